What follows belongs to an exercise in optimizing a design on an open flow for small area; a production flow would make more cautious choices.
Where RTL was checked, it was by simulation tests only, not by an equivalence proof against the original.
Runs are listed by start time; runs that overlapped did not see each other's results, and the first one shown may already differ from the original design.
The series may have gaps, and a smaller design here may also do less where the tests do not look.
The RTL of runs 3 to 11 was laid out without a check of its function.
No driver is modelled on the clock port, so clocking that relies on it looks cheaper here than on a real chip.

## design.v

```verilog
module egcoding(
	input wire clk,
	input wire rst,
	input wire rx,
	output wire tx
);
	localparam S_IDLE  = 4'd0;
	localparam S_RLEN0 = 4'd1;
	localparam S_RLEN1 = 4'd2;
	localparam S_RDATA = 4'd3;
	localparam S_WRITE = 4'd4;
	localparam S_RESP  = 4'd5;
	localparam S_FETCH = 4'd6;
	localparam S_RUN   = 4'd7;
	localparam S_TX    = 4'd8;
	localparam S_END   = 4'd9;
	localparam S_CNT0  = 4'd10;
	localparam S_CNT1  = 4'd11;
	localparam S_TXF   = 4'd12;
	reg[3:0] state;
	reg[511:0] ra, rb;
	reg[5:0] ph;
	wire[7:0] ra_out = ra[511:504];
	wire[7:0] rb_out = rb[511:504];
	reg ubusy, umode;         
	reg[3:0] baud, bitn;      
	reg[7:0] sr;              
	reg bor;                  
	wire udone = ubusy && bitn == 4'd9 && baud == 4'd15;
	wire ushift = ubusy && bitn != 4'd0 && bitn != 4'd9 && baud == (umode ? 4'd15 : 4'd8);
	wire rxv = ubusy && !umode && bitn == 4'd8 && baud == 4'd9;
	wire rxend = udone && !umode;
	assign tx = !(ubusy && umode) || bitn == 4'd9 || (bitn != 4'd0 && (sr[0] ^ bor));
	reg[6:0] i;
	reg[6:0] len_in, len_res;
	reg mcomp;
	reg[7:0] cur;
	reg[3:0] p;       
	reg[3:0] bc;      
	reg zm;           
	reg ex;           
	reg dry;          
	wire[7:0] inc = rb_out + 8'd1;
	reg[2:0] msb;
	integer k;
	always @(*) begin
		msb = 3'd0;
		for (k = 1; k < 8; k = k + 1)
			if (inc[k]) msb = k;
	end
	wire ebit = !p[3] && cur[p[2:0]];
	wire code_done = zm ? (p == 4'd1) : (cur[0] && p == 4'd0);
	wire wslot = state == S_WRITE && ph[4:0] == i[4:0];
	always @(posedge clk) begin
		ph <= ph + 6'd1;
		ra <= {ra[503:256], (wslot && ph[5] != i[5]) ? sr : ra[255:248],
		       ra[247:0], (wslot && ph[5] == i[5]) ? sr : ra_out};
		rb <= {rb[503:0], state == S_RESP ? ra_out : rb_out};
	end
	always @(posedge clk) begin
		if (ubusy) begin
			baud <= baud + 4'd1;
			if (baud == 4'd15)
				bitn <= bitn + 4'd1;
			if (udone)
				ubusy <= 0;
		end else if (!rx) begin
			ubusy <= 1;
			umode <= 0;
			baud <= 4'd1;
			bitn <= 4'd0;
		end
		if (ushift) begin
			sr <= {rx && !umode, sr[7:1]};
			bor <= bor && !sr[0];
		end
		case (state)
		S_IDLE: if (rxend) begin
			case (sr[1:0])
			2'd0: state <= S_RLEN0;
			2'd1: begin
				dry <= 1;
				i <= 7'd0;
				bc <= 4'd0;
				p <= 4'd0;
				zm <= 0;
				sr <= 8'd0;
				state <= S_FETCH;
			end
			default: begin
				mcomp <= !sr[0];
				len_res <= len_in;
				sr <= 8'd0;
				ubusy <= 1; umode <= 1; baud <= 4'd0; bitn <= 4'd0; bor <= 0;
				state <= S_RESP;
			end
			endcase
		end
		S_RLEN0: if (rxv) begin
			len_in <= sr[6:0];
			state <= S_RLEN1;
		end
		S_RLEN1: if (rxv) begin
			i <= 7'd0;
			state <= S_RDATA;
		end
		S_RDATA: begin
			if (i == len_in) begin
				if (!ubusy || !bitn[3])
					state <= S_IDLE;
			end else if (rxv)
				state <= S_WRITE;
		end
		S_WRITE: if (wslot) begin
			i <= i + 7'd1;
			state <= S_RDATA;
		end
		S_RESP: if (udone)
			state <= S_IDLE;
		S_FETCH: begin
			if (i == len_res)
				state <= S_END;
			else if (ph == i[5:0]) begin
				if (mcomp) begin
					cur <= inc;
					p <= {msb, 1'b0};
				end else
					cur <= rb_out;
				i <= i + 7'd1;
				ex <= 0;
				state <= S_RUN;
			end
		end
		S_RUN: begin
			if (ex)
				state <= S_FETCH;
			else if (mcomp) begin
				bc <= bc + 4'd1;
				p <= p - 4'd1;
				ex <= p == 4'd0;
				if (dry) begin
					if (bc == 4'd0)
						sr <= sr + 8'd1;
				end else begin
					sr <= {ebit, sr[7:1]};
					if (bc[2:0] == 3'd7) begin
						ubusy <= 1; umode <= 1; baud <= 4'd0; bitn <= 4'd0; bor <= 0;
						state <= S_TX;
					end
				end
			end else begin
				cur <= {1'b0, cur[7:1]};
				bc <= bc + 4'd1;
				ex <= bc[2:0] == 3'd7;
				if (!zm) begin
					if (cur[0]) begin
						zm <= 1;
						if (!dry)
							sr <= {sr[6:0], 1'b1};
					end else
						p <= p + 4'd1;
				end else begin
					if (!dry)
						sr <= {sr[6:0], cur[0]};
					p <= p - 4'd1;
				end
				if (code_done) begin
					zm <= 0;
					p <= 4'd0;
					if (dry)
						sr <= sr + 8'd1;
					else begin
						ubusy <= 1; umode <= 1; baud <= 4'd0; bitn <= 4'd0; bor <= 1;
						state <= S_TX;
					end
				end
			end
		end
		S_TX: if (udone)
			state <= S_RUN;
		S_END: begin
			if (dry) begin
				if (!mcomp)
					sr <= sr + 8'd1;
				ubusy <= 1; umode <= 1; baud <= 4'd0; bitn <= 4'd0; bor <= 0;
				state <= S_CNT0;
			end else if (mcomp) begin
				if (bc == 4'd0)
					state <= S_IDLE;
				else begin
					bc <= bc + 4'd1;
					sr <= {1'b0, sr[7:1]};
					if (bc[2:0] == 3'd7) begin
						ubusy <= 1; umode <= 1; baud <= 4'd0; bitn <= 4'd0; bor <= 0;
						state <= S_TX;
					end
				end
			end else begin
				ubusy <= 1; umode <= 1; baud <= 4'd0; bitn <= 4'd0; bor <= 1;
				state <= S_TXF;
			end
		end
		S_CNT0: if (udone) begin
			ubusy <= 1; umode <= 1; baud <= 4'd0; bitn <= 4'd0; bor <= 0;
			state <= S_CNT1;
		end
		S_CNT1: if (udone) begin
			dry <= 0;
			i <= 7'd0;
			bc <= 4'd0;
			p <= 4'd0;
			zm <= 0;
			state <= S_FETCH;
		end
		S_TXF: if (udone)
			state <= S_IDLE;
		default: state <= S_IDLE;
		endcase
		if (!rst) begin
			state <= S_IDLE;
			ubusy <= 0;
		end
	end
endmodule
```

## constraint.sdc

```tcl
create_clock -name core_clock -period 12.0 [get_ports {clk}]
set_input_delay 2.4000 -clock core_clock [delete_from_list [all_inputs] [get_ports {clk}]]
set_output_delay 2.4000 -clock core_clock [all_outputs]
set_load 0.01 [all_outputs]
```

## config.mk

```make
export PLATFORM = sky130hd
export DESIGN_NAME = egcoding
export DESIGN_NICKNAME = egcoding
export VERILOG_FILES = /design/flow/design.v
export SDC_FILE = /design/flow/constraint.sdc
export NUM_CORES = 4
export LEC_CHECK = 0
export CAP_MARGIN = 20
export CORE_MARGIN = 2
export CORE_UTILIZATION = 40
export SLEW_MARGIN = 20
```

## run.sh

```bash
#!/bin/bash
# synth_recipe.tcl (not shown) runs the flow's synth.tcl, then flattens the netlist and writes it again
# the make line also repeats each setting of config.mk as NAME=value (left out here)
make -C /OpenROAD-flow-scripts/flow DESIGN_CONFIG=/design/flow/config.mk WORK_HOME=/design/flow/orfs CLKGATE_MAP_FILE= SYNTH_SCRIPT=/design/flow/synth_recipe.tcl finish
```

==> impl_metrics.env, run 1 <==
export IMPL_outcome="timing/DRC/antenna clean"
export IMPL_finClkSkew_ns=0.0195
export IMPL_area_growth_pct=16.4
export IMPL_yosysSeqAreaShare_pct=85.3
export IMPL_antenna_found_initial=2
export IMPL_critical_path_slowest_cell="clkdlybuf4s50_1"
export IMPL_clockBufferDepth=3
export IMPL_synth_edf_count=41
export IMPL_seq_area_mm2=0.0223
export IMPL_htreeDepth=3
export IMPL_holdCritPathClass="register to register"
export IMPL_syn_cell_area_mm2=0.0262
export IMPL_clock_sinks=1094
export IMPL_core_rowCount=93
export IMPL_viasPerCell=4.36
export IMPL_slew_viol_final=0
export IMPL_ioPinCount=4
export IMPL_rsz0062_at_grt="false"
export IMPL_cp_buffers_inverters=2
export IMPL_tightest_slew_ns=1.02
export IMPL_wl_per_cell_um=14.1
export IMPL_ant_nets=0
export IMPL_yosys_area_top_type="dfxtp_1"
export IMPL_cts_tree="done"
export IMPL_die_y_um=260
export IMPL_cp_end_kind="output pin"
export IMPL_path_delay_family="buffers and inverters"
export IMPL_drc_errors=0
export IMPL_via_count=11600
export IMPL_required_ns=9.60
export IMPL_worstSkewPairLatency_ns=0.64
export IMPL_cpPeakStageDelay_ns=0.58
export IMPL_multi_input_area_mm2=0.00358
export IMPL_yosys_top_cells_area="dfxtp_1 (81%), edfxtp_1 (4.7%), xor2_1 (0.97%), ha_1 (0.86%), mux2_2 (0.86%)"
export IMPL_n_fill_cell=5553
export IMPL_clock_fmax_mhz=200
export IMPL_start_util_pct=40.5
export IMPL_grt_first_pass_wirelength_um=61700
export IMPL_maxSlewHeadroom_pct=31.4
export IMPL_synth_cell_type_count=70
export IMPL_cts_root_buf="clkbuf_16"
export IMPL_drt_first_pass_iters=5
export IMPL_numCtsBuffers=94
export IMPL_cp_start_kind="register"
export IMPL_crit_arrival_ns=2.59
export IMPL_drive_gt1_share_pct=11.2
export IMPL_dieArea_mm2=0.0675
export IMPL_finalWeightedCongestion=0.851
export IMPL_postSynthCellCount=1686
export IMPL_die_x_um=260
export IMPL_synth_common_cells="dfxtp_1 (1053), nor2_1 (52), nand2_1 (47), o21ai_0 (44), edfxtp_1 (41)"
export IMPL_ys_flop_type="dfxtp_1"
export IMPL_cts_setup_buffers=0
export IMPL_grt_pass1_vias=11500
export IMPL_synth_warnings=1
export IMPL_ys_ff_latch=1094
export IMPL_final_util_pct=47.2
export IMPL_setup_tns_ns=0
export IMPL_nets=1759
export IMPL_synth_most_common_cell="dfxtp_1"
export IMPL_drt_iter0_drc=696
export IMPL_min_period_ns=4.99
export IMPL_core_mm2=0.0646
export IMPL_final_hold_violation_count=0
export IMPL_clk_pin_slew_worst_paths_ns=0.07
export IMPL_drt_wl_total_um=37600
export IMPL_maxCapViolCount=0
export IMPL_worstSetupPathType="register to output pin"
export IMPL_synth_nets=1707
export IMPL_finalSetupViolations=0
export IMPL_avgSynthCellArea_um2=15.5
export IMPL_yosysTopAreaCellShare_pct=80.6
export IMPL_cts_resized=0
export IMPL_dp_hpwl_um=20800
export IMPL_async_flop_share_pct=0
export IMPL_timing_final_crit_share_pct=41.6
export IMPL_grt_max_degree=29
export IMPL_io_buffers=3
export IMPL_gr_total_overflow=0
export IMPL_crit_fanout=10
export IMPL_track_usage_pct=11.5
export IMPL_cp_cell_sequence="inv_1 > ha_1 > o2111ai_1 > clkdlybuf4s50_1"
export IMPL_holdBufCountCts=0
metrics by stage:
| step | instance area, um^2 | worst slack (ns) | hold slack, ns | std cells |
|---|---|---|---|---|
| 2_1_floorplan | 26200 | 8.44 | 0.310 | 1686 |
| 3_3_place_gp | 27100 | 7.71 | 0.310 | 2497 |
| 3_5_place_dp | 27100 | 7.68 | 0.312 | 2497 |
| 4_1_cts | 30400 | 6.97 | 0.312 | 2670 |
| 5_1_grt | 30500 | 6.86 | 0.312 | 2670 |
| 6_report | 30500 | 7.01 | 0.308 | 2671 |
worst paths after layout:
check             slack (ns)     from  depth (start not counted)      end
setup / recovery        7.01    sr[0]                          4       tx
hold / removal          0.31  ra[264]                          0  ra[272]
setup reg to reg        8.99  baud[0]                          6     p[3]
hold reg to reg         0.31  ra[264]                          0  ra[272]
cell families (layout without fill, tap and decap cells):
group           after synthesis  after routing  synth area share (%)
compound gates              174            174                  4.52
xor+xnor                     52             52                  1.74
fa+ha+maj                    18             18                 0.861
buf+inv                      71            200                  1.12
flops                      1094           1094                  85.3
mux                          34             34                  1.49
other cells                   0              1                     0
simple gates                243            243                  4.98
worst reg2reg max path, cell delays in order, from the launching register on:
cell,delay (ns)
dfxtp_1,0.48
ha_1,0.31
nand4_2,0.23
or2_2,0.40
a22oi_1,0.33
o21ai_0,0.24
a211oi_1,0.64
placed cells by master, fill, tap and decap left out, types with 6 or more instances in the layout:
cell type,n
a21oi_1,35
or3_1,7
nor3_1,20
nor2b_1,12
o221ai_1,12
and2_1,7
a31oi_1,10
xor2_1,29
mux2_2,20
nor3b_1,7
nand4_1,7
nor2_1,51
mux2i_1,12
o21ai_0,44
clkbuf_1,15
xnor2_1,23
clkbuf_16,98
ha_1,18
and3_1,14
inv_1,18
o211ai_1,6
dfxtp_1,1053
bufinv_16,10
o2111ai_1,8
nand3_1,33
clkinv_2,12
buf_4,6
edfxtp_1,41
o22ai_1,6
nand2_1,47
nand2b_1,11
clkbuf_8,20
cell type report:
class,count,share of cell area (%)
inverter,18,0.222
timing repair buffer,9,0.247
antenna,1,0.00822
clock buffer,133,9.14
tap,855,3.51
multi-input combinational,521,11.7
sequential,1094,73.3
clock inverter,40,1.87
state kept, by name (all words and copies together) (netlist names):
signal / count
p: 4
bc: 4
bitn: 4
ex: 1
cur: 8
len_res: 7
rb: 512
ph: 6
len_in: 7
dry: 1
mcomp: 1
umode: 1
i: 7
bor: 1
baud: 4
zm: 1
state: 4
sr: 8
ubusy: 1
ra: 512
routing by layer:
metal,global-route usage [%],vias to the layer above,share of wire [%]
met4,5.03,0,3.3
li1,-,5744,-
met3,3.58,93,5.7
met5,0,-,0
met2,15.9,263,41
met1,16.3,5540,51
Power of run 1 is not shown: the default activity estimate is doubtful for this run.
==> run 2: changes to the inputs <==
--- a/config.mk
+++ b/config.mk
@@ -8,4 +8,5 @@
 export CAP_MARGIN = 20
 export CORE_MARGIN = 2
 export CORE_UTILIZATION = 40
+export CTS_BUF_LIST = sky130_fd_sc_hd__clkbuf_8
 export SLEW_MARGIN = 20
==> impl_metrics.env, run 2 <==
export IMPL_setup_tns_ns=0
export IMPL_worstSkewPairLatency_ns=0.77
export IMPL_min_period_ns=5.12
export IMPL_cp_end_kind="output pin"
export IMPL_crit_arrival_ns=2.72
export IMPL_layout_commonest_cell="dfxtp_1"
export IMPL_ant_nets=0
export IMPL_n_fill_cell=5651
export IMPL_drive_gt1_share_pct=13.7
export IMPL_yosysTopAreaCellShare_pct=80.6
export IMPL_core_rowCount=93
export IMPL_dp_hpwl_um=20800
export IMPL_die_x_um=260
export IMPL_final_hold_violation_count=0
export IMPL_cts_resized=0
export IMPL_htreeDepth=4
export IMPL_required_ns=9.60
export IMPL_via_count=12000
export IMPL_ys_flop_type="dfxtp_1"
export IMPL_timing_final_crit_share_pct=42.7
export IMPL_die_y_um=260
export IMPL_avgSynthCellArea_um2=15.5
export IMPL_reg_largest_list="ra (512), rb (512)"
export IMPL_clock_sinks=1094
export IMPL_path_depth=4
export IMPL_track_usage_pct=11.8
export IMPL_grt_pass1_vias=12100
export IMPL_cts_setup_buffers=0
export IMPL_viasPerCell=4.30
export IMPL_async_flop_share_pct=0
export IMPL_clockBufferDepth=3
export IMPL_slew_viol_final=0
export IMPL_clock_fmax_mhz=195
export IMPL_yosys_area_top_type="dfxtp_1"
export IMPL_drt_wl_total_um=38400
export IMPL_crit_fanout=10
export IMPL_finClkSkew_ns=0.0295
export IMPL_design_area_mm2=0.0301
export IMPL_rsz0062_at_grt="false"
export IMPL_start_util_pct=40.5
export IMPL_holdCritPathClass="register to register"
export IMPL_wl_per_cell_um=13.8
export IMPL_synth_edf_count=41
export IMPL_gr_total_overflow=0
export IMPL_worstSetupPathType="register to output pin"
export IMPL_cp_start_kind="register"
export IMPL_finalWeightedCongestion=0.851
export IMPL_path_delay_family="buffers and inverters"
export IMPL_holdBufCountCts=0
export IMPL_yosys_top_cells_area="dfxtp_1 (81%), edfxtp_1 (4.7%), xor2_1 (0.97%), ha_1 (0.86%), mux2_2 (0.86%)"
export IMPL_cts_tree="done"
export IMPL_core_mm2=0.0646
export IMPL_synth_nets=1707
export IMPL_placed_area_mm2=0.0271
export IMPL_drc_errors=0
export IMPL_tightest_slew_ns=0.966
export IMPL_critical_path_slowest_cell="clkdlybuf4s50_1"
export IMPL_outcome="timing/DRC/antenna clean"
export IMPL_synth_most_common_cell="dfxtp_1"
export IMPL_cts_root_buf="clkbuf_8"
export IMPL_synth_warnings=1
export IMPL_grt_max_degree=29
export IMPL_numCtsBuffers=155
export IMPL_synth_common_cells="dfxtp_1 (1053), nor2_1 (52), nand2_1 (47), o21ai_0 (44), edfxtp_1 (41)"
export IMPL_worst_r2r_cell_count=6
export IMPL_min_path_cells=0
export IMPL_io_buffers=3
export IMPL_cpPeakStageDelay_ns=0.58
export IMPL_synth_cell_type_count=70
export IMPL_nets=1820
export IMPL_maxCapViolCount=0
export IMPL_area_growth_pct=15.2
export IMPL_layout_common_cells="dfxtp_1 (1053), clkbuf_8 (178), inv_1 (78)"
export IMPL_finalSetupViolations=0
export IMPL_antenna_found_initial=2
export IMPL_ys_ff_latch=1094
export IMPL_ioPinCount=4
export IMPL_final_util_pct=46.7
export IMPL_postSynthCellCount=1686
export IMPL_yosysSeqAreaShare_pct=85.3
export IMPL_maxSlewHeadroom_pct=35.2
export IMPL_drt_first_pass_iters=7
export IMPL_syn_cell_area_mm2=0.0262
export IMPL_drt_iter0_drc=676
export IMPL_grt_first_pass_wirelength_um=62900
export IMPL_dieArea_mm2=0.0675
export IMPL_cp_buffers_inverters=2
export IMPL_clk_pin_slew_worst_paths_ns=0.06
export IMPL_cp_cell_sequence="inv_1 > ha_1 > o2111ai_1 > clkdlybuf4s50_1"
run 2: cell families after synthesis:
family                   synth area share (%)
adder cells (fa/ha/maj)                 0.861
XOR/XNOR                                 1.74
flip-flops                               85.3
AO/OA/AOI/OAI                            4.52
multiplexers                             1.49
buffers and inverters                    1.12
AND/OR/NAND/NOR                          4.98
run 2: area by class of cell:
type | count | area [um^2] | share of cell area [%]
sequential | 1094 | 22300 | 74.0
multi-input combinational | 521 | 3580 | 11.9
clock buffer | 178 | 2450 | 8.13
tap | 855 | 1070 | 3.55
clock inverter | 101 | 574 | 1.91
timing repair buffer | 9 | 75.1 | 0.249
inverter | 18 | 67.6 | 0.224
antenna | 1 | 2.50 | 0.00830
run 2: stage by stage:
stage | hold WS (ns) | worst slack, ns | cells
finish | 0.309 | 6.88 | 2777
global route | 0.309 | 6.71 | 2776
CTS | 0.305 | 6.80 | 2776
detailed placement | 0.312 | 7.68 | 2497
global placement | 0.310 | 7.71 | 2497
floorplan | 0.310 | 8.44 | 1686
run 2: metal layers:
layer / routed length (um) / GRT usage (%) / up-vias
li1: - / - / 5892
met1: 19200 / 16.2 / 5676
met3: 2330 / 4.06 / 81
met2: 15700 / 16.0 / 303
met5: 0 / 0 / -
met4: 1130 / 6.98 / 0
run 2: worst paths after layout:
check | startpoint | to | slack [ns]
setup / recovery | sr[0] | tx | 6.88
hold / removal | ra[362] | ra[370] | 0.31
setup reg to reg | baud[0] | p[0] | 8.96
hold reg to reg | ra[362] | ra[370] | 0.31
Power of run 2 is not shown: the default activity estimate is doubtful for this run.
==> run 3: changes to the inputs <==
==> design.v (replaced) <==
module egcoding(
	input wire clk,
	input wire rst,
	input wire rx,
	output wire tx
);
	localparam S_IDLE  = 4'd0;
	localparam S_RLEN  = 4'd1;
	localparam S_RDATA = 4'd2;
	localparam S_WRITE = 4'd3;
	localparam S_FETCH = 4'd4;
	localparam S_RUN   = 4'd5;
	localparam S_END   = 4'd6;
	localparam S_RESP  = 4'd8;
	localparam S_TX    = 4'd9;
	localparam S_CNT   = 4'd10;
	reg[3:0] state;
	reg[511:0] ra, rb;
	reg[5:0] ph;
	wire[7:0] ra_out = ra[511:504];
	wire[7:0] rb_out = rb[511:504];
	wire umode = state[3];    
	reg ubusy;
	reg[3:0] baud, bitn;      
	reg[7:0] sr;              
	reg bor;                  
	wire udone = ubusy && bitn == 4'd9 && baud == 4'd15;
	wire ushift = ubusy && bitn != 4'd0 && bitn != 4'd9 && baud == (umode ? 4'd15 : 4'd8);
	wire rxv = ubusy && !umode && bitn == 4'd8 && baud == 4'd9;
	wire rxend = udone && !umode;
	assign tx = !(ubusy && umode) || bitn == 4'd9 || (bitn != 4'd0 && (sr[0] ^ bor));
	reg[6:0] i;
	reg[6:0] len_in;
	reg mcomp;
	reg[7:0] cur;
	reg[3:0] p;       
	reg[3:0] bc;      
	reg zm;           
	reg dry;          
	wire[7:0] ld = rb_out + {7'd0, mcomp};
	reg[2:0] msb;
	integer k;
	always @(*) begin
		msb = 3'd0;
		for (k = 1; k < 8; k = k + 1)
			if (ld[k]) msb = k;
	end
	wire cbit = cur[mcomp ? p[2:0] : bc[2:0]];
	wire ebit = cbit && !p[3];
	wire code_done = zm ? (p == 4'd1) : (cbit && p == 4'd0);
	wire used = mcomp ? p == 4'd15 : bc[2:0] == 3'd0;
	wire wslot = state == S_WRITE && ph[4:0] == i[4:0];
	wire copy = state == S_RESP && dry;
	wire beyond = !len_in[6] && ph >= len_in[5:0];
	always @(posedge clk) begin
		ph <= ph + 6'd1;
		ra <= {ra[503:256], (wslot && ph[5] != i[5]) ? sr : ra[255:248],
		       ra[247:0], (wslot && ph[5] == i[5]) ? sr : ra_out};
		rb <= {rb[503:0], copy ? (beyond ? {8{mcomp}} : ra_out) : rb_out};
	end
	always @(posedge clk) begin
		if (ubusy) begin
			baud <= baud + 4'd1;
			if (baud == 4'd15)
				bitn <= bitn + 4'd1;
			if (udone)
				ubusy <= 0;
		end else if (!rx) begin
			ubusy <= 1;
			baud <= 4'd1;
			bitn <= 4'd0;
		end
		if (ushift) begin
			sr <= {rx && !umode, sr[7:1]};
			bor <= bor && !sr[0];
		end
		case (state)
		S_IDLE: if (rxend) begin
			case (sr[1:0])
			2'd0: state <= S_RLEN;
			2'd1: begin
				dry <= 1;
				i <= 7'd0;
				bc <= 4'd0;
				p <= 4'd0;
				zm <= 0;
				sr <= {7'd0, !mcomp};
				state <= S_FETCH;
			end
			default: begin
				mcomp <= !sr[0];
				dry <= 1;
				sr <= 8'd0;
				ubusy <= 1; baud <= 4'd0; bitn <= 4'd0; bor <= 0;
				state <= S_RESP;
			end
			endcase
		end
		S_RLEN: if (rxv) begin
			len_in <= sr[6:0];
			i <= 7'h7f;
			state <= S_RDATA;
		end
		S_RDATA: begin
			if (i == len_in) begin
				if (!ubusy || !bitn[3])
					state <= S_IDLE;
			end else if (rxv)
				state <= S_WRITE;
		end
		S_WRITE: if (wslot) begin
			i <= i + 7'd1;
			state <= S_RDATA;
		end
		S_RESP: if (udone)
			state <= S_IDLE;
		S_FETCH: begin
			if (i[6])
				state <= S_END;
			else if (ph == i[5:0]) begin
				if (mcomp && rb_out == 8'hff)
					state <= S_END;
				else begin
					cur <= ld;
					if (mcomp)
						p <= {msb, 1'b0};
					i <= i + 7'd1;
					state <= S_RUN;
				end
			end
		end
		S_RUN: begin
			bc <= bc + 4'd1;
			if (mcomp) begin
				p <= p - 4'd1;
				if (dry) begin
					if (bc == 4'd0)
						sr <= sr + 8'd1;
				end else
					sr <= {ebit, sr[7:1]};
				if (!dry && bc[2:0] == 3'd7) begin
					ubusy <= 1; baud <= 4'd0; bitn <= 4'd0; bor <= 0;
					state <= S_TX;
				end else if (p == 4'd0)
					state <= S_FETCH;
			end else begin
				if (!zm) begin
					if (cbit)
						zm <= 1;
					else
						p <= p + 4'd1;
				end else
					p <= p - 4'd1;
				if (!dry && (zm || cbit))
					sr <= {sr[6:0], cbit};
				if (code_done) begin
					zm <= 0;
					p <= 4'd0;
					if (dry)
						sr <= sr + 8'd1;
				end
				if (code_done && !dry) begin
					ubusy <= 1; baud <= 4'd0; bitn <= 4'd0; bor <= 1;
					state <= S_TX;
				end else if (bc[2:0] == 3'd7)
					state <= S_FETCH;
			end
		end
		S_TX: if (udone)
			state <= used ? S_FETCH : S_RUN;
		S_END: begin
			if (dry) begin
				ubusy <= 1; baud <= 4'd0; bitn <= 4'd0; bor <= 0;
				state <= S_CNT;
			end else if (!mcomp) begin
				ubusy <= 1; baud <= 4'd0; bitn <= 4'd0; bor <= 1;
				state <= S_RESP;
			end else if (bc == 4'd0)
				state <= S_IDLE;
			else begin
				bc <= bc + 4'd1;
				sr <= {1'b0, sr[7:1]};
				if (bc[2:0] == 3'd7) begin
					ubusy <= 1; baud <= 4'd0; bitn <= 4'd0; bor <= 0;
					state <= S_TX;
				end
			end
		end
		S_CNT: if (udone) begin
			if (dry) begin
				dry <= 0;
				ubusy <= 1; baud <= 4'd0; bitn <= 4'd0; bor <= 0;
			end else begin
				i <= 7'd0;
				bc <= 4'd0;
				p <= 4'd0;
				zm <= 0;
				state <= S_FETCH;
			end
		end
		default: state <= S_IDLE;
		endcase
		if (!rst) begin
			state <= S_IDLE;
			ubusy <= 0;
		end
	end
endmodule
==> flow/run.sh (new file) <==
#!/bin/bash
# Standard layout, with the clock tree built without dummy loads.
set -euo pipefail
bash standard.sh "CTS_ARGS=-sink_clustering_enable -repair_clock_nets -dont_use_dummy_load" finish > standard.log 2>&1
==> standard.sh (new file) <==
#!/bin/bash
# synth_recipe.tcl (not shown) runs the flow's synth.tcl, then flattens the netlist and writes it again
# the make line also repeats each setting of config.mk as NAME=value (left out here)
make -C /OpenROAD-flow-scripts/flow DESIGN_CONFIG=/design/flow/config.mk WORK_HOME=/design/flow/orfs CLKGATE_MAP_FILE= SYNTH_SCRIPT=/design/flow/synth_recipe.tcl "${@:-finish}"
--- a/config.mk
+++ b/config.mk
@@ -8,5 +8,4 @@
 export CAP_MARGIN = 20
 export CORE_MARGIN = 2
 export CORE_UTILIZATION = 40
-export CTS_BUF_LIST = sky130_fd_sc_hd__clkbuf_8
 export SLEW_MARGIN = 20
removed: run.sh
==> impl_metrics.env, run 3 <==
export IMPL_outcome="timing/DRC/antenna clean"
export IMPL_yosysTopAreaCellShare_pct=81.4
export IMPL_n_fill_cell=5640
export IMPL_grt_max_degree=33
export IMPL_area_growth_pct=12.9
export IMPL_synth_top_family_by_area="compound AO/OA/AOI/OAI gates"
export IMPL_dieArea_mm2=0.0667
export IMPL_layout_commonest_cell="dfxtp_1"
export IMPL_rsz0062_at_grt="false"
export IMPL_ys_ff_latch=1085
export IMPL_min_period_ns=5.05
export IMPL_htreeDepth=3
export IMPL_drive_gt1_share_pct=8.05
export IMPL_synth_most_common_cell="dfxtp_1"
export IMPL_synth_warnings=1
export IMPL_postSynthCellCount=1673
export IMPL_critPathCapture="tx"
export IMPL_yosys_top_cells_area="dfxtp_1 (81%), edfxtp_1 (3.8%), ha_1 (1.3%), xnor2_1 (0.98%), nor2_1 (0.87%)"
export IMPL_finClkSkew_ns=0.0689
export IMPL_synth_common_cells="dfxtp_1 (1052), nor2_1 (60), nand2_1 (51), a21oi_1 (43), o21ai_0 (41)"
export IMPL_synth_edf_count=33
export IMPL_drt_iter0_drc=685
export IMPL_grt_first_pass_wirelength_um=61200
export IMPL_clk_pin_slew_worst_paths_ns=0.06
export IMPL_ioPinCount=4
export IMPL_avgSynthCellArea_um2=15.5
export IMPL_core_mm2=0.0642
export IMPL_clock_sinks=1085
export IMPL_yosys_area_top_type="dfxtp_1"
export IMPL_synth_simple_gate_area_share_pct=4.62
export IMPL_io_buffers=3
export IMPL_timing_final_crit_share_pct=42.1
export IMPL_synth_xor_area_share_pct=1.39
export IMPL_drc_errors=0
export IMPL_nets=1772
export IMPL_gr_total_overflow=0
export IMPL_r2r_start="mcomp"
export IMPL_synth_cell_type_count=73
export IMPL_cts_root_buf="clkbuf_16"
export IMPL_worstSetupPathType="register to output pin"
export IMPL_holdBufCountCts=0
export IMPL_clock_fmax_mhz=198
export IMPL_crit_fanout=11
export IMPL_dp_hpwl_um=21800
export IMPL_required_ns=9.60
export IMPL_reg_largest_list="ra (512), rb (512)"
export IMPL_maxCapViolCount=0
export IMPL_numCtsBuffers=95
export IMPL_slew_viol_final=0
export IMPL_drt_first_pass_iters=5
export IMPL_finalSetupViolations=0
export IMPL_startpoint="sr[0]"
export IMPL_cts_tree="done"
export IMPL_die_x_um=258
export IMPL_track_usage_pct=11.5
export IMPL_clockBufferDepth=3
export IMPL_via_count=11500
export IMPL_maxSlewHeadroom_pct=34.1
export IMPL_wl_per_cell_um=14.2
export IMPL_tightest_slew_ns=0.988
export IMPL_cp_start_kind="register"
export IMPL_finalWeightedCongestion=0.837
export IMPL_rrSetupSlack_ns=8.60
export IMPL_drt_wl_total_um=37000
export IMPL_yosys_area_share_adder_pct=1.31
export IMPL_holdCritPathClass="register to register"
export IMPL_antenna_found_initial=0
export IMPL_synth_nets=1703
export IMPL_layout_common_cells="dfxtp_1 (1052), clkbuf_16 (95), nor2_1 (60)"
export IMPL_async_flop_share_pct=0
export IMPL_ys_flop_type="dfxtp_1"
export IMPL_cts_resized=0
export IMPL_syn_cell_area_mm2=0.0259
export IMPL_setup_tns_ns=0
export IMPL_die_y_um=258
export IMPL_worst_r2r_cell_count=8
export IMPL_viasPerCell=4.42
export IMPL_cts_setup_buffers=0
export IMPL_synthMuxAreaShare_pct=1.21
export IMPL_r2r_end="p[1]"
export IMPL_crit_arrival_ns=2.65
export IMPL_synth_compound_gate_area_share_pct=5.16
export IMPL_grt_pass1_vias=11600
export IMPL_start_util_pct=40.3
export IMPL_final_hold_violation_count=0
export IMPL_cp_end_kind="output pin"
export IMPL_yosysSeqAreaShare_pct=85.2
export IMPL_worstSkewPairLatency_ns=0.64
export IMPL_ant_nets=0
export IMPL_core_rowCount=93
## run 3: worst min path at each step
stage / start / end / slack (ns) / cells past startpoint
finish: ra[133] / ra[141] / 0.26 / 0
global route: ra[133] / ra[141] / 0.27 / 0
floorplan: ra[92] / ra[100] / 0.31 / 0
CTS: ra[133] / ra[141] / 0.27 / 0
detailed placement: rb[150] / rb[158] / 0.31 / 0
global placement: rb[73] / rb[81] / 0.31 / 0
## run 3: stage by stage
step / setup WS [ns] / area [um^2] / util, % / cells / hold slack [ns]
6_report: 6.95 / 29200 / 45.5 / 2596 / 0.261
5_1_grt: 6.78 / 29200 / 45.5 / 2595 / 0.271
4_1_cts: 6.90 / 29200 / 45.5 / 2595 / 0.266
3_5_place_dp: 7.56 / 26800 / 41.8 / 2500 / 0.312
3_3_place_gp: 7.68 / 26800 / 41.8 / 2500 / 0.310
2_1_floorplan: 8.38 / 25900 / - / 1673 / 0.310
## run 3: critical path: stages (launching register included)
cell             delay (ns)
dfxtp_1                0.56
inv_1                  0.25
ha_1                   0.37
a21oi_1                0.12
o21ai_0                0.10
nand3_1                0.10
clkdlybuf4s50_1        0.54
## run 3: routing by layer
metal  up-vias  share of wire [%]  wire length [um]  GRT usage [%]
met5         -                  0                 0              0
met4         0                3.3              1210           5.22
met3        98                5.1              1870           3.12
met2       232                 41             15300           16.2
met1      5509                 50             18600           16.4
li1       5640                  -                 -              -
## run 3: final cells by class
type | count | area (um^2) | area share (%)
sequential | 1085 | 22100 | 75.5
tap | 855 | 1070 | 3.66
antenna | 1 | 2.50 | 0.00856
timing repair buffer | 8 | 67.6 | 0.231
clock buffer | 95 | 2380 | 8.14
multi-input combinational | 523 | 3540 | 12.1
inverter | 29 | 109 | 0.373
## run 3: cell families after synthesis
group,count (synthesis)
buffers and inverters,65
AND/OR/NAND/NOR,234
multiplexers,28
AO/OA/AOI/OAI,193
flip-flops,1085
XOR/XNOR,41
adder cells (fa/ha/maj),27
Power of run 3 is not shown: the default activity estimate is doubtful for this run.
==> run 4: changes to the inputs <==
==> flow/run.sh (replaced) <==
#!/bin/bash
# Standard layout, with the clock tree built without dummy loads.
set -euo pipefail
bash standard.sh "CTS_ARGS=-sink_clustering_enable -repair_clock_nets -dont_use_dummy_load -buf_list sky130_fd_sc_hd__clkbuf_16 -sink_clustering_size 35 -sink_clustering_max_diameter 60" finish > standard.log 2>&1
==> impl_metrics.env, run 4 <==
export IMPL_min_period_ns=5.00
export IMPL_crit_fanout=11
export IMPL_synth_warnings=1
export IMPL_dp_hpwl_um=21800
export IMPL_yosys_area_top_type="dfxtp_1"
export IMPL_clock_sinks=1085
export IMPL_clock_fmax_mhz=200
export IMPL_setup_tns_ns=0
export IMPL_cts_tree="done"
export IMPL_worstSkewPairLatency_ns=0.61
export IMPL_grt_use_met1_pct=16.4
export IMPL_worstSetupPathType="register to output pin"
export IMPL_core_rowCount=93
export IMPL_yosysTopAreaCellShare_pct=81.4
export IMPL_grt_pass1_vias=10900
export IMPL_finalWeightedCongestion=0.837
export IMPL_numCtsBuffers=45
export IMPL_yosys_top_cells_area="dfxtp_1 (81%), edfxtp_1 (3.8%), ha_1 (1.3%), xnor2_1 (0.98%), nor2_1 (0.87%)"
export IMPL_reg_largest_list="ra (512), rb (512)"
export IMPL_ys_ff_latch=1085
export IMPL_io_buffers=3
export IMPL_seq_area_mm2=0.0221
export IMPL_grt_max_degree=36
export IMPL_cts_setup_buffers=0
export IMPL_track_usage_pct=10.9
export IMPL_required_ns=9.60
export IMPL_start_util_pct=40.3
export IMPL_drc_errors=0
export IMPL_holdBufCountCts=0
export IMPL_layout_common_cells="dfxtp_1 (1052), nor2_1 (60), nand2_1 (51)"
export IMPL_nets=1722
export IMPL_async_flop_share_pct=0
export IMPL_synth_most_common_cell="dfxtp_1"
export IMPL_htreeDepth=2
export IMPL_rsz0062_at_grt="false"
export IMPL_area_growth_pct=8.09
export IMPL_ioPinCount=4
export IMPL_multi_input_area_mm2=0.00354
export IMPL_n_fill_cell=5753
export IMPL_grt_first_pass_wirelength_um=58900
export IMPL_syn_cell_area_mm2=0.0259
export IMPL_ant_nets=0
export IMPL_tightest_slew_ns=0.986
export IMPL_core_mm2=0.0642
export IMPL_avgSynthCellArea_um2=15.5
export IMPL_die_x_um=258
export IMPL_finClkSkew_ns=0.0990
export IMPL_crit_arrival_ns=2.60
export IMPL_dieArea_mm2=0.0667
export IMPL_finalSetupViolations=0
export IMPL_drt_wl_total_um=35800
export IMPL_wl_per_cell_um=14.1
export IMPL_antenna_found_initial=0
export IMPL_via_count=11100
export IMPL_grt_most_used_layer="met1"
export IMPL_slew_viol_final=0
export IMPL_synth_cell_type_count=73
export IMPL_final_hold_violation_count=0
export IMPL_drt_first_pass_iters=5
export IMPL_ys_flop_type="dfxtp_1"
export IMPL_yosysSeqAreaShare_pct=85.2
export IMPL_cp_end_kind="output pin"
export IMPL_die_y_um=258
export IMPL_synth_edf_count=33
export IMPL_viasPerCell=4.37
export IMPL_diodes=0
export IMPL_cts_resized=0
export IMPL_grt_use_met3_pct=2.35
export IMPL_layout_commonest_cell="dfxtp_1"
export IMPL_outcome="timing/DRC/antenna clean"
export IMPL_synth_nets=1703
export IMPL_grtUsageMet2_pct=15.5
export IMPL_clockBufferDepth=3
export IMPL_cp_start_kind="register"
export IMPL_timing_final_crit_share_pct=41.7
export IMPL_clk_pin_slew_worst_paths_ns=0.11
export IMPL_maxCapViolCount=0
export IMPL_synth_common_cells="dfxtp_1 (1052), nor2_1 (60), nand2_1 (51), a21oi_1 (43), o21ai_0 (41)"
export IMPL_maxSlewHeadroom_pct=34.3
export IMPL_drt_iter0_drc=696
export IMPL_holdCritPathClass="register to register"
export IMPL_cts_root_buf="clkbuf_16"
export IMPL_gr_total_overflow=0
export IMPL_drive_gt1_share_pct=5.33
export IMPL_postSynthCellCount=1673
run 4: cell counts after synthesis:
No cell type changed its count.
run 4: critical path, cell delays in order (launching register included):
cell and delay, ns:
dfxtp_1 0.56, inv_1 0.24, ha_1 0.37, a21oi_1 0.12
o21ai_0 0.10, nand3_1 0.10, clkdlybuf4s50_1 0.54
run 4: path summary, 6_finish.rpt:
check                from  endpoint  slack [ns]  cells after the start
hold reg to reg   rb[503]   rb[511]        0.25                      0
hold / removal    rb[503]   rb[511]        0.25                      0
setup reg to reg    mcomp      p[2]        8.57                      8
setup / recovery    sr[0]        tx        7.00                      6
run 4: cells by family after synthesis:
| family | Yosys count | share of synthesized area (%) |
|---|---|---|
| AO/OA/AOI/OAI | 193 | 5.16 |
| XOR/XNOR | 41 | 1.39 |
| adder cells (fa/ha/maj) | 27 | 1.31 |
| buffers and inverters | 65 | 1.08 |
| flip-flops | 1085 | 85.2 |
| multiplexers | 28 | 1.21 |
| AND/OR/NAND/NOR | 234 | 4.62 |
run 4: cell type report:
class / instances / share of cell area, %
inverter: 29 / 0.389
timing repair buffer: 8 / 0.242
tap: 855 / 3.83
multi-input combinational: 523 / 12.7
sequential: 1085 / 78.9
clock buffer: 45 / 4.03
run 4: metal layers:
layer	vias to the layer above	wire length, um
li1	5536	-
met1	5320	18700
met2	199	14500
met3	67	1660
met4	0	990
met5	-	0
run 4: metrics by stage:
stage	cell area, um^2	utilization (%)	cells	setup WS [ns]	hold slack, ns
after global placement	26800	41.8	2500	7.68	0.310
after detailed placement	26800	41.8	2500	7.56	0.312
final	28000	43.5	2545	7.00	0.246
after floorplan	25900	-	1673	8.38	0.310
after global routing	28000	43.5	2545	6.82	0.231
after CTS	28000	43.5	2545	6.94	0.233
Power of run 4 is not shown: the default activity estimate is doubtful for this run.
==> run 5: changes to the inputs <==
--- a/design.v
+++ b/design.v
@@ -37,7 +37,8 @@
 	reg[3:0] bc;      
 	reg zm;           
 	reg dry;          
-	wire[7:0] ld = rb_out + {7'd0, mcomp};
+	wire[7:0] inc = rb_out + 8'd1;
+	wire[7:0] ld = mcomp ? inc : rb_out;
 	reg[2:0] msb;
 	integer k;
 	always @(*) begin
@@ -49,17 +50,18 @@
 	wire ebit = cbit && !p[3];
 	wire code_done = zm ? (p == 4'd1) : (cbit && p == 4'd0);
 	wire used = mcomp ? p == 4'd15 : bc[2:0] == 3'd0;
-	wire wslot = state == S_WRITE && ph[4:0] == i[4:0];
+	wire hit = ph == i[5:0];
+	wire wslot = state == S_WRITE && hit;
+	wire cnt = state == S_RUN && dry && (mcomp ? bc == 4'd0 : code_done);
 	wire copy = state == S_RESP && dry;
 	wire beyond = !len_in[6] && ph >= len_in[5:0];
 	always @(posedge clk) begin
 		ph <= ph + 6'd1;
-		ra <= {ra[503:256], (wslot && ph[5] != i[5]) ? sr : ra[255:248],
-		       ra[247:0], (wslot && ph[5] == i[5]) ? sr : ra_out};
+		ra <= {ra[503:0], wslot ? cur : ra_out};
 		rb <= {rb[503:0], copy ? (beyond ? {8{mcomp}} : ra_out) : rb_out};
 	end
 	always @(posedge clk) begin
-		if (ubusy) begin
+		if (ubusy || cnt) begin
 			baud <= baud + 4'd1;
 			if (baud == 4'd15)
 				bitn <= bitn + 4'd1;
@@ -84,7 +86,8 @@
 				bc <= 4'd0;
 				p <= 4'd0;
 				zm <= 0;
-				sr <= {7'd0, !mcomp};
+				bitn <= 4'd0;
+				baud <= {3'd0, !mcomp};
 				state <= S_FETCH;
 			end
 			default: begin
@@ -105,8 +108,10 @@
 			if (i == len_in) begin
 				if (!ubusy || !bitn[3])
 					state <= S_IDLE;
-			end else if (rxv)
+			end else if (rxv) begin
+				cur <= sr;
 				state <= S_WRITE;
+			end
 		end
 		S_WRITE: if (wslot) begin
 			i <= i + 7'd1;
@@ -117,7 +122,7 @@
 		S_FETCH: begin
 			if (i[6])
 				state <= S_END;
-			else if (ph == i[5:0]) begin
+			else if (hit) begin
 				if (mcomp && rb_out == 8'hff)
 					state <= S_END;
 				else begin
@@ -133,10 +138,7 @@
 			bc <= bc + 4'd1;
 			if (mcomp) begin
 				p <= p - 4'd1;
-				if (dry) begin
-					if (bc == 4'd0)
-						sr <= sr + 8'd1;
-				end else
+				if (!dry)
 					sr <= {ebit, sr[7:1]};
 				if (!dry && bc[2:0] == 3'd7) begin
 					ubusy <= 1; baud <= 4'd0; bitn <= 4'd0; bor <= 0;
@@ -156,8 +158,6 @@
 				if (code_done) begin
 					zm <= 0;
 					p <= 4'd0;
-					if (dry)
-						sr <= sr + 8'd1;
 				end
 				if (code_done && !dry) begin
 					ubusy <= 1; baud <= 4'd0; bitn <= 4'd0; bor <= 1;
@@ -170,6 +170,7 @@
 			state <= used ? S_FETCH : S_RUN;
 		S_END: begin
 			if (dry) begin
+				sr <= {bitn, baud};
 				ubusy <= 1; baud <= 4'd0; bitn <= 4'd0; bor <= 0;
 				state <= S_CNT;
 			end else if (!mcomp) begin
==> flow/run.sh (replaced) <==
#!/bin/bash
# Standard layout, with the clock tree built without dummy loads.
set -euo pipefail
bash standard.sh "CTS_ARGS=-sink_clustering_enable -repair_clock_nets -dont_use_dummy_load -buf_list sky130_fd_sc_hd__clkbuf_16 -sink_clustering_size 38 -sink_clustering_max_diameter 50" finish > standard.log 2>&1
==> impl_metrics.env, run 5 <==
export IMPL_layout_common_cells="dfxtp_1 (1052), clkbuf_16 (71), nor2_1 (58)"
export IMPL_synth_common_cells="dfxtp_1 (1052), nor2_1 (58), o21ai_0 (55), a21oi_1 (47), nand2_1 (40)"
export IMPL_synth_cell_type_count=77
export IMPL_core_mm2=0.0631
export IMPL_worstSetupPathType="register to output pin"
export IMPL_clock_fmax_mhz=211
export IMPL_worstSkewPairLatency_ns=0.64
export IMPL_grt_pass1_vias=10900
export IMPL_synth_edf_count=33
export IMPL_dieArea_mm2=0.0659
export IMPL_drc_errors=0
export IMPL_async_flop_share_pct=0
export IMPL_postSynthCellCount=1636
export IMPL_seq_area_mm2=0.0221
export IMPL_cp_end_kind="output pin"
export IMPL_wl_per_cell_um=14.6
export IMPL_drt_wl_total_um=36900
export IMPL_crit_fanout=7
export IMPL_n_fill_cell=5579
export IMPL_finClkSkew_ns=0.0746
export IMPL_viasPerCell=4.32
export IMPL_finalWeightedCongestion=0.823
export IMPL_core_rowCount=92
export IMPL_via_count=10900
export IMPL_outcome="timing/DRC/antenna clean"
export IMPL_yosys_top_cells_area="dfxtp_1 (82%), edfxtp_1 (3.9%), ha_1 (1.1%), o21ai_0 (1.1%), a21oi_1 (0.92%)"
export IMPL_crit_arrival_ns=2.34
export IMPL_numCtsBuffers=71
export IMPL_multi_input_area_mm2=0.00323
export IMPL_maxSlewHeadroom_pct=31.0
export IMPL_startpoint="sr[0]"
export IMPL_syn_cell_area_mm2=0.0255
export IMPL_tightest_slew_ns=1.03
export IMPL_timing_final_crit_share_pct=39.5
export IMPL_track_usage_pct=11.5
export IMPL_maxCapViolCount=0
export IMPL_die_y_um=257
export IMPL_yosysTopAreaCellShare_pct=82.5
export IMPL_slew_viol_final=0
export IMPL_ioPinCount=4
export IMPL_grt_max_degree=39
export IMPL_area_growth_pct=10.9
export IMPL_cts_tree="done"
export IMPL_r2r_start="state[2]"
export IMPL_yosys_area_top_type="dfxtp_1"
export IMPL_clk_pin_slew_worst_paths_ns=0.11
export IMPL_cp_start_kind="register"
export IMPL_clock_sinks=1085
export IMPL_gr_total_overflow=0
export IMPL_cts_setup_buffers=0
export IMPL_dp_hpwl_um=21700
export IMPL_cts_resized=0
export IMPL_finalNonFillerCells=2525
export IMPL_ant_nets=0
export IMPL_clockBufferDepth=3
export IMPL_layout_commonest_cell="dfxtp_1"
export IMPL_holdBufCountCts=0
export IMPL_drive_gt1_share_pct=6.37
export IMPL_ys_ff_latch=1085
export IMPL_start_util_pct=40.5
export IMPL_die_x_um=257
export IMPL_dp_cells=2454
export IMPL_cts_root_buf="clkbuf_16"
export IMPL_grt_first_pass_wirelength_um=60000
export IMPL_drt_first_pass_iters=5
export IMPL_synth_warnings=1
export IMPL_reg_largest_list="ra (512), rb (512)"
export IMPL_drt_iter0_drc=523
export IMPL_setup_tns_ns=0
export IMPL_avgSynthCellArea_um2=15.6
export IMPL_yosysSeqAreaShare_pct=86.4
export IMPL_hp_start="ra[256]"
export IMPL_io_buffers=3
export IMPL_nets=1706
export IMPL_rsz0062_at_grt="false"
export IMPL_htreeDepth=3
export IMPL_min_period_ns=4.74
export IMPL_synth_most_common_cell="dfxtp_1"
export IMPL_holdCritPathClass="register to register"
export IMPL_final_util_pct=44.9
export IMPL_ys_flop_type="dfxtp_1"
export IMPL_synth_nets=1661
export IMPL_finalSetupViolations=0
export IMPL_final_hold_violation_count=0
export IMPL_diodes=0
export IMPL_antenna_found_initial=0
export IMPL_required_ns=9.60
==> run 5: cell count changes after synthesis, moves of 7 or more <==
cell      change
a211oi_1      -7
clkbuf_1     +10
nand2_1      -11
nor4_1        -9
a31oi_1       -9
o21ai_0      +14
==> run 5: critical path, cell delays in order (launching register included) <==
cell             delay, ns
dfxtp_1               0.42
inv_1                 0.12
ha_1                  0.36
a21oi_1               0.13
o21ai_0               0.09
nand3_1               0.11
clkdlybuf4s50_1       0.54
==> run 5: cells by family after synthesis <==
| family | share of synthesized area (%) |
|---|---|
| XOR/XNOR | 1.20 |
| adder cells (fa/ha/maj) | 1.08 |
| AND/OR/NAND/NOR | 4.30 |
| AO/OA/AOI/OAI | 4.81 |
| flip-flops | 86.4 |
| multiplexers | 1.26 |
| buffers and inverters | 1.00 |
==> run 5: cell type report <==
cell class | instances | area share [%]
Tap cell | 846 | 3.74
Timing Repair Buffer | 10 | 0.292
Inverter | 28 | 0.371
Multi-Input combinational cell | 485 | 11.4
Clock buffer | 71 | 6.28
Sequential cell | 1085 | 77.9
==> run 5: path summary, 6_finish.rpt <==
kind	cells after the start	slack, ns	end
max reg2reg	7	8.69	bitn[3]
min	0	0.25	ra[264]
max	6	7.26	tx
min reg2reg	0	0.25	ra[264]
==> run 5: metrics by stage <==
step	hold WS, ns	setup slack, ns	area, um^2
floorplan	0.310	8.35	25500
global placement	0.310	7.86	26500
detailed placement	0.312	7.87	26500
CTS	0.254	7.23	28300
global route	0.256	7.08	28300
finish	0.254	7.26	28300
==> run 5: per-layer routing <==
layer / global-route usage (%) / part of all wire [%] / vias up
met5: 0 / 0 / -
met4: 5.43 / 3.5 / 0
met3: 2.46 / 4.0 / 87
met2: 16.3 / 40 / 170
met1: 16.7 / 52 / 5229
li1: - / - / 5434
Power of run 5 is not shown: the default activity estimate is doubtful for this run.
==> run 6: changes to the inputs <==
==> flow/run.sh (replaced) <==
#!/bin/bash
# Standard layout, with the clock tree built without dummy loads.
set -euo pipefail
bash standard.sh "CTS_ARGS=-sink_clustering_enable -repair_clock_nets -dont_use_dummy_load -buf_list sky130_fd_sc_hd__clkbuf_8 -sink_clustering_size 22 -sink_clustering_max_diameter 45" finish > standard.log 2>&1
==> impl_metrics.env, run 6 <==
export IMPL_outcome="timing/DRC/antenna clean"
export IMPL_required_ns=9.60
export IMPL_cpPeakStageDelay_ns=0.54
export IMPL_reg_largest_list="ra (512), rb (512)"
export IMPL_ant_nets=0
export IMPL_min_period_ns=4.81
export IMPL_synth_cell_type_count=77
export IMPL_ys_ff_latch=1085
export IMPL_holdCritPathClass="register to register"
export IMPL_drt_iter0_drc=526
export IMPL_synth_most_common_cell="dfxtp_1"
export IMPL_finalSetupViolations=0
export IMPL_final_hold_violation_count=0
export IMPL_gr_total_overflow=0
export IMPL_crit_fanout=7
export IMPL_drive_gt1_share_pct=7.37
export IMPL_die_y_um=257
export IMPL_setup_tns_ns=0
export IMPL_via_count=11000
export IMPL_io_buffers=3
export IMPL_holdBufCountCts=0
export IMPL_tightest_slew_ns=1.04
export IMPL_synth_simple_gate_area_share_pct=4.30
export IMPL_cts_setup_buffers=0
export IMPL_yosys_area_share_adder_pct=1.08
export IMPL_clockBufferDepth=3
export IMPL_n_fill_cell=5657
export IMPL_critical_path_slowest_cell="clkdlybuf4s50_1"
export IMPL_core_rowCount=92
export IMPL_viasPerCell=4.31
export IMPL_maxCapViolCount=0
export IMPL_synth_warnings=1
export IMPL_dieArea_mm2=0.0659
export IMPL_cp_end_kind="output pin"
export IMPL_async_flop_share_pct=0
export IMPL_drt_wl_total_um=36700
export IMPL_core_mm2=0.0631
export IMPL_yosys_top_cells_area="dfxtp_1 (82%), edfxtp_1 (3.9%), ha_1 (1.1%), o21ai_0 (1.1%), a21oi_1 (0.92%)"
export IMPL_synth_compound_gate_area_share_pct=4.81
export IMPL_synth_xor_area_share_pct=1.20
export IMPL_drt_first_pass_iters=6
export IMPL_clock_fmax_mhz=208
export IMPL_diodes=0
export IMPL_ioPinCount=4
export IMPL_hp_start="ra[210]"
export IMPL_yosysTopAreaCellShare_pct=82.5
export IMPL_numCtsBuffers=89
export IMPL_cts_root_buf="clkbuf_8"
export IMPL_synth_top_family_by_area="compound AO/OA/AOI/OAI gates"
export IMPL_yosys_area_top_type="dfxtp_1"
export IMPL_nets=1724
export IMPL_avgSynthCellArea_um2=15.6
export IMPL_synth_edf_count=33
export IMPL_cts_resized=0
export IMPL_synth_nets=1661
export IMPL_clock_sinks=1085
export IMPL_track_usage_pct=11.5
export IMPL_maxSlewHeadroom_pct=30.3
export IMPL_timing_final_crit_share_pct=40.1
export IMPL_worstSkewPairLatency_ns=0.68
export IMPL_synthMuxAreaShare_pct=1.26
export IMPL_layout_common_cells="dfxtp_1 (1052), clkbuf_8 (89), nor2_1 (58)"
export IMPL_yosysSeqAreaShare_pct=86.4
export IMPL_rsz0062_at_grt="false"
export IMPL_startpoint="sr[0]"
export IMPL_grt_max_degree=34
export IMPL_cp_start_kind="register"
export IMPL_finalWeightedCongestion=0.823
export IMPL_worstSetupPathType="register to output pin"
export IMPL_grt_pass1_vias=11000
export IMPL_dp_hpwl_um=21700
export IMPL_crit_arrival_ns=2.41
export IMPL_r2r_start="state[2]"
export IMPL_antenna_found_initial=0
export IMPL_clk_pin_slew_worst_paths_ns=0.11
export IMPL_die_x_um=257
export IMPL_postSynthCellCount=1636
export IMPL_cts_tree="done"
export IMPL_layout_commonest_cell="dfxtp_1"
export IMPL_slew_viol_final=0
export IMPL_wl_per_cell_um=14.4
export IMPL_syn_cell_area_mm2=0.0255
export IMPL_cp_cell_sequence="inv_1 > ha_1 > a21oi_1 > o21ai_0 > nand3_1 > clkdlybuf4s50_1"
export IMPL_synth_common_cells="dfxtp_1 (1052), nor2_1 (58), o21ai_0 (55), a21oi_1 (47), nand2_1 (40)"
export IMPL_drc_errors=0
export IMPL_finClkSkew_ns=0.0826
export IMPL_ys_flop_type="dfxtp_1"
export IMPL_grt_first_pass_wirelength_um=60300
export IMPL_start_util_pct=40.5
export IMPL_area_growth_pct=8.70
export IMPL_htreeDepth=3
## run 6: cell counts after synthesis
No cell type changed its count.
## run 6: cell type report
type	count	area, um^2	share of cell area, %
Tap cell	846	1060	3.81
Sequential cell	1085	22100	79.4
Timing Repair Buffer	10	82.6	0.298
Multi-Input combinational cell	485	3230	11.7
Inverter	28	105	0.379
Clock buffer	89	1220	4.41
## run 6: path summary, 6_finish.rpt
path                   to  slack [ns]  cells after the start
hold reg to reg   ra[218]        0.24                      0
setup / recovery       tx        7.19                      6
hold / removal    ra[218]        0.24                      0
setup reg to reg  bitn[3]        8.67                      7
## run 6: worst max-delay path, delay by kind of cell, from the launching register on
| family | cells | cell delay, ns |
|---|---|---|
| buffers and inverters | 2 | 0.66 |
| DFF | 1 | 0.42 |
| adders and majority gates | 1 | 0.36 |
| AOI/OAI and AO/OA | 2 | 0.23 |
| and+or+nand+nor | 1 | 0.11 |
## run 6: logic make-up after synthesis
kind of cell	count (synthesis)
xor gates and xnor gates	35
buffers and inverters	66
DFF	1085
and+or+nand+nor	215
muxes	30
AOI/OAI and AO/OA	183
adders and majority gates	22
## run 6: stage by stage
step           std cells  setup WS [ns]  util, %  instance area [um^2]  hold slack, ns
2_1_floorplan       1636           8.35        -                 25500           0.310
3_3_place_gp        2454           7.86     42.1                 26500           0.310
3_5_place_dp        2454           7.87     42.1                 26500           0.312
4_1_cts             2543           7.14     44.0                 27800           0.241
5_1_grt             2543           7.00     44.0                 27800           0.234
6_report            2543           7.19     44.0                 27800           0.241
## run 6: layer usage
metal	global-route usage (%)	vias up	wire length, um
met3	3.00	78	1480
met5	0	-	0
met2	16.3	170	15000
li1	-	5460	-
met4	4.54	0	1100
met1	16.6	5257	19200
Power of run 6 is not shown: the default activity estimate is doubtful for this run.
==> run 7: changes to the inputs <==
==> flow/run.sh (replaced) <==
#!/bin/bash
# Standard layout with a custom clock tree (flow/cts_tree.tcl) in place of TritonCTS.
set -euo pipefail
export CT_LEAF=sky130_fd_sc_hd__clkbuf_8
export CT_LEAF_SIZE=24
export CT_MID=sky130_fd_sc_hd__clkbuf_16
export CT_MID_SIZE=8
bash standard.sh "PRE_CTS_TCL=$PWD/flow/cts_tree.tcl" finish > standard.log 2>&1
==> flow/cts_tree.tcl (new file) <==
# Clock tree built in place of TritonCTS (sourced as the PRE_CTS hook).
# The flip-flops are split into compact clusters of nearly equal size by
# recursive bisection of their placement; each cluster gets one leaf buffer
# at its centre, the leaf buffers are grouped the same way under mid-level
# buffers, and one root buffer at the clock port drives the mid-level ones.
# Every flip-flop sees the same number of buffers between it and the port.

proc ct_env {name default} {
  if {[info exists ::env($name)] && $::env($name) ne ""} { return $::env($name) }
  return $default
}

set ct_leaf_master [ct_env CT_LEAF sky130_fd_sc_hd__clkbuf_4]
set ct_leaf_size   [ct_env CT_LEAF_SIZE 14]
set ct_mid_master  [ct_env CT_MID sky130_fd_sc_hd__clkbuf_16]
set ct_mid_size    [ct_env CT_MID_SIZE 20]
set ct_root_master [ct_env CT_ROOT sky130_fd_sc_hd__clkbuf_16]

set ct_db [ord::get_db]
set ct_block [ord::get_db_block]

# Items are {x y object}; returns k groups of near-equal size.
proc ct_split {items k} {
  if {$k <= 1 || [llength $items] <= 1} { return [list $items] }
  set xs {}; set ys {}
  foreach it $items { lappend xs [lindex $it 0]; lappend ys [lindex $it 1] }
  set xs [lsort -real $xs]; set ys [lsort -real $ys]
  set axis [expr {([lindex $xs end] - [lindex $xs 0]) >= ([lindex $ys end] - [lindex $ys 0]) ? 0 : 1}]
  set sorted [lsort -real -index $axis $items]
  set k1 [expr {$k / 2}]
  set k2 [expr {$k - $k1}]
  set n [llength $sorted]
  set n1 [expr {int(round(double($n) * $k1 / $k))}]
  return [concat [ct_split [lrange $sorted 0 [expr {$n1 - 1}]] $k1] \
                 [ct_split [lrange $sorted $n1 end] $k2]]
}

proc ct_centre {items} {
  set sx 0.0; set sy 0.0
  foreach it $items { set sx [expr {$sx + [lindex $it 0]}]; set sy [expr {$sy + [lindex $it 1]}] }
  set n [llength $items]
  return [list [expr {$sx / $n}] [expr {$sy / $n}]]
}

set ct_count 0
# Makes a buffer at the centre of items, drives every item's input terminal
# from it, and returns {x y input_iterm}.
proc ct_buffer {master_name items level} {
  global ct_db ct_block ct_count
  set master [$ct_db findMaster $master_name]
  set name "ctree_${level}_${ct_count}"
  incr ct_count
  set inst [odb::dbInst_create $ct_block $master $name]
  set c [ct_centre $items]
  set w [$master getWidth]
  set h [$master getHeight]
  $inst setLocation [expr {int([lindex $c 0] - $w / 2)}] [expr {int([lindex $c 1] - $h / 2)}]
  $inst setPlacementStatus PLACED
  set net [odb::dbNet_create $ct_block "clknet_${name}"]
  $net setSigType CLOCK
  foreach it $items {
    set term [lindex $it 2]
    $term disconnect
    $term connect $net
  }
  [$inst findITerm X] connect $net
  return [list [lindex $c 0] [lindex $c 1] [$inst findITerm A]]
}

set ct_clk [$ct_block findNet clk]
set ct_sinks {}
foreach term [$ct_clk getITerms] {
  set b [[$term getInst] getBBox]
  lappend ct_sinks [list [expr {([$b xMin] + [$b xMax]) / 2.0}] [expr {([$b yMin] + [$b yMax]) / 2.0}] $term]
}
set n_sinks [llength $ct_sinks]
set n_leaf [expr {int(ceil(double($n_sinks) / $ct_leaf_size))}]
set leaves {}
foreach group [ct_split $ct_sinks $n_leaf] {
  lappend leaves [ct_buffer $ct_leaf_master $group leaf]
}
set n_mid [expr {int(ceil(double([llength $leaves]) / $ct_mid_size))}]
set mids {}
foreach group [ct_split $leaves $n_mid] {
  lappend mids [ct_buffer $ct_mid_master $group mid]
}
set root [ct_buffer $ct_root_master $mids root]
[lindex $root 2] connect $ct_clk
puts "custom clock tree: $n_sinks sinks, $n_leaf leaf ($ct_leaf_master), $n_mid mid ($ct_mid_master), 1 root ($ct_root_master)"
global_connect

# The tree is built: keep the rest of cts.tcl, without TritonCTS.
rename clock_tree_synthesis ct_unused_clock_tree_synthesis
proc clock_tree_synthesis {args} { puts "clock_tree_synthesis skipped: custom tree" }
--- a/config.mk
+++ b/config.mk
@@ -5,6 +5,7 @@
 export SDC_FILE = /design/flow/constraint.sdc
 export NUM_CORES = 4
 export LEC_CHECK = 0
+export ABC_AREA = 1
 export CAP_MARGIN = 20
 export CORE_MARGIN = 2
 export CORE_UTILIZATION = 40
==> impl_metrics.env, run 7 <==
export IMPL_io_buffers=3
export IMPL_synth_most_common_cell="dfxtp_1"
export IMPL_start_util_pct=40.4
export IMPL_tool_error="Error: cts.tcl, 6 can't read \"ct_db\": no such variable"
export IMPL_yosys_area_top_type="dfxtp_1"
export IMPL_ys_flop_type="dfxtp_1"
export IMPL_finalWeightedCongestion=0.821
export IMPL_postSynthCellCount=1732
export IMPL_core_rowCount=92
export IMPL_ioPinCount=4
export IMPL_synth_edf_count=33
export IMPL_dp_hpwl_um=21900
export IMPL_synth_warnings=1
export IMPL_yosysTopAreaCellShare_pct=83.0
export IMPL_async_flop_share_pct=0
export IMPL_synth_nets=1757
export IMPL_synth_common_cells="dfxtp_1 (1052), nand2_1 (176), inv_1 (97), nor2_1 (70), nand3_1 (56)"
export IMPL_avgSynthCellArea_um2=14.7
export IMPL_yosysSeqAreaShare_pct=86.9
export IMPL_synth_cell_type_count=43
export IMPL_die_x_um=256
export IMPL_stop_stage="clock tree synthesis (4_1_cts)"
export IMPL_yosys_top_cells_area="dfxtp_1 (83%), edfxtp_1 (3.9%), nand2_1 (2.6%), inv_1 (1.4%), nand3_1 (1.1%)"
export IMPL_ys_ff_latch=1085
export IMPL_die_y_um=256
export IMPL_syn_cell_area_mm2=0.0254
export IMPL_outcome="did not finish"
==> run 7: changes by cell type after synthesis, moves of 6 or more <==
cell and delta:
a21oi_1 -13, a31oi_1 +8, clkbuf_1 -21, inv_1 +70, inv_2 +6, mux2i_1 -16
nand2_1 +136, nand2b_1 -16, nand3_1 +27, nor2_1 +12, o21ai_0 -14, o31ai_1 -8
xnor2_1 -16, xor2_1 +10
==> run 7: worst max path at each step <==
stage	end	slack (ns)	cells after the start
detailed placement	tx	7.89	4
floorplan	tx	8.59	3
global placement	tx	7.89	4
==> run 7: through the flow <==
stage / hold slack (ns) / worst slack, ns / instance area (um^2) / utilization (%) / instances
global placement: 0.310 / 7.89 / 26400 / 42.0 / 2568
floorplan: 0.310 / 8.59 / 25400 / - / 1732
detailed placement: 0.312 / 7.89 / 26400 / 42.0 / 2568
==> run 7: cells by family after synthesis <==
family                   share of synthesized area [%]
multiplexers                                     0.355
flip-flops                                        86.9
adder cells (fa/ha/maj)                           1.08
AND/OR/NAND/NOR                                   6.16
buffers and inverters                             1.83
XOR/XNOR                                          1.00
AO/OA/AOI/OAI                                     2.68
==> run 8: changes to the inputs <==
==> flow/run.sh (replaced) <==
#!/bin/bash
# Standard layout with a custom clock tree (flow/cts_tree.tcl) in place of TritonCTS.
set -euo pipefail
export CT_LEAF=sky130_fd_sc_hd__clkbuf_4
export CT_LEAF_SIZE=12
export CT_MID=sky130_fd_sc_hd__clkbuf_16
export CT_MID_SIZE=12
bash standard.sh "PRE_CTS_TCL=$PWD/flow/cts_tree.tcl" finish > standard.log 2>&1
==> impl_metrics.env, run 8 <==
export IMPL_finalWeightedCongestion=0.821
export IMPL_dp_cells=2568
export IMPL_die_y_um=256
export IMPL_yosysTopAreaCellShare_pct=83.0
export IMPL_stop_stage="clock tree synthesis (4_1_cts)"
export IMPL_tool_error="Error: cts.tcl, 6 can't read \"ct_db\": no such variable"
export IMPL_dp_hpwl_um=21900
export IMPL_async_flop_share_pct=0
export IMPL_dpl_worst_slack_ns=7.89
export IMPL_synth_nets=1757
export IMPL_yosysSeqAreaShare_pct=86.9
export IMPL_die_x_um=256
export IMPL_io_buffers=3
export IMPL_outcome="did not finish"
export IMPL_ys_ff_latch=1085
export IMPL_synth_edf_count=33
export IMPL_synth_warnings=1
export IMPL_ioPinCount=4
export IMPL_avgSynthCellArea_um2=14.7
export IMPL_core_rowCount=92
export IMPL_start_util_pct=40.4
export IMPL_synth_cell_type_count=43
export IMPL_ys_flop_type="dfxtp_1"
export IMPL_postSynthCellCount=1732
export IMPL_yosys_top_cells_area="dfxtp_1 (83%), edfxtp_1 (3.9%), nand2_1 (2.6%), inv_1 (1.4%), nand3_1 (1.1%)"
export IMPL_yosys_area_top_type="dfxtp_1"
export IMPL_synth_most_common_cell="dfxtp_1"
export IMPL_syn_cell_area_mm2=0.0254
export IMPL_synth_common_cells="dfxtp_1 (1052), nand2_1 (176), inv_1 (97), nor2_1 (70), nand3_1 (56)"
run 8: cell counts after synthesis:
Identical to the previous run, type by type.
run 8: worst max path at each step:
stage,slack (ns),cells past startpoint,to
after detailed placement,7.89,4,tx
after global placement,7.89,4,tx
after floorplan,8.59,3,tx
run 8: cell families after synthesis:
kind of cell | synth area share (%)
buffers and inverters | 1.83
adders and majority gates | 1.08
and+or+nand+nor | 6.16
xor gates and xnor gates | 1.00
DFF | 86.9
muxes | 0.355
AOI/OAI and AO/OA | 2.68
run 8: stage by stage:
step | util, % | hold slack, ns | area, um^2
detailed placement | 42.0 | 0.312 | 26400
floorplan | - | 0.310 | 25400
global placement | 42.0 | 0.310 | 26400
==> run 9: changes to the inputs <==
==> flow/run.sh (replaced) <==
#!/bin/bash
# Standard layout, with the clock tree built without dummy loads.
set -euo pipefail
bash standard.sh "CTS_ARGS=-sink_clustering_enable -repair_clock_nets -dont_use_dummy_load -buf_list sky130_fd_sc_hd__clkbuf_16 -sink_clustering_size 36 -sink_clustering_max_diameter 50" finish > standard.log 2>&1
--- a/config.mk
+++ b/config.mk
@@ -8,5 +8,5 @@
 export ABC_AREA = 1
 export CAP_MARGIN = 20
 export CORE_MARGIN = 2
-export CORE_UTILIZATION = 40
+export CORE_UTILIZATION = 70
 export SLEW_MARGIN = 20
removed: flow/cts_tree.tcl
==> impl_metrics.env, run 9 <==
export IMPL_outcome="timing/DRC/antenna clean"
export IMPL_clockBufferDepth=3
export IMPL_grt_max_degree=37
export IMPL_dp_hpwl_um=23300
export IMPL_reg_largest_list="ra (512), rb (512)"
export IMPL_synth_cell_type_count=43
export IMPL_clk_pin_slew_worst_paths_ns=0.12
export IMPL_layout_commonest_cell="dfxtp_1"
export IMPL_finalSetupViolations=0
export IMPL_worstSkewPairLatency_ns=0.63
export IMPL_dieArea_mm2=0.0378
export IMPL_cts_resized=0
export IMPL_crit_arrival_ns=2.29
export IMPL_final_hold_violation_count=0
export IMPL_synth_compound_gate_area_share_pct=2.68
export IMPL_drt_iter0_drc=956
export IMPL_n_fill_cell=1965
export IMPL_synthMuxAreaShare_pct=0.355
export IMPL_htreeDepth=2
export IMPL_area_growth_pct=6.86
export IMPL_design_area_mm2=0.0271
export IMPL_synth_simple_gate_area_share_pct=6.16
export IMPL_required_ns=9.60
export IMPL_cts_setup_buffers=0
export IMPL_grt_pass1_vias=11700
export IMPL_synth_edf_count=33
export IMPL_cts_root_buf="clkbuf_16"
export IMPL_slew_viol_final=0
export IMPL_grt_first_pass_wirelength_um=66100
export IMPL_holdCritPathClass="register to register"
export IMPL_worstSetupPathType="register to output pin"
export IMPL_die_y_um=194
export IMPL_grt_use_met3_pct=3.19
export IMPL_gr_total_overflow=0
export IMPL_timing_final_crit_share_pct=39.1
export IMPL_grtUsageMet2_pct=37.6
export IMPL_synth_top_family_by_area="simple AND/OR/NAND/NOR gates"
export IMPL_io_buffers=3
export IMPL_synth_warnings=1
export IMPL_yosys_top_cells_area="dfxtp_1 (83%), edfxtp_1 (3.9%), nand2_1 (2.6%), inv_1 (1.4%), nand3_1 (1.1%)"
export IMPL_die_x_um=194
export IMPL_dp_cells=2185
export IMPL_synth_common_cells="dfxtp_1 (1052), nand2_1 (176), inv_1 (97), nor2_1 (70), nand3_1 (56)"
export IMPL_viasPerCell=5.06
export IMPL_crit_fanout=6
export IMPL_cts_tree="done"
export IMPL_grt_most_used_layer="met2"
export IMPL_drt_first_pass_iters=8
export IMPL_ys_ff_latch=1085
export IMPL_rsz0062_at_grt="false"
export IMPL_synth_most_common_cell="dfxtp_1"
export IMPL_clock_fmax_mhz=213
export IMPL_core_mm2=0.0357
export IMPL_track_usage_pct=22.8
export IMPL_yosysSeqAreaShare_pct=86.9
export IMPL_cp_start_kind="register"
export IMPL_ant_nets=0
export IMPL_min_period_ns=4.69
export IMPL_postSynthCellCount=1732
export IMPL_cpPeakStageDelay_ns=0.57
export IMPL_diodes=0
export IMPL_cp_end_kind="output pin"
export IMPL_finClkSkew_ns=0.101
export IMPL_antenna_found_initial=1
export IMPL_critical_path_slowest_cell="clkdlybuf4s50_1"
export IMPL_finalWeightedCongestion=0.872
export IMPL_final_util_pct=76.1
export IMPL_finalNonFillerCells=2232
export IMPL_synth_nets=1757
export IMPL_drt_wl_total_um=41600
export IMPL_tightest_slew_ns=1.05
export IMPL_yosysTopAreaCellShare_pct=83.0
export IMPL_ys_flop_type="dfxtp_1"
export IMPL_grt_use_met1_pct=31.5
export IMPL_yosys_area_top_type="dfxtp_1"
export IMPL_yosys_area_share_adder_pct=1.08
export IMPL_nets=1798
export IMPL_synth_xor_area_share_pct=1.00
export IMPL_drc_errors=0
export IMPL_drive_gt1_share_pct=4.86
export IMPL_start_util_pct=71.2
export IMPL_ioPinCount=4
export IMPL_holdBufCountCts=0
export IMPL_core_rowCount=69
export IMPL_clock_sinks=1085
export IMPL_avgSynthCellArea_um2=14.7
export IMPL_cp_cell_sequence="inv_1 > ha_1 > o2111ai_1 > clkdlybuf4s50_1"
export IMPL_wl_per_cell_um=18.6
export IMPL_layout_common_cells="dfxtp_1 (1052), nand2_1 (176), inv_1 (97)"
export IMPL_setup_tns_ns=0
export IMPL_maxSlewHeadroom_pct=30.1
export IMPL_maxCapViolCount=0
export IMPL_via_count=11300
export IMPL_placed_area_mm2=0.0259
export IMPL_async_flop_share_pct=0
export IMPL_syn_cell_area_mm2=0.0254
export IMPL_numCtsBuffers=47
-- run 9: worst paths after layout --
check,start,to,slack [ns],cells past startpoint
max reg2reg,mcomp,p[3],8.88,10
min,rb[341],rb[349],0.29,0
max,sr[0],tx,7.31,4
min reg2reg,rb[341],rb[349],0.29,0
-- run 9: layout make-up --
cell class                 count  area, um^2  share of cell area (%)
sequential                  1085       22100                    81.3
multi-input combinational    529        2870                    10.6
inverter                     103         387                    1.43
clock buffer                  47        1180                    4.34
timing repair buffer           7        60.1                   0.221
tap                          461         577                    2.13
-- run 9: kinds of logic (layout without fill, tap and decap cells) --
logic type	Yosys count	count (layout)
compound gates	118	118
fa+ha+maj	22	22
simple gates	352	352
buf+inv	118	157
mux	8	8
xor+xnor	29	29
flops	1085	1085
-- run 9: critical path: cells and delay by family (launching register included) --
kind / cells / cell delay (ns)
buf+inv: 2 / 0.69
flops: 1 / 0.46
fa+ha+maj: 1 / 0.32
compound gates: 1 / 0.22
-- run 9: layer usage --
layer | up-vias | routed length, um
met4 | 0 | 1110
met1 | 5370 | 19200
met5 | - | 0
met2 | 318 | 19600
li1 | 5531 | -
met3 | 85 | 1620
-- run 9: stage by stage --
stage | setup WS, ns | hold WS, ns
floorplan | 8.59 | 0.310
global placement | 7.97 | 0.310
detailed placement | 7.93 | 0.312
CTS | 7.28 | 0.290
global route | 7.23 | 0.292
finish | 7.31 | 0.294
Power of run 9 is not shown: the default activity estimate is doubtful for this run.
==> run 10: changes to the inputs <==
==> flow/run.sh (replaced) <==
#!/bin/bash
# Standard layout, with the clock tree built without dummy loads.
set -euo pipefail
bash standard.sh "CTS_ARGS=-sink_clustering_enable -repair_clock_nets -dont_use_dummy_load -buf_list sky130_fd_sc_hd__clkbuf_8 -sink_clustering_size 20 -sink_clustering_max_diameter 40" finish > standard.log 2>&1
==> impl_metrics.env, run 10 <==
export IMPL_outcome="timing/DRC/antenna clean"
export IMPL_clock_sinks=1085
export IMPL_ioPinCount=4
export IMPL_holdBufCountCts=0
export IMPL_reg_largest_list="ra (512), rb (512)"
export IMPL_drt_first_pass_iters=6
export IMPL_drc_errors=0
export IMPL_critPathCapture="tx"
export IMPL_holdCritPathClass="register to register"
export IMPL_maxCapViolCount=0
export IMPL_setup_tns_ns=0
export IMPL_maxSlewHeadroom_pct=29.1
export IMPL_layout_commonest_cell="dfxtp_1"
export IMPL_dp_hpwl_um=23300
export IMPL_numCtsBuffers=78
export IMPL_grt_max_degree=24
export IMPL_rsz0062_at_grt="false"
export IMPL_cp_end_kind="output pin"
export IMPL_multi_input_area_mm2=0.00287
export IMPL_n_fill_cell=2001
export IMPL_grt_first_pass_wirelength_um=62200
export IMPL_syn_cell_area_mm2=0.0254
export IMPL_dieArea_mm2=0.0378
export IMPL_grt_pass1_vias=11500
export IMPL_cts_resized=0
export IMPL_yosys_top_cells_area="dfxtp_1 (83%), edfxtp_1 (3.9%), nand2_1 (2.6%), inv_1 (1.4%), nand3_1 (1.1%)"
export IMPL_drt_iter0_drc=788
export IMPL_htreeDepth=3
export IMPL_yosysTopAreaCellShare_pct=83.0
export IMPL_die_x_um=194
export IMPL_cts_tree="done"
export IMPL_worstSkewPairLatency_ns=0.65
export IMPL_layout_common_cells="dfxtp_1 (1052), nand2_1 (176), inv_1 (97)"
export IMPL_ys_ff_latch=1085
export IMPL_min_period_ns=4.71
export IMPL_synth_warnings=1
export IMPL_ys_flop_type="dfxtp_1"
export IMPL_yosys_area_top_type="dfxtp_1"
export IMPL_r2r_end="p[3]"
export IMPL_final_hold_violation_count=0
export IMPL_track_usage_pct=21.2
export IMPL_ant_nets=0
export IMPL_wl_per_cell_um=16.9
export IMPL_clk_pin_slew_worst_paths_ns=0.10
export IMPL_core_mm2=0.0357
export IMPL_avgSynthCellArea_um2=14.7
export IMPL_cp_start_kind="register"
export IMPL_cts_root_buf="clkbuf_8"
export IMPL_drt_wl_total_um=38300
export IMPL_yosysSeqAreaShare_pct=86.9
export IMPL_gr_total_overflow=0
export IMPL_tightest_slew_ns=1.06
export IMPL_finalSetupViolations=0
export IMPL_crit_arrival_ns=2.31
export IMPL_seq_area_mm2=0.0221
export IMPL_viasPerCell=4.94
export IMPL_postSynthCellCount=1732
export IMPL_io_buffers=3
export IMPL_timing_final_crit_share_pct=39.2
export IMPL_area_growth_pct=6.46
export IMPL_diodes=0
export IMPL_cts_setup_buffers=0
export IMPL_synth_common_cells="dfxtp_1 (1052), nand2_1 (176), inv_1 (97), nor2_1 (70), nand3_1 (56)"
export IMPL_crit_fanout=6
export IMPL_drive_gt1_share_pct=6.49
export IMPL_finalWeightedCongestion=0.872
export IMPL_worstSetupPathType="register to output pin"
export IMPL_die_y_um=194
export IMPL_nets=1829
export IMPL_synth_edf_count=33
export IMPL_clock_fmax_mhz=212
export IMPL_synth_cell_type_count=43
export IMPL_via_count=11200
export IMPL_async_flop_share_pct=0
export IMPL_startpoint="sr[0]"
export IMPL_synth_most_common_cell="dfxtp_1"
export IMPL_required_ns=9.60
export IMPL_r2r_start="mcomp"
export IMPL_finClkSkew_ns=0.0789
export IMPL_worst_r2r_cell_count=10
export IMPL_clockBufferDepth=3
export IMPL_core_rowCount=69
export IMPL_synth_nets=1757
export IMPL_rrSetupSlack_ns=8.89
export IMPL_start_util_pct=71.2
export IMPL_antenna_found_initial=0
export IMPL_slew_viol_final=0
[run 10: cell counts after synthesis]
No cell type changed its count.
[run 10: how the worst min path moves through the flow]
stage,start,end,slack (ns),cells past startpoint
after floorplan,ra[92],ra[100],0.31,0
after detailed placement,ra[320],ra[328],0.31,0
final,rb[18],rb[26],0.28,0
after global routing,rb[18],rb[26],0.27,0
after CTS,ra[353],ra[361],0.27,0
after global placement,ra[497],ra[505],0.31,0
[run 10: worst max-delay path, cell delays in order, from the launching register on]
cell             delay (ns)
dfxtp_1                0.44
inv_1                  0.12
ha_1                   0.32
o2111ai_1              0.23
clkdlybuf4s50_1        0.58
[run 10: logic make-up after synthesis]
group	share of synthesized area, %
XOR/XNOR	1.00
AO/OA/AOI/OAI	2.68
AND/OR/NAND/NOR	6.16
multiplexers	0.355
flip-flops	86.9
buffers and inverters	1.83
adder cells (fa/ha/maj)	1.08
[run 10: area by class of cell]
cell class / instances / area share (%)
Multi-Input combinational cell: 529 / 10.6
Tap cell: 461 / 2.14
Sequential cell: 1085 / 81.6
Inverter: 103 / 1.43
Timing Repair Buffer: 7 / 0.222
Clock buffer: 78 / 3.97
[run 10: per-stage QoR]
| stage | instance area, um^2 | setup WS, ns | std cells | utilization (%) | hold slack (ns) |
|---|---|---|---|---|---|
| after floorplan | 25400 | 8.59 | 1732 | - | 0.310 |
| after global placement | 25900 | 7.97 | 2185 | 72.7 | 0.310 |
| after detailed placement | 25900 | 7.93 | 2185 | 72.7 | 0.312 |
| after CTS | 27000 | 7.24 | 2263 | 75.8 | 0.272 |
| after global routing | 27000 | 7.18 | 2263 | 75.8 | 0.271 |
| final | 27000 | 7.29 | 2263 | 75.8 | 0.285 |
[run 10: layer usage]
metal	vias up	track usage [%]	share of wire (%)
li1	5576	-	-
met5	-	0	0
met2	284	33.5	45
met4	0	6.92	2.6
met1	5240	29.5	47
met3	81	4.79	4.9
Power of run 10 is not shown: the default activity estimate is doubtful for this run.
==> run 11: changes to the inputs <==
==> flow/run.sh (replaced) <==
#!/bin/bash
# Standard layout, with the clock tree built without dummy loads.
set -euo pipefail
bash standard.sh "CTS_ARGS=-sink_clustering_enable -repair_clock_nets -dont_use_dummy_load -buf_list sky130_fd_sc_hd__clkbuf_8 -sink_clustering_size 22 -sink_clustering_max_diameter 45" finish > standard.log 2>&1
--- a/config.mk
+++ b/config.mk
@@ -8,5 +8,5 @@
 export ABC_AREA = 1
 export CAP_MARGIN = 20
 export CORE_MARGIN = 2
-export CORE_UTILIZATION = 70
+export CORE_UTILIZATION = 85
 export SLEW_MARGIN = 20
==> impl_metrics.env, run 11 <==
export IMPL_async_flop_share_pct=0
export IMPL_synth_common_cells="dfxtp_1 (1052), nand2_1 (176), inv_1 (97), nor2_1 (70), nand3_1 (56)"
export IMPL_dp_hpwl_um=45700
export IMPL_start_util_pct=86.1
export IMPL_synth_warnings=1
export IMPL_yosysTopAreaCellShare_pct=83.0
export IMPL_yosys_top_cells_area="dfxtp_1 (83%), edfxtp_1 (3.9%), nand2_1 (2.6%), inv_1 (1.4%), nand3_1 (1.1%)"
export IMPL_ys_flop_type="dfxtp_1"
export IMPL_postSynthCellCount=1732
export IMPL_synth_cell_type_count=43
export IMPL_yosys_area_top_type="dfxtp_1"
export IMPL_syn_cell_area_mm2=0.0254
export IMPL_finalWeightedCongestion=0.923
export IMPL_yosysSeqAreaShare_pct=86.9
export IMPL_ys_ff_latch=1085
export IMPL_avgSynthCellArea_um2=14.7
export IMPL_synth_edf_count=33
export IMPL_core_rowCount=63
export IMPL_ioPinCount=4
export IMPL_die_y_um=177
export IMPL_synth_nets=1757
export IMPL_io_buffers=3
export IMPL_outcome="did not finish"
export IMPL_die_x_um=177
export IMPL_synth_most_common_cell="dfxtp_1"
export IMPL_stop_stage="detailed placement (3_5_place_dp)"
export IMPL_tool_error="[ERROR DPL-0033] detailed placement checks failed during check placement."
==> run 11: cell counts after synthesis <==
Identical to the previous run, type by type.
==> run 11: worst max path at each step <==
stage,endpoint,slack [ns],cells after the start
3_3_place_gp,tx,8.01,4
2_1_floorplan,tx,8.59,3
==> run 11: through the flow <==
stage / area [um^2] / cells / setup slack, ns
global placement: 25800 / 2113 / 8.01
floorplan: 25400 / 1732 / 8.59
==> run 11: cell families after synthesis <==
group / synth area share [%]
AOI/OAI and AO/OA: 2.68
xor gates and xnor gates: 1.00
adders and majority gates: 1.08
buffers and inverters: 1.83
DFF: 86.9
muxes: 0.355
and+or+nand+nor: 6.16
==> run 12: changes to the inputs <==
--- a/design.v
+++ b/design.v
@@ -21,12 +21,12 @@
 	wire[7:0] rb_out = rb[511:504];
 	wire umode = state[3];    
 	reg ubusy;
-	reg[3:0] baud, bitn;      
+	reg[3:0] baud, bitn;
 	reg[7:0] sr;              
 	reg bor;                  
-	wire udone = ubusy && bitn == 4'd9 && baud == 4'd15;
-	wire ushift = ubusy && bitn != 4'd0 && bitn != 4'd9 && baud == (umode ? 4'd15 : 4'd8);
-	wire rxv = ubusy && !umode && bitn == 4'd8 && baud == 4'd9;
+	wire udone = ubusy && bitn == 4'd9 && baud == {3'b111, umode};
+	wire ushift = ubusy && bitn != 4'd0 && bitn != 4'd9 && baud == {umode, 3'b111};
+	wire rxv = ubusy && !umode && bitn == 4'd8 && baud == 4'd8;
 	wire rxend = udone && !umode;
 	assign tx = !(ubusy && umode) || bitn == 4'd9 || (bitn != 4'd0 && (sr[0] ^ bor));
 	reg[6:0] i;
@@ -48,13 +48,34 @@
 	end
 	wire cbit = cur[mcomp ? p[2:0] : bc[2:0]];
 	wire ebit = cbit && !p[3];
-	wire code_done = zm ? (p == 4'd1) : (cbit && p == 4'd0);
+	wire code_done = p == 4'd0 && (zm || cbit);
 	wire used = mcomp ? p == 4'd15 : bc[2:0] == 3'd0;
 	wire hit = ph == i[5:0];
 	wire wslot = state == S_WRITE && hit;
-	wire cnt = state == S_RUN && dry && (mcomp ? bc == 4'd0 : code_done);
 	wire copy = state == S_RESP && dry;
 	wire beyond = !len_in[6] && ph >= len_in[5:0];
+	reg txgo;
+	reg cnt;
+	always @(*) begin
+		txgo = 0;
+		cnt = 0;
+		case (state)
+		S_IDLE: txgo = rxend && sr[1];
+		S_RUN: begin
+			if (mcomp) begin
+				txgo = !dry && bc[2:0] == 3'd7;
+				cnt = dry && bc == 4'd0;
+			end else begin
+				txgo = !dry && code_done;
+				cnt = dry && code_done;
+			end
+		end
+		S_FETCH: cnt = dry && !mcomp && i[6];
+		S_END: txgo = dry || !mcomp || (bc != 4'd0 && bc[2:0] == 3'd7);
+		S_CNT: txgo = udone && dry;
+		default: ;
+		endcase
+	end
 	always @(posedge clk) begin
 		ph <= ph + 6'd1;
 		ra <= {ra[503:0], wslot ? cur : ra_out};
@@ -65,17 +86,21 @@
 			baud <= baud + 4'd1;
 			if (baud == 4'd15)
 				bitn <= bitn + 4'd1;
-			if (udone)
-				ubusy <= 0;
-		end else if (!rx) begin
+		end
+		if (udone)
+			ubusy <= 0;
+		if (!ubusy && !rx || txgo || state == S_IDLE && rxend && sr[1:0] == 2'd1) begin
+			baud <= 4'd0;
+			bitn <= 4'd0;
+		end
+		if (!ubusy && !rx || txgo)
 			ubusy <= 1;
-			baud <= 4'd1;
-			bitn <= 4'd0;
-		end
 		if (ushift) begin
 			sr <= {rx && !umode, sr[7:1]};
 			bor <= bor && !sr[0];
 		end
+		if (txgo)
+			bor <= !mcomp && !dry && (state == S_RUN || state == S_END);
 		case (state)
 		S_IDLE: if (rxend) begin
 			case (sr[1:0])
@@ -86,15 +111,12 @@
 				bc <= 4'd0;
 				p <= 4'd0;
 				zm <= 0;
-				bitn <= 4'd0;
-				baud <= {3'd0, !mcomp};
 				state <= S_FETCH;
 			end
 			default: begin
 				mcomp <= !sr[0];
 				dry <= 1;
 				sr <= 8'd0;
-				ubusy <= 1; baud <= 4'd0; bitn <= 4'd0; bor <= 0;
 				state <= S_RESP;
 			end
 			endcase
@@ -113,7 +135,7 @@
 				state <= S_WRITE;
 			end
 		end
-		S_WRITE: if (wslot) begin
+		S_WRITE: if (hit) begin
 			i <= i + 7'd1;
 			state <= S_RDATA;
 		end
@@ -136,33 +158,28 @@
 		end
 		S_RUN: begin
 			bc <= bc + 4'd1;
+			p <= p - 4'd1;
 			if (mcomp) begin
-				p <= p - 4'd1;
 				if (!dry)
 					sr <= {ebit, sr[7:1]};
-				if (!dry && bc[2:0] == 3'd7) begin
-					ubusy <= 1; baud <= 4'd0; bitn <= 4'd0; bor <= 0;
+				if (txgo)
 					state <= S_TX;
-				end else if (p == 4'd0)
+				else if (p == 4'd0)
 					state <= S_FETCH;
 			end else begin
-				if (!zm) begin
-					if (cbit)
-						zm <= 1;
-					else
-						p <= p + 4'd1;
-				end else
-					p <= p - 4'd1;
+				if (!zm && cbit) begin
+					zm <= 1;
+					p <= ~p;
+				end
 				if (!dry && (zm || cbit))
 					sr <= {sr[6:0], cbit};
 				if (code_done) begin
 					zm <= 0;
 					p <= 4'd0;
 				end
-				if (code_done && !dry) begin
-					ubusy <= 1; baud <= 4'd0; bitn <= 4'd0; bor <= 1;
+				if (txgo)
 					state <= S_TX;
-				end else if (bc[2:0] == 3'd7)
+				else if (bc[2:0] == 3'd7)
 					state <= S_FETCH;
 			end
 		end
@@ -171,27 +188,22 @@
 		S_END: begin
 			if (dry) begin
 				sr <= {bitn, baud};
-				ubusy <= 1; baud <= 4'd0; bitn <= 4'd0; bor <= 0;
 				state <= S_CNT;
-			end else if (!mcomp) begin
-				ubusy <= 1; baud <= 4'd0; bitn <= 4'd0; bor <= 1;
+			end else if (!mcomp)
 				state <= S_RESP;
-			end else if (bc == 4'd0)
+			else if (bc == 4'd0)
 				state <= S_IDLE;
 			else begin
 				bc <= bc + 4'd1;
 				sr <= {1'b0, sr[7:1]};
-				if (bc[2:0] == 3'd7) begin
-					ubusy <= 1; baud <= 4'd0; bitn <= 4'd0; bor <= 0;
+				if (txgo)
 					state <= S_TX;
-				end
 			end
 		end
 		S_CNT: if (udone) begin
-			if (dry) begin
+			if (dry)
 				dry <= 0;
-				ubusy <= 1; baud <= 4'd0; bitn <= 4'd0; bor <= 0;
-			end else begin
+			else begin
 				i <= 7'd0;
 				bc <= 4'd0;
 				p <= 4'd0;
==> flow/run.sh (replaced) <==
#!/bin/bash
# The standard layout, with TritonCTS run without dummy loads and with
# small clusters of clkbuf_8 leaf buffers.
set -euo pipefail
bash standard.sh "CTS_ARGS=-sink_clustering_enable -repair_clock_nets -dont_use_dummy_load -buf_list sky130_fd_sc_hd__clkbuf_8 -sink_clustering_size 20 -sink_clustering_max_diameter 40" finish > standard.log 2>&1
--- a/config.mk
+++ b/config.mk
@@ -8,5 +8,5 @@
 export ABC_AREA = 1
 export CAP_MARGIN = 20
 export CORE_MARGIN = 2
-export CORE_UTILIZATION = 85
+export CORE_UTILIZATION = 70
 export SLEW_MARGIN = 20
==> impl_metrics.env, run 12 <==
export IMPL_outcome="timing/DRC/antenna clean"
export IMPL_clock_sinks=1085
export IMPL_r2r_end="p[3]"
export IMPL_finalSetupViolations=0
export IMPL_diodes=0
export IMPL_maxSlewHeadroom_pct=24.7
export IMPL_ys_ff_latch=1085
export IMPL_antenna_found_initial=0
export IMPL_finalNonFillerCells=2242
export IMPL_drc_errors=0
export IMPL_nets=1807
export IMPL_grtUsageMet2_pct=33.9
export IMPL_timing_final_crit_share_pct=38.7
export IMPL_hp_start="ra[410]"
export IMPL_viasPerCell=4.91
export IMPL_area_growth_pct=6.83
export IMPL_worstSkewPairLatency_ns=0.66
export IMPL_dp_cells=2158
export IMPL_numCtsBuffers=84
export IMPL_worst_r2r_cell_count=9
export IMPL_cp_start_kind="register"
export IMPL_drt_first_pass_iters=8
export IMPL_cts_resized=0
export IMPL_yosys_area_top_type="dfxtp_1"
export IMPL_crit_fanout=5
export IMPL_crit_arrival_ns=2.25
export IMPL_grt_pass1_vias=11600
export IMPL_drt_wl_total_um=38200
export IMPL_dp_hpwl_um=23600
export IMPL_maxCapViolCount=0
export IMPL_via_count=11000
export IMPL_synth_edf_count=34
export IMPL_layout_commonest_cell="dfxtp_1"
export IMPL_synth_warnings=1
export IMPL_core_mm2=0.0357
export IMPL_synth_nets=1726
export IMPL_wl_per_cell_um=17.0
export IMPL_postSynthCellCount=1702
export IMPL_clockBufferDepth=3
export IMPL_whs_endpoint="ra[418]"
export IMPL_min_path_cells=0
export IMPL_drive_gt1_share_pct=9.10
export IMPL_rrSetupSlack_ns=9.11
export IMPL_cp_cell_sequence="inv_1 > ha_1 > nand3_1 > inv_1 > o2111ai_1 > clkdlybuf4s50_1"
export IMPL_cp_buffers_inverters=3
export IMPL_cts_tree="done"
export IMPL_die_y_um=195
export IMPL_final_hold_violation_count=0
export IMPL_track_usage_pct=21.3
export IMPL_cts_setup_buffers=0
export IMPL_cts_root_buf="clkbuf_8"
export IMPL_ys_flop_type="dfxtp_1"
export IMPL_dpl_worst_slack_ns=7.94
export IMPL_drt_iter0_drc=563
export IMPL_dieArea_mm2=0.0378
export IMPL_reg_largest_list="ra (512), rb (512)"
export IMPL_gr_total_overflow=0
export IMPL_worstSetupPathType="register to output pin"
export IMPL_path_delay_family="buffers and inverters"
export IMPL_holdWs_ns=0.283
export IMPL_required_ns=9.60
export IMPL_setup_slack_ns=7.35
export IMPL_clk_pin_slew_worst_paths_ns=0.11
export IMPL_htreeDepth=3
export IMPL_grt_use_met1_pct=29.5
export IMPL_async_flop_share_pct=0
export IMPL_cp_end_kind="output pin"
export IMPL_yosysSeqAreaShare_pct=86.8
export IMPL_synth_most_common_cell="dfxtp_1"
export IMPL_critical_path_slowest_cell="clkdlybuf4s50_1"
export IMPL_cpPeakStageDelay_ns=0.58
export IMPL_tightest_slew_ns=1.12
export IMPL_synth_cell_type_count=50
export IMPL_grt_max_degree=31
export IMPL_r2r_start="mcomp"
export IMPL_synth_common_cells="dfxtp_1 (1051), nand2_1 (137), inv_1 (100), a21oi_1 (53)"
export IMPL_avgSynthCellArea_um2=14.9
export IMPL_finClkSkew_ns=0.0795
export IMPL_holdBufCountCts=0
export IMPL_clock_fmax_mhz=215
export IMPL_grt_first_pass_wirelength_um=62500
export IMPL_setup_tns_ns=0
export IMPL_yosys_top_cells_area="dfxtp_1 (83%), edfxtp_1 (4.0%), nand2_1 (2.0%), inv_1 (1.5%), a21oi_1 (1.0%)"
export IMPL_finalWeightedCongestion=0.871
export IMPL_core_rowCount=69
export IMPL_grt_use_met3_pct=4.16
export IMPL_io_buffers=3
export IMPL_holdCritPathClass="register to register"
export IMPL_min_period_ns=4.65
export IMPL_ant_nets=0
export IMPL_yosysTopAreaCellShare_pct=82.8
export IMPL_grt_most_used_layer="met2"
export IMPL_slew_viol_final=0
export IMPL_syn_cell_area_mm2=0.0254
export IMPL_path_common_cell="inv_1"
export IMPL_layout_common_cells="dfxtp_1 (1051), nand2_1 (137), inv_1 (100)"
export IMPL_start_util_pct=71.3
export IMPL_die_x_um=195
export IMPL_ioPinCount=4
export IMPL_rsz0062_at_grt="false"
## run 12: metal layers
layer  up-vias  wire length [um]  part of all wire [%]
met4         0              1200                   3.1
met3        97              1690                   4.4
met1      5144             17800                    47
li1       5522                 -                     -
met5         -                 0                     0
met2       254             17500                    46
## run 12: worst max path at each step
stage | from | end | slack, ns | cells after the start
after floorplan | bitn[0] | tx | 8.55 | 5
after global placement | bitn[0] | tx | 7.94 | 6
after detailed placement | bitn[0] | tx | 7.94 | 6
after CTS | bitn[0] | tx | 7.27 | 6
after global routing | bitn[0] | tx | 7.19 | 6
final | bitn[0] | tx | 7.35 | 6
## run 12: through the flow
step | util [%] | area, um^2
finish | 76.1 | 27100
global route | 76.1 | 27100
CTS | 76.1 | 27100
detailed placement | 72.9 | 26000
global placement | 72.9 | 26000
floorplan | - | 25400
## run 12: kinds of logic after synthesis
kind of cell / Yosys count / synth area share [%]
flip-flops: 1085 / 86.8
AND/OR/NAND/NOR: 283 / 5.43
AO/OA/AOI/OAI: 156 / 3.64
buffers and inverters: 127 / 1.96
XOR/XNOR: 22 / 0.758
adder cells (fa/ha/maj): 21 / 1.03
multiplexers: 8 / 0.355
## run 12: cell type report
| type | count | area [um^2] |
|---|---|---|
| Sequential cell | 1085 | 22100 |
| Fill cell | 1936 | 8510 |
| Tap cell | 461 | 577 |
| Multi-Input combinational cell | 490 | 2850 |
| Clock buffer | 84 | 1160 |
| Timing Repair Buffer | 8 | 65.1 |
| Inverter | 114 | 433 |
## run 12: worst reg2reg max path, stage by stage (launching register included)
cell and delay, ns:
edfxtp_1 0.32, buf_4 0.29, inv_2 0.29, nor4_2 0.50
nand3_1 0.19, nor3_1 0.25, xnor2_1 0.21, nand2_1 0.16
o21ai_0 0.31, o211ai_1 0.14
Power of run 12 is not shown: the default activity estimate is doubtful for this run.
==> run 13: changes to the inputs <==
==> flow/run.sh (replaced) <==
#!/bin/bash
# The standard layout; TritonCTS runs without dummy loads, and flow/cts_fix.tcl
# upsizes the clock buffers of clusters whose slew is over the target.
set -euo pipefail
export CT_TARGET_PS=118
bash standard.sh "CTS_ARGS=-sink_clustering_enable -repair_clock_nets -dont_use_dummy_load -buf_list sky130_fd_sc_hd__clkbuf_8 -sink_clustering_size 26 -sink_clustering_max_diameter 50" "PRE_CTS_TCL=$PWD/flow/cts_fix.tcl" finish > standard.log 2>&1
==> flow/cts_fix.tcl (new file) <==
# PRE_CTS hook: run TritonCTS as ORFS would, then give each clock buffer
# whose output slew (estimated from placement) is over the target the next
# larger clock buffer, so that the few wide clusters still meet the slew
# limit at the flip-flop clock pins.
rename ::clock_tree_synthesis ::ct_tritoncts
proc ::clock_tree_synthesis {args} {
  ::ct_tritoncts {*}$args
  set target [expr {[info exists ::env(CT_TARGET_PS)] ? $::env(CT_TARGET_PS) : 118}]
  set bigger [dict create sky130_fd_sc_hd__clkbuf_4 sky130_fd_sc_hd__clkbuf_8 sky130_fd_sc_hd__clkbuf_8 sky130_fd_sc_hd__clkbuf_16]
  set_propagated_clock [all_clocks]
  for {set pass 0} {$pass < 3} {incr pass} {
    estimate_parasitics -placement
    set changed 0
    foreach inst [get_cells -filter "ref_name=~sky130_fd_sc_hd__clkbuf_*"] {
      set out [get_pins -of_objects $inst -filter "direction==output"]
      set worst 0
      foreach edge {rise fall} {
        set worst [expr {max($worst, [sta::time_ui_sta [get_property $out slew_max_$edge]] * 1e12)}]
      }
      set ref [get_property $inst ref_name]
      if {$worst > $target && [dict exists $bigger $ref]} {
        replace_cell $inst [dict get $bigger $ref]
        incr changed
      }
    }
    puts "clock buffer upsizing pass $pass: $changed buffers upsized"
    if {$changed == 0} break
  }
  unset_propagated_clock [all_clocks]
}
==> impl_metrics.env, run 13 <==
export IMPL_viasPerCell=5.13
export IMPL_drt_iter0_drc=866
export IMPL_finalWeightedCongestion=0.871
export IMPL_die_y_um=195
export IMPL_yosys_area_top_type="dfxtp_1"
export IMPL_final_hold_violation_count=0
export IMPL_min_path_cells=0
export IMPL_start_util_pct=71.3
export IMPL_clock_fmax_mhz=217
export IMPL_cts_tree="done"
export IMPL_grt_max_degree=31
export IMPL_track_usage_pct=24.4
export IMPL_holdCritPathClass="register to register"
export IMPL_slew_viol_final=0
export IMPL_maxSlewHeadroom_pct=27.4
export IMPL_crit_fanout=5
export IMPL_area_growth_pct=7.02
export IMPL_yosysTopAreaCellShare_pct=82.8
export IMPL_synth_simple_gate_area_share_pct=5.43
export IMPL_timing_final_crit_share_pct=38.4
export IMPL_worst_r2r_cell_count=13
export IMPL_multi_input_area_mm2=0.00285
export IMPL_cts_resized=0
export IMPL_ioPinCount=4
export IMPL_drive_gt1_share_pct=7.54
export IMPL_synth_common_cells="dfxtp_1 (1051), nand2_1 (137), inv_1 (100), a21oi_1 (53)"
export IMPL_dieArea_mm2=0.0378
export IMPL_synth_cell_type_count=50
export IMPL_min_period_ns=4.61
export IMPL_synth_edf_count=34
export IMPL_worstSkewPairLatency_ns=0.63
export IMPL_yosys_top_cells_area="dfxtp_1 (83%), edfxtp_1 (4.0%), nand2_1 (2.0%), inv_1 (1.5%), a21oi_1 (1.0%)"
export IMPL_setup_tns_ns=0
export IMPL_maxCapViolCount=0
export IMPL_finalSetupViolations=0
export IMPL_required_ns=9.60
export IMPL_crit_arrival_ns=2.21
export IMPL_ys_ff_latch=1085
export IMPL_rsz0062_at_grt="false"
export IMPL_numCtsBuffers=54
export IMPL_drt_first_pass_iters=6
export IMPL_grt_pass1_vias=12100
export IMPL_wl_per_cell_um=20.0
export IMPL_drc_errors=0
export IMPL_die_x_um=195
export IMPL_clock_sinks=1085
export IMPL_avgSynthCellArea_um2=14.9
export IMPL_antenna_found_initial=1
export IMPL_ys_flop_type="dfxtp_1"
export IMPL_core_mm2=0.0357
export IMPL_tightest_slew_ns=1.08
export IMPL_yosysSeqAreaShare_pct=86.8
export IMPL_synth_top_family_by_area="simple AND/OR/NAND/NOR gates"
export IMPL_grt_first_pass_wirelength_um=70200
export IMPL_cts_setup_buffers=0
export IMPL_diodes=0
export IMPL_ant_nets=0
export IMPL_outcome="timing/DRC/antenna clean"
export IMPL_critical_path_slowest_cell="clkdlybuf4s50_1"
export IMPL_async_flop_share_pct=0
export IMPL_reg_largest_list="ra (512), rb (512)"
export IMPL_layout_common_cells="dfxtp_1 (1051), nand2_1 (137), inv_1 (100)"
export IMPL_drt_wl_total_um=44200
export IMPL_synth_warnings=1
export IMPL_synth_most_common_cell="dfxtp_1"
export IMPL_cpPeakStageDelay_ns=0.58
export IMPL_cp_cell_sequence="inv_1 > ha_1 > nand3_1 > inv_1 > o2111ai_1 > clkdlybuf4s50_1"
export IMPL_final_util_pct=76.3
export IMPL_nets=1777
export IMPL_yosys_area_share_adder_pct=1.03
export IMPL_synth_xor_area_share_pct=0.758
export IMPL_path_common_cell="inv_1"
export IMPL_dp_hpwl_um=23600
export IMPL_gr_total_overflow=0
export IMPL_via_count=11400
export IMPL_syn_cell_area_mm2=0.0254
export IMPL_synth_compound_gate_area_share_pct=3.64
export IMPL_postSynthCellCount=1702
export IMPL_io_buffers=3
export IMPL_seq_area_mm2=0.0221
export IMPL_core_rowCount=69
export IMPL_layout_commonest_cell="dfxtp_1"
export IMPL_synthMuxAreaShare_pct=0.355
export IMPL_clk_pin_slew_worst_paths_ns=0.10
export IMPL_synth_nets=1726
export IMPL_cp_end_kind="output pin"
export IMPL_finClkSkew_ns=0.116
export IMPL_cp_start_kind="register"
export IMPL_holdBufCountCts=0
export IMPL_n_fill_cell=1917
export IMPL_worstSetupPathType="register to output pin"
-- run 13: cell type report --
cell class,count,share of cell area (%)
Sequential cell,1085,81.1
Multi-Input combinational cell,490,10.5
Clock buffer,54,4.43
Tap cell,461,2.12
Inverter,114,1.59
Timing Repair Buffer,8,0.239
-- run 13: logic make-up (layout without fill, tap and decap cells) --
family                   after synthesis  count (layout)
flip-flops                          1085            1085
multiplexers                           8               8
XOR/XNOR                              22              22
buffers and inverters                127             176
adder cells (fa/ha/maj)               21              21
AO/OA/AOI/OAI                        156             156
AND/OR/NAND/NOR                      283             283
-- run 13: final timing paths --
path / from / endpoint / slack [ns]
hold reg to reg: ra[40] / ra[48] / 0.29
hold / removal: ra[40] / ra[48] / 0.29
setup reg to reg: mcomp / sr[3] / 9.10
setup / recovery: bitn[0] / tx / 7.39
-- run 13: per-stage QoR --
| stage | setup slack, ns | std cells | instance area (um^2) | hold slack (ns) |
|---|---|---|---|---|
| final | 7.39 | 2212 | 27200 | 0.288 |
| after global routing | 7.25 | 2212 | 27200 | 0.294 |
| after CTS | 7.93 | 2212 | 27200 | 0.312 |
| after detailed placement | 7.94 | 2158 | 26000 | 0.312 |
| after global placement | 7.94 | 2157 | 26000 | 0.310 |
| after floorplan | 8.55 | 1702 | 25400 | 0.310 |
-- run 13: worst max-delay path, delay by kind of cell (launching register included) --
kind / cells / cell delay [ns]
buffers and inverters: 3 / 0.75
AO/OA/AOI/OAI: 1 / 0.20
flip-flops: 1 / 0.40
AND/OR/NAND/NOR: 1 / 0.10
adder cells (fa/ha/maj): 1 / 0.23
-- run 13: metal layers --
layer,track usage (%),routed length (um)
met5,0,0
met4,8.66,1570
met3,4.42,2540
met2,40.2,21000
met1,32.8,19100
Power of run 13 is not shown: the default activity estimate is doubtful for this run.
==> run 14: changes to the inputs <==
==> flow/run.sh (replaced) <==
#!/bin/bash
# The standard layout, with TritonCTS run without dummy loads and with
# small clusters of clkbuf_8 leaf buffers.
set -euo pipefail
bash standard.sh "CTS_ARGS=-sink_clustering_enable -repair_clock_nets -dont_use_dummy_load -buf_list sky130_fd_sc_hd__clkbuf_8 -sink_clustering_size 20 -sink_clustering_max_diameter 40" finish > standard.log 2>&1
--- a/config.mk
+++ b/config.mk
@@ -9,4 +9,5 @@
 export CAP_MARGIN = 20
 export CORE_MARGIN = 2
 export CORE_UTILIZATION = 70
+export PLACE_DENSITY = 0.95
 export SLEW_MARGIN = 20
removed: flow/cts_fix.tcl
==> impl_metrics.env, run 14 <==
export IMPL_tightest_slew_ns=1.02
export IMPL_ant_nets=0
export IMPL_holdCritPathClass="register to register"
export IMPL_dieArea_mm2=0.0378
export IMPL_die_x_um=195
export IMPL_drc_errors=0
export IMPL_reg_largest_list="ra (512), rb (512)"
export IMPL_async_flop_share_pct=0
export IMPL_r2r_start="dry"
export IMPL_clockBufferDepth=3
export IMPL_holdBufCountCts=0
export IMPL_core_rowCount=69
export IMPL_cts_setup_buffers=0
export IMPL_synth_common_cells="dfxtp_1 (1051), nand2_1 (137), inv_1 (100), a21oi_1 (53)"
export IMPL_cp_start_kind="register"
export IMPL_synth_cell_type_count=50
export IMPL_synth_warnings=1
export IMPL_grt_max_degree=32
export IMPL_clock_sinks=1085
export IMPL_yosysTopAreaCellShare_pct=82.8
export IMPL_wl_per_cell_um=19.1
export IMPL_gr_total_overflow=0
export IMPL_finalWeightedCongestion=0.885
export IMPL_synth_most_common_cell="dfxtp_1"
export IMPL_grt_first_pass_wirelength_um=67200
export IMPL_track_usage_pct=23.3
export IMPL_maxSlewHeadroom_pct=31.4
export IMPL_yosys_area_top_type="dfxtp_1"
export IMPL_viasPerCell=5.12
export IMPL_required_ns=9.60
export IMPL_ioPinCount=4
export IMPL_n_fill_cell=1889
export IMPL_avgSynthCellArea_um2=14.9
export IMPL_cp_end_kind="output pin"
export IMPL_crit_arrival_ns=2.26
export IMPL_drt_first_pass_iters=6
export IMPL_die_y_um=195
export IMPL_numCtsBuffers=82
export IMPL_critical_path_slowest_cell="clkdlybuf4s50_1"
export IMPL_cts_root_buf="clkbuf_8"
export IMPL_ys_ff_latch=1085
export IMPL_slew_viol_final=0
export IMPL_drt_iter0_drc=879
export IMPL_io_buffers=3
export IMPL_critPathCapture="tx"
export IMPL_drive_gt1_share_pct=9.01
export IMPL_startpoint="bitn[0]"
export IMPL_cts_resized=0
export IMPL_area_growth_pct=6.71
export IMPL_diodes=0
export IMPL_final_util_pct=76.0
export IMPL_grt_pass1_vias=12100
export IMPL_antenna_found_initial=1
export IMPL_nets=1802
export IMPL_worst_r2r_cell_count=5
export IMPL_min_period_ns=4.66
export IMPL_synth_edf_count=34
export IMPL_yosys_top_cells_area="dfxtp_1 (83%), edfxtp_1 (4.0%), nand2_1 (2.0%), inv_1 (1.5%), a21oi_1 (1.0%)"
export IMPL_cts_tree="done"
export IMPL_synth_nets=1726
export IMPL_layout_common_cells="dfxtp_1 (1051), nand2_1 (137), inv_1 (100)"
export IMPL_setup_tns_ns=0
export IMPL_ys_flop_type="dfxtp_1"
export IMPL_via_count=11500
export IMPL_rrSetupSlack_ns=9.02
export IMPL_crit_fanout=5
export IMPL_postSynthCellCount=1702
export IMPL_outcome="timing/DRC/antenna clean"
export IMPL_yosysSeqAreaShare_pct=86.8
export IMPL_rsz0062_at_grt="false"
export IMPL_syn_cell_area_mm2=0.0254
export IMPL_path_common_cell="inv_1"
export IMPL_core_mm2=0.0357
export IMPL_final_hold_violation_count=0
export IMPL_layout_commonest_cell="dfxtp_1"
export IMPL_finClkSkew_ns=0.0911
export IMPL_worstSkewPairLatency_ns=0.65
export IMPL_timing_final_crit_share_pct=38.8
export IMPL_maxCapViolCount=0
export IMPL_finalSetupViolations=0
export IMPL_htreeDepth=3
export IMPL_cpPeakStageDelay_ns=0.57
export IMPL_r2r_end="rb[0]"
export IMPL_cp_cell_sequence="inv_1 > ha_1 > nand3_1 > inv_1 > o2111ai_1 > clkdlybuf4s50_1"
export IMPL_worstSetupPathType="register to output pin"
export IMPL_start_util_pct=71.3
export IMPL_clock_fmax_mhz=215
export IMPL_clk_pin_slew_worst_paths_ns=0.11
export IMPL_dp_hpwl_um=26500
export IMPL_drt_wl_total_um=42800
## run 14: cell types whose count changed in the layout (fill, tap and decap cells not counted)
cell	before	now
buf_2	1	0
a211oi_1	1	0
clkbuf_8	13	82
nor4_1	4	2
buf_4	4	2
nor4_2	1	3
clkbuf_16	41	0
a211oi_2	0	1
## run 14: cells by family after synthesis
kind of cell               count (synthesis)  synth area share, %
xor gates and xnor gates                  22                0.758
and+or+nand+nor                          283                 5.43
buffers and inverters                    127                 1.96
DFF                                     1085                 86.8
muxes                                      8                0.355
AOI/OAI and AO/OA                        156                 3.64
adders and majority gates                 21                 1.03
## run 14: how the worst min path moves through the flow
stage / startpoint / endpoint / slack [ns] / depth (start not counted)
detailed placement: ra[156] / ra[164] / 0.31 / 0
finish: ra[196] / ra[204] / 0.27 / 0
CTS: ra[196] / ra[204] / 0.28 / 0
floorplan: ra[92] / ra[100] / 0.31 / 0
global placement: rb[281] / rb[289] / 0.31 / 0
global route: ra[196] / ra[204] / 0.28 / 0
## run 14: per-stage QoR
stage / cell area, um^2 / worst slack (ns) / instances / hold WS, ns
final: 27100 / 7.34 / 2237 / 0.274
after CTS: 27100 / 7.30 / 2237 / 0.278
after detailed placement: 26000 / 7.93 / 2155 / 0.312
after global routing: 27100 / 7.23 / 2237 / 0.285
after global placement: 26000 / 8.00 / 2155 / 0.310
after floorplan: 25400 / 8.55 / 1702 / 0.310
## run 14: cell type report
cell class	instances	area (um^2)	share of cell area (%)
sequential	1085	22100	81.4
multi-input combinational	490	2870	10.6
clock buffer	82	1130	4.16
tap	461	577	2.13
inverter	114	433	1.60
timing repair buffer	5	45.0	0.166
## run 14: critical path: cells and delay by family, from the launching register on
kind,cells,cell delay [ns]
and+or+nand+nor,1,0.10
adders and majority gates,1,0.23
buffers and inverters,3,0.75
AOI/OAI and AO/OA,1,0.19
DFF,1,0.41
## run 14: per-layer routing
metal | wire, um | track usage [%]
met5 | 0 | 0
met2 | 20800 | 39.4
met1 | 18000 | 29.6
met4 | 1460 | 8.58
met3 | 2550 | 5.24
Power of run 14 is not shown: the default activity estimate is doubtful for this run.
==> run 15: changes to the inputs <==
--- a/config.mk
+++ b/config.mk
@@ -8,6 +8,6 @@
 export ABC_AREA = 1
 export CAP_MARGIN = 20
 export CORE_MARGIN = 2
-export CORE_UTILIZATION = 70
-export PLACE_DENSITY = 0.95
+export CORE_UTILIZATION = 78
+export PLACE_DENSITY = 0.9
 export SLEW_MARGIN = 20
==> impl_metrics.env, run 15 <==
export IMPL_hp_start="ra[22]"
export IMPL_finalWeightedCongestion=0.912
export IMPL_postSynthCellCount=1702
export IMPL_grt_max_degree=32
export IMPL_synth_nets=1726
export IMPL_timing_final_crit_share_pct=39.2
export IMPL_yosysSeqAreaShare_pct=86.8
export IMPL_placed_area_mm2=0.0259
export IMPL_numCtsBuffers=73
export IMPL_ys_ff_latch=1085
export IMPL_holdCritPathClass="register to register"
export IMPL_core_mm2=0.0323
export IMPL_setup_tns_ns=0
export IMPL_grt_pass1_vias=11900
export IMPL_synth_cell_type_count=50
export IMPL_avgSynthCellArea_um2=14.9
export IMPL_dieArea_mm2=0.0340
export IMPL_finClkSkew_ns=0.0640
export IMPL_async_flop_share_pct=0
export IMPL_diodes=0
export IMPL_required_ns=9.60
export IMPL_track_usage_pct=25.4
export IMPL_yosys_area_top_type="dfxtp_1"
export IMPL_start_util_pct=78.7
export IMPL_holdBufCountCts=0
export IMPL_clk_pin_slew_worst_paths_ns=0.11
export IMPL_synth_edf_count=34
export IMPL_maxCapViolCount=0
export IMPL_cts_root_buf="clkbuf_8"
export IMPL_syn_cell_area_mm2=0.0254
export IMPL_cp_start_kind="register"
export IMPL_worstSetupPathType="register to output pin"
export IMPL_ioPinCount=4
export IMPL_crit_arrival_ns=2.30
export IMPL_io_buffers=3
export IMPL_synth_warnings=1
export IMPL_rsz0062_at_grt="false"
export IMPL_core_rowCount=66
export IMPL_slew_viol_final=0
export IMPL_r2r_start="mcomp"
export IMPL_clock_fmax_mhz=213
export IMPL_cp_end_kind="output pin"
export IMPL_crit_fanout=5
export IMPL_design_area_mm2=0.0270
export IMPL_cts_resized=0
export IMPL_ys_flop_type="dfxtp_1"
export IMPL_cts_setup_buffers=0
export IMPL_reg_largest_list="ra (512), rb (512)"
export IMPL_drc_errors=0
export IMPL_dp_hpwl_um=27200
export IMPL_worstSkewPairLatency_ns=0.67
export IMPL_layout_common_cells="dfxtp_1 (1051), nand2_1 (137), inv_1 (100)"
export IMPL_min_period_ns=4.70
export IMPL_viasPerCell=5.23
export IMPL_finalSetupViolations=0
export IMPL_area_growth_pct=6.08
export IMPL_clock_sinks=1085
export IMPL_tightest_slew_ns=1.07
export IMPL_startpoint="bitn[0]"
export IMPL_final_hold_violation_count=0
export IMPL_seq_area_mm2=0.0221
export IMPL_layout_commonest_cell="dfxtp_1"
export IMPL_grt_first_pass_wirelength_um=64600
export IMPL_cts_tree="done"
export IMPL_yosysTopAreaCellShare_pct=82.8
export IMPL_n_fill_cell=1378
export IMPL_yosys_top_cells_area="dfxtp_1 (83%), edfxtp_1 (4.0%), nand2_1 (2.0%), inv_1 (1.5%), a21oi_1 (1.0%)"
export IMPL_ant_nets=0
export IMPL_gr_total_overflow=0
export IMPL_synth_most_common_cell="dfxtp_1"
export IMPL_drt_first_pass_iters=6
export IMPL_die_y_um=184
export IMPL_drive_gt1_share_pct=8.44
export IMPL_drt_wl_total_um=41300
export IMPL_clockBufferDepth=3
export IMPL_outcome="timing/DRC/antenna clean"
export IMPL_synth_common_cells="dfxtp_1 (1051), nand2_1 (137), inv_1 (100), a21oi_1 (53)"
export IMPL_via_count=11500
export IMPL_drt_iter0_drc=1268
export IMPL_die_x_um=184
export IMPL_wl_per_cell_um=18.7
export IMPL_maxSlewHeadroom_pct=28.0
export IMPL_multi_input_area_mm2=0.00286
export IMPL_nets=1792
export IMPL_antenna_found_initial=0
export IMPL_htreeDepth=3
run 15: per-stage QoR:
stage | hold slack, ns | utilization (%) | cells | setup WS (ns)
final | 0.275 | 83.5 | 2208 | 7.30
after global routing | 0.285 | 83.5 | 2208 | 7.21
after CTS | 0.286 | 83.4 | 2208 | 7.27
after detailed placement | 0.312 | 80.3 | 2135 | 7.95
after global placement | 0.311 | 80.3 | 2135 | 8.03
after floorplan | 0.310 | - | 1702 | 8.55
run 15: path summary, 6_finish.rpt:
| path | endpoint | slack (ns) | cells after the start |
|---|---|---|---|
| worst max-delay path | tx | 7.30 | 6 |
| worst min-delay path | ra[30] | 0.27 | 0 |
| worst max register to register | sr[3] | 8.58 | 11 |
| worst min register to register | ra[30] | 0.27 | 0 |
run 15: kinds of logic after synthesis:
| logic type | share of synthesized area [%] |
|---|---|
| compound gates | 3.64 |
| xor+xnor | 0.758 |
| fa+ha+maj | 1.03 |
| buf+inv | 1.96 |
| flops | 86.8 |
| mux | 0.355 |
| simple gates | 5.43 |
run 15: worst max-delay path, stage by stage, from the launching register on:
cell and delay [ns]:
dfxtp_1 0.41, inv_1 0.13, ha_1 0.23, nand3_1 0.10
inv_1 0.04, o2111ai_1 0.18, clkdlybuf4s50_1 0.59
run 15: layer usage:
| metal | track usage, % | share of wire (%) |
|---|---|---|
| met1 | 32.2 | 41 |
| met2 | 42.5 | 49 |
| met3 | 4.43 | 5.7 |
| met4 | 13.1 | 5.1 |
| met5 | 0 | 0 |
run 15: cell type report:
class | count | share of cell area [%]
sequential | 1085 | 81.9
multi-input combinational | 490 | 10.6
clock buffer | 73 | 3.73
tap | 442 | 2.05
timing repair buffer | 4 | 0.139
inverter | 114 | 1.61
Power of run 15 is not shown: the default activity estimate is doubtful for this run.
==> run 16: changes to the inputs <==
==> flow/run.sh (replaced) <==
#!/bin/bash
# The standard layout, with two changes:
#  - synthesis maps with an area-only ABC script (flow/synth.tcl,
#    flow/area.script); the registers are the standard synthesis's;
#  - TritonCTS runs without dummy loads, with small clusters of clkbuf_8.
set -euo pipefail
export MY_ABC_SCRIPT=$PWD/flow/area.script
bash standard.sh "SYNTH_SCRIPT=$PWD/flow/synth.tcl" "CTS_ARGS=-sink_clustering_enable -repair_clock_nets -dont_use_dummy_load -buf_list sky130_fd_sc_hd__clkbuf_8 -sink_clustering_size 20 -sink_clustering_max_diameter 40" finish > standard.log 2>&1
==> flow/area.script (new file) <==
strash
&get -n
&fraig -x
&put
scorr
dc2
dch -f
map -a
strash
dch -f
map -a
strash
dch -f
amap
topo
==> flow/synth.tcl (new file) <==
proc synth {args} { yosys synth -nofsm -noshare {*}$args }
# The standard synthesis (synth_recipe.tcl), but with ABC mapping by an
# area-only script (flow/area.script) in place of ORFS's, which also
# buffers and upsizes for speed.
proc abc {args} {
  set i [lsearch $args -script]
  if {$i >= 0} { set args [lreplace $args $i [expr {$i + 1}] -script $::env(MY_ABC_SCRIPT)] }
  set j [lsearch $args -D]
  if {$j >= 0} { set args [lreplace $args $j [expr {$j + 1}]] }
  yosys abc {*}$args
}
source $::env(SCRIPTS_DIR)/synth.tcl
# left out here: clear keep_hierarchy, flatten, clean up, hide names made inside functions, write 1_2_yosys.v
--- a/config.mk
+++ b/config.mk
@@ -8,6 +8,5 @@
 export ABC_AREA = 1
 export CAP_MARGIN = 20
 export CORE_MARGIN = 2
-export CORE_UTILIZATION = 78
-export PLACE_DENSITY = 0.9
+export CORE_UTILIZATION = 70
 export SLEW_MARGIN = 20
==> impl_metrics.env, run 16 <==
export IMPL_die_x_um=192
export IMPL_ys_flop_type="dfxtp_1"
export IMPL_setup_tns_ns=0
export IMPL_cpPeakStageDelay_ns=0.92
export IMPL_synth_common_cells="dfxtp_1 (1051), clkinv_1 (85), nor2_1 (80), o21ai_0 (37), edfxtp_1 (34)"
export IMPL_yosysTopAreaCellShare_pct=85.3
export IMPL_io_buffers=3
export IMPL_worstSkewPairLatency_ns=0.67
export IMPL_grt_max_degree=24
export IMPL_cp_start_kind="register"
export IMPL_avgSynthCellArea_um2=15.9
export IMPL_critical_path_slowest_cell="edfxtp_1"
export IMPL_dp_hpwl_um=21400
export IMPL_core_mm2=0.0346
export IMPL_layout_commonest_cell="dfxtp_1"
export IMPL_cp_end_kind="register"
export IMPL_holdBufCountCts=0
export IMPL_dpl_worst_slack_ns=6.85
export IMPL_clockBufferDepth=3
export IMPL_ys_ff_latch=1085
export IMPL_via_count=10400
export IMPL_drt_iter0_drc=675
export IMPL_yosys_top_cells_area="dfxtp_1 (85%), edfxtp_1 (4.1%), clkinv_1 (1.3%), nor2_1 (1.2%), ha_1 (1.1%)"
export IMPL_ioPinCount=4
export IMPL_cts_resized=0
export IMPL_track_usage_pct=20.7
export IMPL_clock_sinks=1085
export IMPL_synth_most_common_cell="dfxtp_1"
export IMPL_outcome="timing/DRC/antenna clean"
export IMPL_maxSlewHeadroom_pct=31.7
export IMPL_synth_warnings=1
export IMPL_drive_gt1_share_pct=5.13
export IMPL_synth_cell_type_count=37
export IMPL_postSynthCellCount=1551
export IMPL_worstSetupPathType="register to register"
export IMPL_grt_pass1_vias=10700
export IMPL_holdCritPathClass="register to register"
export IMPL_met1_length_um=17300
export IMPL_viasPerCell=4.98
export IMPL_gr_total_overflow=0
export IMPL_final_hold_violation_count=0
export IMPL_clk_pin_slew_worst_paths_ns=0.11
export IMPL_required_ns=12.45
export IMPL_htreeDepth=3
export IMPL_nets=1663
export IMPL_finalWeightedCongestion=0.847
export IMPL_n_fill_cell=1831
export IMPL_drt_wl_total_um=36400
export IMPL_cts_setup_buffers=0
export IMPL_async_flop_share_pct=0
export IMPL_wl_per_cell_um=17.4
export IMPL_reg_largest_list="ra (512), rb (512)"
export IMPL_wl_met2_um=16700
export IMPL_yosys_area_top_type="dfxtp_1"
export IMPL_die_y_um=192
export IMPL_clock_fmax_mhz=190
export IMPL_synth_edf_count=34
export IMPL_drt_first_pass_iters=6
export IMPL_wl_met3_um=1460
export IMPL_layout_common_cells="dfxtp_1 (1051), clkinv_1 (85), clkbuf_8 (81)"
export IMPL_rsz0062_at_grt="false"
export IMPL_finClkSkew_ns=0.0916
export IMPL_ant_nets=0
export IMPL_start_util_pct=71.3
export IMPL_antenna_found_initial=1
export IMPL_tightest_slew_ns=1.02
export IMPL_core_rowCount=68
export IMPL_maxCapViolCount=0
export IMPL_cp_cell_sequence="clkinv_1 > o22ai_1 > clkinv_1 > o22ai_1 > a22oi_1 > o21ai_0 > nor2b_1 > nor2_1 > nor2_1 > a2111oi_0 > a311oi_1 > nor2_1 > nand3_1 > clkinv_1 > a21oi_1 > a311oi_1"
export IMPL_drc_errors=0
export IMPL_numCtsBuffers=81
export IMPL_min_period_ns=5.27
export IMPL_syn_cell_area_mm2=0.0247
export IMPL_area_growth_pct=7.05
export IMPL_cts_tree="done"
export IMPL_dieArea_mm2=0.0368
export IMPL_finalSetupViolations=0
export IMPL_route_top_layer_used="met4"
export IMPL_synth_nets=1575
export IMPL_crit_arrival_ns=5.72
export IMPL_timing_final_crit_share_pct=44.0
export IMPL_cts_root_buf="clkbuf_8"
export IMPL_grt_first_pass_wirelength_um=57800
export IMPL_slew_viol_final=0
export IMPL_yosysSeqAreaShare_pct=89.4
export IMPL_crit_fanout=23
export IMPL_setup_slack_ns=6.73
[run 16: kinds of logic (layout without fill, tap and decap cells)]
| logic type | after synthesis | in the layout | synth area share [%] |
|---|---|---|---|
| flip-flops | 1085 | 1085 | 89.4 |
| AO/OA/AOI/OAI | 184 | 184 | 5.07 |
| AND/OR/NAND/NOR | 176 | 176 | 3.17 |
| buffers and inverters | 85 | 171 | 1.29 |
| adder cells (fa/ha/maj) | 21 | 21 | 1.06 |
| other | 0 | 1 | 0 |
[run 16: metrics by stage]
| stage | util (%) | instance area, um^2 | hold WS [ns] | std cells |
|---|---|---|---|---|
| finish | 76.3 | 26400 | 0.256 | 2093 |
| global route | 76.3 | 26400 | 0.241 | 2093 |
| CTS | 76.3 | 26400 | 0.243 | 2092 |
| detailed placement | 73.0 | 25300 | 0.312 | 2011 |
| global placement | 73.0 | 25300 | 0.310 | 2011 |
| floorplan | - | 24700 | 0.310 | 1551 |
[run 16: worst paths after layout]
check               start       to  slack, ns  depth (start not counted)
setup reg to reg    mcomp  bitn[2]       6.73                         16
hold / removal    ra[386]  ra[394]       0.26                          0
hold reg to reg   ra[386]  ra[394]       0.26                          0
setup / recovery    mcomp  bitn[2]       6.73                         16
[run 16: area by class of cell]
| class | count | area [um^2] | area share, % |
|---|---|---|---|
| sequential | 1085 | 22100 | 83.5 |
| tap | 455 | 569 | 2.16 |
| multi-input combinational | 381 | 2300 | 8.72 |
| clock buffer | 81 | 1110 | 4.22 |
| inverter | 85 | 319 | 1.21 |
| timing repair buffer | 5 | 45.0 | 0.171 |
| antenna | 1 | 2.50 | 0.00947 |
[run 16: worst max-delay path: cells and delay by family, from the launching register on]
family | cells | cell delay [ns]
flops | 1 | 0.92
simple gates | 5 | 0.93
compound gates | 8 | 2.29
buf+inv | 3 | 0.95
[run 16: layer usage]
metal | track usage (%) | up-vias
met5 | 0 | -
met4 | 7.66 | 0
met3 | 4.59 | 79
li1 | - | 5231
met2 | 32.2 | 241
met1 | 28.8 | 4867
Power of run 16 is not shown: the default activity estimate is doubtful for this run.
==> run 17: changes to the inputs <==
--- a/design.v
+++ b/design.v
@@ -100,7 +100,7 @@
 			bor <= bor && !sr[0];
 		end
 		if (txgo)
-			bor <= !mcomp && !dry && (state == S_RUN || state == S_END);
+			bor <= state == S_IDLE || !mcomp && !dry && (state == S_RUN || state == S_END);
 		case (state)
 		S_IDLE: if (rxend) begin
 			case (sr[1:0])
@@ -116,7 +116,7 @@
 			default: begin
 				mcomp <= !sr[0];
 				dry <= 1;
-				sr <= 8'd0;
+				sr <= {1'b0, sr[7:1]};
 				state <= S_RESP;
 			end
 			endcase
==> flow/run.sh (replaced) <==
#!/bin/bash
# The standard layout, with three changes:
#  - synthesis maps with an area-only ABC script (flow/synth.tcl,
#    flow/area.script) in place of ORFS's, which buffers and upsizes for
#    speed; the registers are the standard synthesis's;
#  - TritonCTS runs without dummy loads, with small clusters of clkbuf_8;
#  - flow/cts_fix.tcl then upsizes the few clock buffers whose estimated
#    slew is over CT_TARGET_PS.
# Each tool's log is under orfs/logs; make's own output is in standard.log.
set -euo pipefail
export MY_ABC_SCRIPT=$PWD/flow/area.script
export CT_TARGET_PS=114
bash standard.sh "SYNTH_SCRIPT=$PWD/flow/synth.tcl" "PRE_CTS_TCL=$PWD/flow/cts_fix.tcl" "POST_CTS_TCL=$PWD/flow/cts_post.tcl" "CTS_ARGS=-sink_clustering_enable -repair_clock_nets -dont_use_dummy_load -buf_list sky130_fd_sc_hd__clkbuf_8 -sink_clustering_size 22 -sink_clustering_max_diameter 45" finish > standard.log 2>&1
==> flow/area.script (replaced) <==
strash
&get -n
&fraig -x
&put
scorr
dc2
&get -n
&deepsyn -T 60
&put
dch -f
map -a
strash
dch -f
amap
topo
==> flow/cts_fix.tcl (new file) <==
# PRE_CTS hook: run TritonCTS as ORFS would, then give each clock buffer
# whose output slew (estimated from placement) is over CT_TARGET_PS the
# next larger clock buffer, so that the few wide clusters still meet the
# slew limit at the flip-flop clock pins. flow/cts_post.tcl repeats the
# check once cts.tcl has legalized the placement.
proc ct_upsize {} {
  set target [expr {[info exists ::env(CT_TARGET_PS)] ? $::env(CT_TARGET_PS) : 114}]
  set bigger [dict create sky130_fd_sc_hd__clkbuf_4 sky130_fd_sc_hd__clkbuf_8 sky130_fd_sc_hd__clkbuf_8 sky130_fd_sc_hd__clkbuf_16]
  set_propagated_clock [all_clocks]
  set total 0
  for {set pass 0} {$pass < 3} {incr pass} {
    estimate_parasitics -placement
    set changed 0
    foreach inst [get_cells -filter "ref_name=~sky130_fd_sc_hd__clkbuf_*"] {
      set out [get_pins -of_objects $inst -filter "direction==output"]
      set worst 0
      foreach edge {rise fall} {
        set worst [expr {max($worst, [sta::time_ui_sta [get_property $out slew_max_$edge]] * 1e12)}]
      }
      set ref [get_property $inst ref_name]
      if {$worst > $target && [dict exists $bigger $ref]} {
        replace_cell $inst [dict get $bigger $ref]
        incr changed
      }
    }
    incr total $changed
    puts "clock buffer upsizing pass $pass: $changed buffers upsized"
    if {$changed == 0} break
  }
  unset_propagated_clock [all_clocks]
  return $total
}
rename ::clock_tree_synthesis ::ct_tritoncts
proc ::clock_tree_synthesis {args} {
  ::ct_tritoncts {*}$args
  ct_upsize
}
==> flow/cts_post.tcl (new file) <==
# POST_CTS hook: the clock buffer check of flow/cts_fix.tcl again, on the
# legalized placement; legalize again if a buffer grew.
if {[ct_upsize] > 0} {
  detailed_placement
  check_placement -verbose
}
==> impl_metrics.env, run 17 <==
export IMPL_drive_gt1_share_pct=4.04
export IMPL_start_util_pct=70.7
export IMPL_yosysSeqAreaShare_pct=90.7
export IMPL_nets=1587
export IMPL_crit_fanout=13
export IMPL_grt_first_pass_wirelength_um=66100
export IMPL_synth_edf_count=34
export IMPL_final_util_pct=76.4
export IMPL_cpPeakStageDelay_ns=0.59
export IMPL_grt_max_degree=23
export IMPL_worstSetupPathType="register to register"
export IMPL_grt_use_met1_pct=31.1
export IMPL_yosys_top_cells_area="dfxtp_1 (87%), edfxtp_1 (4.2%), clkinv_1 (1.3%), ha_1 (1.1%), nor2_1 (1.0%)"
export IMPL_grt_most_used_layer="met2"
export IMPL_cp_end_kind="register"
export IMPL_cp_start_kind="register"
export IMPL_slew_viol_final=0
export IMPL_required_ns=12.46
export IMPL_ys_flop_type="dfxtp_1"
export IMPL_yosys_area_top_type="dfxtp_1"
export IMPL_maxCapViolCount=0
export IMPL_holdCritPathClass="register to register"
export IMPL_cp_cell_sequence="clkinv_1 > o22ai_1 > clkinv_1 > o22ai_1 > o22ai_1 > o21ai_0 > clkinv_1 > o21ai_0 > or3_1 > o22ai_1 > a2111oi_0 > buf_4 > clkinv_1 > o21ai_0 > or2_0 > a31o_1 > o21ai_0"
export IMPL_syn_cell_area_mm2=0.0243
export IMPL_drt_wl_total_um=42100
export IMPL_hp_start="rb[10]"
export IMPL_finClkSkew_ns=0.0904
export IMPL_ant_nets=0
export IMPL_antenna_found_initial=0
export IMPL_crit_arrival_ns=5.18
export IMPL_drc_errors=0
export IMPL_grt_pass1_vias=11200
export IMPL_dpl_worst_slack_ns=7.36
export IMPL_reg_largest_list="ra (512), rb (512)"
export IMPL_synth_warnings=1
export IMPL_r2r_start="mcomp"
export IMPL_drt_iter0_drc=751
export IMPL_synth_nets=1519
export IMPL_seq_area_mm2=0.0221
export IMPL_maxSlewHeadroom_pct=29.9
export IMPL_holdWs_ns=0.267
export IMPL_timing_final_crit_share_pct=39.4
export IMPL_finalSetupViolations=0
export IMPL_tightest_slew_ns=1.04
export IMPL_synth_cell_type_count=35
export IMPL_synth_most_common_cell="dfxtp_1"
export IMPL_viasPerCell=5.17
export IMPL_diodes=0
export IMPL_dp_hpwl_um=20500
export IMPL_clock_sinks=1085
export IMPL_layout_commonest_cell="dfxtp_1"
export IMPL_ys_ff_latch=1085
export IMPL_clock_fmax_mhz=212
export IMPL_critical_path_slowest_cell="edfxtp_1"
export IMPL_track_usage_pct=24.4
export IMPL_finalWeightedCongestion=0.861
export IMPL_n_fill_cell=1778
export IMPL_avgSynthCellArea_um2=16.3
export IMPL_postSynthCellCount=1495
export IMPL_startpoint="mcomp"
export IMPL_die_y_um=190
export IMPL_synth_common_cells="dfxtp_1 (1051), clkinv_1 (84), nor2_1 (65), o21ai_0 (37), o22ai_1 (35)"
export IMPL_outcome="timing/DRC/antenna clean"
export IMPL_dieArea_mm2=0.0362
export IMPL_core_mm2=0.0344
export IMPL_area_growth_pct=7.99
export IMPL_die_x_um=190
export IMPL_yosysTopAreaCellShare_pct=86.5
export IMPL_multi_input_area_mm2=0.00194
export IMPL_layout_common_cells="dfxtp_1 (1051), clkinv_1 (84), nor2_1 (65)"
export IMPL_grtUsageMet2_pct=42.9
export IMPL_async_flop_share_pct=0
export IMPL_min_period_ns=4.72
export IMPL_gr_total_overflow=0
export IMPL_clk_pin_slew_worst_paths_ns=0.10
export IMPL_wl_per_cell_um=20.9
export IMPL_rsz0062_at_grt="false"
export IMPL_final_hold_violation_count=0
export IMPL_core_rowCount=68
export IMPL_setup_tns_ns=0
export IMPL_grt_use_met3_pct=4.29
export IMPL_io_buffers=3
export IMPL_setup_slack_ns=7.28
export IMPL_drt_first_pass_iters=5
export IMPL_via_count=10400
export IMPL_ioPinCount=4
export IMPL_cts_tree="done"
export IMPL_worstSkewPairLatency_ns=0.64
==> run 17: path summary, 6_finish.rpt <==
path | end | slack [ns] | cells past startpoint
hold / removal | rb[18] | 0.27 | 0
hold reg to reg | rb[18] | 0.27 | 0
setup / recovery | state[2] | 7.28 | 17
setup reg to reg | state[2] | 7.28 | 17
==> run 17: kinds of logic (layout without fill, tap and decap cells) <==
group	count (synthesis)	count (layout)	synth area share (%)
AOI/OAI and AO/OA	152	152	4.06
DFF	1085	1085	90.7
and+or+nand+nor	153	153	2.83
buffers and inverters	84	150	1.30
adders and majority gates	21	21	1.08
==> run 17: stage by stage <==
step           area, um^2  instances
3_5_place_dp        24900       1956
5_1_grt             26300       2016
3_3_place_gp        24900       1956
2_1_floorplan       24300       1495
6_report            26300       2016
==> run 17: cell type report <==
class	instances	area share (%)
tap	455	2.17
inverter	84	1.20
multi-input combinational	326	7.38
sequential	1085	84.0
timing repair buffer	6	0.200
clock buffer	60	5.03
==> run 17: per-layer routing <==
metal	wire length [um]	share of wire [%]
met5	0	0
met4	1110	2.6
met3	1770	4.2
met2	21600	51
met1	17700	42
==> run 17: critical path: cells and delay by family, from the launching register on <==
family                 cells  cell delay (ns)
AND/OR/NAND/NOR            2             0.63
AO/OA/AOI/OAI             10             2.27
flip-flops                 1             0.59
buffers and inverters      5             1.12
Power of run 17 is not shown: the default activity estimate is doubtful for this run.
==> run 18: changes to the inputs <==
==> flow/run.sh (replaced) <==
#!/bin/bash
# The standard layout, with two changes:
#  - synthesis maps with an area-only ABC script (flow/synth.tcl,
#    flow/area.script) in place of ORFS's, which buffers and upsizes for
#    speed; the registers are the standard synthesis's;
#  - TritonCTS runs without dummy loads, with small clusters of clkbuf_8.
# Each tool's log is under orfs/logs; make's own output is in standard.log.
set -euo pipefail
export MY_ABC_SCRIPT=$PWD/flow/area.script
bash standard.sh "SYNTH_SCRIPT=$PWD/flow/synth.tcl" "CTS_ARGS=-sink_clustering_enable -repair_clock_nets -dont_use_dummy_load -buf_list sky130_fd_sc_hd__clkbuf_8 -sink_clustering_size 20 -sink_clustering_max_diameter 40" finish > standard.log 2>&1
removed: flow/cts_fix.tcl
removed: flow/cts_post.tcl
==> impl_metrics.env, run 18 <==
export IMPL_core_rowCount=68
export IMPL_synth_common_cells="dfxtp_1 (1051), clkinv_1 (84), nor2_1 (65), o21ai_0 (37), o22ai_1 (35)"
export IMPL_rsz0062_at_grt="false"
export IMPL_io_buffers=3
export IMPL_nets=1609
export IMPL_die_x_um=190
export IMPL_syn_cell_area_mm2=0.0243
export IMPL_postSynthCellCount=1495
export IMPL_yosys_area_top_type="dfxtp_1"
export IMPL_finalSetupViolations=0
export IMPL_finClkSkew_ns=0.0915
export IMPL_diodes=0
export IMPL_grt_first_pass_wirelength_um=54600
export IMPL_grt_max_degree=21
export IMPL_async_flop_share_pct=0
export IMPL_cts_resized=0
export IMPL_ant_nets=0
export IMPL_clock_fmax_mhz=213
export IMPL_wl_per_cell_um=16.5
export IMPL_setup_tns_ns=0
export IMPL_timing_final_crit_share_pct=39.1
export IMPL_die_y_um=190
export IMPL_gr_total_overflow=0
export IMPL_dpl_worst_slack_ns=7.36
export IMPL_layout_common_cells="dfxtp_1 (1051), clkinv_1 (84), clkbuf_8 (81)"
export IMPL_clockBufferDepth=3
export IMPL_avgSynthCellArea_um2=16.3
export IMPL_crit_arrival_ns=5.16
export IMPL_track_usage_pct=19.7
export IMPL_drc_errors=0
export IMPL_dieArea_mm2=0.0362
export IMPL_hp_start="rb[4]"
export IMPL_maxSlewHeadroom_pct=34.6
export IMPL_drive_gt1_share_pct=5.37
export IMPL_r2r_start="mcomp"
export IMPL_min_path_cells=0
export IMPL_final_util_pct=75.8
export IMPL_ys_flop_type="dfxtp_1"
export IMPL_start_util_pct=70.7
export IMPL_cp_start_kind="register"
export IMPL_grt_pass1_vias=10400
export IMPL_setup_slack_ns=7.31
export IMPL_synth_warnings=1
export IMPL_viasPerCell=4.91
export IMPL_yosysTopAreaCellShare_pct=86.5
export IMPL_min_period_ns=4.69
export IMPL_worst_r2r_cell_count=17
export IMPL_core_mm2=0.0344
export IMPL_r2r_end="state[2]"
export IMPL_whs_endpoint="rb[12]"
export IMPL_clock_sinks=1085
export IMPL_cts_root_buf="clkbuf_8"
export IMPL_antenna_found_initial=0
export IMPL_drt_iter0_drc=391
export IMPL_synth_edf_count=34
export IMPL_dp_hpwl_um=20500
export IMPL_finalWeightedCongestion=0.861
export IMPL_clk_pin_slew_worst_paths_ns=0.11
export IMPL_holdCritPathClass="register to register"
export IMPL_cts_tree="done"
export IMPL_design_area_mm2=0.0261
export IMPL_crit_fanout=13
export IMPL_placed_area_mm2=0.0249
export IMPL_drt_first_pass_iters=6
export IMPL_ioPinCount=4
export IMPL_worstSkewPairLatency_ns=0.67
export IMPL_htreeDepth=3
export IMPL_cp_end_kind="register"
export IMPL_final_hold_violation_count=0
export IMPL_cts_setup_buffers=0
export IMPL_holdBufCountCts=0
export IMPL_required_ns=12.47
export IMPL_synth_nets=1519
export IMPL_rrSetupSlack_ns=7.31
export IMPL_numCtsBuffers=81
export IMPL_n_fill_cell=1865
export IMPL_outcome="timing/DRC/antenna clean"
export IMPL_drt_wl_total_um=33700
export IMPL_layout_commonest_cell="dfxtp_1"
export IMPL_slew_viol_final=0
export IMPL_area_growth_pct=7.16
export IMPL_synth_most_common_cell="dfxtp_1"
export IMPL_synth_cell_type_count=35
export IMPL_via_count=10000
export IMPL_ys_ff_latch=1085
export IMPL_worstSetupPathType="register to register"
export IMPL_maxCapViolCount=0
export IMPL_reg_largest_list="ra (512), rb (512)"
export IMPL_tightest_slew_ns=0.978
export IMPL_yosysSeqAreaShare_pct=90.7
export IMPL_yosys_top_cells_area="dfxtp_1 (87%), edfxtp_1 (4.2%), clkinv_1 (1.3%), ha_1 (1.1%), nor2_1 (1.0%)"
## run 18: cell counts after synthesis
No cell type changed its count.
## run 18: worst max-delay path by stage
stage,startpoint,end,cells past startpoint
after detailed placement,mcomp,state[2],17
after CTS,bitn[0],tx,6
after floorplan,mcomp,bitn[2],13
after global placement,mcomp,state[2],17
final,mcomp,state[2],17
after global routing,mcomp,state[2],17
## run 18: per-layer routing
metal | vias up | global-route usage, % | part of all wire [%]
li1 | 5000 | - | -
met1 | 4712 | 26.7 | 46
met2 | 199 | 31.0 | 46
met3 | 100 | 4.44 | 4.1
met4 | 0 | 8.62 | 3.5
met5 | - | 0 | 0
## run 18: critical path, stage by stage, from the launching register on
cell and delay, ns:
edfxtp_1 0.58, clkinv_1 0.42, o22ai_1 0.46, clkinv_1 0.21
o22ai_1 0.19, o22ai_1 0.09, o21ai_0 0.34, clkinv_1 0.16
o21ai_0 0.22, or3_1 0.41, o22ai_1 0.18, a2111oi_0 0.38
buf_4 0.23, clkinv_1 0.07, o21ai_0 0.20, or2_0 0.22
a31o_1 0.12, o21ai_0 0.08
## run 18: final cells by class
cell class,count,area (um^2),share of cell area [%]
flip-flops and latches,1085,22100,84.7
multi-input cells,326,1940,7.44
clock buffers,81,1110,4.28
well taps,455,569,2.18
inverters,84,315,1.21
repair buffers,7,57.6,0.221
## run 18: kinds of logic after synthesis
kind of cell,synth area share (%)
DFF,90.7
and+or+nand+nor,2.83
buffers and inverters,1.30
AOI/OAI and AO/OA,4.06
adders and majority gates,1.08
## run 18: per-stage QoR
stage	cells	hold WS, ns
6_report	2038	0.231
5_1_grt	2038	0.230
4_1_cts	2037	0.227
3_5_place_dp	1956	0.312
3_3_place_gp	1956	0.310
2_1_floorplan	1495	0.310
Power of run 18 is not shown: the default activity estimate is doubtful for this run.
==> run 19: changes to the inputs <==
==> flow/run.sh (replaced) <==
#!/bin/bash
# The standard layout, with three changes:
#  - synthesis maps with an area-only ABC script (flow/synth.tcl,
#    flow/area.script) in place of ORFS's, which buffers and upsizes for
#    speed; the registers are the standard synthesis's;
#  - TritonCTS runs without dummy loads, with small clusters of clkbuf_8;
#  - flow/cts_fix.tcl then upsizes the few clock buffers whose estimated
#    slew is over CT_TARGET_PS.
# Each tool's log is under orfs/logs; make's own output is in standard.log.
set -euo pipefail
export MY_ABC_SCRIPT=$PWD/flow/area.script
export CT_TARGET_PS=114
bash standard.sh "SYNTH_SCRIPT=$PWD/flow/synth.tcl" "PRE_CTS_TCL=$PWD/flow/cts_fix.tcl" "POST_CTS_TCL=$PWD/flow/cts_post.tcl" "CTS_ARGS=-sink_clustering_enable -repair_clock_nets -dont_use_dummy_load -buf_list {sky130_fd_sc_hd__clkbuf_8 sky130_fd_sc_hd__clkbuf_16} -root_buf sky130_fd_sc_hd__clkbuf_16 -tree_buf sky130_fd_sc_hd__clkbuf_16 -sink_clustering_buffer sky130_fd_sc_hd__clkbuf_8 -sink_clustering_size 24 -sink_clustering_max_diameter 50" finish > standard.log 2>&1
==> flow/cts_fix.tcl (new file) <==
# PRE_CTS hook: run TritonCTS as ORFS would, then give each clock buffer
# whose output slew (estimated from placement) is over CT_TARGET_PS the
# next larger clock buffer, so that the few wide clusters still meet the
# slew limit at the flip-flop clock pins. flow/cts_post.tcl repeats the
# check once cts.tcl has legalized the placement.
proc ct_upsize {} {
  set target [expr {[info exists ::env(CT_TARGET_PS)] ? $::env(CT_TARGET_PS) : 114}]
  set bigger [dict create sky130_fd_sc_hd__clkbuf_4 sky130_fd_sc_hd__clkbuf_8 sky130_fd_sc_hd__clkbuf_8 sky130_fd_sc_hd__clkbuf_16]
  set_propagated_clock [all_clocks]
  set total 0
  for {set pass 0} {$pass < 3} {incr pass} {
    estimate_parasitics -placement
    set changed 0
    foreach inst [get_cells -filter "ref_name=~sky130_fd_sc_hd__clkbuf_*"] {
      set out [get_pins -of_objects $inst -filter "direction==output"]
      set worst 0
      foreach edge {rise fall} {
        set worst [expr {max($worst, [sta::time_ui_sta [get_property $out slew_max_$edge]] * 1e12)}]
      }
      set ref [get_property $inst ref_name]
      if {$worst > $target && [dict exists $bigger $ref]} {
        replace_cell $inst [dict get $bigger $ref]
        incr changed
      }
    }
    incr total $changed
    puts "clock buffer upsizing pass $pass: $changed buffers upsized"
    if {$changed == 0} break
  }
  unset_propagated_clock [all_clocks]
  return $total
}
rename ::clock_tree_synthesis ::ct_tritoncts
proc ::clock_tree_synthesis {args} {
  ::ct_tritoncts {*}$args
  ct_upsize
}
==> flow/cts_post.tcl (new file) <==
# POST_CTS hook: the clock buffer check of flow/cts_fix.tcl again, on the
# legalized placement; legalize again if a buffer grew.
if {[ct_upsize] > 0} {
  detailed_placement
  check_placement -verbose
}
==> impl_metrics.env, run 19 <==
export IMPL_outcome="timing/DRC/antenna clean"
export IMPL_cts_tree="done"
export IMPL_clk_pin_slew_worst_paths_ns=0.10
export IMPL_cp_end_kind="register"
export IMPL_io_buffers=3
export IMPL_drive_gt1_share_pct=3.68
export IMPL_r2r_start="mcomp"
export IMPL_synth_most_common_cell="dfxtp_1"
export IMPL_dp_hpwl_um=21300
export IMPL_clock_fmax_mhz=204
export IMPL_track_usage_pct=25.3
export IMPL_layout_commonest_cell="dfxtp_1"
export IMPL_wl_per_cell_um=21.8
export IMPL_core_rowCount=68
export IMPL_synth_warnings=1
export IMPL_r2r_end="sr[5]"
export IMPL_holdCritPathClass="register to register"
export IMPL_worstSkewPairLatency_ns=0.63
export IMPL_gr_total_overflow=0
export IMPL_drt_wl_total_um=43600
export IMPL_timing_final_crit_share_pct=40.9
export IMPL_synth_nets=1512
export IMPL_avgSynthCellArea_um2=16.3
export IMPL_worstSetupPathType="register to register"
export IMPL_yosys_area_top_type="dfxtp_1"
export IMPL_synth_common_cells="dfxtp_1 (1051), clkinv_1 (87), nor2_1 (60), edfxtp_1 (34), o21ai_0 (34)"
export IMPL_required_ns=12.50
export IMPL_slew_viol_final=0
export IMPL_crit_fanout=14
export IMPL_min_period_ns=4.91
export IMPL_synth_cell_type_count=36
export IMPL_finalSetupViolations=0
export IMPL_grt_first_pass_wirelength_um=68000
export IMPL_tightest_slew_ns=1.09
export IMPL_die_y_um=190
export IMPL_antenna_found_initial=1
export IMPL_rrSetupSlack_ns=7.09
export IMPL_rsz0062_at_grt="false"
export IMPL_ys_ff_latch=1085
export IMPL_n_fill_cell=1791
export IMPL_async_flop_share_pct=0
export IMPL_yosysSeqAreaShare_pct=90.8
export IMPL_dieArea_mm2=0.0362
export IMPL_yosys_top_cells_area="dfxtp_1 (87%), edfxtp_1 (4.2%), clkinv_1 (1.3%), ha_1 (1.1%), nor2_1 (0.93%)"
export IMPL_drt_iter0_drc=832
export IMPL_postSynthCellCount=1488
export IMPL_critPathCapture="sr[5]"
export IMPL_grt_max_degree=25
export IMPL_syn_cell_area_mm2=0.0243
export IMPL_layout_common_cells="dfxtp_1 (1051), clkinv_1 (87), nor2_1 (60)"
export IMPL_startpoint="mcomp"
export IMPL_reg_largest_list="ra (512), rb (512)"
export IMPL_drc_errors=0
export IMPL_ioPinCount=4
export IMPL_ant_nets=0
export IMPL_worst_r2r_cell_count=15
export IMPL_area_growth_pct=7.81
export IMPL_maxSlewHeadroom_pct=26.9
export IMPL_clock_sinks=1085
export IMPL_core_mm2=0.0344
export IMPL_maxCapViolCount=0
export IMPL_grt_pass1_vias=11200
export IMPL_final_hold_violation_count=0
export IMPL_setup_tns_ns=0
export IMPL_yosysTopAreaCellShare_pct=86.6
export IMPL_viasPerCell=5.17
export IMPL_nets=1574
export IMPL_finClkSkew_ns=0.113
export IMPL_drt_first_pass_iters=5
export IMPL_ys_flop_type="dfxtp_1"
export IMPL_synth_edf_count=34
export IMPL_finalWeightedCongestion=0.860
export IMPL_crit_arrival_ns=5.41
export IMPL_start_util_pct=70.7
export IMPL_via_count=10400
export IMPL_die_x_um=190
export IMPL_cp_start_kind="register"
[run 19: changes by cell type after synthesis, sizes merged, moves of 3 or more]
| cell | before | now |
|---|---|---|
| a2111oi | 5 | 0 |
| a221oi | 1 | 5 |
| o22ai | 35 | 31 |
| a221o | 0 | 4 |
| nor2 | 65 | 60 |
| nand3 | 14 | 11 |
| o21ai | 37 | 34 |
| clkinv | 84 | 87 |
| nand2b | 3 | 0 |
[run 19: cell families after synthesis]
family | share of synthesized area (%)
adders and majority gates | 1.08
DFF | 90.8
buffers and inverters | 1.34
and+or+nand+nor | 2.61
AOI/OAI and AO/OA | 4.19
[run 19: worst max-delay path, cell delays in order, from the launching register on]
cell	delay (ns)
edfxtp_1	0.66
clkinv_1	0.47
o22ai_1	0.46
o22ai_1	0.13
nand2_1	0.09
a21oi_1	0.07
a31oi_1	0.22
o21ai_0	0.14
nor3_1	0.86
clkinv_1	0.32
nand3_1	0.16
nand3_1	0.10
nor2_1	0.42
nand3_1	0.35
o22ai_1	0.27
a221o_1	0.14
[run 19: metal layers]
layer | vias to the layer above | part of all wire, % | GRT usage [%]
met5 | - | 0 | 0
met4 | 0 | 2.5 | 7.30
met2 | 358 | 50 | 43.7
li1 | 4921 | - | -
met3 | 90 | 5.9 | 4.93
met1 | 5000 | 41 | 32.6
[run 19: how the worst min path moves through the flow]
stage,startpoint,cells after the start,end,slack (ns)
after floorplan,ra[92],0,ra[100],0.31
after global placement,rb[275],0,rb[283],0.31
after detailed placement,ra[121],0,ra[129],0.31
after global routing,rb[147],0,rb[155],0.24
final,rb[147],0,rb[155],0.24
[run 19: layout make-up]
cell class | instances | area (um^2) | share of cell area (%)
repair buffers | 6 | 52.6 | 0.201
clock buffers | 54 | 1270 | 4.86
flip-flops and latches | 1085 | 22100 | 84.2
multi-input cells | 316 | 1910 | 7.31
well taps | 455 | 569 | 2.17
diodes | 1 | 2.50 | 0.00955
inverters | 87 | 327 | 1.25
[run 19: through the flow]
step,hold slack (ns),std cells,worst slack [ns],util (%),cell area [um^2]
after floorplan,0.310,1488,8.47,-,24300
after global placement,0.310,1949,7.21,72.5,24900
after detailed placement,0.312,1949,7.24,72.5,24900
after global routing,0.241,2003,6.69,76.2,26200
final,0.243,2004,7.09,76.2,26200
Power of run 19 is not shown: the default activity estimate is doubtful for this run.
==> run 20: changes to the inputs <==
==> flow/run.sh (replaced) <==
#!/bin/bash
# The standard layout, with two changes:
#  - synthesis maps with an area-only ABC script (flow/synth.tcl,
#    flow/area.script) in place of ORFS's, which buffers and upsizes for
#    speed; the registers are the standard synthesis's;
#  - TritonCTS runs without dummy loads, with small clusters of clkbuf_8.
# Each tool's log is under orfs/logs; make's own output is in standard.log.
set -euo pipefail
export MY_ABC_SCRIPT=$PWD/flow/area.script
bash standard.sh "SYNTH_SCRIPT=$PWD/flow/synth.tcl" "CTS_ARGS=-sink_clustering_enable -repair_clock_nets -dont_use_dummy_load -buf_list sky130_fd_sc_hd__clkbuf_8 -sink_clustering_size 20 -sink_clustering_max_diameter 40" finish > standard.log 2>&1
--- a/config.mk
+++ b/config.mk
@@ -8,5 +8,5 @@
 export ABC_AREA = 1
 export CAP_MARGIN = 20
 export CORE_MARGIN = 2
-export CORE_UTILIZATION = 70
+export CORE_UTILIZATION = 65
 export SLEW_MARGIN = 20
removed: flow/cts_fix.tcl
removed: flow/cts_post.tcl
==> impl_metrics.env, run 20 <==
export IMPL_maxCapViolCount=0
export IMPL_cp_buffers_inverters=5
export IMPL_io_buffers=3
export IMPL_reg_largest_list="ra (512), rb (512)"
export IMPL_final_hold_violation_count=0
export IMPL_diodes=0
export IMPL_die_y_um=197
export IMPL_critical_path_slowest_cell="edfxtp_1"
export IMPL_path_delay_family="compound AO/OA/AOI/OAI gates"
export IMPL_ys_ff_latch=1085
export IMPL_tightest_slew_ns=0.973
export IMPL_die_x_um=197
export IMPL_drc_errors=0
export IMPL_drive_gt1_share_pct=5.55
export IMPL_track_usage_pct=17.0
export IMPL_viasPerCell=4.80
export IMPL_worstSkewPairLatency_ns=0.66
export IMPL_holdBufCountCts=0
export IMPL_core_rowCount=70
export IMPL_start_util_pct=66.3
export IMPL_clock_fmax_mhz=212
export IMPL_min_period_ns=4.73
export IMPL_clockBufferDepth=3
export IMPL_layout_common_cells="dfxtp_1 (1051), clkbuf_8 (85), clkinv_1 (84)"
export IMPL_antenna_found_initial=0
export IMPL_layout_commonest_cell="dfxtp_1"
export IMPL_avgSynthCellArea_um2=16.3
export IMPL_cts_tree="done"
export IMPL_finClkSkew_ns=0.106
export IMPL_crit_arrival_ns=5.19
export IMPL_synth_warnings=1
export IMPL_maxSlewHeadroom_pct=34.9
export IMPL_dieArea_mm2=0.0390
export IMPL_yosysSeqAreaShare_pct=90.7
export IMPL_ioPinCount=4
export IMPL_yosys_area_top_type="dfxtp_1"
export IMPL_yosys_top_cells_area="dfxtp_1 (87%), edfxtp_1 (4.2%), clkinv_1 (1.3%), ha_1 (1.1%), nor2_1 (1.0%)"
export IMPL_slew_viol_final=0
export IMPL_core_mm2=0.0367
export IMPL_finalWeightedCongestion=0.918
export IMPL_grt_first_pass_wirelength_um=51300
export IMPL_ys_flop_type="dfxtp_1"
export IMPL_clock_sinks=1085
export IMPL_cp_end_kind="register"
export IMPL_timing_final_crit_share_pct=39.4
export IMPL_cpPeakStageDelay_ns=0.60
export IMPL_ant_nets=0
export IMPL_yosysTopAreaCellShare_pct=86.5
export IMPL_grt_pass1_vias=9943
export IMPL_worstSetupPathType="register to register"
export IMPL_clk_pin_slew_worst_paths_ns=0.10
export IMPL_n_fill_cell=2298
export IMPL_cp_start_kind="register"
export IMPL_drt_wl_total_um=31500
export IMPL_via_count=9861
export IMPL_drt_first_pass_iters=4
export IMPL_multi_input_area_mm2=0.00194
export IMPL_cp_cell_sequence="clkinv_1 > o22ai_1 > clkinv_1 > o22ai_1 > o22ai_1 > o21ai_0 > clkinv_1 > o21ai_0 > or3_1 > o22ai_1 > a2111oi_0 > buf_4 > clkinv_1 > o21ai_0 > or2_0 > a31o_1 > o21ai_0"
export IMPL_seq_area_mm2=0.0221
export IMPL_required_ns=12.47
export IMPL_drt_iter0_drc=470
export IMPL_htreeDepth=3
export IMPL_async_flop_share_pct=0
export IMPL_synth_nets=1519
export IMPL_postSynthCellCount=1495
export IMPL_syn_cell_area_mm2=0.0243
export IMPL_finalSetupViolations=0
export IMPL_synth_cell_type_count=35
export IMPL_synth_most_common_cell="dfxtp_1"
export IMPL_crit_fanout=13
export IMPL_nets=1612
export IMPL_dp_hpwl_um=18600
export IMPL_numCtsBuffers=85
export IMPL_rsz0062_at_grt="false"
export IMPL_outcome="timing/DRC/antenna clean"
export IMPL_grt_max_degree=21
export IMPL_synth_common_cells="dfxtp_1 (1051), clkinv_1 (84), nor2_1 (65), o21ai_0 (37), o22ai_1 (35)"
export IMPL_setup_tns_ns=0
export IMPL_holdCritPathClass="register to register"
export IMPL_synth_edf_count=34
export IMPL_gr_total_overflow=0
export IMPL_wl_per_cell_um=15.4
export IMPL_cts_root_buf="clkbuf_8"
export IMPL_cts_resized=0
export IMPL_area_growth_pct=7.44
export IMPL_cts_setup_buffers=0
[run 20: cells by family after synthesis]
family	Yosys count	synth area share, %
adders and majority gates	21	1.08
buffers and inverters	84	1.30
and+or+nand+nor	153	2.83
AOI/OAI and AO/OA	152	4.06
DFF	1085	90.7
[run 20: worst paths after layout]
check	startpoint	endpoint	slack (ns)	cells after the start
worst min-delay path	ra[487]	ra[495]	0.26	0
worst min register to register	ra[487]	ra[495]	0.26	0
worst max register to register	mcomp	state[2]	7.27	17
worst max-delay path	mcomp	state[2]	7.27	17
[run 20: metrics by stage]
stage	cell area, um^2	std cells	utilization, %	hold WS (ns)	setup slack [ns]
6_report	26100	2054	71.2	0.256	7.27
5_1_grt	26100	2054	71.2	0.247	6.82
4_1_cts	26100	2054	71.2	0.255	7.23
3_5_place_dp	25000	1969	68.0	0.312	7.37
3_3_place_gp	25000	1969	68.0	0.310	7.52
2_1_floorplan	24300	1495	-	0.310	7.65
[run 20: layout make-up]
type / instances / area share, %
Clock buffer: 85 / 4.48
Inverter: 84 / 1.21
Multi-Input combinational cell: 326 / 7.42
Sequential cell: 1085 / 84.5
Tap cell: 468 / 2.24
Timing Repair Buffer: 6 / 0.201
[run 20: worst register-to-register path: cells and delay by family (launching register included)]
kind | cells | cell delay [ns]
AND/OR/NAND/NOR | 2 | 0.63
AO/OA/AOI/OAI | 10 | 2.25
flip-flops | 1 | 0.60
buffers and inverters | 5 | 1.15
[run 20: per-layer routing]
metal / global-route usage, % / routed length, um / part of all wire (%) / vias to the layer above
met2: 24.6 / 13200 / 42 / 160
met3: 4.22 / 1340 / 4.2 / 79
met4: 7.24 / 1010 / 3.2 / 0
li1: - / - / - / 5004
met5: 0 / 0 / 0 / -
met1: 24.6 / 16000 / 51 / 4618
Power of run 20 is not shown: the default activity estimate is doubtful for this run.
==> run 21: changes to the inputs <==
--- a/config.mk
+++ b/config.mk
@@ -8,5 +8,5 @@
 export ABC_AREA = 1
 export CAP_MARGIN = 20
 export CORE_MARGIN = 2
-export CORE_UTILIZATION = 65
+export CORE_UTILIZATION = 75
 export SLEW_MARGIN = 20
==> impl_metrics.env, run 21 <==
export IMPL_avgSynthCellArea_um2=16.3
export IMPL_synth_edf_count=34
export IMPL_ys_ff_latch=1085
export IMPL_hp_start="ra[250]"
export IMPL_die_x_um=184
export IMPL_core_mm2=0.0317
export IMPL_syn_cell_area_mm2=0.0243
export IMPL_multi_input_area_mm2=0.00191
export IMPL_ant_nets=0
export IMPL_worstSkewPairLatency_ns=0.63
export IMPL_yosys_area_top_type="dfxtp_1"
export IMPL_required_ns=12.47
export IMPL_cts_root_buf="clkbuf_8"
export IMPL_timing_final_crit_share_pct=41.2
export IMPL_dp_hpwl_um=27300
export IMPL_whs_endpoint="ra[258]"
export IMPL_final_hold_violation_count=0
export IMPL_reg_largest_list="ra (512), rb (512)"
export IMPL_yosysTopAreaCellShare_pct=86.6
export IMPL_finalSetupViolations=0
export IMPL_rrSetupSlack_ns=7.06
export IMPL_maxCapViolCount=0
export IMPL_gr_total_overflow=0
export IMPL_cpPeakStageDelay_ns=0.86
export IMPL_cts_setup_buffers=0
export IMPL_n_fill_cell=1439
export IMPL_synth_nets=1512
export IMPL_finClkSkew_ns=0.0902
export IMPL_synth_warnings=1
export IMPL_area_growth_pct=6.24
export IMPL_ioPinCount=4
export IMPL_holdBufCountCts=0
export IMPL_synth_most_common_cell="dfxtp_1"
export IMPL_yosysSeqAreaShare_pct=90.8
export IMPL_drc_errors=0
export IMPL_clk_pin_slew_worst_paths_ns=0.11
export IMPL_viasPerCell=5.40
export IMPL_critical_path_slowest_cell="nor3_1"
export IMPL_drive_gt1_share_pct=4.61
export IMPL_nets=1589
export IMPL_grt_pass1_vias=11200
export IMPL_clock_fmax_mhz=202
export IMPL_finalWeightedCongestion=0.874
export IMPL_min_path_cells=0
export IMPL_numCtsBuffers=70
export IMPL_grt_first_pass_wirelength_um=63500
export IMPL_slew_viol_final=0
export IMPL_maxSlewHeadroom_pct=27.4
export IMPL_drt_first_pass_iters=6
export IMPL_holdCritPathClass="register to register"
export IMPL_cts_tree="done"
export IMPL_cp_cell_sequence="clkinv_1 > o22ai_1 > o22ai_1 > nand2_1 > a21oi_1 > a31oi_1 > o21ai_0 > nor3_1 > clkinv_1 > o22ai_1 > a2111o_1 > a31oi_1 > o21ai_0 > clkinv_1 > o21ai_0 > a21oi_1"
export IMPL_clockBufferDepth=3
export IMPL_seq_area_mm2=0.0221
export IMPL_setup_tns_ns=0
export IMPL_die_y_um=184
export IMPL_worst_r2r_cell_count=16
export IMPL_layout_common_cells="dfxtp_1 (1051), clkinv_1 (87), clkbuf_8 (70)"
export IMPL_holdWs_ns=0.295
export IMPL_drt_wl_total_um=41100
export IMPL_track_usage_pct=25.4
export IMPL_r2r_end="baud[1]"
export IMPL_synth_common_cells="dfxtp_1 (1051), clkinv_1 (87), nor2_1 (60), edfxtp_1 (34), o21ai_0 (34)"
export IMPL_dieArea_mm2=0.0339
export IMPL_clock_sinks=1085
export IMPL_grt_max_degree=21
export IMPL_cp_start_kind="register"
export IMPL_path_delay_family="compound AO/OA/AOI/OAI gates"
export IMPL_cts_resized=0
export IMPL_async_flop_share_pct=0
export IMPL_wl_per_cell_um=20.9
export IMPL_start_util_pct=76.6
export IMPL_core_rowCount=65
export IMPL_ys_flop_type="dfxtp_1"
export IMPL_rsz0062_at_grt="false"
export IMPL_drt_iter0_drc=912
export IMPL_cp_end_kind="register"
export IMPL_postSynthCellCount=1488
export IMPL_antenna_found_initial=2
export IMPL_via_count=10600
export IMPL_io_buffers=3
export IMPL_layout_commonest_cell="dfxtp_1"
export IMPL_htreeDepth=3
export IMPL_outcome="timing/DRC/antenna clean"
export IMPL_synth_cell_type_count=36
export IMPL_crit_fanout=14
export IMPL_crit_arrival_ns=5.41
export IMPL_worstSetupPathType="register to register"
export IMPL_cp_buffers_inverters=3
export IMPL_yosys_top_cells_area="dfxtp_1 (87%), edfxtp_1 (4.2%), clkinv_1 (1.3%), ha_1 (1.1%), nor2_1 (0.93%)"
export IMPL_min_period_ns=4.94
export IMPL_tightest_slew_ns=1.08
export IMPL_r2r_start="mcomp"
==> run 21: cell count changes after synthesis, sizes merged, moves of 3 or more <==
cell	delta
o21ai	-3
a221o	+4
nor2	-5
nand2b	-3
a2111oi	-5
nand3	-3
a221oi	+4
clkinv	+3
o22ai	-4
==> run 21: cell families (layout without fill, tap and decap cells) <==
logic type      count (synthesis)  in the layout  share of synthesized area (%)
flops                        1085           1085                           90.8
buf+inv                        87            162                           1.34
other cells                     0              2                              0
simple gates                  143            143                           2.61
fa+ha+maj                      21             21                           1.08
compound gates                152            152                           4.19
==> run 21: cell type report <==
cell class | count | share of cell area, %
Multi-Input combinational cell | 316 | 7.41
Sequential cell | 1085 | 85.4
Tap cell | 402 | 1.95
Inverter | 87 | 1.26
Timing Repair Buffer | 5 | 0.174
Clock buffer | 70 | 3.73
Antenna cell | 2 | 0.0194
==> run 21: per-stage QoR <==
step | utilization (%) | setup slack [ns] | cell area, um^2 | std cells
after floorplan | - | 8.47 | 24300 | 1488
after global placement | 78.3 | 7.30 | 24900 | 1895
after detailed placement | 78.3 | 7.25 | 24900 | 1895
after CTS | 81.4 | 7.10 | 25800 | 1965
after global routing | 81.4 | 6.64 | 25800 | 1965
final | 81.4 | 7.06 | 25800 | 1967
==> run 21: routing by layer <==
metal / GRT usage, % / share of wire (%) / vias to the layer above
met5: 0 / 0 / -
met4: 13.9 / 5.6 / 0
met3: 5.57 / 6.9 / 192
met2: 41.5 / 47 / 524
met1: 31.8 / 40 / 4945
li1: - / - / 4956
==> run 21: how the worst max path moves through the flow <==
stage / from / endpoint / slack (ns) / cells past startpoint
global placement: mcomp / baud[1] / 7.30 / 16
CTS: sr[0] / tx / 7.10 / 4
floorplan: mcomp / sr[0] / 8.47 / 15
finish: mcomp / baud[1] / 7.06 / 16
detailed placement: mcomp / baud[1] / 7.25 / 16
global route: mcomp / baud[1] / 6.64 / 16
Power of run 21 is not shown: the default activity estimate is doubtful for this run.
==> run 22: changes to the inputs <==
--- a/flow/run.sh
+++ b/flow/run.sh
@@ -7,4 +7,4 @@
 # Each tool's log is under orfs/logs; make's own output is in standard.log.
 set -euo pipefail
 export MY_ABC_SCRIPT=$PWD/flow/area.script
-bash standard.sh "SYNTH_SCRIPT=$PWD/flow/synth.tcl" "CTS_ARGS=-sink_clustering_enable -repair_clock_nets -dont_use_dummy_load -buf_list sky130_fd_sc_hd__clkbuf_8 -sink_clustering_size 20 -sink_clustering_max_diameter 40" finish > standard.log 2>&1
+bash standard.sh "SYNTH_SCRIPT=$PWD/flow/synth.tcl" "MIN_CLK_ROUTING_LAYER=met1" "CTS_ARGS=-sink_clustering_enable -repair_clock_nets -dont_use_dummy_load -buf_list sky130_fd_sc_hd__clkbuf_8 -sink_clustering_size 22 -sink_clustering_max_diameter 45" finish > standard.log 2>&1
--- a/config.mk
+++ b/config.mk
@@ -8,5 +8,5 @@
 export ABC_AREA = 1
 export CAP_MARGIN = 20
 export CORE_MARGIN = 2
-export CORE_UTILIZATION = 75
+export CORE_UTILIZATION = 70
 export SLEW_MARGIN = 20
==> impl_metrics.env, run 22 <==
export IMPL_outcome="timing/DRC/antenna clean"
export IMPL_cts_tree="done"
export IMPL_cp_cell_sequence="clkinv_1 > o22ai_1 > o22ai_1 > nand2_1 > a21oi_1 > a31oi_1 > o21ai_0 > nor3_1 > clkinv_1 > nand3_1 > nand3_1 > nor2_1 > nand3_1 > o221ai_1 > a21oi_1"
export IMPL_core_rowCount=68
export IMPL_ys_ff_latch=1085
export IMPL_synth_most_common_cell="dfxtp_1"
export IMPL_crit_fanout=14
export IMPL_min_path_cells=0
export IMPL_die_x_um=190
export IMPL_holdCritPathClass="register to register"
export IMPL_worst_r2r_cell_count=15
export IMPL_r2r_end="sr[0]"
export IMPL_holdBufCountCts=0
export IMPL_min_period_ns=4.93
export IMPL_final_hold_violation_count=0
export IMPL_grt_first_pass_wirelength_um=54600
export IMPL_maxSlewHeadroom_pct=22.8
export IMPL_via_count=9784
export IMPL_clock_fmax_mhz=203
export IMPL_maxCapViolCount=0
export IMPL_synth_warnings=1
export IMPL_dp_hpwl_um=21300
export IMPL_finalSetupViolations=0
export IMPL_rrSetupSlack_ns=7.07
export IMPL_finClkSkew_ns=0.0717
export IMPL_critical_path_slowest_cell="nor3_1"
export IMPL_cts_root_buf="clkbuf_8"
export IMPL_whs_endpoint="ra[273]"
export IMPL_slew_viol_final=0
export IMPL_setup_tns_ns=0
export IMPL_yosysTopAreaCellShare_pct=86.6
export IMPL_grt_max_degree=23
export IMPL_synth_xor_area_share_pct=0
export IMPL_cpPeakStageDelay_ns=0.90
export IMPL_required_ns=12.48
export IMPL_ant_nets=0
export IMPL_synth_compound_gate_area_share_pct=4.19
export IMPL_seq_area_mm2=0.0221
export IMPL_start_util_pct=70.7
export IMPL_io_buffers=3
export IMPL_crit_arrival_ns=5.41
export IMPL_drt_wl_total_um=34000
export IMPL_async_flop_share_pct=0
export IMPL_synth_nets=1512
export IMPL_syn_cell_area_mm2=0.0243
export IMPL_synth_simple_gate_area_share_pct=2.61
export IMPL_dp_cells=1949
export IMPL_cp_end_kind="register"
export IMPL_clk_pin_slew_worst_paths_ns=0.12
export IMPL_diodes=0
export IMPL_reg_largest_list="ra (512), rb (512)"
export IMPL_wl_per_cell_um=17.0
export IMPL_die_y_um=190
export IMPL_core_mm2=0.0344
export IMPL_cts_setup_buffers=0
export IMPL_r2r_start="mcomp"
export IMPL_multi_input_area_mm2=0.00191
export IMPL_layout_commonest_cell="dfxtp_1"
export IMPL_synth_common_cells="dfxtp_1 (1051), clkinv_1 (87), nor2_1 (60), edfxtp_1 (34), o21ai_0 (34)"
export IMPL_ys_flop_type="dfxtp_1"
export IMPL_layout_common_cells="dfxtp_1 (1051), clkinv_1 (87), nor2_1 (60)"
export IMPL_hp_start="ra[265]"
export IMPL_synthMuxAreaShare_pct=0
export IMPL_finalWeightedCongestion=0.860
export IMPL_finalNonFillerCells=2008
export IMPL_tightest_slew_ns=1.15
export IMPL_ioPinCount=4
export IMPL_cp_start_kind="register"
export IMPL_synth_top_family_by_area="compound AO/OA/AOI/OAI gates"
export IMPL_worstSkewPairLatency_ns=0.67
export IMPL_area_growth_pct=5.90
export IMPL_clockBufferDepth=3
export IMPL_timing_final_crit_share_pct=41.1
export IMPL_worstSetupPathType="register to register"
export IMPL_yosys_area_top_type="dfxtp_1"
export IMPL_yosys_area_share_adder_pct=1.08
export IMPL_avgSynthCellArea_um2=16.3
export IMPL_synth_edf_count=34
export IMPL_htreeDepth=2
export IMPL_rsz0062_at_grt="false"
export IMPL_nets=1579
export IMPL_viasPerCell=4.87
export IMPL_drc_errors=0
export IMPL_yosys_top_cells_area="dfxtp_1 (87%), edfxtp_1 (4.2%), clkinv_1 (1.3%), ha_1 (1.1%), nor2_1 (0.93%)"
export IMPL_yosysSeqAreaShare_pct=90.8
export IMPL_n_fill_cell=1896
export IMPL_drt_iter0_drc=584
export IMPL_drive_gt1_share_pct=3.99
export IMPL_numCtsBuffers=59
export IMPL_antenna_found_initial=0
export IMPL_synth_cell_type_count=36
export IMPL_grt_pass1_vias=9873
export IMPL_path_common_cell="nand3_1"
export IMPL_drt_first_pass_iters=5
export IMPL_gr_total_overflow=0
export IMPL_dieArea_mm2=0.0362
export IMPL_postSynthCellCount=1488
export IMPL_clock_sinks=1085
export IMPL_cts_resized=0
export IMPL_track_usage_pct=19.6
==> run 22: cell counts after synthesis <==
No cell type changed its count.
==> run 22: worst max path at each step <==
| stage | depth (start not counted) | end | start | slack (ns) |
|---|---|---|---|---|
| 5_1_grt | 15 | sr[0] | mcomp | 6.65 |
| 2_1_floorplan | 15 | sr[0] | mcomp | 8.47 |
| 4_1_cts | 4 | tx | sr[0] | 7.04 |
| 6_report | 15 | sr[0] | mcomp | 7.07 |
| 3_3_place_gp | 15 | sr[0] | mcomp | 7.21 |
| 3_5_place_dp | 15 | sr[0] | mcomp | 7.24 |
==> run 22: layout make-up <==
class,count,share of cell area (%)
flip-flops and latches,1085,85.7
multi-input cells,316,7.44
repair buffers,6,0.204
clock buffers,59,3.16
well taps,455,2.21
inverters,87,1.27
==> run 22: critical path, delay by kind of cell, from the launching register on <==
kind / cells / cell delay, ns
flops: 1 / 0.65
simple gates: 6 / 2.03
compound gates: 7 / 1.31
buf+inv: 2 / 0.79
==> run 22: logic make-up after synthesis <==
| logic type | Yosys count |
|---|---|
| compound gates | 152 |
| fa+ha+maj | 21 |
| buf+inv | 87 |
| flops | 1085 |
| simple gates | 143 |
==> run 22: layer usage <==
metal	vias up	track usage, %	share of wire [%]
li1	4921	-	-
met4	0	0.268	0.11
met5	-	0	0
met2	135	33.7	48
met3	4	0.810	2.5
met1	4724	29.9	49
==> run 22: through the flow <==
step / cell area [um^2] / util (%) / setup slack (ns) / hold WS (ns)
after floorplan: 24300 / - / 8.47 / 0.310
after global placement: 24900 / 72.5 / 7.21 / 0.310
after detailed placement: 24900 / 72.5 / 7.24 / 0.312
after CTS: 25700 / 74.9 / 7.04 / 0.284
after global routing: 25700 / 74.9 / 6.65 / 0.283
final: 25700 / 74.9 / 7.07 / 0.289
Power of run 22 is not shown: the default activity estimate is doubtful for this run.
==> run 23: changes to the inputs <==
==> flow/run.sh (replaced) <==
#!/bin/bash
# The standard layout, with two changes:
#  - synthesis maps with an area-only ABC script (flow/synth.tcl,
#    flow/area.script) in place of ORFS's, which buffers and upsizes for
#    speed; the registers are the standard synthesis's;
#  - TritonCTS runs without dummy loads, with small clusters of clkbuf_8.
# Each tool's log is under orfs/logs; make's own output is in standard.log.
set -euo pipefail
export MY_ABC_SCRIPT=$PWD/flow/area.script
bash standard.sh "SYNTH_SCRIPT=$PWD/flow/synth.tcl" "MIN_CLK_ROUTING_LAYER=met1" "CTS_ARGS=-sink_clustering_enable -repair_clock_nets -dont_use_dummy_load -buf_list sky130_fd_sc_hd__clkbuf_8 -sink_clustering_size 20 -sink_clustering_max_diameter 40" finish > standard.log 2>&1
==> impl_metrics.env, run 23 <==
export IMPL_layout_common_cells="dfxtp_1 (1051), clkinv_1 (84), clkbuf_8 (81)"
export IMPL_yosys_top_cells_area="dfxtp_1 (87%), edfxtp_1 (4.2%), clkinv_1 (1.3%), ha_1 (1.1%), nor2_1 (1.0%)"
export IMPL_cp_buffers_inverters=5
export IMPL_diodes=0
export IMPL_setup_tns_ns=0
export IMPL_rsz0062_at_grt="false"
export IMPL_cts_resized=0
export IMPL_yosysTopAreaCellShare_pct=86.5
export IMPL_via_count=9916
export IMPL_finalSetupViolations=0
export IMPL_reg_largest_list="ra (512), rb (512)"
export IMPL_yosys_area_top_type="dfxtp_1"
export IMPL_maxSlewHeadroom_pct=35.1
export IMPL_start_util_pct=70.7
export IMPL_finClkSkew_ns=0.0983
export IMPL_core_mm2=0.0344
export IMPL_synth_cell_type_count=35
export IMPL_drive_gt1_share_pct=5.37
export IMPL_yosysSeqAreaShare_pct=90.7
export IMPL_layout_commonest_cell="dfxtp_1"
export IMPL_synth_edf_count=34
export IMPL_placed_area_mm2=0.0249
export IMPL_syn_cell_area_mm2=0.0243
export IMPL_cts_setup_buffers=0
export IMPL_required_ns=12.45
export IMPL_n_fill_cell=1865
export IMPL_async_flop_share_pct=0
export IMPL_critical_path_slowest_cell="edfxtp_1"
export IMPL_synth_simple_gate_area_share_pct=2.83
export IMPL_dieArea_mm2=0.0362
export IMPL_synthMuxAreaShare_pct=0
export IMPL_dp_hpwl_um=20500
export IMPL_finalWeightedCongestion=0.861
export IMPL_timing_final_crit_share_pct=39.2
export IMPL_grt_first_pass_wirelength_um=54600
export IMPL_crit_arrival_ns=5.16
export IMPL_synth_top_family_by_area="compound AO/OA/AOI/OAI gates"
export IMPL_cp_start_kind="register"
export IMPL_ant_nets=0
export IMPL_die_x_um=190
export IMPL_cts_root_buf="clkbuf_8"
export IMPL_holdCritPathClass="register to register"
export IMPL_design_area_mm2=0.0261
export IMPL_drt_iter0_drc=475
export IMPL_drt_wl_total_um=33700
export IMPL_tightest_slew_ns=0.971
export IMPL_synth_xor_area_share_pct=0
export IMPL_numCtsBuffers=81
export IMPL_dpl_worst_slack_ns=7.36
export IMPL_cp_cell_sequence="clkinv_1 > o22ai_1 > clkinv_1 > o22ai_1 > o22ai_1 > o21ai_0 > clkinv_1 > o21ai_0 > or3_1 > o22ai_1 > a2111oi_0 > buf_4 > clkinv_1 > o21ai_0 > or2_0 > a31o_1 > o21ai_0"
export IMPL_yosys_area_share_adder_pct=1.08
export IMPL_cts_tree="done"
export IMPL_drc_errors=0
export IMPL_final_hold_violation_count=0
export IMPL_grt_max_degree=21
export IMPL_clock_sinks=1085
export IMPL_synth_most_common_cell="dfxtp_1"
export IMPL_cpPeakStageDelay_ns=0.58
export IMPL_avgSynthCellArea_um2=16.3
export IMPL_worstSetupPathType="register to register"
export IMPL_io_buffers=3
export IMPL_setup_slack_ns=7.30
export IMPL_holdBufCountCts=0
export IMPL_clock_fmax_mhz=213
export IMPL_synth_compound_gate_area_share_pct=4.06
export IMPL_wl_per_cell_um=16.5
export IMPL_cp_end_kind="register"
export IMPL_outcome="timing/DRC/antenna clean"
export IMPL_path_delay_family="compound AO/OA/AOI/OAI gates"
export IMPL_synth_common_cells="dfxtp_1 (1051), clkinv_1 (84), nor2_1 (65), o21ai_0 (37), o22ai_1 (35)"
export IMPL_slew_viol_final=0
export IMPL_clk_pin_slew_worst_paths_ns=0.11
export IMPL_clockBufferDepth=3
export IMPL_ys_ff_latch=1085
export IMPL_nets=1609
export IMPL_track_usage_pct=19.7
export IMPL_antenna_found_initial=0
export IMPL_grt_pass1_vias=10200
export IMPL_synth_warnings=1
export IMPL_viasPerCell=4.87
export IMPL_synth_nets=1519
export IMPL_ioPinCount=4
export IMPL_drt_first_pass_iters=4
export IMPL_worstSkewPairLatency_ns=0.66
export IMPL_htreeDepth=3
export IMPL_postSynthCellCount=1495
export IMPL_ys_flop_type="dfxtp_1"
export IMPL_maxCapViolCount=0
export IMPL_die_y_um=190
export IMPL_final_util_pct=75.8
export IMPL_crit_fanout=13
export IMPL_gr_total_overflow=0
export IMPL_core_rowCount=68
export IMPL_min_period_ns=4.70
export IMPL_area_growth_pct=7.16
-- run 23: cell types whose count changed after synthesis, moves of 3 or more --
cell,delta
a221o_1,-4
a2111oi_0,+5
o21ai_0,+3
clkinv_1,-3
o22ai_1,+4
a221oi_1,-4
nand3_1,+3
nor2_1,+5
nand2b_1,+3
-- run 23: layout make-up --
class,count,area [um^2],area share (%)
Tap cell,455,569,2.18
Sequential cell,1085,22100,84.7
Inverter,84,315,1.21
Multi-Input combinational cell,326,1940,7.44
Timing Repair Buffer,7,57.6,0.221
Clock buffer,81,1110,4.28
-- run 23: metrics by stage --
step,hold WS (ns),instances
global placement,0.310,1956
detailed placement,0.312,1956
floorplan,0.310,1495
CTS,0.227,2037
global route,0.232,2038
finish,0.225,2038
-- run 23: path summary, 6_finish.rpt --
path | start | end | slack (ns) | depth (start not counted)
min reg2reg | rb[4] | rb[12] | 0.22 | 0
max reg2reg | mcomp | state[2] | 7.30 | 17
min | rb[4] | rb[12] | 0.22 | 0
max | mcomp | state[2] | 7.30 | 17
-- run 23: logic make-up (layout without fill, tap and decap cells) --
family / after synthesis / in the layout
buffers and inverters: 84 / 172
AOI/OAI and AO/OA: 152 / 152
DFF: 1085 / 1085
adders and majority gates: 21 / 21
and+or+nand+nor: 153 / 153
-- run 23: per-layer routing --
metal  wire length (um)  vias up  part of all wire, %  track usage (%)
met5                  0        -                    0                0
met4                372        0                  1.1             2.03
met3                868       28                  2.6             1.09
met2              16200      136                   48             34.1
met1              16200     4752                   48             29.0
li1                   -     5000                    -                -
Power of run 23 is not shown: the default activity estimate is doubtful for this run.
==> run 24: changes to the inputs <==
==> flow/run.sh (replaced) <==
#!/bin/bash
# The standard layout, with two changes:
#  - synthesis maps with an area-only ABC script (flow/synth.tcl,
#    flow/area.script) in place of ORFS's, which buffers and upsizes for
#    speed; the registers are the standard synthesis's;
#  - TritonCTS runs without dummy loads, with small clusters of clkbuf_8;
#  - clock nets may be routed from met1 up (the platform's default starts at
#    met3, whose wires have more capacitance).
# Each tool's log is under orfs/logs; make's own output is in standard.log.
set -euo pipefail
export MY_ABC_SCRIPT=$PWD/flow/area.script
bash standard.sh "SYNTH_SCRIPT=$PWD/flow/synth.tcl" "MIN_CLK_ROUTING_LAYER=met1" "CTS_ARGS=-sink_clustering_enable -repair_clock_nets -dont_use_dummy_load -buf_list sky130_fd_sc_hd__clkbuf_8 -sink_clustering_size 22 -sink_clustering_max_diameter 45" finish > standard.log 2>&1
==> impl_metrics.env, run 24 <==
export IMPL_grt_max_degree=23
export IMPL_worstSetupPathType="register to register"
export IMPL_r2r_end="sr[0]"
export IMPL_nets=1579
export IMPL_core_mm2=0.0344
export IMPL_holdCritPathClass="register to register"
export IMPL_drt_iter0_drc=584
export IMPL_start_util_pct=70.7
export IMPL_cts_setup_buffers=0
export IMPL_diodes=0
export IMPL_min_period_ns=4.93
export IMPL_synth_compound_gate_area_share_pct=4.19
export IMPL_grt_pass1_vias=9873
export IMPL_clock_sinks=1085
export IMPL_cpPeakStageDelay_ns=0.90
export IMPL_clock_fmax_mhz=203
export IMPL_yosys_area_share_adder_pct=1.08
export IMPL_finalNonFillerCells=2008
export IMPL_rsz0062_at_grt="false"
export IMPL_layout_common_cells="dfxtp_1 (1051), clkinv_1 (87), nor2_1 (60)"
export IMPL_die_x_um=190
export IMPL_holdBufCountCts=0
export IMPL_cp_end_kind="register"
export IMPL_gr_total_overflow=0
export IMPL_finClkSkew_ns=0.0717
export IMPL_synth_common_cells="dfxtp_1 (1051), clkinv_1 (87), nor2_1 (60), edfxtp_1 (34), o21ai_0 (34)"
export IMPL_whs_endpoint="ra[273]"
export IMPL_track_usage_pct=19.6
export IMPL_dieArea_mm2=0.0362
export IMPL_io_buffers=3
export IMPL_avgSynthCellArea_um2=16.3
export IMPL_path_delay_family="simple AND/OR/NAND/NOR gates"
export IMPL_via_count=9784
export IMPL_die_y_um=190
export IMPL_seq_area_mm2=0.0221
export IMPL_tightest_slew_ns=1.15
export IMPL_multi_input_area_mm2=0.00191
export IMPL_finalSetupViolations=0
export IMPL_outcome="timing/DRC/antenna clean"
export IMPL_r2r_start="mcomp"
export IMPL_synth_most_common_cell="dfxtp_1"
export IMPL_viasPerCell=4.87
export IMPL_path_depth=15
export IMPL_synth_edf_count=34
export IMPL_synth_xor_area_share_pct=0
export IMPL_worstSkewPairLatency_ns=0.67
export IMPL_reg_largest_list="ra (512), rb (512)"
export IMPL_antenna_found_initial=0
export IMPL_yosysSeqAreaShare_pct=90.8
export IMPL_maxSlewHeadroom_pct=22.8
export IMPL_ant_nets=0
export IMPL_dp_hpwl_um=21300
export IMPL_cts_tree="done"
export IMPL_drc_errors=0
export IMPL_timing_final_crit_share_pct=41.1
export IMPL_required_ns=12.48
export IMPL_path_common_cell="nand3_1"
export IMPL_n_fill_cell=1896
export IMPL_numCtsBuffers=59
export IMPL_ioPinCount=4
export IMPL_htreeDepth=2
export IMPL_syn_cell_area_mm2=0.0243
export IMPL_min_path_cells=0
export IMPL_yosys_area_top_type="dfxtp_1"
export IMPL_clockBufferDepth=3
export IMPL_yosys_top_cells_area="dfxtp_1 (87%), edfxtp_1 (4.2%), clkinv_1 (1.3%), ha_1 (1.1%), nor2_1 (0.93%)"
export IMPL_synth_simple_gate_area_share_pct=2.61
export IMPL_drt_first_pass_iters=5
export IMPL_final_hold_violation_count=0
export IMPL_rrSetupSlack_ns=7.07
export IMPL_slew_viol_final=0
export IMPL_synth_warnings=1
export IMPL_synthMuxAreaShare_pct=0
export IMPL_hp_start="ra[265]"
export IMPL_maxCapViolCount=0
export IMPL_clk_pin_slew_worst_paths_ns=0.12
export IMPL_cp_cell_sequence="clkinv_1 > o22ai_1 > o22ai_1 > nand2_1 > a21oi_1 > a31oi_1 > o21ai_0 > nor3_1 > clkinv_1 > nand3_1 > nand3_1 > nor2_1 > nand3_1 > o221ai_1 > a21oi_1"
export IMPL_cts_root_buf="clkbuf_8"
export IMPL_critical_path_slowest_cell="nor3_1"
export IMPL_area_growth_pct=5.90
export IMPL_crit_fanout=14
export IMPL_crit_arrival_ns=5.41
export IMPL_ys_flop_type="dfxtp_1"
export IMPL_yosysTopAreaCellShare_pct=86.6
export IMPL_ys_ff_latch=1085
export IMPL_async_flop_share_pct=0
export IMPL_layout_commonest_cell="dfxtp_1"
export IMPL_grt_first_pass_wirelength_um=54600
export IMPL_drive_gt1_share_pct=3.99
export IMPL_core_rowCount=68
export IMPL_cp_buffers_inverters=2
export IMPL_drt_wl_total_um=34000
export IMPL_wl_per_cell_um=17.0
export IMPL_synth_nets=1512
export IMPL_dp_cells=1949
export IMPL_synth_top_family_by_area="compound AO/OA/AOI/OAI gates"
export IMPL_synth_cell_type_count=36
export IMPL_cp_start_kind="register"
export IMPL_setup_tns_ns=0
export IMPL_worst_r2r_cell_count=15
export IMPL_postSynthCellCount=1488
export IMPL_finalWeightedCongestion=0.860
export IMPL_cts_resized=0
[run 24: metal layers]
layer | track usage [%] | wire [um]
met1 | 29.9 | 16800
met2 | 33.7 | 16400
met3 | 0.810 | 843
met4 | 0.268 | 38
met5 | 0 | 0
[run 24: how the worst max path moves through the flow]
stage           from    end  slack (ns)
3_5_place_dp   mcomp  sr[0]        7.24
6_report       mcomp  sr[0]        7.07
3_3_place_gp   mcomp  sr[0]        7.21
2_1_floorplan  mcomp  sr[0]        8.47
4_1_cts        sr[0]     tx        7.04
5_1_grt        mcomp  sr[0]        6.65
[run 24: cell type report]
class	count	share of cell area [%]
Clock buffer	59	3.16
Inverter	87	1.27
Multi-Input combinational cell	316	7.44
Sequential cell	1085	85.7
Tap cell	455	2.21
Timing Repair Buffer	6	0.204
[run 24: cells by family (layout without fill, tap and decap cells)]
kind of cell | Yosys count | count (layout)
flip-flops | 1085 | 1085
AO/OA/AOI/OAI | 152 | 152
AND/OR/NAND/NOR | 143 | 143
buffers and inverters | 87 | 152
adder cells (fa/ha/maj) | 21 | 21
[run 24: stage by stage]
stage	hold slack (ns)	cell area [um^2]	worst slack, ns	util [%]
floorplan	0.310	24300	8.47	-
global placement	0.310	24900	7.21	72.5
detailed placement	0.312	24900	7.24	72.5
CTS	0.284	25700	7.04	74.9
global route	0.283	25700	6.65	74.9
finish	0.289	25700	7.07	74.9
Power of run 24 is not shown: the default activity estimate is doubtful for this run.
==> run 25: changes to the inputs <==
--- a/config.mk
+++ b/config.mk
@@ -8,5 +8,5 @@
 export ABC_AREA = 1
 export CAP_MARGIN = 20
 export CORE_MARGIN = 2
-export CORE_UTILIZATION = 70
+export CORE_UTILIZATION = 72
 export SLEW_MARGIN = 20
==> impl_metrics.env, run 25 <==
export IMPL_drive_gt1_share_pct=3.99
export IMPL_holdBufCountCts=0
export IMPL_reg_largest_list="ra (512), rb (512)"
export IMPL_design_area_mm2=0.0257
export IMPL_core_mm2=0.0334
export IMPL_drt_first_pass_iters=5
export IMPL_avgSynthCellArea_um2=16.3
export IMPL_clock_sinks=1085
export IMPL_dieArea_mm2=0.0352
export IMPL_yosys_area_top_type="dfxtp_1"
export IMPL_antenna_found_initial=0
export IMPL_dp_hpwl_um=23500
export IMPL_ioPinCount=4
export IMPL_cts_tree="done"
export IMPL_synth_edf_count=34
export IMPL_crit_fanout=6
export IMPL_io_buffers=3
export IMPL_ys_flop_type="dfxtp_1"
export IMPL_clockBufferDepth=3
export IMPL_syn_cell_area_mm2=0.0243
export IMPL_maxSlewHeadroom_pct=28.0
export IMPL_clock_fmax_mhz=206
export IMPL_track_usage_pct=21.7
export IMPL_synthMuxAreaShare_pct=0
export IMPL_synth_most_common_cell="dfxtp_1"
export IMPL_ys_ff_latch=1085
export IMPL_grt_first_pass_wirelength_um=58100
export IMPL_min_period_ns=4.86
export IMPL_worstSkewPairLatency_ns=0.67
export IMPL_worstSetupPathType="register to output pin"
export IMPL_async_flop_share_pct=0
export IMPL_cp_start_kind="register"
export IMPL_placed_area_mm2=0.0249
export IMPL_clk_pin_slew_worst_paths_ns=0.12
export IMPL_ant_nets=0
export IMPL_holdCritPathClass="register to register"
export IMPL_viasPerCell=4.96
export IMPL_synth_simple_gate_area_share_pct=2.61
export IMPL_yosys_area_share_adder_pct=1.08
export IMPL_critical_path_slowest_cell="clkdlybuf4s50_1"
export IMPL_cpPeakStageDelay_ns=0.57
export IMPL_htreeDepth=2
export IMPL_required_ns=9.60
export IMPL_path_delay_family="buffers and inverters"
export IMPL_yosysSeqAreaShare_pct=90.8
export IMPL_cp_buffers_inverters=2
export IMPL_area_growth_pct=5.84
export IMPL_layout_common_cells="dfxtp_1 (1051), clkinv_1 (87), nor2_1 (60)"
export IMPL_synth_common_cells="dfxtp_1 (1051), clkinv_1 (87), nor2_1 (60), edfxtp_1 (34), o21ai_0 (34)"
export IMPL_finalSetupViolations=0
export IMPL_setup_tns_ns=0
export IMPL_cts_setup_buffers=0
export IMPL_grt_max_degree=23
export IMPL_yosysTopAreaCellShare_pct=86.6
export IMPL_drt_iter0_drc=795
export IMPL_slew_viol_final=0
export IMPL_synth_warnings=1
export IMPL_nets=1579
export IMPL_cp_cell_sequence="clkinv_1 > ha_1 > o21ai_0 > clkdlybuf4s50_1"
export IMPL_synth_top_family_by_area="compound AO/OA/AOI/OAI gates"
export IMPL_synth_compound_gate_area_share_pct=4.19
export IMPL_synth_cell_type_count=36
export IMPL_wl_per_cell_um=18.4
export IMPL_postSynthCellCount=1488
export IMPL_synth_nets=1512
export IMPL_die_x_um=188
export IMPL_yosys_top_cells_area="dfxtp_1 (87%), edfxtp_1 (4.2%), clkinv_1 (1.3%), ha_1 (1.1%), nor2_1 (0.93%)"
export IMPL_via_count=9922
export IMPL_numCtsBuffers=58
export IMPL_tightest_slew_ns=1.08
export IMPL_rsz0062_at_grt="false"
export IMPL_synth_xor_area_share_pct=0
export IMPL_finClkSkew_ns=0.0780
export IMPL_final_hold_violation_count=0
export IMPL_gr_total_overflow=0
export IMPL_maxCapViolCount=0
export IMPL_crit_arrival_ns=2.46
export IMPL_timing_final_crit_share_pct=40.5
export IMPL_cp_end_kind="output pin"
export IMPL_cts_resized=0
export IMPL_die_y_um=188
export IMPL_layout_commonest_cell="dfxtp_1"
export IMPL_diodes=0
export IMPL_drc_errors=0
export IMPL_finalWeightedCongestion=0.876
export IMPL_grt_pass1_vias=10300
export IMPL_start_util_pct=72.8
export IMPL_core_rowCount=67
export IMPL_drt_wl_total_um=36900
export IMPL_cts_root_buf="clkbuf_8"
export IMPL_outcome="timing/DRC/antenna clean"
-- run 25: cell types whose count changed in the layout (fill, tap and decap cells not counted) --
cell	before	now
buf_4	3	4
clkbuf_8	59	58
-- run 25: final timing paths --
kind / end / cells after the start / from / slack, ns
worst max-delay path: tx / 4 / sr[0] / 7.14
worst min register to register: rb[32] / 0 / rb[24] / 0.29
worst max register to register: bitn[0] / 16 / mcomp / 7.73
worst min-delay path: rb[32] / 0 / rb[24] / 0.29
-- run 25: stage by stage --
step / util [%] / hold WS, ns / cells / setup WS, ns
finish: 77.1 / 0.287 / 2001 / 7.14
global route: 77.1 / 0.279 / 2001 / 7.09
CTS: 77.1 / 0.285 / 2001 / 7.07
detailed placement: 74.7 / 0.312 / 1943 / 7.81
global placement: 74.7 / 0.310 / 1943 / 7.82
floorplan: - / 0.310 / 1488 / 8.47
-- run 25: logic make-up after synthesis --
logic type	count (synthesis)
simple gates	143
buf+inv	87
fa+ha+maj	21
flops	1085
compound gates	152
-- run 25: cell type report --
class	instances	area, um^2
timing repair buffer	7	60.1
multi-input combinational	316	1910
clock buffer	58	798
tap	448	561
inverter	87	327
fill	1773	7640
sequential	1085	22100
-- run 25: metal layers --
layer | GRT usage, % | vias to the layer above | routed length [um]
li1 | - | 4923 | -
met3 | 1.31 | 55 | 1140
met5 | 0 | - | 0
met1 | 30.9 | 4729 | 17200
met4 | 2.85 | 0 | 620
met2 | 38.2 | 215 | 17900
-- run 25: worst register-to-register path: stages, from the launching register on --
cell,delay (ns)
edfxtp_1,0.64
clkinv_1,0.41
o22ai_1,0.42
clkinv_1,0.21
o22ai_1,0.18
nand2_1,0.07
a21oi_1,0.16
a31oi_1,0.08
o21ai_0,0.25
nor3_1,0.09
buf_4,0.20
clkinv_1,0.09
o22ai_1,0.10
a2111o_1,0.42
a31oi_1,0.18
o21ai_0,0.34
a211oi_1,0.35
Power of run 25 is not shown: the default activity estimate is doubtful for this run.
==> run 26: changes to the inputs <==
--- a/flow/run.sh
+++ b/flow/run.sh
@@ -9,4 +9,4 @@
 # Each tool's log is under orfs/logs; make's own output is in standard.log.
 set -euo pipefail
 export MY_ABC_SCRIPT=$PWD/flow/area.script
-bash standard.sh "SYNTH_SCRIPT=$PWD/flow/synth.tcl" "MIN_CLK_ROUTING_LAYER=met1" "CTS_ARGS=-sink_clustering_enable -repair_clock_nets -dont_use_dummy_load -buf_list sky130_fd_sc_hd__clkbuf_8 -sink_clustering_size 22 -sink_clustering_max_diameter 45" finish > standard.log 2>&1
+bash standard.sh "SYNTH_SCRIPT=$PWD/flow/synth.tcl" "MIN_CLK_ROUTING_LAYER=met1" "CTS_ARGS=-sink_clustering_enable -repair_clock_nets -dont_use_dummy_load -buf_list sky130_fd_sc_hd__buf_4 -sink_clustering_size 12 -sink_clustering_max_diameter 30" finish > standard.log 2>&1
--- a/config.mk
+++ b/config.mk
@@ -8,5 +8,5 @@
 export ABC_AREA = 1
 export CAP_MARGIN = 20
 export CORE_MARGIN = 2
-export CORE_UTILIZATION = 72
+export CORE_UTILIZATION = 70
 export SLEW_MARGIN = 20
==> impl_metrics.env, run 26 <==
export IMPL_outcome="timing/DRC/antenna clean"
export IMPL_drive_gt1_share_pct=7.62
export IMPL_critical_path_slowest_cell="clkdlybuf4s50_1"
export IMPL_yosysSeqAreaShare_pct=90.8
export IMPL_ant_nets=0
export IMPL_synth_compound_gate_area_share_pct=4.19
export IMPL_track_usage_pct=19.7
export IMPL_drt_iter0_drc=503
export IMPL_core_rowCount=68
export IMPL_antenna_found_initial=1
export IMPL_min_path_cells=0
export IMPL_async_flop_share_pct=0
export IMPL_cp_cell_sequence="clkinv_1 > ha_1 > o21ai_0 > clkdlybuf4s50_1"
export IMPL_yosys_top_cells_area="dfxtp_1 (87%), edfxtp_1 (4.2%), clkinv_1 (1.3%), ha_1 (1.1%), nor2_1 (0.93%)"
export IMPL_slew_viol_final=0
export IMPL_synth_cell_type_count=36
export IMPL_start_util_pct=70.7
export IMPL_min_period_ns=4.91
export IMPL_postSynthCellCount=1488
export IMPL_cpPeakStageDelay_ns=0.57
export IMPL_layout_commonest_cell="dfxtp_1"
export IMPL_dpl_worst_slack_ns=7.24
export IMPL_grt_max_degree=18
export IMPL_ioPinCount=4
export IMPL_cts_tree="done"
export IMPL_whs_endpoint="ra[57]"
export IMPL_synthMuxAreaShare_pct=0
export IMPL_r2r_end="sr[0]"
export IMPL_core_mm2=0.0344
export IMPL_synth_edf_count=34
export IMPL_syn_cell_area_mm2=0.0243
export IMPL_cts_root_buf="buf_4"
export IMPL_avgSynthCellArea_um2=16.3
export IMPL_final_hold_violation_count=0
export IMPL_area_growth_pct=6.28
export IMPL_r2r_start="mcomp"
export IMPL_synth_xor_area_share_pct=0
export IMPL_worstSetupPathType="register to output pin"
export IMPL_maxSlewHeadroom_pct=25.5
export IMPL_viasPerCell=4.84
export IMPL_yosysTopAreaCellShare_pct=86.6
export IMPL_nets=1640
export IMPL_finClkSkew_ns=0.0783
export IMPL_dp_hpwl_um=21300
export IMPL_setup_slack_ns=7.09
export IMPL_cts_setup_buffers=0
export IMPL_yosys_area_share_adder_pct=1.08
export IMPL_timing_final_crit_share_pct=40.9
export IMPL_die_y_um=190
export IMPL_yosys_area_top_type="dfxtp_1"
export IMPL_maxCapViolCount=0
export IMPL_cts_resized=0
export IMPL_grt_first_pass_wirelength_um=55100
export IMPL_worst_r2r_cell_count=15
export IMPL_synth_simple_gate_area_share_pct=2.61
export IMPL_numCtsBuffers=120
export IMPL_die_x_um=190
export IMPL_grt_pass1_vias=10200
export IMPL_rrSetupSlack_ns=7.11
export IMPL_dieArea_mm2=0.0362
export IMPL_ys_ff_latch=1085
export IMPL_tightest_slew_ns=1.11
export IMPL_finalWeightedCongestion=0.860
export IMPL_drt_first_pass_iters=5
export IMPL_clock_fmax_mhz=204
export IMPL_synth_most_common_cell="dfxtp_1"
export IMPL_finalSetupViolations=0
export IMPL_required_ns=9.60
export IMPL_clk_pin_slew_worst_paths_ns=0.10
export IMPL_crit_fanout=6
export IMPL_drt_wl_total_um=34000
export IMPL_holdCritPathClass="register to register"
export IMPL_synth_top_family_by_area="compound AO/OA/AOI/OAI gates"
export IMPL_worstSkewPairLatency_ns=0.71
export IMPL_wl_met3_um=974
export IMPL_synth_warnings=1
export IMPL_reg_largest_list="ra (512), rb (512)"
export IMPL_crit_arrival_ns=2.51
export IMPL_route_top_layer_used="met4"
export IMPL_via_count=10000
export IMPL_gr_total_overflow=0
export IMPL_hp_start="ra[49]"
export IMPL_holdBufCountCts=0
export IMPL_cp_start_kind="register"
export IMPL_layout_common_cells="dfxtp_1 (1051), buf_4 (123), clkinv_1 (87)"
export IMPL_clockBufferDepth=3
export IMPL_met1_length_um=16600
export IMPL_clock_sinks=1085
export IMPL_drc_errors=0
export IMPL_synth_nets=1512
export IMPL_wl_per_cell_um=16.4
export IMPL_ys_flop_type="dfxtp_1"
export IMPL_placed_area_mm2=0.0249
export IMPL_design_area_mm2=0.0258
export IMPL_cp_end_kind="output pin"
export IMPL_setup_tns_ns=0
export IMPL_htreeDepth=3
export IMPL_synth_common_cells="dfxtp_1 (1051), clkinv_1 (87), nor2_1 (60), edfxtp_1 (34), o21ai_0 (34)"
export IMPL_io_buffers=3
export IMPL_rsz0062_at_grt="false"
export IMPL_wl_met2_um=16300
==> run 26: cell counts after synthesis <==
Identical to the previous run, type by type.
==> run 26: worst max-delay path, delay by kind of cell (launching register included) <==
family / cells / cell delay (ns)
buffers and inverters: 2 / 0.78
flip-flops: 1 / 0.51
adder cells (fa/ha/maj): 1 / 0.33
AO/OA/AOI/OAI: 1 / 0.20
==> run 26: worst max path at each step <==
stage	startpoint	end	slack (ns)	cells after the start
after floorplan	mcomp	sr[0]	8.47	15
after global placement	mcomp	sr[0]	7.21	15
after detailed placement	mcomp	sr[0]	7.24	15
after CTS	sr[0]	tx	6.95	4
after global routing	mcomp	sr[0]	6.66	15
final	sr[0]	tx	7.09	4
==> run 26: layout make-up <==
cell class	instances	area [um^2]
clock buffers	120	901
well taps	455	569
inverters	87	327
flip-flops and latches	1085	22100
fillers	1956	8550
diodes	1	2.50
multi-input cells	316	1910
repair buffers	6	52.6
==> run 26: through the flow <==
stage | hold WS [ns] | utilization, % | std cells
final | 0.255 | 75.1 | 2070
after global routing | 0.252 | 75.1 | 2070
after CTS | 0.242 | 75.1 | 2069
after detailed placement | 0.312 | 72.5 | 1949
after global placement | 0.310 | 72.5 | 1949
after floorplan | 0.310 | - | 1488
==> run 26: per-layer routing <==
layer | vias up | GRT usage, %
met5 | - | 0
met4 | 0 | 0.775
met3 | 14 | 0.847
met2 | 158 | 33.6
met1 | 4808 | 30.2
li1 | 5047 | -
==> run 26: kinds of logic (layout without fill, tap and decap cells) <==
logic type / after synthesis / in the layout
other: 0 / 1
AOI/OAI and AO/OA: 152 / 152
adders and majority gates: 21 / 21
buffers and inverters: 87 / 213
DFF: 1085 / 1085
and+or+nand+nor: 143 / 143
Power of run 26 is not shown: the default activity estimate is doubtful for this run.
==> run 27: changes to the inputs <==
--- a/flow/run.sh
+++ b/flow/run.sh
@@ -9,4 +9,4 @@
 # Each tool's log is under orfs/logs; make's own output is in standard.log.
 set -euo pipefail
 export MY_ABC_SCRIPT=$PWD/flow/area.script
-bash standard.sh "SYNTH_SCRIPT=$PWD/flow/synth.tcl" "MIN_CLK_ROUTING_LAYER=met1" "CTS_ARGS=-sink_clustering_enable -repair_clock_nets -dont_use_dummy_load -buf_list sky130_fd_sc_hd__buf_4 -sink_clustering_size 12 -sink_clustering_max_diameter 30" finish > standard.log 2>&1
+bash standard.sh "SYNTH_SCRIPT=$PWD/flow/synth.tcl" "MIN_CLK_ROUTING_LAYER=met1" "CTS_ARGS=-sink_clustering_enable -repair_clock_nets -dont_use_dummy_load -buf_list sky130_fd_sc_hd__clkbuf_4 -sink_clustering_size 12 -sink_clustering_max_diameter 30" finish > standard.log 2>&1
==> impl_metrics.env, run 27 <==
export IMPL_worstSetupPathType="register to output pin"
export IMPL_clock_sinks=1085
export IMPL_die_y_um=190
export IMPL_synth_cell_type_count=36
export IMPL_synth_most_common_cell="dfxtp_1"
export IMPL_yosysSeqAreaShare_pct=90.8
export IMPL_ioPinCount=4
export IMPL_cp_buffers_inverters=2
export IMPL_cts_resized=0
export IMPL_grt_pass1_vias=10200
export IMPL_core_rowCount=68
export IMPL_final_hold_violation_count=0
export IMPL_dp_hpwl_um=21300
export IMPL_worst_r2r_cell_count=15
export IMPL_synth_edf_count=34
export IMPL_grt_max_degree=18
export IMPL_cp_end_kind="output pin"
export IMPL_ant_nets=0
export IMPL_clock_fmax_mhz=199
export IMPL_min_path_cells=0
export IMPL_die_x_um=190
export IMPL_dieArea_mm2=0.0362
export IMPL_clk_pin_slew_worst_paths_ns=0.11
export IMPL_finClkSkew_ns=0.0870
export IMPL_drc_errors=0
export IMPL_setup_slack_ns=6.98
export IMPL_outcome="timing/DRC/antenna clean"
export IMPL_required_ns=9.60
export IMPL_cts_root_buf="clkbuf_4"
export IMPL_yosysTopAreaCellShare_pct=86.6
export IMPL_synth_warnings=1
export IMPL_crit_fanout=6
export IMPL_yosys_top_cells_area="dfxtp_1 (87%), edfxtp_1 (4.2%), clkinv_1 (1.3%), ha_1 (1.1%), nor2_1 (0.93%)"
export IMPL_rrSetupSlack_ns=7.06
export IMPL_tightest_slew_ns=1.10
export IMPL_clockBufferDepth=3
export IMPL_timing_final_crit_share_pct=41.8
export IMPL_slew_viol_final=0
export IMPL_drt_iter0_drc=567
export IMPL_syn_cell_area_mm2=0.0243
export IMPL_cpPeakStageDelay_ns=0.57
export IMPL_whs_endpoint="ra[57]"
export IMPL_viasPerCell=4.90
export IMPL_async_flop_share_pct=0
export IMPL_r2r_end="sr[5]"
export IMPL_io_buffers=3
export IMPL_grt_first_pass_wirelength_um=54900
export IMPL_area_growth_pct=6.28
export IMPL_cts_tree="done"
export IMPL_r2r_start="mcomp"
export IMPL_numCtsBuffers=120
export IMPL_finalWeightedCongestion=0.860
export IMPL_rsz0062_at_grt="false"
export IMPL_synth_common_cells="dfxtp_1 (1051), clkinv_1 (87), nor2_1 (60), edfxtp_1 (34), o21ai_0 (34)"
export IMPL_crit_arrival_ns=2.62
export IMPL_layout_commonest_cell="dfxtp_1"
export IMPL_gr_total_overflow=0
export IMPL_cp_cell_sequence="clkinv_1 > ha_1 > o21ai_0 > clkdlybuf4s50_1"
export IMPL_worstSkewPairLatency_ns=0.81
export IMPL_via_count=10100
export IMPL_hp_start="ra[49]"
export IMPL_setup_tns_ns=0
export IMPL_drt_first_pass_iters=5
export IMPL_holdBufCountCts=0
export IMPL_ys_ff_latch=1085
export IMPL_antenna_found_initial=1
export IMPL_holdCritPathClass="register to register"
export IMPL_drive_gt1_share_pct=7.62
export IMPL_cp_start_kind="register"
export IMPL_drt_wl_total_um=33800
export IMPL_core_mm2=0.0344
export IMPL_synth_nets=1512
export IMPL_wl_per_cell_um=16.3
export IMPL_track_usage_pct=19.7
export IMPL_postSynthCellCount=1488
export IMPL_min_period_ns=5.02
export IMPL_htreeDepth=3
export IMPL_yosys_area_top_type="dfxtp_1"
export IMPL_reg_largest_list="ra (512), rb (512)"
export IMPL_nets=1640
export IMPL_critical_path_slowest_cell="clkdlybuf4s50_1"
export IMPL_start_util_pct=70.7
export IMPL_finalSetupViolations=0
export IMPL_path_delay_family="buffers and inverters"
export IMPL_layout_common_cells="dfxtp_1 (1051), clkbuf_4 (120), clkinv_1 (87)"
export IMPL_maxCapViolCount=0
export IMPL_avgSynthCellArea_um2=16.3
export IMPL_cts_setup_buffers=0
export IMPL_ys_flop_type="dfxtp_1"
export IMPL_dpl_worst_slack_ns=7.24
export IMPL_maxSlewHeadroom_pct=25.9
[run 27: cells by family (layout without fill, tap and decap cells)]
logic type	count (synthesis)	in the layout	share of synthesized area [%]
AO/OA/AOI/OAI	152	152	4.19
adder cells (fa/ha/maj)	21	21	1.08
buffers and inverters	87	213	1.34
flip-flops	1085	1085	90.8
other	0	1	0
AND/OR/NAND/NOR	143	143	2.61
[run 27: worst max-delay path by stage]
stage	to	from	cells past startpoint
after floorplan	sr[0]	mcomp	15
after global placement	sr[0]	mcomp	15
after detailed placement	sr[0]	mcomp	15
after CTS	tx	sr[0]	4
after global routing	sr[0]	mcomp	15
final	tx	sr[0]	4
[run 27: layer usage]
| layer | share of wire [%] | routed length (um) | vias up | track usage (%) |
|---|---|---|---|---|
| met2 | 48 | 16200 | 186 | 33.6 |
| li1 | - | - | 5105 | - |
| met1 | 48 | 16300 | 4836 | 30.0 |
| met4 | 0.49 | 167 | 0 | 0.745 |
| met3 | 3.4 | 1130 | 17 | 0.865 |
| met5 | 0 | 0 | - | 0 |
[run 27: final cells by class]
cell class | count | area, um^2
flip-flops and latches | 1085 | 22100
fillers | 1956 | 8550
multi-input cells | 316 | 1910
clock buffers | 120 | 901
well taps | 455 | 569
inverters | 87 | 327
repair buffers | 6 | 52.6
diodes | 1 | 2.50
[run 27: per-stage QoR]
stage | area (um^2) | hold WS (ns) | std cells | util (%)
2_1_floorplan | 24300 | 0.310 | 1488 | -
3_3_place_gp | 24900 | 0.310 | 1949 | 72.5
3_5_place_dp | 24900 | 0.312 | 1949 | 72.5
4_1_cts | 25800 | 0.235 | 2069 | 75.1
5_1_grt | 25800 | 0.240 | 2070 | 75.1
6_report | 25800 | 0.256 | 2070 | 75.1
[run 27: worst register-to-register path: stages (launching register included)]
cell	delay (ns)
edfxtp_1	0.66
clkinv_1	0.45
o22ai_1	0.44
o22ai_1	0.12
nand2_1	0.09
a21oi_1	0.07
a31oi_1	0.22
o21ai_0	0.14
nor3_1	0.86
clkinv_1	0.33
nand3_1	0.17
nand3_1	0.11
nor2_1	0.42
nand3_1	0.36
o22ai_1	0.27
a221o_1	0.14
Power of run 27 is not shown: the default activity estimate is doubtful for this run.
==> run 28: changes to the inputs <==
--- a/flow/run.sh
+++ b/flow/run.sh
@@ -9,4 +9,4 @@
 # Each tool's log is under orfs/logs; make's own output is in standard.log.
 set -euo pipefail
 export MY_ABC_SCRIPT=$PWD/flow/area.script
-bash standard.sh "SYNTH_SCRIPT=$PWD/flow/synth.tcl" "MIN_CLK_ROUTING_LAYER=met1" "CTS_ARGS=-sink_clustering_enable -repair_clock_nets -dont_use_dummy_load -buf_list sky130_fd_sc_hd__clkbuf_4 -sink_clustering_size 12 -sink_clustering_max_diameter 30" finish > standard.log 2>&1
+bash standard.sh "SYNTH_SCRIPT=$PWD/flow/synth.tcl" "MIN_CLK_ROUTING_LAYER=met1" "CTS_ARGS=-sink_clustering_enable -repair_clock_nets -dont_use_dummy_load -buf_list sky130_fd_sc_hd__buf_4 -sink_clustering_size 14 -sink_clustering_max_diameter 34" finish > standard.log 2>&1
==> impl_metrics.env, run 28 <==
export IMPL_outcome="timing/DRC/antenna clean"
export IMPL_rrSetupSlack_ns=7.29
export IMPL_track_usage_pct=19.2
export IMPL_tightest_slew_ns=1.10
export IMPL_layout_common_cells="dfxtp_1 (1051), buf_4 (112), clkinv_1 (84)"
export IMPL_syn_cell_area_mm2=0.0243
export IMPL_wl_per_cell_um=15.9
export IMPL_die_x_um=190
export IMPL_finClkSkew_ns=0.103
export IMPL_r2r_end="state[2]"
export IMPL_ioPinCount=4
export IMPL_ant_nets=0
export IMPL_drive_gt1_share_pct=6.96
export IMPL_core_mm2=0.0344
export IMPL_cts_setup_buffers=0
export IMPL_final_hold_violation_count=0
export IMPL_cts_tree="done"
export IMPL_area_growth_pct=5.94
export IMPL_yosysTopAreaCellShare_pct=86.5
export IMPL_grt_max_degree=18
export IMPL_path_delay_family="compound AO/OA/AOI/OAI gates"
export IMPL_holdBufCountCts=0
export IMPL_synth_nets=1519
export IMPL_drc_errors=0
export IMPL_ys_flop_type="dfxtp_1"
export IMPL_crit_fanout=13
export IMPL_avgSynthCellArea_um2=16.3
export IMPL_postSynthCellCount=1495
export IMPL_grt_first_pass_wirelength_um=53800
export IMPL_layout_commonest_cell="dfxtp_1"
export IMPL_drt_iter0_drc=512
export IMPL_setup_tns_ns=0
export IMPL_clk_pin_slew_worst_paths_ns=0.11
export IMPL_antenna_found_initial=2
export IMPL_r2r_start="mcomp"
export IMPL_min_path_cells=0
export IMPL_n_fill_cell=1978
export IMPL_whs_endpoint="rb[24]"
export IMPL_cpPeakStageDelay_ns=0.58
export IMPL_startpoint="mcomp"
export IMPL_synth_warnings=1
export IMPL_clock_fmax_mhz=212
export IMPL_rsz0062_at_grt="false"
export IMPL_via_count=10000
export IMPL_htreeDepth=3
export IMPL_dp_hpwl_um=20500
export IMPL_maxSlewHeadroom_pct=25.9
export IMPL_clockBufferDepth=3
export IMPL_viasPerCell=4.85
export IMPL_cts_resized=0
export IMPL_yosys_area_top_type="dfxtp_1"
export IMPL_reg_largest_list="ra (512), rb (512)"
export IMPL_gr_total_overflow=0
export IMPL_worstSetupPathType="register to register"
export IMPL_maxCapViolCount=0
export IMPL_cp_end_kind="register"
export IMPL_synth_cell_type_count=35
export IMPL_seq_area_mm2=0.0221
export IMPL_dieArea_mm2=0.0362
export IMPL_hp_start="rb[16]"
export IMPL_clock_sinks=1085
export IMPL_io_buffers=3
export IMPL_slew_viol_final=0
export IMPL_timing_final_crit_share_pct=39.3
export IMPL_multi_input_area_mm2=0.00194
export IMPL_cp_buffers_inverters=5
export IMPL_worst_r2r_cell_count=17
export IMPL_async_flop_share_pct=0
export IMPL_crit_arrival_ns=5.19
export IMPL_required_ns=12.47
export IMPL_holdCritPathClass="register to register"
export IMPL_drt_wl_total_um=32800
export IMPL_grt_pass1_vias=10200
export IMPL_yosysSeqAreaShare_pct=90.7
export IMPL_finalSetupViolations=0
export IMPL_synth_common_cells="dfxtp_1 (1051), clkinv_1 (84), nor2_1 (65), o21ai_0 (37), o22ai_1 (35)"
export IMPL_yosys_top_cells_area="dfxtp_1 (87%), edfxtp_1 (4.2%), clkinv_1 (1.3%), ha_1 (1.1%), nor2_1 (1.0%)"
export IMPL_core_rowCount=68
export IMPL_die_y_um=190
export IMPL_numCtsBuffers=109
export IMPL_start_util_pct=70.7
export IMPL_cp_start_kind="register"
export IMPL_finalWeightedCongestion=0.861
export IMPL_drt_first_pass_iters=5
export IMPL_synth_edf_count=34
export IMPL_ys_ff_latch=1085
export IMPL_min_period_ns=4.71
export IMPL_critical_path_slowest_cell="edfxtp_1"
export IMPL_synth_most_common_cell="dfxtp_1"
export IMPL_cts_root_buf="buf_4"
export IMPL_cp_cell_sequence="clkinv_1 > o22ai_1 > clkinv_1 > o22ai_1 > o22ai_1 > o21ai_0 > clkinv_1 > o21ai_0 > or3_1 > o22ai_1 > a2111oi_0 > buf_4 > clkinv_1 > o21ai_0 > or2_0 > a31o_1 > o21ai_0"
export IMPL_nets=1636
export IMPL_worstSkewPairLatency_ns=0.69
run 28: cell count changes after synthesis, sizes merged, moves of 4 or more:
cell     change
a221o        -4
nor2         +5
o22ai        +4
a2111oi      +5
a221oi       -4
run 28: logic make-up (layout without fill, tap and decap cells):
| logic type | after synthesis | in the layout | synth area share, % |
|---|---|---|---|
| DFF | 1085 | 1085 | 90.7 |
| and+or+nand+nor | 153 | 153 | 2.83 |
| AOI/OAI and AO/OA | 152 | 152 | 4.06 |
| buffers and inverters | 84 | 199 | 1.30 |
| adders and majority gates | 21 | 21 | 1.08 |
| other | 0 | 2 | 0 |
run 28: per-layer routing:
layer / vias to the layer above / track usage [%] / wire length [um]
li1: 5055 / - / -
met1: 4795 / 28.7 / 16100
met2: 146 / 32.7 / 15400
met3: 30 / 0.957 / 935
met4: 0 / 2.03 / 398
met5: - / 0 / 0
run 28: final cells by class:
| class | instances | share of cell area (%) |
|---|---|---|
| Clock buffer | 109 | 3.18 |
| Sequential cell | 1085 | 85.6 |
| Multi-Input combinational cell | 326 | 7.52 |
| Timing Repair Buffer | 6 | 0.204 |
| Tap cell | 455 | 2.21 |
| Antenna cell | 2 | 0.0194 |
| Inverter | 84 | 1.22 |
run 28: worst register-to-register path, stage by stage (launching register included):
cell	delay, ns
edfxtp_1	0.58
clkinv_1	0.43
o22ai_1	0.46
clkinv_1	0.22
o22ai_1	0.19
o22ai_1	0.09
o21ai_0	0.33
clkinv_1	0.16
o21ai_0	0.22
or3_1	0.42
o22ai_1	0.19
a2111oi_0	0.38
buf_4	0.23
clkinv_1	0.08
o21ai_0	0.20
or2_0	0.22
a31o_1	0.12
o21ai_0	0.08
run 28: worst max-delay path by stage:
| stage | slack [ns] | cells after the start | end |
|---|---|---|---|
| after floorplan | 7.65 | 13 | bitn[2] |
| after global placement | 7.60 | 17 | state[2] |
| after detailed placement | 7.36 | 17 | state[2] |
| after CTS | 7.18 | 6 | tx |
| after global routing | 6.76 | 17 | state[2] |
| final | 7.29 | 17 | state[2] |
run 28: per-stage QoR:
stage	instances	hold WS [ns]	setup WS (ns)	cell area, um^2	util (%)
6_report	2067	0.263	7.29	25800	74.9
5_1_grt	2066	0.252	6.76	25800	74.9
4_1_cts	2065	0.245	7.18	25800	74.9
3_5_place_dp	1956	0.312	7.36	24900	72.5
3_3_place_gp	1956	0.310	7.60	24900	72.5
2_1_floorplan	1495	0.310	7.65	24300	-
Power of run 28 is not shown: the default activity estimate is doubtful for this run.
==> run 29: changes to the inputs <==
--- a/flow/run.sh
+++ b/flow/run.sh
@@ -9,4 +9,4 @@
 # Each tool's log is under orfs/logs; make's own output is in standard.log.
 set -euo pipefail
 export MY_ABC_SCRIPT=$PWD/flow/area.script
-bash standard.sh "SYNTH_SCRIPT=$PWD/flow/synth.tcl" "MIN_CLK_ROUTING_LAYER=met1" "CTS_ARGS=-sink_clustering_enable -repair_clock_nets -dont_use_dummy_load -buf_list sky130_fd_sc_hd__buf_4 -sink_clustering_size 14 -sink_clustering_max_diameter 34" finish > standard.log 2>&1
+bash standard.sh "SYNTH_SCRIPT=$PWD/flow/synth.tcl" "MIN_CLK_ROUTING_LAYER=met1" "CTS_ARGS=-sink_clustering_enable -repair_clock_nets -dont_use_dummy_load -buf_list sky130_fd_sc_hd__buf_6 -sink_clustering_size 18 -sink_clustering_max_diameter 40" finish > standard.log 2>&1
==> impl_metrics.env, run 29 <==
export IMPL_outcome="timing/DRC/antenna clean"
export IMPL_maxSlewHeadroom_pct=25.5
export IMPL_holdCritPathClass="register to register"
export IMPL_drive_gt1_share_pct=5.27
export IMPL_cts_root_buf="buf_6"
export IMPL_viasPerCell=4.87
export IMPL_ys_flop_type="dfxtp_1"
export IMPL_layout_commonest_cell="dfxtp_1"
export IMPL_finalSetupViolations=0
export IMPL_cp_start_kind="register"
export IMPL_synth_common_cells="dfxtp_1 (1051), clkinv_1 (87), nor2_1 (60), edfxtp_1 (34), o21ai_0 (34)"
export IMPL_cts_setup_buffers=0
export IMPL_cts_tree="done"
export IMPL_nets=1600
export IMPL_diodes=0
export IMPL_reg_largest_list="ra (512), rb (512)"
export IMPL_crit_fanout=14
export IMPL_timing_final_crit_share_pct=41.2
export IMPL_ioPinCount=4
export IMPL_die_x_um=190
export IMPL_finalNonFillerCells=2029
export IMPL_cpPeakStageDelay_ns=0.87
export IMPL_antenna_found_initial=0
export IMPL_synth_cell_type_count=36
export IMPL_core_rowCount=68
export IMPL_cp_buffers_inverters=2
export IMPL_synth_edf_count=34
export IMPL_critical_path_slowest_cell="nor3_1"
export IMPL_clock_sinks=1085
export IMPL_die_y_um=190
export IMPL_drt_wl_total_um=33600
export IMPL_drc_errors=0
export IMPL_syn_cell_area_mm2=0.0243
export IMPL_dp_cells=1949
export IMPL_start_util_pct=70.7
export IMPL_io_buffers=3
export IMPL_postSynthCellCount=1488
export IMPL_via_count=9872
export IMPL_grt_first_pass_wirelength_um=54100
export IMPL_cp_end_kind="register"
export IMPL_clock_fmax_mhz=202
export IMPL_async_flop_share_pct=0
export IMPL_required_ns=12.35
export IMPL_yosys_top_cells_area="dfxtp_1 (87%), edfxtp_1 (4.2%), clkinv_1 (1.3%), ha_1 (1.1%), nor2_1 (0.93%)"
export IMPL_tightest_slew_ns=1.11
export IMPL_rsz0062_at_grt="false"
export IMPL_area_growth_pct=6.27
export IMPL_numCtsBuffers=80
export IMPL_clk_pin_slew_worst_paths_ns=0.10
export IMPL_wl_per_cell_um=16.6
export IMPL_worstSetupPathType="register to register"
export IMPL_grt_pass1_vias=9904
export IMPL_drt_first_pass_iters=5
export IMPL_finClkSkew_ns=0.0948
export IMPL_min_period_ns=4.95
export IMPL_yosys_area_top_type="dfxtp_1"
export IMPL_synth_warnings=1
export IMPL_seq_area_mm2=0.0221
export IMPL_core_mm2=0.0344
export IMPL_n_fill_cell=1918
export IMPL_layout_common_cells="dfxtp_1 (1051), clkinv_1 (87), buf_6 (80)"
export IMPL_cts_resized=0
export IMPL_dieArea_mm2=0.0362
export IMPL_synth_most_common_cell="dfxtp_1"
export IMPL_cp_cell_sequence="clkinv_1 > o22ai_1 > o22ai_1 > nand2_1 > a21oi_1 > a31oi_1 > o21ai_0 > nor3_1 > clkinv_1 > nand3_1 > nand3_1 > nor2_1 > nand3_1 > o221ai_1 > a21oi_1"
export IMPL_finalWeightedCongestion=0.860
export IMPL_setup_tns_ns=0
export IMPL_path_common_cell="nand3_1"
export IMPL_dp_hpwl_um=21300
export IMPL_crit_arrival_ns=5.30
export IMPL_track_usage_pct=19.5
export IMPL_worstSkewPairLatency_ns=0.61
export IMPL_multi_input_area_mm2=0.00191
export IMPL_avgSynthCellArea_um2=16.3
export IMPL_holdBufCountCts=0
export IMPL_path_delay_family="simple AND/OR/NAND/NOR gates"
export IMPL_maxCapViolCount=0
export IMPL_synth_nets=1512
export IMPL_yosysSeqAreaShare_pct=90.8
export IMPL_htreeDepth=3
export IMPL_ys_ff_latch=1085
export IMPL_slew_viol_final=0
export IMPL_clockBufferDepth=3
export IMPL_grt_max_degree=19
export IMPL_gr_total_overflow=0
export IMPL_yosysTopAreaCellShare_pct=86.6
export IMPL_final_hold_violation_count=0
export IMPL_ant_nets=0
export IMPL_drt_iter0_drc=615
-- run 29: changes by cell type after synthesis, sizes merged, moves of 3 or more --
cell / before / now
clkinv: 84 / 87
nand3: 14 / 11
nand2b: 3 / 0
o21ai: 37 / 34
o22ai: 35 / 31
a221oi: 1 / 5
a2111oi: 5 / 0
a221o: 0 / 4
nor2: 65 / 60
-- run 29: area by class of cell --
cell class / count / area share, %
Clock buffer: 80 / 3.49
Inverter: 87 / 1.26
Multi-Input combinational cell: 316 / 7.41
Sequential cell: 1085 / 85.4
Tap cell: 455 / 2.20
Timing Repair Buffer: 6 / 0.203
-- run 29: metal layers --
metal	vias up	track usage [%]	routed length, um
met5	-	0	0
met4	0	0.656	134
met3	16	1.01	1090
met2	179	33.2	16100
met1	4695	29.7	16300
li1	4982	-	-
-- run 29: logic make-up (layout without fill, tap and decap cells) --
logic type | count (synthesis) | in the layout | share of synthesized area (%)
AO/OA/AOI/OAI | 152 | 152 | 4.19
flip-flops | 1085 | 1085 | 90.8
buffers and inverters | 87 | 173 | 1.34
AND/OR/NAND/NOR | 143 | 143 | 2.61
adder cells (fa/ha/maj) | 21 | 21 | 1.08
-- run 29: per-stage QoR --
stage / utilization, % / setup slack [ns] / instance area [um^2] / hold slack [ns]
after CTS: 75.1 / 7.19 / 25800 / 0.256
after detailed placement: 72.5 / 7.24 / 24900 / 0.312
final: 75.1 / 7.05 / 25800 / 0.274
after global placement: 72.5 / 7.21 / 24900 / 0.310
after floorplan: - / 8.47 / 24300 / 0.310
after global routing: 75.1 / 6.61 / 25800 / 0.275
-- run 29: worst paths after layout --
path                            start  cells past startpoint  slack, ns  endpoint
worst max-delay path            mcomp                     15       7.05     sr[0]
worst min-delay path            rb[1]                      0       0.27     rb[9]
worst max register to register  mcomp                     15       7.05     sr[0]
worst min register to register  rb[1]                      0       0.27     rb[9]
Power of run 29 is not shown: the default activity estimate is doubtful for this run.
==> run 30: changes to the inputs <==
==> flow/run.sh (replaced) <==
#!/bin/bash
# The standard layout, with three changes:
#  - synthesis maps with an area-only ABC script (flow/synth.tcl,
#    flow/area.script) in place of ORFS's, which buffers and upsizes for
#    speed; the registers are the standard synthesis's;
#  - TritonCTS runs without dummy loads, with small clusters of buf_4;
#  - clock nets may be routed from met1 up (the platform's default starts at
#    met3, whose wires have more capacitance).
# Each tool's log is under orfs/logs; make's own output is in standard.log.
set -euo pipefail
export MY_ABC_SCRIPT=$PWD/flow/area.script
bash standard.sh "SYNTH_SCRIPT=$PWD/flow/synth.tcl" "MIN_CLK_ROUTING_LAYER=met1" "CTS_ARGS=-sink_clustering_enable -repair_clock_nets -dont_use_dummy_load -buf_list sky130_fd_sc_hd__buf_4 -sink_clustering_size 14 -sink_clustering_max_diameter 34" finish > standard.log 2>&1
==> impl_metrics.env, run 30 <==
export IMPL_outcome="timing/DRC/antenna clean"
export IMPL_viasPerCell=4.89
export IMPL_yosys_area_top_type="dfxtp_1"
export IMPL_track_usage_pct=19.7
export IMPL_area_growth_pct=5.91
export IMPL_final_hold_violation_count=0
export IMPL_drive_gt1_share_pct=6.93
export IMPL_drt_wl_total_um=33900
export IMPL_layout_commonest_cell="dfxtp_1"
export IMPL_min_path_cells=0
export IMPL_io_buffers=3
export IMPL_maxSlewHeadroom_pct=25.3
export IMPL_worstSkewPairLatency_ns=0.72
export IMPL_drt_first_pass_iters=5
export IMPL_yosysSeqAreaShare_pct=90.8
export IMPL_core_mm2=0.0344
export IMPL_critPathCapture="sr[0]"
export IMPL_synth_most_common_cell="dfxtp_1"
export IMPL_grt_first_pass_wirelength_um=54700
export IMPL_dp_hpwl_um=21300
export IMPL_r2r_start="mcomp"
export IMPL_setup_tns_ns=0
export IMPL_synth_nets=1512
export IMPL_clock_sinks=1085
export IMPL_crit_fanout=14
export IMPL_worstSetupPathType="register to register"
export IMPL_synth_edf_count=34
export IMPL_via_count=10100
export IMPL_dieArea_mm2=0.0362
export IMPL_antenna_found_initial=1
export IMPL_start_util_pct=70.7
export IMPL_rrSetupSlack_ns=6.94
export IMPL_clk_pin_slew_worst_paths_ns=0.11
export IMPL_reg_largest_list="ra (512), rb (512)"
export IMPL_ant_nets=0
export IMPL_die_x_um=190
export IMPL_holdCritPathClass="register to register"
export IMPL_yosysTopAreaCellShare_pct=86.6
export IMPL_yosys_top_cells_area="dfxtp_1 (87%), edfxtp_1 (4.2%), clkinv_1 (1.3%), ha_1 (1.1%), nor2_1 (0.93%)"
export IMPL_startpoint="mcomp"
export IMPL_grt_pass1_vias=10100
export IMPL_slew_viol_final=0
export IMPL_layout_common_cells="dfxtp_1 (1051), buf_4 (111), clkinv_1 (87)"
export IMPL_min_period_ns=5.06
export IMPL_wl_per_cell_um=16.5
export IMPL_postSynthCellCount=1488
export IMPL_nets=1628
export IMPL_finalWeightedCongestion=0.860
export IMPL_synth_warnings=1
export IMPL_cts_setup_buffers=0
export IMPL_numCtsBuffers=108
export IMPL_r2r_end="sr[0]"
export IMPL_clock_fmax_mhz=197
export IMPL_gr_total_overflow=0
export IMPL_timing_final_crit_share_pct=42.2
export IMPL_holdBufCountCts=0
export IMPL_rsz0062_at_grt="false"
export IMPL_ys_ff_latch=1085
export IMPL_synth_common_cells="dfxtp_1 (1051), clkinv_1 (87), nor2_1 (60), edfxtp_1 (34), o21ai_0 (34)"
export IMPL_avgSynthCellArea_um2=16.3
export IMPL_maxCapViolCount=0
export IMPL_cp_start_kind="register"
export IMPL_tightest_slew_ns=1.11
export IMPL_cts_root_buf="buf_4"
export IMPL_ioPinCount=4
export IMPL_worst_r2r_cell_count=15
export IMPL_async_flop_share_pct=0
export IMPL_synth_cell_type_count=36
export IMPL_cp_end_kind="register"
export IMPL_die_y_um=190
export IMPL_clockBufferDepth=3
export IMPL_cts_tree="done"
export IMPL_cts_resized=0
export IMPL_syn_cell_area_mm2=0.0243
export IMPL_finalSetupViolations=0
export IMPL_grt_max_degree=18
export IMPL_drt_iter0_drc=498
export IMPL_core_rowCount=68
export IMPL_required_ns=12.49
export IMPL_finClkSkew_ns=0.0865
export IMPL_ys_flop_type="dfxtp_1"
export IMPL_htreeDepth=3
export IMPL_crit_arrival_ns=5.55
export IMPL_drc_errors=0
==> run 30: cell type report <==
class                           instances  area (um^2)
Clock buffer                          108          811
Tap cell                              455          569
Inverter                               87          327
Timing Repair Buffer                    6         52.6
Antenna cell                            1         2.50
Fill cell                            1982         8640
Multi-Input combinational cell        316         1910
Sequential cell                      1085        22100
==> run 30: worst min path at each step <==
stage | from | to
after global routing | rb[19] | rb[27]
after CTS | ra[448] | ra[456]
after detailed placement | ra[121] | ra[129]
after global placement | rb[275] | rb[283]
final | ra[448] | ra[456]
after floorplan | ra[92] | ra[100]
==> run 30: critical path, cell delays in order, from the launching register on <==
cell and delay [ns]:
edfxtp_1 0.68, clkinv_1 0.47, o22ai_1 0.45, o22ai_1 0.14, nand2_1 0.10, a21oi_1 0.06, a31oi_1 0.23, o21ai_0 0.15
nor3_1 0.87, clkinv_1 0.33, nand3_1 0.17, nand3_1 0.11, nor2_1 0.43, nand3_1 0.36, o221ai_1 0.27, a21oi_1 0.07
==> run 30: kinds of logic after synthesis <==
family,count (synthesis),synth area share (%)
adder cells (fa/ha/maj),21,1.08
buffers and inverters,87,1.34
AND/OR/NAND/NOR,143,2.61
AO/OA/AOI/OAI,152,4.19
flip-flops,1085,90.8
==> run 30: metrics by stage <==
| step | worst slack [ns] | hold WS [ns] | instance area (um^2) | util, % | instances |
|---|---|---|---|---|---|
| 2_1_floorplan | 8.47 | 0.310 | 24300 | - | 1488 |
| 3_3_place_gp | 7.21 | 0.310 | 24900 | 72.5 | 1949 |
| 3_5_place_dp | 7.24 | 0.312 | 24900 | 72.5 | 1949 |
| 4_1_cts | 7.00 | 0.261 | 25700 | 74.9 | 2057 |
| 5_1_grt | 6.60 | 0.257 | 25700 | 74.9 | 2058 |
| 6_report | 6.94 | 0.276 | 25700 | 74.9 | 2058 |
==> run 30: per-layer routing <==
metal  up-vias  GRT usage [%]  share of wire (%)
met3        22          0.865                3.5
met1      4811           29.8                 48
met5         -              0                  0
li1       5029              -                  -
met2       208           33.5                 48
met4         0           1.25               0.74
Power of run 30 is not shown: the default activity estimate is doubtful for this run.

==> what the ideal ports hide <==
How much do the figures lean on ideal ports? The routed layouts below were timed once more, with nothing changed but the port constraints.
Step 1 (the two cells are an assumption about what drives the block):
set clk [get_ports {clk}]
set_driving_cell -lib_cell sky130_fd_sc_hd__clkbuf_16 $clk
set_driving_cell -lib_cell sky130_fd_sc_hd__buf_2 [delete_from_list [all_inputs] $clk]
Step 2 moves the port delays by t, midway between the first and last clock arrival at a register: inputs arrive t later, outputs are due t later. That takes back most of the time a late clock gives input paths.
Three values: no drivers, after step 1, after step 2; two values: the first two.
| run | shift t [ns] | setup slack, ns | clock arrival spread, ns | slew at the worst register clock pin (ns) | pins driven straight from the clock port |
|---|---|---|---|---|---|
| run 1 | 0.685 | 7.009 / 6.954 / 7.639 | 0.025 / 0.024 | 0.07 / 0.07 | 1 |
| run 2 | 0.796 | 6.879 / 6.826 / 7.622 | 0.044 / 0.044 | 0.07 / 0.07 | 1 |
| run 3 | 0.652 | 6.950 / 6.895 / 7.548 | 0.091 / 0.091 | 0.06 / 0.06 | 1 |
| run 4 | 0.619 | 6.996 / 6.942 / 7.561 | 0.104 / 0.103 | 0.11 / 0.11 | 1 |
| run 5 | 0.653 | 7.260 / 7.202 / 7.855 | 0.087 / 0.086 | 0.12 / 0.12 | 1 |
| run 6 | 0.693 | 7.189 / 7.137 / 7.830 | 0.088 / 0.088 | 0.11 / 0.11 | 1 |
| run 9 | 0.632 | 7.310 / 7.253 / 7.885 | 0.115 / 0.114 | 0.12 / 0.12 | 1 |
| run 10 | 0.670 | 7.293 / 7.241 / 7.911 | 0.087 / 0.088 | 0.11 / 0.11 | 1 |
| run 12 | 0.666 | 7.351 / 7.301 / 7.968 | 0.080 / 0.081 | 0.11 / 0.11 | 1 |
| run 13 | 0.629 | 7.388 / 7.331 / 7.960 | 0.124 / 0.124 | 0.13 / 0.13 | 1 |
| run 14 | 0.659 | 7.339 / 7.291 / 7.951 | 0.097 / 0.097 | 0.12 / 0.12 | 1 |
| run 15 | 0.688 | 7.301 / 7.249 / 7.936 | 0.067 / 0.067 | 0.11 / 0.11 | 1 |
| run 16 | 0.672 | 6.725 / 6.725 / 6.725 | 0.096 / 0.097 | 0.11 / 0.11 | 1 |
| run 17 | 0.651 | 7.276 / 7.276 / 7.276 | 0.092 / 0.093 | 0.11 / 0.11 | 1 |
| run 18 | 0.669 | 7.309 / 7.281 / 7.309 | 0.096 / 0.096 | 0.11 / 0.11 | 1 |
| run 19 | 0.631 | 7.094 / 7.094 / 7.094 | 0.123 / 0.123 | 0.11 / 0.11 | 1 |
| run 20 | 0.656 | 7.274 / 7.250 / 7.274 | 0.109 / 0.109 | 0.11 / 0.11 | 1 |
| run 21 | 0.631 | 7.060 / 7.060 / 7.060 | 0.092 / 0.091 | 0.12 / 0.12 | 1 |
| run 22 | 0.681 | 7.066 / 7.066 / 7.066 | 0.072 / 0.073 | 0.12 / 0.12 | 1 |
| run 23 | 0.655 | 7.297 / 7.294 / 7.297 | 0.101 / 0.101 | 0.11 / 0.11 | 1 |
| run 24 | 0.681 | 7.066 / 7.066 / 7.066 | 0.072 / 0.073 | 0.12 / 0.12 | 1 |
| run 25 | 0.672 | 7.140 / 7.095 / 7.735 | 0.079 / 0.079 | 0.13 / 0.13 | 1 |
| run 26 | 0.717 | 7.092 / 7.049 / 7.115 | 0.084 / 0.084 | 0.11 / 0.11 | 1 |
| run 27 | 0.812 | 6.984 / 6.940 / 7.060 | 0.094 / 0.094 | 0.12 / 0.12 | 1 |
| run 28 | 0.679 | 7.288 / 7.269 / 7.288 | 0.106 / 0.106 | 0.12 / 0.12 | 1 |
| run 29 | 0.604 | 7.050 / 7.050 / 7.050 | 0.095 / 0.095 | 0.11 / 0.11 | 1 |
| run 30 | 0.713 | 6.936 / 6.936 / 6.936 | 0.095 / 0.095 | 0.12 / 0.12 | 1 |
After both steps every run listed still meets setup and hold.
